Context: an optimization exercise on an open-source flow, tuned for small area. The choices shown serve that exercise and are no tape-out recipe. At most, simulation tests tie the RTL to the original design; equivalence was not proved. Order is by start time. A run may have started before the one above it ended, and the first run may already hold edits. The series may have gaps, and a smaller design here may also do less where the tests do not look. For runs 3, 4 and 6, only the layout was checked, not whether the RTL still works. In runs 6 to 13 the design's own scripts or RTL, not TritonCTS, make the clock network. The clock port is modelled as an ideal driver, which makes a skipped or thinned clock tree look cheaper than it is; a real chip needs a root buffer or a tree. Power and IR drop assume default switching activity.

[design/flow/run.sh]
#!/bin/bash
# synth_recipe.tcl (not shown) runs the flow's synth.tcl, then flattens the netlist and writes it again
# the make line also repeats each setting of config.mk as NAME=value (left out here)
make -C /OpenROAD-flow-scripts/flow DESIGN_CONFIG=/design/flow/config.mk WORK_HOME=/design/flow/orfs CLKGATE_MAP_FILE= SYNTH_SCRIPT=/design/flow/synth_recipe.tcl finish
[design/flow/config.mk]
export PLATFORM = sky130hd
export DESIGN_NAME = breakout
export DESIGN_NICKNAME = breakout
export VERILOG_FILES = /design/flow/design.v
export SDC_FILE = /design/flow/constraint.sdc
export NUM_CORES = 4
export LEC_CHECK = 0
export CAP_MARGIN = 20
export CORE_MARGIN = 2
export CORE_UTILIZATION = 40
export SLEW_MARGIN = 20
[design/flow/constraint.sdc]
create_clock -name core_clock -period 20.0 [get_ports {clk}]
set_input_delay 4.0000 -clock core_clock [delete_from_list [all_inputs] [get_ports {clk}]]
set_output_delay 4.0000 -clock core_clock [all_outputs]
set_load 0.01 [all_outputs]
[design/flow/design.v]
`timescale 1ns / 1ns  
module paddle_control(
    input clk,
    input en,
    input resetn,
    input [1:0] go,  
	 input [8:0] ball_x,
	 input [7:0] ball_y,
	 output reg [2:0] PADDLE_HIT,
    output reg draw,
	 output reg [8:0] current_state
    );
    reg [8:0] next_state; 
    localparam  BRICK_WIDTH = 8'd16,
					 BRICK_HEIGHT = 8'd8,
					 PADDLE_WIDTH= 8'd32,  
					 PADDLE_HEIGHT = 8'd2,
					 PADDLE_SIZE = 8'd32,
					 PADDLE_Y_POS = 9'd220;    
    always @(posedge clk)
    if(en) begin
		if(resetn) begin
         case (current_state)
					9'd8: current_state <= 2'd2 * go[0] + current_state;  
					9'd280: current_state <= current_state - (2'd2 * go[1]);  
            default: current_state <= (2'd2 * go[0]) - (2'd2 * go[1]) + current_state;  
         endcase
			if (go[0] || go[1]) draw <= 1'b1;
			else draw <= 1'b0;
		end
		if(resetn == 1'b0) begin
			draw <= 1'b1;
			current_state <= 9'd152;
		end
    end  
	 always@(posedge clk) if(en) begin
		PADDLE_HIT <= 0;
		if(ball_y >= PADDLE_Y_POS && ball_y <= PADDLE_Y_POS + 9'd3 && ball_x >= current_state && ball_x <= current_state + PADDLE_WIDTH)  
			PADDLE_HIT <= ((ball_x - current_state) / 9'd8) + 1'b1;
	 end
endmodule
`timescale 1ns / 1ns  
module ball_control(input clk, 
	input en,
	input reset,
	input [2:0] PADDLE_HIT,
	output reg [8:0] x,
	output reg [7:0] y,
	output reg BRICK_HIT,
	output reg [8:0] brick_x,
	output reg [7:0] brick_y
	);
	localparam LEFT_UP = 3'd0, UP_LEFT = 3'd1, UP_RIGHT = 3'd2, RIGHT_UP = 3'd3, LEFT_DOWN = 3'd4, DOWN_LEFT = 3'd5, DOWN_RIGHT = 3'd6, RIGHT_DOWN = 3'd7,
					LEFT_WALL_X = 9'd12,
					TOP_WALL_Y = 8'd20,
					RIGHT_WALL_X = 9'd320 - 9'd12,
					BRICK_WIDTH = 9'd32, BRICK_HEIGHT = 8'd4,
					BRICK_ONE_X = 9'd100, BRICK_ONE_Y = 8'd60,
					BRICK_TWO_X = 9'd150, BRICK_TWO_Y = 8'd60,
					BRICK_THREE_X = 9'd200, BRICK_THREE_Y = 8'd60;
	reg [8:0] d_x;
	reg [7:0] d_y;
	reg [2:0] current_direction;
	reg [1:0] WALL_HIT; 
	reg [2:0] status;  
	always @(posedge clk) if(en) begin
		case(current_direction)
			LEFT_UP: begin
				d_x <= -9'd2;
				d_y <= -8'd1;
			end
			UP_LEFT: begin
				d_x <= -9'd1;
				d_y <= -8'd2;
			end
			UP_RIGHT: begin
				d_x <= 9'd1;
				d_y <= -8'd2;
			end
			RIGHT_UP: begin
				d_x <= 9'd2;
				d_y <= -8'd1;
			end
			LEFT_DOWN: begin
				d_x <= -9'd2;
				d_y <= 8'd1;
			end
			DOWN_LEFT: begin
				d_x <= -9'd1;
				d_y <= 8'd2;
			end
			DOWN_RIGHT: begin
				d_x <= 9'd1;
				d_y <= 8'd2;
			end
			RIGHT_DOWN: begin
				d_x <= 9'd2;
				d_y <= 8'd1;
			end
		endcase
		if(!reset) begin
			x <= 9'd160;
			y <= 8'd218;
			current_direction <= UP_RIGHT; 
			d_x <= 9'd1;
			d_y <= -8'd2;
		end
		if(!reset) begin 
			status <= 3'b111;
			BRICK_HIT <= 1'b0;
		end
		BRICK_HIT <= 1'b0;
		if(y >= BRICK_ONE_Y && y <= (BRICK_ONE_Y + BRICK_HEIGHT) && x >= BRICK_ONE_X && x <= (BRICK_ONE_X + BRICK_WIDTH) && status[0] == 1'b1) begin
			BRICK_HIT <= 1'b1;
			brick_x <= BRICK_ONE_X; brick_y <= BRICK_ONE_Y;
			status[0] <= 1'b0;
			if(current_direction == LEFT_UP || current_direction == UP_LEFT || current_direction == RIGHT_UP || current_direction == UP_RIGHT)
				current_direction <= ((x - BRICK_ONE_X) / 9'd8) + 3'd4;
			else 
				current_direction <= (x - BRICK_ONE_X) / 9'd8;
		end
		if(y >= BRICK_TWO_Y && y <= (BRICK_TWO_Y + BRICK_HEIGHT) && x >= BRICK_TWO_X && x <= (BRICK_TWO_X + BRICK_WIDTH) && status[1] == 1'b1) begin
			BRICK_HIT <= 1'b1;
			brick_x <= BRICK_TWO_X; brick_y <= BRICK_TWO_Y;
			status[1] <= 1'b0;
			if(current_direction == LEFT_UP || current_direction == UP_LEFT || current_direction == RIGHT_UP || current_direction == UP_RIGHT)
				current_direction <= ((x - BRICK_TWO_X) / 9'd8) + 3'd4;
			else 
				current_direction <= (x - BRICK_TWO_X) / 9'd8;
		end
		if(y >= BRICK_THREE_Y && y <= (BRICK_THREE_Y + BRICK_HEIGHT) && x >= BRICK_THREE_X && x <= (BRICK_THREE_X + BRICK_WIDTH) && status[2] == 1'b1) begin
			BRICK_HIT <= 1'b1;
			brick_x <= BRICK_THREE_X; brick_y <= BRICK_THREE_Y;
			status[2] <= 1'b0;
			if(current_direction == LEFT_UP || current_direction == UP_LEFT || current_direction == RIGHT_UP || current_direction == UP_RIGHT)
				current_direction <= ((x - BRICK_THREE_X) / 9'd8) + 3'd4;
			else 
				current_direction <= (x - BRICK_THREE_X) / 9'd8;
		end
		if(reset && PADDLE_HIT !== 0) current_direction <= PADDLE_HIT - 3'b1;
		if(reset && WALL_HIT !== 0) begin
			case(WALL_HIT)
				2'd1: begin case(current_direction)
							LEFT_UP: begin current_direction <= RIGHT_UP;
											d_x <= 9'd2;
											d_y <= -8'd1;
										end
							UP_LEFT: begin current_direction <= UP_RIGHT;
											d_x <= 9'd1;
											d_y <= -8'd2;
										end
							LEFT_DOWN: begin current_direction <= RIGHT_DOWN;
												d_x <= 9'd2;
												d_y <= 8'd1;
											end
							DOWN_LEFT: begin current_direction <= DOWN_RIGHT;
												d_x <= 9'd1;
												d_y <= 8'd2;
											end
						endcase
					end
				2'd2: begin case(current_direction)
							LEFT_UP: begin current_direction <= LEFT_DOWN;
											d_x <= -9'd2;
											d_y <= 8'd1;
										end
							UP_LEFT: begin current_direction <= DOWN_LEFT;
											d_x <= -9'd1;
											d_y <= 8'd2;
										end
							RIGHT_UP: begin current_direction <= RIGHT_DOWN;
											d_x <= 9'd2;
											d_y <= 8'd1;
										end
							UP_RIGHT: begin current_direction <= DOWN_RIGHT;
												d_x <= 9'd1;
												d_y <= 8'd2;
										end
						endcase
					end
				2'd3: begin case(current_direction)
							RIGHT_UP: begin current_direction <= LEFT_UP;
											d_x <= -9'd2;
											d_y <= -8'd1;
										end
							UP_RIGHT: begin current_direction <= UP_LEFT;
											d_x <= -9'd1;
											d_y <= -8'd2;
										end
							RIGHT_DOWN: begin current_direction <= LEFT_DOWN;
												d_x <= -9'd2;
												d_y <= 8'd1;
										end
							DOWN_RIGHT: begin current_direction <= DOWN_LEFT;
												d_x <= -9'd2;
												d_y <= 8'd1;
										end
						endcase
					end
			endcase
		end
		if(reset) begin 
			x <= x + d_x;
			y <= y + d_y;
		end
		if(y >= 8'd235 && y <= 8'd240) begin
			d_x <= 1'b0;
			d_y <= 1'b0;
		end
	end
	always @(posedge clk) if(en) begin
		if(!reset) WALL_HIT <= 2'b0;
		else begin
			if(x <= LEFT_WALL_X) WALL_HIT <= 2'd1; 
			else begin
				if(y <= TOP_WALL_Y) WALL_HIT <= 2'd2;
				else begin
					if(x >= RIGHT_WALL_X) WALL_HIT <= 2'd3;
					else WALL_HIT <= 2'b0;
				end
			end
		end
	end
endmodule
`timescale 1ns / 1ns  
module new_draw(input clk,
	input reset,
	input [8:0] paddle_pos,
	input p_draw,
	input [8:0] ball_x,
	input [7:0] ball_y,
	input fps,
	input BRICK_HIT,
	input [8:0] brick_x,
	input [7:0] brick_y,
	output reg [8:0] x,
	output reg [7:0] y,
	output reg [2:0] color,
	output reg wren);
	reg [30:0] current_state, next_state;	
	reg [8:0] current_paddle;
	reg [8:0] current_ball_x;
	reg [7:0] current_ball_y;
	reg [3:0] current_brick;
	reg paddle_draw;
	reg ball_draw;
	reg brick_hit;
	reg [15:0] wall_draw_progress;
	reg [6:0] paddle_draw_progress;
	reg [31:0] reset_progress;
	reg [8:0] brick_draw_progress;
	localparam  PADDLE_SIZE = 8'd64,
					INIT = 32'd0,
					LEFT_WALL_FINISHED = INIT + 32'd1920,
					TOP_WALL_FINISHED = LEFT_WALL_FINISHED + 32'd2560,
					RIGHT_WALL_FINISHED = TOP_WALL_FINISHED + 32'd1920,
					DRAW_BRICKS = RIGHT_WALL_FINISHED + 1,
					BRICKS_FINISHED = DRAW_BRICKS + 32'd128,
					WAIT = BRICKS_FINISHED + 1'd1,
					PADDLE_ERASE_START = WAIT + 1'd1,
					PADDLE_DRAW_START = PADDLE_ERASE_START + PADDLE_SIZE + 1'd1,
					PADDLE_CYCLE_END = PADDLE_DRAW_START + PADDLE_SIZE + 1'd1,
					BALL_ERASE = PADDLE_CYCLE_END + 1,
					BALL_DRAW = BALL_ERASE + 2'd2,
					BALL_CYCLE_END = BALL_DRAW + 2'd2,
					RESET_START = BRICK_ERASE_END + 1'b1,
					RESET_END = RESET_START + 32'd76800,
					BRICK_ERASE_START = BALL_CYCLE_END + 1'b1,
					BRICK_ERASE_END = BRICK_ERASE_START + 8'd128;
	always @(posedge clk) begin
		case (current_state)
			WAIT: next_state <= ball_draw ? BALL_ERASE : (paddle_draw ? PADDLE_ERASE_START: WAIT);  
			PADDLE_CYCLE_END: next_state <= (ball_draw ? BALL_ERASE : WAIT);
			BALL_CYCLE_END: next_state <= (brick_hit ? BRICK_ERASE_START : WAIT);
			BRICKS_FINISHED: begin
				if(current_brick < 3'd3) next_state <= DRAW_BRICKS;
				else next_state <= WAIT;
			end
			BRICK_ERASE_END: next_state <= (paddle_draw ? PADDLE_ERASE_START : WAIT);
			RESET_END: next_state <= INIT;
			default: next_state <= current_state + 1'd1;
		endcase			
		if(!reset) begin
			current_state <= INIT;
		end
		else current_state <= next_state;
	end
	always @(posedge clk) begin
		if(fps) ball_draw <= 1'b1;
		if(BRICK_HIT) brick_hit <= 1'b1;
		if(!reset) begin 
			brick_hit <= 1'b0;
			current_brick <= 3'b0;
		end
		case (current_state)
			INIT: begin 
				wall_draw_progress <= 16'd0;
				wren <= 1'b1;
			end	
			LEFT_WALL_FINISHED: begin
				wall_draw_progress <= 16'd0;
			end
			TOP_WALL_FINISHED: begin
				wall_draw_progress <= 16'd0;
			end
			WAIT: begin
				paddle_draw <= p_draw;
				wren <= 1'b0;
			end
			PADDLE_ERASE_START: begin 
				wren <= 1'b1;
				paddle_draw_progress <= 6'd0;
			end
			PADDLE_DRAW_START: begin
				paddle_draw_progress <= 6'd0;
				current_paddle <= paddle_pos;
			end
			PADDLE_CYCLE_END: paddle_draw <= 1'b0;
			BALL_ERASE: wren <= 1'b1;
			BALL_DRAW: begin
				current_ball_x <= ball_x;
				current_ball_y <= ball_y;
			end
			BALL_CYCLE_END: ball_draw <= 1'b0;
			RESET_START: begin 
				wren <= 1'b1;
				reset_progress <= 32'd0;
				y <= 8'd8;
			end
			DRAW_BRICKS: begin 
				wren <= 1'b1;
				brick_draw_progress <= 9'd0;
				current_brick <= current_brick + 1'b1;
			end
			BRICKS_FINISHED: wren <= 1'b0;
			BRICK_ERASE_START: brick_draw_progress <= 9'd0;
			BRICK_ERASE_END: brick_hit <= 1'b0;
			default: begin
				if(INIT < current_state && current_state < LEFT_WALL_FINISHED) begin
					color <= 3'b100;
					x <= wall_draw_progress % 4'd8;
					y <= wall_draw_progress / 4'd8;
				end
				if(LEFT_WALL_FINISHED < current_state && current_state < TOP_WALL_FINISHED) begin
					color <= 3'b100;
					x <= wall_draw_progress % 9'd320;
					y <= wall_draw_progress / 9'd320;
				end
				if(TOP_WALL_FINISHED < current_state && current_state < RIGHT_WALL_FINISHED) begin
					color <= 3'b100;
					x <= 9'd320 - (wall_draw_progress % 4'd8);
					y <= wall_draw_progress / 4'd8;
				end
				if(PADDLE_ERASE_START < current_state && current_state < PADDLE_DRAW_START) begin
					color <= 3'b000;
					x <= current_paddle + (paddle_draw_progress % 6'd32);
					y <= 9'd220 + (paddle_draw_progress / 6'd32);
				end
				if(PADDLE_DRAW_START < current_state && current_state < PADDLE_CYCLE_END) begin
					color <= 3'b001;
					x <= current_paddle + (paddle_draw_progress % 6'd32);
					y <= 9'd220 + (paddle_draw_progress / 6'd32);
				end
				if(BALL_ERASE < current_state && current_state < BALL_DRAW) begin
					color <= 3'b000;
					x <= current_ball_x;
					y <= current_ball_y;
				end
				if(BALL_DRAW < current_state && current_state < BALL_CYCLE_END) begin
					color <= 3'b010;
					x <= current_ball_x;
					y <= current_ball_y;
				end
				if(RESET_START < current_state && current_state < RESET_END) begin
					color<= 3'b000;
					x <= reset_progress % 9'd320;
					y <= reset_progress / 9'd320;
				end
				if(DRAW_BRICKS < current_state && current_state < BRICKS_FINISHED && current_brick == 4'd1) begin
					color <= 3'b110;
					x <= 9'd100 + (brick_draw_progress % 9'd32);
					y <= 8'd60 + (brick_draw_progress / 8'd32);
				end
				if(DRAW_BRICKS < current_state && current_state < BRICKS_FINISHED && current_brick == 4'd2) begin
					color <= 3'b110;
					x <= 9'd150 + (brick_draw_progress % 9'd32);
					y <= 8'd60 + (brick_draw_progress / 8'd32);
				end
				if(DRAW_BRICKS < current_state && current_state < BRICKS_FINISHED && current_brick == 4'd3) begin
					color <= 3'b110;
					x <= 9'd200 + (brick_draw_progress % 9'd32);
					y <= 8'd60 + (brick_draw_progress / 8'd32);
				end
				if(BRICK_ERASE_START < current_state && current_state < BRICK_ERASE_END) begin
					wren <= 1'b1;
					color <= 3'b000;
					x <= brick_x + (brick_draw_progress % 9'd32);
					y <= brick_y + (brick_draw_progress / 8'd32);
				end
				wall_draw_progress <= wall_draw_progress + 1'b1;
				paddle_draw_progress <= paddle_draw_progress + 1'b1;
				reset_progress <= reset_progress + 1'b1;
				brick_draw_progress <= brick_draw_progress + 1'b1;
			end
		endcase
		if(!reset) begin
			x <= 9'd0;
			y <= 8'd0;
			color <= 3'b000;
			paddle_draw <= 1'b0;
			current_paddle <= 9'd152;
			current_ball_x <= 9'd160;
			current_ball_y <= 8'd218;
		end
	end
endmodule
`timescale 1ns / 1ns  
module breakout
	(
		input         clk,
		input         resetn,        
		input  [1:0]  go,            
		input         paddle_tick,   
		input         ball_tick,     
		output [8:0]  x,
		output [7:0]  y,
		output [2:0]  colour,
		output        plot
	);
	 wire draw_paddle;
	 wire[8:0] paddle_pos;
	 wire[8:0] ball_x; wire [7:0] ball_y;
	 wire[2:0] BALL_HIT;
	 wire BRICK_HIT;
	 wire [8:0] brick_x;
	 wire [7:0] brick_y;
	 wire fps_clock = paddle_tick | ~resetn;
	 wire thirty_clock = ball_tick | ~resetn;
	paddle_control PC(.clk(clk), .en(fps_clock), .resetn(resetn), .go(go), .ball_x(ball_x), .ball_y(ball_y), .draw(draw_paddle), .current_state(paddle_pos), .PADDLE_HIT(BALL_HIT));
	ball_control BC(.clk(clk), .en(thirty_clock), .reset(resetn), .x(ball_x), .y(ball_y), .PADDLE_HIT(BALL_HIT), .BRICK_HIT(BRICK_HIT), .brick_x(brick_x), .brick_y(brick_y));
	new_draw ND(.clk(clk), .reset(resetn), .paddle_pos(paddle_pos), .p_draw(draw_paddle), .ball_x(ball_x), .ball_y(ball_y), .x(x), .y(y), .color(colour), .wren(plot), .fps(thirty_clock), .BRICK_HIT(BRICK_HIT), .brick_x(brick_x), .brick_y(brick_y));
endmodule
==> results of run 1 <==
[metrics by stage]
stage,instance area [µm²],setup slack (ns)
floorplan,18700,11.28
global placement,19100,9.72
detailed placement,19100,9.39
CTS,20100,9.35
global route,20100,8.52
finish,20100,9.37
[worst max path at each step]
stage / start / to / slack (ns) / cells after the start
6_report: ND.reset_progress[26] / ND.x[8] / 9.37 / 38
4_1_cts: ND.reset_progress[31] / ND.x[8] / 9.35 / 36
2_1_floorplan: ND.reset_progress[27] / ND.x[8] / 11.28 / 37
3_3_place_gp: ND.reset_progress[26] / ND.x[8] / 9.72 / 36
5_1_grt: ND.reset_progress[25] / ND.x[8] / 8.52 / 38
3_5_place_dp: ND.reset_progress[31] / ND.x[8] / 9.39 / 36
[worst register-to-register path, delay by kind of cell, from the launching register on]
kind	cells	cell delay [ns]
buffers and inverters	1	0.31
and+or+nand+nor	7	1.68
muxes	6	1.65
DFF	1	0.73
AOI/OAI and AO/OA	24	6.16
[flip-flops by register name, summed over array words and instances (netlist names), 6 cells and up, named ones only]
| register | flops |
|---|---|
| ND.brick_draw_progress | 9 |
| BC.x | 9 |
| ND.current_paddle | 8 |
| ND.paddle_draw_progress | 7 |
| ND.reset_progress | 32 |
| ND.wall_draw_progress | 16 |
| ND.current_state | 31 |
| PC.current_state | 8 |
| ND.y | 8 |
| ND.x | 9 |
| ND.current_ball_x | 9 |
| BC.brick_x | 6 |
| BC.y | 8 |
| ND.next_state | 31 |
| ND.current_ball_y | 8 |
[cells by family after synthesis]
kind of cell / Yosys count
and+or+nand+nor: 968
DFF: 235
muxes: 40
buffers and inverters: 246
adders and majority gates: 88
xor gates and xnor gates: 154
AOI/OAI and AO/OA: 595
[synth_stat cells, types with 15 or more instances]
cell type / instances / area, µm²
nand4_1: 34 / 213
nor4_1: 19 / 119
o22ai_1: 16 / 100
a21boi_0: 21 / 158
nor2b_1: 38 / 238
dfxtp_1: 116 / 2320
a31oi_1: 26 / 163
nor3_1: 64 / 320
a21o_1: 22 / 165
a211oi_1: 24 / 180
or3_1: 19 / 119
inv_1: 88 / 330
ha_1: 80 / 1000
clkbuf_1: 97 / 364
and2_1: 59 / 369
o21ai_0: 123 / 616
o211ai_1: 25 / 188
o21ai_1: 15 / 75.1
xor2_1: 53 / 464
a21oi_1: 145 / 726
edfxtp_1: 119 / 3570
mux2i_1: 29 / 290
nand2b_1: 31 / 194
xnor2_1: 99 / 867
buf_2: 24 / 120
and3_1: 29 / 181
o21a_1: 17 / 128
nor2_1: 246 / 923
o31ai_1: 20 / 150
nand2_1: 255 / 957
nand3_1: 109 / 546
[final cells by class]
cell class                      instances  area, µm²
Sequential cell                       235       5900
Clock inverter                         17        133
Fill cell                            4627      26300
Multi-Input combinational cell       1845      11800
Timing Repair Buffer                   38        348
Inverter                               97        364
Clock buffer                           37        796
Tap cell                              607        759
[layer usage]
metal  vias to the layer above  GRT usage, %  share of wire, %
met1                      8092          26.9                46
met3                        73          1.86               3.9
met2                       385          33.3                47
met4                         0          5.64               2.7
li1                       8223             -                 -
met5                         -             0                 0
[power breakdown]
part / switching [W] / leakage (nW) / internal [W] / total [W]
combinational: 0.00109 / 4.93 / 0.000786 / 0.00188
clock: 0.000215 / 0.461 / 0.000295 / 0.000510
sequential: 0.000144 / 2.13 / 0.000598 / 0.000743
==> impl_metrics.tcl, run 1 <==
set metrics [dict create \
    endpoint_kind "register" \
    synthMuxAreaShare_pct 2.31 \
    cap_violations 0 \
    die_height_um 220 \
    crit_arrival_ns 11.08 \
    cts.path.max_buffers 3 \
    cp_slowest_cell "edfxtp_1" \
    gr-usage-all-layers_pct 19.7 \
    coreArea_um2 46400 \
    cp.required_ns 20.45 \
    irDropWorstVdd_mv 0.193 \
    synth_compound_area_share_pct 21.9 \
    cts_buffers 29 \
    worst_clock_skew_ns 0.0147 \
    total_power_w 0.00313 \
    crit_family "compound AO/OA/AOI/OAI gates" \
    cts.sinks 235 \
    cts_resized 0 \
    post-route-util_pct 43.3 \
    synth_cell_type_count 125 \
    synth.cell_area_um2 18700 \
    synth-xor-area-share_pct 7.36 \
    grt_max_degree 103 \
    r2r_slack_ns 9.37 \
    cts_setup_buffers 0 \
    ys_seq_area_share_pct 31.5 \
    clk_latency_ns 0.55 \
    rsz0062_at_grt "false" \
    r2r_end "ND.x[8]" \
    min-delay-start "ND.next_state[3]" \
    routed_via_density 5.83 \
    powerDensity_nw_per_um2 156 \
    yosysWarnings 3 \
    dp_cells 2822 \
    cp_slowest_stage_delay_ns 0.73 \
    cts-htree-levels 1 \
    hold_end "ND.current_state[3]" \
    drv_slew 0 \
    crit-reg2reg-launch "ND.reset_progress[26]" \
    postRouteWirelength_um 49100 \
    wl_per_cell_um 17.1 \
    start_util_pct 40.3 \
    cpMostUsedCell "mux2i_1" \
    synth_fa_ha_area_share_pct 6.06 \
    instances_no_fill 2876 \
    setup_viol 0 \
    async_reset_ff_share_pct 0 \
    antenna-diode-count 0 \
    ys.flop_type "edfxtp_1" \
    drt_iter0_drc 1449 \
    critPathBufInv 1 \
    hold_class "register to register" \
    vias 16800 \
    status "timing/DRC/antenna clean" \
    drtAntennaViolNets 0 \
    syn_inst 2326 \
    fin_setup_tns_ns 0 \
    max_freq_ghz 0.0940 \
    first_global_vias 15400 \
    antenna_found_initial 0 \
    post-route-min-period_ns 10.63 \
    die_area_um2 48500 \
    die_w_um 220 \
    clk_pin_slew_ns 0.06 \
    dp_hpwl_um 34500 \
    layout-drive-gt1-share_pct 6.04 \
    globalplace.congestion 0.894 \
    layout_commonest_cell "nand2_1" \
    port_buffers 26 \
    whs_ns 0.428 \
    worst-slew-pin-transition_ns 1.06 \
    grt-ovfl-total 0 \
    cts_root_buf "clkbuf_16" \
    syn_to_final_growth_pct 7.49 \
    synth_top_family_by_area "simple AND/OR/NAND/NOR gates" \
    drc 0 \
    cts_hold_repair.buffers 0 \
    syn_area_per_cell_um2 8.04 \
    ys_ff_latch 235 \
    critical_path_class "register to register" \
    synth_fp_nets 2417 \
    hold_violations 0 \
    worst_setup_path_start_kind "register" \
    crit_path_max_fanout 29 \
    synth_enable_flop_cells 119 \
    final_cell_mix "255 x nand2_1, 244 x nor2_1, 145 x a21oi_1" \
    slew_headroom_pct 29.3 \
    synth-simple-area-share_pct 25.3 \
    p_leak_nw 7.52 \
    drtPass1Iterations 7 \
    io_pins 27 \
    fp-row-count 79 \
    hold_depth 1 \
    cts_tree "yes" \
    nNetsFinal 2337 \
    min_period_over_period_pct 53.2 \
    grt_pass1_wl_um 79800 \
    ff2ff_path_depth 38 \
]
==> run 2: changes to the inputs <==
==> design/flow/design.v (replaced) <==
module paddle_control(
	input            clk,
	input            en,
	input            resetn,
	input      [1:0] go,
	input      [8:0] ball_x,
	input      [7:0] ball_y,
	output reg [2:0] PADDLE_HIT,
	output reg       draw,
	output reg [7:0] pos_half
	);
	wire [8:0] pos = {pos_half, 1'b0};
	wire [8:0] diff = ball_x - pos;
	wire hit = ball_y >= 8'd220 && ball_y <= 8'd223 && ball_x >= pos && diff <= 9'd32;
	always @(posedge clk) if (en) begin
		if (!resetn) begin
			draw <= 1'b1;
			pos_half <= 8'd76;
		end else begin
			draw <= go[0] | go[1];
			if (pos_half == 8'd4) pos_half <= pos_half + go[0];
			else if (pos_half == 8'd140) pos_half <= pos_half - go[1];
			else pos_half <= pos_half + go[0] - go[1];
		end
		PADDLE_HIT <= hit ? diff[5:3] + 3'd1 : 3'd0;
	end
endmodule
module ball_control(
	input            clk,
	input            en,
	input            reset,
	input      [2:0] PADDLE_HIT,
	output reg [8:0] x,
	output reg [7:0] y,
	output reg       BRICK_HIT,
	output reg [1:0] brick       
	);
	localparam LEFT_UP = 3'd0, UP_LEFT = 3'd1, UP_RIGHT = 3'd2, RIGHT_UP = 3'd3,
	           LEFT_DOWN = 3'd4, DOWN_LEFT = 3'd5, DOWN_RIGHT = 3'd6, RIGHT_DOWN = 3'd7;
	reg [3:0] dcode;
	reg [2:0] dir;
	reg [1:0] wall;
	reg [2:0] status;
	wire [2:0] dk = dcode[2:0];
	wire [8:0] d_x = dcode[3] ? 9'd0 :
	                 (dk[1:0] == 2'b00) ? -9'd2 :
	                 (dk[1:0] == 2'b01) ? -9'd1 :
	                 (dk[1:0] == 2'b10) ?  9'd1 : 9'd2;
	wire       big_y = dk[0] ^ dk[1];
	wire [7:0] d_y = dcode[3] ? 8'd0 :
	                 dk[2] ? (big_y ? 8'd2 : 8'd1) : (big_y ? -8'd2 : -8'd1);
	wire row_b = y >= 8'd60 && y <= 8'd64;
	wire in1 = row_b && x >= 9'd100 && x <= 9'd132 && status[0];
	wire in2 = row_b && x >= 9'd150 && x <= 9'd182 && status[1];
	wire in3 = row_b && x >= 9'd200 && x <= 9'd232 && status[2];
	wire [8:0] off = x - (in1 ? 9'd100 : in2 ? 9'd150 : 9'd200);
	wire [2:0] q = off[5:3];
	wire up = ~dir[2];
	wire [2:0] brick_dir = {q[2] ^ up, q[1:0]};
	reg [2:0] dir_n;
	reg [3:0] dcode_n;
	always @* begin
		dir_n = dir;
		dcode_n = {1'b0, dir};
		if (!reset) begin
			dir_n = UP_RIGHT;
			dcode_n = {1'b0, UP_RIGHT};
		end
		if (in1 | in2 | in3) dir_n = brick_dir;
		if (reset && PADDLE_HIT != 3'd0) dir_n = PADDLE_HIT - 3'd1;
		if (reset) case (wall)
			2'd1: case (dir)
				LEFT_UP:   begin dir_n = RIGHT_UP;   dcode_n = {1'b0, RIGHT_UP}; end
				UP_LEFT:   begin dir_n = UP_RIGHT;   dcode_n = {1'b0, UP_RIGHT}; end
				LEFT_DOWN: begin dir_n = RIGHT_DOWN; dcode_n = {1'b0, RIGHT_DOWN}; end
				DOWN_LEFT: begin dir_n = DOWN_RIGHT; dcode_n = {1'b0, DOWN_RIGHT}; end
				default: ;
			endcase
			2'd2: case (dir)
				LEFT_UP:  begin dir_n = LEFT_DOWN;  dcode_n = {1'b0, LEFT_DOWN}; end
				UP_LEFT:  begin dir_n = DOWN_LEFT;  dcode_n = {1'b0, DOWN_LEFT}; end
				RIGHT_UP: begin dir_n = RIGHT_DOWN; dcode_n = {1'b0, RIGHT_DOWN}; end
				UP_RIGHT: begin dir_n = DOWN_RIGHT; dcode_n = {1'b0, DOWN_RIGHT}; end
				default: ;
			endcase
			2'd3: case (dir)
				RIGHT_UP:   begin dir_n = LEFT_UP;   dcode_n = {1'b0, LEFT_UP}; end
				UP_RIGHT:   begin dir_n = UP_LEFT;   dcode_n = {1'b0, UP_LEFT}; end
				RIGHT_DOWN: begin dir_n = LEFT_DOWN; dcode_n = {1'b0, LEFT_DOWN}; end
				DOWN_RIGHT: begin dir_n = DOWN_LEFT; dcode_n = {1'b0, LEFT_DOWN}; end
				default: ;
			endcase
			default: ;
		endcase
		if (y >= 8'd235 && y <= 8'd240) dcode_n = {1'b1, dcode_n[2:0]};
	end
	always @(posedge clk) if (en) begin
		dir <= dir_n;
		dcode <= dcode_n;
		BRICK_HIT <= in1 | in2 | in3;
		if (!reset) status <= 3'b111;
		if (in1) begin brick <= 2'd1; status[0] <= 1'b0; end
		if (in2) begin brick <= 2'd2; status[1] <= 1'b0; end
		if (in3) begin brick <= 2'd3; status[2] <= 1'b0; end
		if (!reset) begin
			x <= 9'd160;
			y <= 8'd218;
		end else begin
			x <= x + d_x;
			y <= y + d_y;
		end
		if (!reset) wall <= 2'd0;
		else if (x <= 9'd12) wall <= 2'd1;
		else if (y <= 8'd20) wall <= 2'd2;
		else if (x >= 9'd308) wall <= 2'd3;
		else wall <= 2'd0;
	end
endmodule
module new_draw(
	input            clk,
	input            reset,
	input      [7:0] paddle_half,
	input            p_draw,
	input      [8:0] ball_x,
	input      [7:0] ball_y,
	input            fps,
	input            BRICK_HIT,
	input      [1:0] brick,
	output reg [8:0] x,
	output reg [7:0] y,
	output reg [2:0] color,
	output reg       wren
	);
	localparam [12:0] INIT = 13'd0, LWF = 13'd1920, TWF = 13'd4480, RWF = 13'd6400,
		DB = 13'd6401, BF = 13'd6529, WAIT = 13'd6530, PES = 13'd6531, PDS = 13'd6596,
		PCE = 13'd6661, BE = 13'd6662, BD = 13'd6664, BCE = 13'd6666, BES = 13'd6667,
		BEE = 13'd6795;
	reg [12:0] cs, ns;
	reg [7:0] cp;
	reg [8:0] cbx;
	reg [7:0] cby;
	reg pass2;
	reg paddle_draw, ball_draw, brick_hit;
	reg [12:0] cnt;      
	reg [6:0] pdp;
	always @(posedge clk) begin
		case (cs)
			WAIT: ns <= ball_draw ? BE : (paddle_draw ? PES : WAIT);
			PCE:  ns <= ball_draw ? BE : WAIT;
			BCE:  ns <= brick_hit ? BES : WAIT;
			BF:   ns <= pass2 ? WAIT : DB;
			BEE:  ns <= paddle_draw ? PES : WAIT;
			default: ns <= cs + 13'd1;
		endcase
		cs <= reset ? ns : INIT;
	end
	wire tw = cs > LWF && cs < TWF;
	reg [8:0] bx;
	always @* case (brick)
		2'd1: bx = 9'd100;
		2'd2: bx = 9'd150;
		default: bx = 9'd200;
	endcase
	always @(posedge clk) begin
		if (fps) ball_draw <= 1'b1;
		if (BRICK_HIT) brick_hit <= 1'b1;
		if (!reset) begin
			brick_hit <= 1'b0;
			pass2 <= 1'b0;
		end
		case (cs)
			INIT: begin cnt <= 13'd0; wren <= 1'b1; end
			LWF: cnt <= 13'd0;
			TWF: cnt <= 13'd0;
			WAIT: begin paddle_draw <= p_draw; wren <= 1'b0; end
			PES: begin wren <= 1'b1; pdp <= 7'd0; end
			PDS: begin pdp <= 7'd0; cp <= paddle_half; end
			PCE: paddle_draw <= 1'b0;
			BE: wren <= 1'b1;
			BD: begin cbx <= ball_x; cby <= ball_y; end
			BCE: ball_draw <= 1'b0;
			DB: begin wren <= 1'b1; cnt <= 13'd0; if (!wren) pass2 <= 1'b1; end
			BF: wren <= 1'b0;
			BES: cnt <= 13'd0;
			BEE: brick_hit <= 1'b0;
			default: begin
				if (cs > INIT && cs < LWF) begin
					color <= 3'b100;
					x <= {6'd0, cnt[2:0]};
					y <= cnt[10:3];
				end
				if (tw) begin
					color <= 3'b100;
					x <= cnt[8:0];
					y <= {4'd0, cnt[12:9]};
				end
				if (cs > TWF && cs < RWF) begin
					color <= 3'b100;
					x <= 9'd320 - cnt[2:0];
					y <= cnt[10:3];
				end
				if (cs > PES && cs < PDS) begin
					color <= 3'b000;
					x <= {cp + {4'd0, pdp[4:1]}, pdp[0]};
					y <= {6'b110111, pdp[6:5]};
				end
				if (cs > PDS && cs < PCE) begin
					color <= 3'b001;
					x <= {cp + {4'd0, pdp[4:1]}, pdp[0]};
					y <= {6'b110111, pdp[6:5]};
				end
				if (cs == BE + 13'd1) begin
					color <= 3'b000;
					x <= cbx;
					y <= cby;
				end
				if (cs == BD + 13'd1) begin
					color <= 3'b010;
					x <= cbx;
					y <= cby;
				end
				if (cs > DB && cs < BF && !pass2) begin
					color <= 3'b110;
					x <= 9'd150 + cnt[4:0];
					y <= 8'd60 + cnt[8:5];
				end
				if (cs > BES && cs < BEE) begin
					wren <= 1'b1;
					color <= 3'b000;
					x <= bx + cnt[4:0];
					y <= 8'd60 + cnt[8:5];
				end
				cnt <= (tw && cnt[8:0] == 9'd319) ? {cnt[12:9] + 4'd1, 9'd0} : cnt + 13'd1;
				pdp <= pdp + 7'd1;
			end
		endcase
		if (!reset) begin
			x <= 9'd0;
			y <= 8'd0;
			color <= 3'b000;
			paddle_draw <= 1'b0;
			cp <= 8'd76;
			cbx <= 9'd160;
			cby <= 8'd218;
		end
	end
endmodule
`timescale 1ns / 1ns
module breakout
	(
		input         clk,
		input         resetn,        
		input  [1:0]  go,            
		input         paddle_tick,
		input         ball_tick,
		output [8:0]  x,
		output [7:0]  y,
		output [2:0]  colour,
		output        plot
	);
	wire draw_paddle;
	wire [7:0] paddle_half;
	wire [8:0] ball_x;
	wire [7:0] ball_y;
	wire [2:0] BALL_HIT;
	wire BRICK_HIT;
	wire [1:0] brick;
	wire fps_clock = paddle_tick | ~resetn;
	wire thirty_clock = ball_tick | ~resetn;
	paddle_control PC(.clk(clk), .en(fps_clock), .resetn(resetn), .go(go), .ball_x(ball_x), .ball_y(ball_y),
		.draw(draw_paddle), .pos_half(paddle_half), .PADDLE_HIT(BALL_HIT));
	ball_control BC(.clk(clk), .en(thirty_clock), .reset(resetn), .x(ball_x), .y(ball_y),
		.PADDLE_HIT(BALL_HIT), .BRICK_HIT(BRICK_HIT), .brick(brick));
	new_draw ND(.clk(clk), .reset(resetn), .paddle_half(paddle_half), .p_draw(draw_paddle),
		.ball_x(ball_x), .ball_y(ball_y), .x(x), .y(y), .color(colour), .wren(plot),
		.fps(thirty_clock), .BRICK_HIT(BRICK_HIT), .brick(brick));
endmodule
==> run 2 against run 1 <==
- cell count is 53% lower
- sequential share of layout area is 4.4 points higher
- combinational power is 87% lower
- power is 70% lower
- clock skew hardly changed
- synthesized cell count is 54% lower
- non-clock buffer count is 4 lower
==> impl_metrics.tcl, run 2 <==
set metrics [dict create \
    crit-reg2reg-launch "ND.cs[8]" \
    cts_resized 0 \
    vias 7815 \
    nNetsFinal 1126 \
    drtAntennaViolNets 0 \
    cap_violations 0 \
    final_cell_mix "122 x nand2_1, 94 x nor2_1, 75 x dfxtp_1" \
    cp_slowest_stage_delay_ns 0.42 \
    dp_cells 1320 \
    min_period_over_period_pct 29.5 \
    hold_end "ND.cs[3]" \
    io_pins 27 \
    port_buffers 26 \
    max_freq_ghz 0.170 \
    start_util_pct 40.9 \
    coreArea_um2 22600 \
    worst_setup_path_start_kind "input port" \
    hold_violations 0 \
    powerDensity_nw_per_um2 92.9 \
    cts_setup_buffers 0 \
    hold_depth 1 \
    cts_hold_repair.buffers 0 \
    postRouteWirelength_um 24100 \
    critical_path_class "input port to register" \
    setup_viol 0 \
    crit_arrival_ns 6.06 \
    status "timing/DRC/antenna clean" \
    top_regs "ND.cnt: 13 flops, ND.cs: 13 flops, ND.ns: 13 flops" \
    instances_no_fill 1352 \
    netlist.area_leader.share_pct 21.1 \
    synthMostInstantiatedCell "nand2_1" \
    cts.path.max_buffers 2 \
    irDropWorstVdd_mv 0.0555 \
    fp-row-count 55 \
    grt_max_degree 65 \
    die_area_um2 24400 \
    p_leak_nw 3.95 \
    cts_buffers 17 \
    hold_class "register to register" \
    endpoint_kind "register" \
    async_reset_ff_share_pct 0 \
    cts_tree "yes" \
    first_global_vias 7271 \
    rsz0062_at_grt "false" \
    die_height_um 156 \
    p_clk_share_pct 32.4 \
    gr-usage-all-layers_pct 20.1 \
    drc 0 \
    syn_area_per_cell_um2 8.72 \
    syn_to_final_growth_pct 10.7 \
    clk_pin_slew_ns 0.06 \
    synth_commonest_cells "122 x nand2_1, 95 x nor2_1, 75 x dfxtp_1" \
    cp.required_ns 20.17 \
    ff2ff_path_depth 8 \
    ys_ff_latch 140 \
    globalplace.congestion 0.865 \
    synth_top_area_cell "edfxtp_1" \
    r2r_slack_ns 16.31 \
    synth_area_leaders "edfxtp_1 21%, dfxtp_1 16%, ha_1 8.3%" \
    grt_pass1_wl_um 39000 \
    min-delay-start "ND.ns[3]" \
    clk_latency_ns 0.43 \
    drtPass1Iterations 5 \
    syn_inst 1061 \
    synth_enable_flop_cells 65 \
    comb_power_share_pct 26.5 \
    intPower_w 0.000636 \
    synth_fp_nets 1133 \
    yosysWarnings 3 \
    cp_slowest_cell "clkdlybuf4s50_1" \
    post-route-min-period_ns 5.89 \
    total_power_w 0.000952 \
    cts_root_buf "clkbuf_16" \
    grt-ovfl-total 0 \
    synth_cell_type_count 76 \
    layout_commonest_cell "nand2_1" \
    crit_path_max_fanout 3 \
    switching_power_w 0.000315 \
    antenna-diode-count 0 \
    cts.sinks 140 \
    dp_hpwl_um 16800 \
    die_w_um 156 \
    antenna_found_initial 0 \
    wl_per_cell_um 17.8 \
    slew_headroom_pct 25.9 \
    fin_setup_tns_ns 0 \
    drt_iter0_drc 668 \
    r2r_end "ND.x[6]" \
    drv_slew 0 \
    layout-drive-gt1-share_pct 5.53 \
    routed_via_density 5.78 \
    path_cells "clkdlybuf4s50_1, ha_1, ha_1, xor2_1, a41oi_1, and2_1, and3_1, nand3_1, xnor2_1, nor2_1" \
    ys_seq_area_share_pct 37.3 \
    synth.cell_area_um2 9250 \
    ys.flop_type "dfxtp_1" \
    p_sw_share_pct 33.1 \
    cts-htree-levels 4 \
    worst_clock_skew_ns 0.0149 \
    cpMostUsedCell "ha_1" \
    seq_power_share_pct 41.1 \
    whs_ns 0.430 \
    worst-slew-pin-transition_ns 1.11 \
]
==> run 2: metal layers <==
metal,global-route usage (%),vias up,part of all wire (%)
li1,-,3823,-
met1,27.8,3711,48
met2,32.8,247,46
met3,2.81,34,4.8
met4,6.20,0,1.7
met5,0,-,0
==> run 2: layout make-up <==
| cell class | instances | area, µm² |
|---|---|---|
| Clock buffer | 21 | 472 |
| Clock inverter | 11 | 92.6 |
| Fill cell | 2194 | 12400 |
| Inverter | 54 | 203 |
| Multi-Input combinational cell | 807 | 5350 |
| Sequential cell | 140 | 3450 |
| Tap cell | 285 | 357 |
| Timing Repair Buffer | 34 | 315 |
==> run 2: cells by family after synthesis <==
kind of cell	synth area share, %
adder cells (fa/ha/maj)	9.33
multiplexers	1.76
buffers and inverters	5.02
AO/OA/AOI/OAI	17.3
XOR/XNOR	6.59
flip-flops	37.3
AND/OR/NAND/NOR	22.7
==> run 2: power groups by stage <==
stage / combinational [W] / clock, W / sequential, W
final: 0.000252 / 0.000308 / 0.000391
after global routing: 0.000289 / 0.000323 / 0.000398
after CTS: 0.000252 / 0.000313 / 0.000391
after detailed placement: 0.000250 / 0 / 0.000397
after global placement: 0.000246 / 0 / 0.000396
after floorplan: 0.000212 / 0 / 0.000367
==> run 2: worst max-delay path by stage <==
| stage | slack (ns) | start | endpoint | cells past startpoint |
|---|---|---|---|---|
| floorplan | 14.28 | go[0] | PC.pos_half[7] | 9 |
| finish | 14.11 | go[0] | PC.pos_half[7] | 10 |
| global route | 13.96 | go[0] | PC.pos_half[7] | 10 |
| detailed placement | 13.66 | go[0] | PC.pos_half[7] | 10 |
| global placement | 13.73 | go[0] | PC.pos_half[7] | 10 |
| CTS | 14.13 | go[0] | PC.pos_half[7] | 10 |
==> run 2: metrics by stage <==
step	cell area (µm²)	setup slack (ns)	util, %
final	10200	14.11	45.2
after global routing	10200	13.96	45.2
after CTS	10200	14.13	45.2
after detailed placement	9670	13.66	42.7
after global placement	9670	13.73	42.7
after floorplan	9250	14.28	-
==> run 2: critical path, delay by kind of cell <==
family / cells / cell delay (ns)
buf+inv: 1 / 0.42
fa+ha+maj: 2 / 0.47
xor+xnor: 2 / 0.30
simple gates: 4 / 0.59
compound gates: 1 / 0.29
==> run 3: changes to the inputs <==
--- a/design/flow/design.v
+++ b/design/flow/design.v
@@ -5,7 +5,7 @@
 	input      [1:0] go,
 	input      [8:0] ball_x,
 	input      [7:0] ball_y,
-	output reg [2:0] PADDLE_HIT,
+	output reg [2:0] PADDLE_HIT,  
 	output reg       draw,
 	output reg [7:0] pos_half
 	);
@@ -22,7 +22,7 @@
 			else if (pos_half == 8'd140) pos_half <= pos_half - go[1];
 			else pos_half <= pos_half + go[0] - go[1];
 		end
-		PADDLE_HIT <= hit ? diff[5:3] + 3'd1 : 3'd0;
+		PADDLE_HIT <= hit ? diff[5:3] : 3'd6;
 	end
 endmodule
 module ball_control(
@@ -67,7 +67,7 @@
 			dcode_n = {1'b0, UP_RIGHT};
 		end
 		if (in1 | in2 | in3) dir_n = brick_dir;
-		if (reset && PADDLE_HIT != 3'd0) dir_n = PADDLE_HIT - 3'd1;
+		if (reset && !(PADDLE_HIT[2] & PADDLE_HIT[1])) dir_n = PADDLE_HIT;
 		if (reset) case (wall)
 			2'd1: case (dir)
 				LEFT_UP:   begin dir_n = RIGHT_UP;   dcode_n = {1'b0, RIGHT_UP}; end
@@ -131,18 +131,30 @@
 	output reg [2:0] color,
 	output reg       wren
 	);
-	localparam [12:0] INIT = 13'd0, LWF = 13'd1920, TWF = 13'd4480, RWF = 13'd6400,
-		DB = 13'd6401, BF = 13'd6529, WAIT = 13'd6530, PES = 13'd6531, PDS = 13'd6596,
-		PCE = 13'd6661, BE = 13'd6662, BD = 13'd6664, BCE = 13'd6666, BES = 13'd6667,
-		BEE = 13'd6795;
-	reg [12:0] cs, ns;
+	localparam [8:0] PCE = 9'd0, BE = 9'd1, BE1 = 9'd2, BD = 9'd3, BD1 = 9'd4, BCE = 9'd5,
+		WAIT = 9'd6,
+		INIT = 9'd16, LW = 9'd17, LWF = 9'd18, TW = 9'd19, TWF = 9'd20, RW = 9'd21,
+		RWF = 9'd22, DB = 9'd23, BR = 9'd24, BF = 9'd25,
+		BES = 9'd127, BEE = 9'd255, PES = 9'd319, PDS = 9'd384, PD0 = 9'd448;
+	reg [8:0] cs, ns;
 	reg [7:0] cp;
 	reg [8:0] cbx;
 	reg [7:0] cby;
 	reg pass2;
 	reg paddle_draw, ball_draw, brick_hit;
-	reg [12:0] cnt;      
+	reg [8:0] lo;
 	reg [6:0] pdp;
+	reg [1:0] hx;
+	wire [8:0] hi = {hx, pdp};
+	wire in_pe  = cs[8:6] == 3'b101;
+	wire in_pd  = cs[8:6] == 3'b111;
+	wire in_ber = cs[8:7] == 2'b01 && cs[6:0] != 7'd127;
+	wire is_lw = cs == LW, is_tw = cs == TW, is_rw = cs == RW;
+	wire wall = is_lw | is_tw | is_rw;
+	wire lo_wrap = is_tw ? (lo[8] && lo[5:0] == 6'b111111) : (lo[2:0] == 3'b111);
+	wire lr_end = hi == 9'd479 && lo[2];                       
+	wire tw_end = hi[3:0] == 4'b1111 && lo[8] && lo[5:2] == 4'b1111;  
+	wire br_end = lo[7:2] == 6'b111111;                        
 	always @(posedge clk) begin
 		case (cs)
 			WAIT: ns <= ball_draw ? BE : (paddle_draw ? PES : WAIT);
@@ -150,13 +162,17 @@
 			BCE:  ns <= brick_hit ? BES : WAIT;
 			BF:   ns <= pass2 ? WAIT : DB;
 			BEE:  ns <= paddle_draw ? PES : WAIT;
-			default: ns <= cs + 13'd1;
+			PDS:  ns <= PD0;
+			LW, RW: ns <= lr_end ? cs + 9'd1 : cs;
+			TW:   ns <= tw_end ? cs + 9'd1 : cs;
+			BR:   ns <= br_end ? cs + 9'd1 : cs;
+			default: ns <= cs + 9'd1;
 		endcase
 		cs <= reset ? ns : INIT;
 	end
-	wire tw = cs > LWF && cs < TWF;
+	wire brk = cs == BR;
 	reg [8:0] bx;
-	always @* case (brick)
+	always @* case (brk ? 2'd2 : brick)
 		2'd1: bx = 9'd100;
 		2'd2: bx = 9'd150;
 		default: bx = 9'd200;
@@ -169,9 +185,9 @@
 			pass2 <= 1'b0;
 		end
 		case (cs)
-			INIT: begin cnt <= 13'd0; wren <= 1'b1; end
-			LWF: cnt <= 13'd0;
-			TWF: cnt <= 13'd0;
+			INIT: begin lo <= 9'd0; pdp <= 7'd0; hx <= 2'd0; wren <= 1'b1; end
+			LWF: begin lo <= 9'd0; pdp <= 7'd0; hx <= 2'd0; end
+			TWF: begin lo <= 9'd0; pdp <= 7'd0; hx <= 2'd0; end
 			WAIT: begin paddle_draw <= p_draw; wren <= 1'b0; end
 			PES: begin wren <= 1'b1; pdp <= 7'd0; end
 			PDS: begin pdp <= 7'd0; cp <= paddle_half; end
@@ -179,59 +195,34 @@
 			BE: wren <= 1'b1;
 			BD: begin cbx <= ball_x; cby <= ball_y; end
 			BCE: ball_draw <= 1'b0;
-			DB: begin wren <= 1'b1; cnt <= 13'd0; if (!wren) pass2 <= 1'b1; end
+			DB: begin wren <= 1'b1; lo <= 9'd0; if (!wren) pass2 <= 1'b1; end
 			BF: wren <= 1'b0;
-			BES: cnt <= 13'd0;
+			BES: lo <= 9'd0;
 			BEE: brick_hit <= 1'b0;
 			default: begin
-				if (cs > INIT && cs < LWF) begin
+				if (wall) begin
 					color <= 3'b100;
-					x <= {6'd0, cnt[2:0]};
-					y <= cnt[10:3];
-				end
-				if (tw) begin
-					color <= 3'b100;
-					x <= cnt[8:0];
-					y <= {4'd0, cnt[12:9]};
-				end
-				if (cs > TWF && cs < RWF) begin
-					color <= 3'b100;
-					x <= 9'd320 - cnt[2:0];
-					y <= cnt[10:3];
-				end
-				if (cs > PES && cs < PDS) begin
-					color <= 3'b000;
+					x <= is_rw ? 9'd320 - lo[2:0] : lo;
+					y <= hi[7:0];
+				end
+				if (in_pe | in_pd) begin
+					color <= {2'b00, in_pd};
 					x <= {cp + {4'd0, pdp[4:1]}, pdp[0]};
 					y <= {6'b110111, pdp[6:5]};
 				end
-				if (cs > PDS && cs < PCE) begin
-					color <= 3'b001;
-					x <= {cp + {4'd0, pdp[4:1]}, pdp[0]};
-					y <= {6'b110111, pdp[6:5]};
-				end
-				if (cs == BE + 13'd1) begin
-					color <= 3'b000;
+				if (cs == BE1 || cs == BD1) begin
+					color <= {1'b0, cs == BD1, 1'b0};
 					x <= cbx;
 					y <= cby;
 				end
-				if (cs == BD + 13'd1) begin
-					color <= 3'b010;
-					x <= cbx;
-					y <= cby;
-				end
-				if (cs > DB && cs < BF && !pass2) begin
-					color <= 3'b110;
-					x <= 9'd150 + cnt[4:0];
-					y <= 8'd60 + cnt[8:5];
-				end
-				if (cs > BES && cs < BEE) begin
-					wren <= 1'b1;
-					color <= 3'b000;
-					x <= bx + cnt[4:0];
-					y <= 8'd60 + cnt[8:5];
-				end
-				cnt <= (tw && cnt[8:0] == 9'd319) ? {cnt[12:9] + 4'd1, 9'd0} : cnt + 13'd1;
-				pdp <= pdp + 7'd1;
+				if ((brk && !pass2) || in_ber) begin
+					if (in_ber) wren <= 1'b1;
+					color <= {brk, brk, 1'b0};
+					x <= bx + lo[4:0];
+					y <= 8'd60 + lo[8:5];
+				end
+				lo <= (wall && lo_wrap) ? 9'd0 : lo + 9'd1;
+				{hx, pdp} <= wall ? hi + lo_wrap : {hx, pdp + 7'd1};
 			end
 		endcase
 		if (!reset) begin
==> run 3 against run 2 <==
- still clean on timing, DRC and antenna
- count of clock-buffer cells in the layout unchanged
- non-clock buffer count down 2
- clock power about the same
- core utilization up 0.52 points
- global-route usage up 0.28 points
- sequential power up 5%
- power up 11%
- register-to-register slack worse by 0.33 ns
- via count down 7.3%
- wire length down 6.9%
- sequential share of layout area down 0.10 points
- clock skew down 0.0028 ns
- critical path type unchanged
- highest routed layer unchanged
==> impl_metrics.tcl, run 3 <==
set metrics [dict create \
    post-route-util_pct 45.7 \
    synth_fp_nets 1070 \
    cts_resized 0 \
    drc 0 \
    drtAntennaViolNets 0 \
    async_reset_ff_share_pct 0 \
    syn_area_per_cell_um2 8.57 \
    cp.required_ns 20.16 \
    final_cell_mix "127 x nand2_1, 94 x nor2_1, 67 x dfxtp_1" \
    synth_area_leaders "edfxtp_1 22%, dfxtp_1 16%, ha_1 8.3%" \
    drv_slew 0 \
    clk_pin_slew_ns 0.06 \
    endpoint_kind "register" \
    netlist.area_leader.share_pct 22.0 \
    seq_power_share_pct 38.8 \
    critPathBufInv 1 \
    post-route-min-period_ns 6.12 \
    hold_class "register to register" \
    status "timing/DRC/antenna clean" \
    port_buffers 26 \
    syn_inst 1002 \
    grt-ovfl-total 0 \
    routed_via_density 5.61 \
    r2r_slack_ns 15.98 \
    cts_tree "yes" \
    drtPass1Iterations 5 \
    wl_per_cell_um 17.4 \
    path_cells "clkdlybuf4s50_1, ha_1, ha_1, xnor2_1, nand3b_1, a311oi_1, nand2_1, mux2i_1, xnor2_1, nor2_1" \
    synthMostInstantiatedCell "nand2_1" \
    rsz0062_at_grt "false" \
    crit-reg2reg-launch "BC.y[7]" \
    cts.path.max_buffers 2 \
    coreArea_um2 21000 \
    die_w_um 151 \
    min_period_over_period_pct 30.6 \
    ys.flop_type "dfxtp_1" \
    nNetsFinal 1071 \
    cap_violations 0 \
    synth_commonest_cells "127 x nand2_1, 95 x nor2_1, 67 x dfxtp_1" \
    comb_power_share_pct 32.1 \
    cp.depth 10 \
    layout-drive-gt1-share_pct 4.92 \
    synth_cell_type_count 76 \
    ys_ff_latch 130 \
    die_height_um 151 \
    max_freq_ghz 0.163 \
    fin_setup_tns_ns 0 \
    syn_to_final_growth_pct 12.0 \
    cts_setup_buffers 0 \
    synth.cell_area_um2 8590 \
    vias 7242 \
    ys_seq_area_share_pct 37.7 \
    dp_hpwl_um 15800 \
    ff2ff_path_depth 12 \
    worst-slew-pin-transition_ns 0.972 \
    irDropWorstVdd_mv 0.0406 \
    intPower_w 0.000671 \
    critical_path_class "input port to register" \
    cts-htree-levels 4 \
    die_area_um2 22700 \
    switching_power_w 0.000383 \
    antenna_found_initial 0 \
    start_util_pct 40.8 \
    p_clk_share_pct 29.1 \
    cts_buffers 17 \
    p_leak_nw 3.77 \
    powerDensity_nw_per_um2 110 \
    cp-startpoint "go[0]" \
    synth_top_area_cell "edfxtp_1" \
    cts_hold_repair.buffers 0 \
    grt_max_degree 50 \
    first_global_vias 6835 \
    worst_clock_skew_ns 0.0121 \
    cts.sinks 130 \
    p_sw_share_pct 36.3 \
    grt_pass1_wl_um 35900 \
    crit_family "adder cells" \
    globalplace.congestion 0.852 \
    gr-usage-all-layers_pct 20.4 \
    clk_latency_ns 0.43 \
    crit_arrival_ns 6.28 \
    antenna-diode-count 0 \
    crit_path_max_fanout 6 \
    fp-row-count 53 \
    slew_headroom_pct 34.9 \
    r2r_end "BC.dir[2]" \
    cts_root_buf "clkbuf_16" \
    yosysWarnings 3 \
    cp_slowest_stage_delay_ns 0.42 \
    worst_setup_path_start_kind "input port" \
    endpoint "PC.pos_half[7]" \
    layout_commonest_cell "nand2_1" \
    setup_viol 0 \
    postRouteWirelength_um 22400 \
    hold_violations 0 \
    synth_enable_flop_cells 63 \
    io_pins 27 \
    cp_slowest_cell "clkdlybuf4s50_1" \
    drt_iter0_drc 584 \
]
-- run 3: changes by cell type in the layout (fill, tap and decap cells not counted), moves of 7 or more --
cell     previous run  this run
o21ai_0            43        57
xnor2_1            46        32
nand3_1            41        32
nor3_1             19        28
dfxtp_1            75        67
or3_1               6        13
-- run 3: cell families (layout without fill, tap and decap cells) --
| family | after synthesis | count (layout) | share of synthesized area, % |
|---|---|---|---|
| adder cells (fa/ha/maj) | 62 | 62 | 9.47 |
| XOR/XNOR | 47 | 47 | 4.79 |
| flip-flops | 130 | 130 | 37.7 |
| AO/OA/AOI/OAI | 239 | 239 | 18.3 |
| buffers and inverters | 105 | 119 | 4.91 |
| multiplexers | 16 | 16 | 1.89 |
| AND/OR/NAND/NOR | 403 | 403 | 22.9 |
-- run 3: layout make-up --
type | instances | area (µm²)
Timing Repair Buffer | 32 | 300
Clock inverter | 11 | 98.8
Sequential cell | 130 | 3230
Tap cell | 275 | 344
Fill cell | 2023 | 11400
Clock buffer | 21 | 482
Multi-Input combinational cell | 767 | 4950
Inverter | 55 | 206
-- run 3: how the worst min path moves through the flow --
| stage | end | slack (ns) | cells past startpoint | start |
|---|---|---|---|---|
| final | ND.cs[4] | 0.40 | 1 | ND.ns[4] |
| after CTS | ND.cs[4] | 0.41 | 1 | ND.ns[4] |
| after detailed placement | ND.cs[4] | 0.40 | 1 | ND.ns[4] |
| after floorplan | ND.cs[4] | 0.39 | 1 | ND.ns[4] |
| after global placement | ND.cs[4] | 0.39 | 1 | ND.ns[4] |
| after global routing | ND.cs[4] | 0.42 | 1 | ND.ns[4] |
-- run 3: layer usage --
layer	vias up	share of wire, %	GRT usage [%]	wire length, µm
li1	3613	-	-	-
met1	3437	47	26.9	10500
met2	165	47	34.0	10600
met3	27	4.3	3.88	961
met4	0	1.7	5.99	386
met5	-	0	0	0
-- run 3: power by group through the flow --
stage	clock, W	combinational [W]	sequential, W
floorplan	0	0.000260	0.000382
global placement	0	0.000331	0.000414
detailed placement	0	0.000335	0.000414
CTS	0.000311	0.000338	0.000409
global route	0.000321	0.000382	0.000418
finish	0.000307	0.000338	0.000409
-- run 3: metrics by stage --
stage / instance area, µm² / cells / power, W / hold WS (ns) / setup WS (ns)
after floorplan: 8590 / 1002 / 0.000643 / 0.386 / 14.05
after global placement: 9020 / 1259 / 0.000745 / 0.388 / 13.49
after detailed placement: 9020 / 1259 / 0.000750 / 0.402 / 13.47
after CTS: 9600 / 1291 / 0.00106 / 0.408 / 13.91
after global routing: 9610 / 1291 / 0.00112 / 0.422 / 13.72
final: 9610 / 1291 / 0.00105 / 0.403 / 13.88
==> run 4: changes to the inputs <==
==> design/flow/flow/run.sh (new file) <==
#!/bin/bash
# Own layout flow: the standard ORFS flow (standard.sh), with
#  - synthesis: ORFS's synth.tcl unchanged except that full adders are not
#    extracted and ABC maps with an area-oriented script (flow/abc_area.script);
#    the Yosys passes before ABC, the flip-flop mapping, the flattening and the
#    renaming are the standard ones, so the registers are the same;
#  - clock tree: no dummy loads, small clock buffers (CTS_ARGS);
#  - port buffers: the smallest buffer (BUFFER_PORTS_ARGS).
# Each tool's output goes to a log file in the work folder.
set -euo pipefail
W=$PWD
F=$W/flow

# synthesis script
sed -e '/^  extract_fa /d' \
    -e 's|^  log_cmd abc {\*}\$abc_args|  set abc_args [lreplace $abc_args 1 1 '"$F"'/abc_area.script]\n  log_cmd abc {*}$abc_args|' \
    "$FLOW_HOME/scripts/synth.tcl" > "$W/own_synth_core.tcl"
grep -q 'abc_area.script' "$W/own_synth_core.tcl"
! grep -q '^  extract_fa ' "$W/own_synth_core.tcl"
sed -e 's|source \$::env(SCRIPTS_DIR)/synth.tcl|source '"$W"'/own_synth_core.tcl|' "$W/synth_recipe.tcl" > "$W/own_synth.tcl"
grep -q own_synth_core "$W/own_synth.tcl"
sed -E 's|SYNTH_SCRIPT=[^ ]+|SYNTH_SCRIPT='"$W"'/own_synth.tcl|' "$W/standard.sh" > "$W/own_standard.sh"
grep -q 'own_synth.tcl' "$W/own_standard.sh"

bash "$W/own_standard.sh" synth > "$W/synth.log" 2>&1

# rest of the layout, the standard flow
export CTS_ARGS="${OWN_CTS_ARGS:--sink_clustering_enable -repair_clock_nets -dont_use_dummy_load -buf_list sky130_fd_sc_hd__clkbuf_8 -root_buf sky130_fd_sc_hd__clkbuf_8}"
export BUFFER_PORTS_ARGS="-buffer_cell sky130_fd_sc_hd__buf_1"
bash "$W/standard.sh" > "$W/layout.log" 2>&1
test -s "$W/out/final.def"
==> design/flow/flow/abc_area.script (new file) <==
strash
&get -n
&deepsyn -T 60
&put
dch -f
amap
topo
==> design/flow/standard.sh (new file) <==
#!/bin/bash
# synth_recipe.tcl (not shown) runs the flow's synth.tcl, then flattens the netlist and writes it again
# the make line also repeats each setting of config.mk as NAME=value (left out here)
make -C /OpenROAD-flow-scripts/flow DESIGN_CONFIG=/design/flow/config.mk WORK_HOME=/design/flow/orfs CLKGATE_MAP_FILE= SYNTH_SCRIPT=/design/flow/synth_recipe.tcl "${@:-finish}"
removed: design/flow/run.sh
==> run 4 against run 3 <==
- still clean on timing, DRC and antenna
- clock skew shrank 0.00052 ns
- sequential power decreased by 26%
- combinational power fell by 81%
- sequential cell count unchanged
- critical path depth is 2 lower
- clock power is 48% lower
- wire length shrank 20%
- synthesized cell count shrank 21%
- count of clock-buffer cells in the layout is 4 lower
- worst hold slack improved by 0.0038 ns
- largest power group unchanged
- highest routed layer unchanged
==> impl_metrics.tcl, run 4 <==
set metrics [dict create \
    cts-htree-levels 4 \
    irDropWorstVdd_mv 0.0463 \
    fp-row-count 46 \
    max_freq_ghz 0.161 \
    clk_pin_slew_ns 0.06 \
    routed_via_density 5.58 \
    dp_hpwl_um 13400 \
    cts_root_buf "clkbuf_8" \
    drv_slew 0 \
    p_sw_share_pct 26.9 \
    crit_family "simple AND/OR/NAND/NOR gates" \
    ff2ff_path_depth 18 \
    cp.required_ns 20.37 \
    status "timing/DRC/antenna clean" \
    antenna_found_initial 0 \
    seq_power_share_pct 57.5 \
    worst_clock_skew_ns 0.0116 \
    start_util_pct 41.1 \
    fin_setup_tns_ns 0 \
    slew_headroom_pct 34.8 \
    crit_path_max_fanout 30 \
    first_global_vias 5415 \
    r2r_end "ND.x[5]" \
    path_cells "buf_1, buf_4, clkinv_1, nor3_1, clkinv_1, nand2_1, nor2_1, a21oi_1" \
    port_buffers 26 \
    multi_input_area_um2 2840 \
    grt_max_degree 46 \
    cp-startpoint "resetn" \
    comb_power_share_pct 11.9 \
    cts_setup_buffers 0 \
    globalplace.congestion 0.916 \
    antenna-diode-count 0 \
    cts_buffers 17 \
    wl_per_cell_um 17.1 \
    cap_violations 0 \
    synthMostInstantiatedCell "nor2_1" \
    die_area_um2 17300 \
    switching_power_w 0.000142 \
    ys.flop_type "dfxtp_1" \
    place_area_um2 6920 \
    grt_busiest_layer "met2" \
    ys_ff_latch 130 \
    drtPass1Iterations 6 \
    fillers 1624 \
    gr-usage-all-layers_pct 21.3 \
    intPower_w 0.000385 \
    powerDensity_nw_per_um2 73.3 \
    synth_commonest_cells "155 x nor2_1, 121 x clkinv_1, 67 x dfxtp_1, 67 x o21ai_0, 63 x edfxtp_1" \
    p_clk_share_pct 30.6 \
    setup_viol 0 \
    drtAntennaViolNets 0 \
    final_cell_mix "155 x nor2_1, 121 x clkinv_1, 67 x dfxtp_1" \
    rsz0062_at_grt "false" \
    synth_area_leaders "edfxtp_1 29%, dfxtp_1 21%, nor2_1 8.9%" \
    critical_path_class "input port to register" \
    hold_class "register to register" \
    yosysWarnings 3 \
    crit-reg2reg-launch "ND.cs[2]" \
    drc 0 \
    cpMostUsedCell "clkinv_1" \
    cp_slowest_cell "nor3_1" \
    nNetsFinal 842 \
    register_area_um2 3230 \
    synth_enable_flop_cells 63 \
    final_cell_area_um2 7180 \
    syn_to_final_growth_pct 10.1 \
    ys_seq_area_share_pct 49.6 \
    layout-drive-gt1-share_pct 2.76 \
    layout_commonest_cell "nor2_1" \
    netlist.area_leader.share_pct 29.0 \
    cts_tree "yes" \
    p_leak_nw 2.30 \
    worst-slew-pin-transition_ns 0.974 \
    grt_util_met2_pct 32.8 \
    critPathBufInv 4 \
    syn_area_per_cell_um2 8.29 \
    r2r_slack_ns 15.08 \
    vias 5857 \
    syn_inst 787 \
    drt_iter0_drc 605 \
    synth_top_area_cell "edfxtp_1" \
    endpoint "ND.cby[3]" \
    cts.path.max_buffers 2 \
    met1_usage_pct 29.4 \
    grt-ovfl-total 0 \
    coreArea_um2 15900 \
    cts.sinks 130 \
    die_w_um 132 \
    synth_cell_type_count 43 \
    clk_latency_ns 0.44 \
    hold_violations 0 \
    cp.depth 8 \
    min_period_over_period_pct 31.0 \
    synth.cell_area_um2 6520 \
    total_power_w 0.000526 \
    grt_pass1_wl_um 29100 \
    gr-usage-met3_pct 4.94 \
    cts_hold_repair.buffers 0 \
    async_reset_ff_share_pct 0 \
    crit_arrival_ns 6.56 \
    cp_slowest_stage_delay_ns 0.74 \
    worst_setup_path_start_kind "input port" \
    cts_resized 0 \
    post-route-min-period_ns 6.19 \
    endpoint_kind "register" \
    postRouteWirelength_um 18000 \
    die_height_um 132 \
    io_pins 27 \
    synth_fp_nets 793 \
]
## run 4: cells by family (layout without fill, tap and decap cells)
kind of cell / Yosys count / count (layout) / synth area share (%)
simple gates: 293 / 293 / 19.3
compound gates: 242 / 242 / 24.1
flops: 130 / 130 / 49.6
buf+inv: 122 / 169 / 7.02
## run 4: worst min path at each step
stage	to	cells past startpoint	slack [ns]	startpoint
after floorplan	ND.cs[4]	1	0.39	ND.ns[4]
after global placement	ND.cs[4]	1	0.40	ND.ns[4]
after detailed placement	ND.cs[4]	1	0.41	ND.ns[4]
after CTS	ND.cs[4]	1	0.41	ND.ns[4]
after global routing	ND.cs[4]	1	0.43	ND.ns[4]
final	ND.cs[4]	1	0.41	ND.ns[4]
## run 4: metal layers
| metal | vias up | wire [µm] |
|---|---|---|
| met4 | 0 | 400 |
| met2 | 194 | 8270 |
| met5 | - | 0 |
| met1 | 2671 | 8310 |
| met3 | 38 | 978 |
| li1 | 2954 | - |
## run 4: power by group through the flow
| stage | clock, W | sequential, W | combinational (W) |
|---|---|---|---|
| 2_1_floorplan | 0 | 0.000305 | 0.0000439 |
| 3_3_place_gp | 0 | 0.000308 | 0.0000611 |
| 3_5_place_dp | 0 | 0.000308 | 0.0000614 |
| 4_1_cts | 0.000166 | 0.000303 | 0.0000617 |
| 5_1_grt | 0.000177 | 0.000305 | 0.0000709 |
| 6_report | 0.000161 | 0.000303 | 0.0000627 |
## run 4: metrics by stage
stage          std cells  hold WS [ns]  worst slack [ns]  utilization (%)
6_report            1050         0.406             13.81             45.2
5_1_grt             1050         0.430             13.59             45.2
4_1_cts             1049         0.414             13.87             45.0
3_5_place_dp        1032         0.408             13.41             43.6
3_3_place_gp        1032         0.399             13.44             43.6
2_1_floorplan        787         0.391             13.64                -
## run 4: final cells by class
class	instances	area share [%]
clock buffer	17	3.26
inverter	121	6.33
multi-input combinational	535	39.5
sequential	130	45.0
tap	216	3.76
timing repair buffer	31	2.13
==> run 5: changes to the inputs <==
==> design/flow/design.v (replaced) <==
module paddle_control(
	input            clk,
	input            en,        
	input            resetn,
	input      [1:0] go,
	input      [8:0] ball_x,
	input      [7:0] ball_y,
	output reg [2:0] PADDLE_HIT,  
	output reg       draw,
	output reg [7:0] pos_half
	);
	wire rst = ~resetn;
	wire run = en & resetn;
	wire at_left = pos_half[7:3] == 5'd0 && pos_half[1:0] == 2'd0;
	wire at_right = pos_half[7] & pos_half[3] & pos_half[2];
	wire up = go[0] & (~go[1] | at_left) & ~at_right;
	wire dn = go[1] & (~go[0] | at_right) & ~at_left;
	wire [7:0] moved = pos_half + {{7{dn & en}}, (up | dn) & en};
	wire [8:0] d8 = {1'b0, ball_x[8:1]} - {1'b0, pos_half};
	wire hit = ball_y[7:2] == 6'b110111 && !d8[8] && (d8[7:4] == 4'd0 || (d8[7:0] == 8'd16 && !ball_x[0]));
	wire [2:0] ph = hit ? d8[4:2] : 3'd6;
	always @(posedge clk) begin
		pos_half <= rst ? 8'd76 : moved;    
		draw <= rst | (run & (go[0] | go[1])) | (~en & draw);
		PADDLE_HIT <= ({3{en}} & ph) | ({3{~en}} & PADDLE_HIT);
	end
endmodule
module ball_control(
	input            clk,
	input            en,         
	input            tick,       
	input            reset,      
	input      [2:0] PADDLE_HIT,
	output reg [8:0] x,
	output reg [7:0] y,
	output reg       BRICK_HIT,
	output reg [1:0] brick       
	);
	localparam LEFT_UP = 3'd0, UP_LEFT = 3'd1, UP_RIGHT = 3'd2, RIGHT_UP = 3'd3,
	           LEFT_DOWN = 3'd4, DOWN_LEFT = 3'd5, DOWN_RIGHT = 3'd6, RIGHT_DOWN = 3'd7;
	reg [3:0] dcode;
	reg [2:0] dir;
	reg [1:0] wall;
	reg [2:0] status;
	wire [2:0] dk = dcode[2:0];
	wire [8:0] d_x = dcode[3] ? 9'd0 :
	                 (dk[1:0] == 2'b00) ? -9'd2 :
	                 (dk[1:0] == 2'b01) ? -9'd1 :
	                 (dk[1:0] == 2'b10) ?  9'd1 : 9'd2;
	wire       big_y = dk[0] ^ dk[1];
	wire [7:0] d_y = dcode[3] ? 8'd0 :
	                 dk[2] ? (big_y ? 8'd2 : 8'd1) : (big_y ? -8'd2 : -8'd1);
	wire row_b = y >= 8'd60 && y <= 8'd64;
	wire in1 = row_b && x >= 9'd100 && x <= 9'd132 && status[0];
	wire in2 = row_b && x >= 9'd150 && x <= 9'd182 && status[1];
	wire in3 = row_b && x >= 9'd200 && x <= 9'd232 && status[2];
	wire inb = in1 | in2 | in3;
	wire [8:0] off = x - (in1 ? 9'd100 : in2 ? 9'd150 : 9'd200);
	wire [2:0] q = off[5:3];
	wire up = ~dir[2];
	wire [2:0] brick_dir = {q[2] ^ up, q[1:0]};
	reg [2:0] dir_n;
	reg [3:0] dcode_n;
	always @* begin
		dir_n = dir;
		dcode_n = {1'b0, dir};
		if (!reset) begin
			dir_n = UP_RIGHT;
			dcode_n = {1'b0, UP_RIGHT};
		end
		if (inb) dir_n = brick_dir;
		if (reset && !(PADDLE_HIT[2] & PADDLE_HIT[1])) dir_n = PADDLE_HIT;
		if (reset) case (wall)
			2'd1: case (dir)
				LEFT_UP:   begin dir_n = RIGHT_UP;   dcode_n = {1'b0, RIGHT_UP}; end
				UP_LEFT:   begin dir_n = UP_RIGHT;   dcode_n = {1'b0, UP_RIGHT}; end
				LEFT_DOWN: begin dir_n = RIGHT_DOWN; dcode_n = {1'b0, RIGHT_DOWN}; end
				DOWN_LEFT: begin dir_n = DOWN_RIGHT; dcode_n = {1'b0, DOWN_RIGHT}; end
				default: ;
			endcase
			2'd2: case (dir)
				LEFT_UP:  begin dir_n = LEFT_DOWN;  dcode_n = {1'b0, LEFT_DOWN}; end
				UP_LEFT:  begin dir_n = DOWN_LEFT;  dcode_n = {1'b0, DOWN_LEFT}; end
				RIGHT_UP: begin dir_n = RIGHT_DOWN; dcode_n = {1'b0, RIGHT_DOWN}; end
				UP_RIGHT: begin dir_n = DOWN_RIGHT; dcode_n = {1'b0, DOWN_RIGHT}; end
				default: ;
			endcase
			2'd3: case (dir)
				RIGHT_UP:   begin dir_n = LEFT_UP;   dcode_n = {1'b0, LEFT_UP}; end
				UP_RIGHT:   begin dir_n = UP_LEFT;   dcode_n = {1'b0, UP_LEFT}; end
				RIGHT_DOWN: begin dir_n = LEFT_DOWN; dcode_n = {1'b0, LEFT_DOWN}; end
				DOWN_RIGHT: begin dir_n = DOWN_LEFT; dcode_n = {1'b0, LEFT_DOWN}; end
				default: ;
			endcase
			default: ;
		endcase
		if (y >= 8'd235 && y <= 8'd240) dcode_n = {1'b1, dcode_n[2:0]};
	end
	wire [2:0] status_n = (reset ? status : 3'b111) & ~({3{en}} & {in3, in2, in1});
	wire [1:0] brick_n = in1 ? 2'd1 : in2 ? 2'd2 : in3 ? 2'd3 : 2'd0;
	wire [8:0] x_n = reset ? x + ({9{tick}} & d_x) : 9'd160;
	wire [7:0] y_n = reset ? y + ({8{tick}} & d_y) : 8'd218;
	wire [1:0] wall_n = !reset ? 2'd0 : (x <= 9'd12) ? 2'd1 : (y <= 8'd20) ? 2'd2 : (x >= 9'd308) ? 2'd3 : 2'd0;
	always @(posedge clk) begin
		dir <= ({3{en}} & dir_n) | ({3{~en}} & dir);
		dcode <= ({4{en}} & dcode_n) | ({4{~en}} & dcode);
		BRICK_HIT <= (en & inb) | (~en & BRICK_HIT);
		status <= status_n;
		brick <= ({2{en & inb}} & brick_n) | ({2{~(en & inb)}} & brick);
		x <= x_n;
		y <= y_n;
		wall <= ({2{en}} & wall_n) | ({2{~en}} & wall);
	end
endmodule
module new_draw(
	input            clk,
	input            reset,
	input      [7:0] paddle_half,
	input            p_draw,
	input      [8:0] ball_x,
	input      [7:0] ball_y,
	input            fps,
	input            BRICK_HIT,
	input      [1:0] brick,
	output reg [8:0] x,
	output reg [7:0] y,
	output reg [2:0] color,
	output reg       wren
	);
	localparam [8:0] PCE = 9'd0, BE = 9'd1, BE1 = 9'd2, BD = 9'd3, BD1 = 9'd4, BCE = 9'd5,
		WAIT = 9'd6,
		INIT = 9'd64, LW = 9'd65, LWF = 9'd66, TW = 9'd67, TWF = 9'd68, RW = 9'd69,
		RWF = 9'd70, DB = 9'd71, BR = 9'd72, BF = 9'd73,
		BES = 9'd127, BEE = 9'd255, PES = 9'd319, PDS = 9'd384, PD0 = 9'd448;
	reg [8:0] cs, ns;
	reg [7:0] cp;
	reg [8:0] cbx;
	reg [7:0] cby;
	reg pass2;
	reg paddle_draw, ball_draw, brick_hit;
	reg [8:0] lo;
	reg [6:0] pdp;
	reg [1:0] hx;
	wire [8:0] hi = {hx, pdp};
	wire rst = ~reset;
	wire g_s  = ~cs[8] & ~cs[7] & ~cs[6];            
	wire i_s  = ~cs[8] & ~cs[7] &  cs[6] & ~cs[5];   
	wire s_pce  = g_s & cs[2:0] == 3'd0;
	wire s_be   = g_s & cs[2:0] == 3'd1;
	wire s_be1  = g_s & cs[2:0] == 3'd2;
	wire s_bd   = g_s & cs[2:0] == 3'd3;
	wire s_bd1  = g_s & cs[2:0] == 3'd4;
	wire s_bce  = g_s & cs[2:0] == 3'd5;
	wire s_wait = g_s & cs[2:1] == 2'd3;
	wire s_bes  = ~cs[8] & ~cs[7] & cs[6] & cs[5];
	wire s_cr   = i_s & ~cs[3] & ~cs[0];                         
	wire s_wall = i_s & ~cs[3] & cs[0] & ~(cs[2] & cs[1]);       
	wire s_tw   = s_wall & cs[1];
	wire s_rw   = s_wall & cs[2];
	wire s_db   = i_s & ~cs[3] & cs[2] & cs[1] & cs[0];
	wire s_br   = i_s & cs[3] & ~cs[0];
	wire s_bf   = i_s & cs[3] & cs[0];
	wire s_berx = ~cs[8] & cs[7];              
	wire s_bee  = s_berx & (&cs[6:0]);
	wire s_ber  = s_berx & ~(&cs[6:0]);
	wire s_pes  = cs[8] & ~cs[7] & ~cs[6];
	wire s_pe   = cs[8] & ~cs[7] &  cs[6];
	wire s_pds  = cs[8] &  cs[7] & ~cs[6];
	wire s_pd   = cs[8] &  cs[7] &  cs[6];
	wire lo_wrap = s_tw ? (lo[8] && lo[5:0] == 6'b111111) : (lo[2:0] == 3'b111);
	wire lr_end = hi == 9'd479 && lo[2];                       
	wire tw_end = hi[3:0] == 4'b1111 && lo[8] && lo[5:2] == 4'b1111;  
	wire br_end = lo[7:2] == 6'b111111;                        
	wire hold = (s_wall & (s_tw ? ~tw_end : ~lr_end)) | (s_br & ~br_end);
	reg [8:0] f;
	always @* begin
		f = cs + {8'd0, ~hold};
		if (s_pce) f = ball_draw ? BE : WAIT;
		if (s_bce) f = brick_hit ? BES : WAIT;
		if (s_wait) f = ball_draw ? BE : (paddle_draw ? PES : WAIT);
		if (s_bee) f = paddle_draw ? PES : WAIT;
		if (s_pds) f = PD0;
		if (s_bf) f = pass2 ? WAIT : DB;
	end
	always @(posedge clk) begin
		ns <= f;
		cs <= reset ? ns : INIT;
	end
	wire w_wall = s_wall;
	wire w_pad  = s_pe | s_pd;
	wire w_ball = s_be1 | s_bd1;
	wire w_brk  = (s_br & ~pass2) | s_ber;
	wire inc    = s_wall | s_br | s_be1 | s_bd1 | s_pe | s_pd | s_ber;    
	wire keep   = ~(w_wall | w_pad | w_ball | w_brk);
	reg [8:0] bx;
	always @* case (s_br ? 2'd2 : brick)
		2'd1: bx = 9'd100;
		2'd2: bx = 9'd150;
		default: bx = 9'd200;
	endcase
	wire [8:0] x_wall = s_rw ? 9'd320 - lo[2:0] : lo;
	wire [8:0] x_pad  = {cp + {4'd0, pdp[4:1]}, pdp[0]};
	wire [8:0] x_brk  = bx + lo[4:0];
	wire [7:0] y_brk  = 8'd60 + lo[8:5];
	wire [8:0] x_new = ({9{w_wall}} & x_wall) | ({9{w_pad}} & x_pad) | ({9{w_ball}} & cbx) | ({9{w_brk}} & x_brk);
	wire [7:0] y_new = ({8{w_wall}} & hi[7:0]) | ({8{w_pad}} & {6'b110111, pdp[6:5]}) | ({8{w_ball}} & cby) | ({8{w_brk}} & y_brk);
	wire [2:0] c_new = {w_wall | (w_brk & s_br), w_brk & s_br | s_bd1, s_pd};
	wire cnt_clr = s_cr;
	wire lo_clr  = s_cr | s_db | s_bes;
	wire pdp_clr = s_cr | s_pes | s_pds;
	wire lo_zero = lo_clr | (inc & s_wall & lo_wrap);
	wire cin = inc & (s_wall ? lo_wrap : 1'b1);
	wire [7:0] pdp_inc = {1'b0, pdp} + cin;
	wire [1:0] hx_inc = hx + (s_wall & pdp_inc[7]);
	wire wren_set = s_db | s_be | s_pes | s_ber;
	wire wren_clr = s_wait | s_bf;
	always @(posedge clk) begin
		x <= {9{~rst}} & (x_new | ({9{keep}} & x));
		y <= {8{~rst}} & (y_new | ({8{keep}} & y));
		color <= {3{~rst}} & (c_new | ({3{keep}} & color));
		wren <= rst | wren_set | (~wren_clr & wren);
		lo <= {9{~lo_zero}} & (lo + {8'd0, inc});
		pdp <= {7{~pdp_clr}} & pdp_inc[6:0];
		hx <= {2{~cnt_clr}} & hx_inc;
		cp <= ({8{rst}} & 8'd76) | ({8{reset & s_pds}} & paddle_half) | ({8{reset & ~s_pds}} & cp);
		cbx <= ({9{rst}} & 9'd160) | ({9{reset & s_bd}} & ball_x) | ({9{reset & ~s_bd}} & cbx);
		cby <= ({8{rst}} & 8'd218) | ({8{reset & s_bd}} & ball_y) | ({8{reset & ~s_bd}} & cby);
		pass2 <= reset & (pass2 | (s_db & ~wren));
		ball_draw <= ~s_bce & (fps | ball_draw);
		brick_hit <= ~s_bee & reset & (BRICK_HIT | brick_hit);
		paddle_draw <= (s_wait & p_draw) | (~s_wait & ~s_pce & paddle_draw);
	end
endmodule
`timescale 1ns / 1ns
module breakout
	(
		input         clk,
		input         resetn,        
		input  [1:0]  go,            
		input         paddle_tick,
		input         ball_tick,
		output [8:0]  x,
		output [7:0]  y,
		output [2:0]  colour,
		output        plot
	);
	wire draw_paddle;
	wire [7:0] paddle_half;
	wire [8:0] ball_x;
	wire [7:0] ball_y;
	wire [2:0] BALL_HIT;
	wire BRICK_HIT;
	wire [1:0] brick;
	wire fps_clock = paddle_tick | ~resetn;
	wire thirty_clock = ball_tick | ~resetn;
	paddle_control PC(.clk(clk), .en(fps_clock), .resetn(resetn), .go(go), .ball_x(ball_x), .ball_y(ball_y),
		.draw(draw_paddle), .pos_half(paddle_half), .PADDLE_HIT(BALL_HIT));
	ball_control BC(.clk(clk), .en(thirty_clock), .tick(ball_tick), .reset(resetn), .x(ball_x), .y(ball_y),
		.PADDLE_HIT(BALL_HIT), .BRICK_HIT(BRICK_HIT), .brick(brick));
	new_draw ND(.clk(clk), .reset(resetn), .paddle_half(paddle_half), .p_draw(draw_paddle),
		.ball_x(ball_x), .ball_y(ball_y), .x(x), .y(y), .color(colour), .wren(plot),
		.fps(thirty_clock), .BRICK_HIT(BRICK_HIT), .brick(brick));
endmodule
==> design/flow/flow/run.sh (replaced) <==
#!/bin/bash
# Own layout flow: the standard ORFS flow (standard.sh), with
#  - synthesis: ORFS's synth.tcl unchanged except that full adders are not
#    extracted and ABC maps with an area-oriented script (flow/abc_area.script);
#    the Yosys passes before ABC, the flip-flop mapping, the flattening and the
#    renaming are the standard ones, so the registers are the same. The
#    flip-flops then get the instance names of the standard synthesis (run
#    first, matched by the register on the Q pin; flow/match_regs.py), since
#    its automatic names depend on the number of cells ABC made before them;
#  - clock tree: no dummy loads, smaller clock buffers (CTS_ARGS);
#  - port buffers: the smallest buffer (BUFFER_PORTS_ARGS).
# Each tool's output goes to a log file in the work folder.
set -euo pipefail
W=$PWD
F=$W/flow
R=$W/orfs/results/$FLOW_PLATFORM/breakout/base

# the standard synthesis, for the flip-flop names
bash "$W/standard.sh" synth > "$W/std_synth.log" 2>&1
cp "$R/1_2_yosys.v" "$W/std_1_2_yosys.v"
rm -rf "$W/orfs"

# own synthesis script
sed -e '/^  extract_fa /d' \
    -e 's|^  log_cmd abc {\*}\$abc_args|  set abc_args [lreplace $abc_args 1 1 '"$F"'/abc_area.script]\n  log_cmd abc {*}$abc_args|' \
    "$FLOW_HOME/scripts/synth.tcl" > "$W/own_synth_core.tcl"
grep -q 'abc_area.script' "$W/own_synth_core.tcl"
! grep -q '^  extract_fa ' "$W/own_synth_core.tcl"
sed -e 's|source \$::env(SCRIPTS_DIR)/synth.tcl|source '"$W"'/own_synth_core.tcl|' "$W/synth_recipe.tcl" > "$W/own_synth.tcl"
grep -q own_synth_core "$W/own_synth.tcl"
sed -E 's|SYNTH_SCRIPT=[^ ]+|SYNTH_SCRIPT='"$W"'/own_synth.tcl|' "$W/standard.sh" > "$W/own_standard.sh"
grep -q 'own_synth.tcl' "$W/own_standard.sh"

bash "$W/own_standard.sh" synth > "$W/synth.log" 2>&1
python3 "$F/match_regs.py" "$W/std_1_2_yosys.v" "$R/1_2_yosys.v" > "$W/match_regs.log" 2>&1
rm -f "$R/1_synth.odb" "$R/1_synth.sdc"

# rest of the layout, the standard flow
export CTS_ARGS="-sink_clustering_enable -repair_clock_nets -dont_use_dummy_load -buf_list sky130_fd_sc_hd__clkbuf_8 -root_buf sky130_fd_sc_hd__clkbuf_8"
export BUFFER_PORTS_ARGS="-buffer_cell sky130_fd_sc_hd__buf_1"
bash "$W/standard.sh" > "$W/layout.log" 2>&1
test -s "$W/out/final.def"
==> design/flow/flow/match_regs.py (new file) <==
#!/usr/bin/env python3
"""Give the flip-flops of a netlist the instance names that the standard
synthesis gave them: a flip-flop is matched by the net on its Q pin (the
register's name in the RTL). Other instances whose names would clash are
renamed. Usage: match_regs.py REFERENCE.v NETLIST.v (NETLIST.v is rewritten)."""
import re
import sys

INST = re.compile(r'^(\s*)(sky130_fd_sc_hd__\w+)\s+(\\\S+|[A-Za-z_][\w$]*)(\s*\()\s*$')
PIN = re.compile(r'^\s*\.(\w+)\((.*)\),?\s*$')


def base(cell):
    return re.sub(r'_\d+$', '', cell)


def parse(lines):
    """instances: list of [line index, cell, name, {pin: net}]"""
    insts = []
    cur = None
    for i, line in enumerate(lines):
        m = INST.match(line)
        if m:
            cur = [i, m.group(2), m.group(3), {}]
            insts.append(cur)
            continue
        if cur is not None:
            p = PIN.match(line)
            if p:
                cur[3][p.group(1)] = p.group(2).strip()
            if line.strip().startswith(');'):
                cur = None
    return insts


def flops(insts):
    return [x for x in insts if 'CLK' in x[3] and 'Q' in x[3]]


def main():
    ref_lines = open(sys.argv[1]).read().split('\n')
    lines = open(sys.argv[2]).read().split('\n')
    ref = flops(parse(ref_lines))
    insts = parse(lines)
    mine = flops(insts)
    by_q = {}
    for x in ref:
        assert x[3]['Q'] not in by_q, 'two reference flip-flops drive ' + x[3]['Q']
        by_q[x[3]['Q']] = x
    assert len(ref) == len(mine), 'flip-flop count %d != reference %d' % (len(mine), len(ref))
    new_name = {}
    for x in mine:
        r = by_q.get(x[3]['Q'])
        assert r is not None, 'no reference flip-flop drives ' + x[3]['Q']
        assert base(r[1]) == base(x[1]), 'cell type %s != reference %s for %s' % (x[1], r[1], x[3]['Q'])
        new_name[x[0]] = r[2]
    targets = set(new_name.values())
    assert len(targets) == len(mine)
    used = set(x[2] for x in insts) | targets
    n = 0
    renamed = 0
    for x in insts:
        if x[0] in new_name:
            continue
        if x[2] in targets:
            while True:
                cand = 'own_cell_%d' % n
                n += 1
                if cand not in used:
                    break
            used.add(cand)
            new_name[x[0]] = cand
    for i, name in new_name.items():
        m = INST.match(lines[i])
        if m.group(3) != name:
            renamed += 1
        sep = ' ' if name.startswith('\\') else ''
        lines[i] = '%s%s %s%s%s' % (m.group(1), m.group(2), name, sep, m.group(4))
    open(sys.argv[2], 'w').write('\n'.join(lines))
    print('%d flip-flops matched, %d instances renamed' % (len(mine), renamed))


main()
--- a/design/flow/config.mk
+++ b/design/flow/config.mk
@@ -7,5 +7,5 @@
 export LEC_CHECK = 0
 export CAP_MARGIN = 20
 export CORE_MARGIN = 2
-export CORE_UTILIZATION = 40
+export CORE_UTILIZATION = 60
 export SLEW_MARGIN = 20
==> run 5 against run 4 <==
- design area down 10%
- synthesized area fell by 8.9%
- worst hold slack better by 0.034 ns
- critical path type unchanged
- largest cell class is now multi-input gates
- largest power group unchanged
- highest routed layer unchanged
==> impl_metrics.tcl, run 5 <==
set metrics [dict create \
    status "timing/DRC/antenna clean" \
    cts_tree "yes" \
    rsz0062_at_grt "false" \
    drv_slew 0 \
    cts_hold_repair.buffers 0 \
    crit_arrival_ns 6.84 \
    hold_violations 0 \
    cts-htree-levels 4 \
    cap_violations 0 \
    cts.sinks 130 \
    cts_resized 0 \
    netlist.area_leader.share_pct 38.8 \
    yosysWarnings 3 \
    nNetsFinal 804 \
    drc 0 \
    synth_area_leaders "dfxtp_1 39%, nor2_1 9.1%, edfxtp_1 7.6%" \
    endpoint_kind "register" \
    die_height_um 104 \
    crit_path_max_fanout 23 \
    final_cell_mix "144 x nor2_1, 115 x dfxtp_1, 102 x clkinv_1" \
    synth_enable_flop_cells 15 \
    vias 5867 \
    fin_setup_tns_ns 0 \
    synth_fp_nets 757 \
    slew_headroom_pct 28.5 \
    setup_viol 0 \
    hold_class "register to register" \
    fillers 858 \
    start_util_pct 61.3 \
    synthMostInstantiatedCell "nor2_1" \
    fp-row-count 36 \
    cts_buffers 17 \
    synth_top_area_cell "dfxtp_1" \
    antenna_found_initial 0 \
    ys_seq_area_share_pct 46.3 \
    syn_to_final_growth_pct 8.64 \
    clk_latency_ns 0.46 \
    cts_root_buf "clkbuf_8" \
    synth_cell_type_count 44 \
    worst-slew-pin-transition_ns 1.06 \
    post-route-min-period_ns 6.45 \
    routed_via_density 6.32 \
    grt_pass1_wl_um 26700 \
    io_pins 27 \
    critical_path_class "input port to register" \
    worst_slack_ns 13.55 \
    irDropWorstVdd_mv 0.0613 \
    ys_ff_latch 130 \
    worst_setup_path_start_kind "input port" \
    cts.path.max_buffers 2 \
    first_global_vias 5474 \
    syn_area_per_cell_um2 7.91 \
    synth_commonest_cells "144 x nor2_1, 115 x dfxtp_1, 102 x clkinv_1" \
    comb_power_share_pct 15.6 \
    clk_pin_slew_ns 0.08 \
    total_power_w 0.000545 \
    ys.flop_type "dfxtp_1" \
    place_ws_ns 13.15 \
    synth.cell_area_um2 5940 \
    layout-drive-gt1-share_pct 2.39 \
    die_area_um2 10700 \
    async_reset_ff_share_pct 0 \
    drtAntennaViolNets 0 \
    grt-ovfl-total 0 \
    intPower_w 0.000384 \
    seq_power_share_pct 54.8 \
    grt_max_degree 45 \
    dp_hpwl_um 12200 \
    cts_setup_buffers 0 \
    final_cell_area_um2 6450 \
    layout_commonest_cell "nor2_1" \
    gr-usage-all-layers_pct 31.7 \
    worst_clock_skew_ns 0.0293 \
    place_area_um2 6220 \
    globalplace.congestion 0.948 \
    antenna-diode-count 0 \
    port_buffers 26 \
    powerDensity_nw_per_um2 84.4 \
    p_sw_share_pct 29.5 \
    drtPass1Iterations 5 \
    min_period_over_period_pct 32.2 \
    max_freq_ghz 0.155 \
    wl_per_cell_um 17.9 \
    syn_inst 751 \
    switching_power_w 0.000161 \
    cp.required_ns 20.39 \
    p_clk_share_pct 29.5 \
    drt_iter0_drc 450 \
    postRouteWirelength_um 16600 \
    coreArea_um2 9680 \
    die_w_um 104 \
    p_leak_nw 2.13 \
]
-- run 5: logic make-up after synthesis --
group / count (synthesis) / share of synthesized area (%)
AOI/OAI and AO/OA: 235 / 26.5
buffers and inverters: 102 / 6.44
DFF: 130 / 46.3
and+or+nand+nor: 284 / 20.8
-- run 5: metrics by stage --
stage | std cells | util (%) | hold WS, ns
3_3_place_gp | 912 | 64.2 | 0.395
5_1_grt | 929 | 66.6 | 0.450
4_1_cts | 929 | 66.6 | 0.442
2_1_floorplan | 751 | - | 0.391
3_5_place_dp | 912 | 64.2 | 0.427
6_report | 929 | 66.6 | 0.440
-- run 5: power by group through the flow --
stage                     clock (W)  sequential, W  combinational (W)
after CTS                  0.000162       0.000298          0.0000835
after global routing       0.000174       0.000301          0.0000945
after floorplan                   0       0.000300          0.0000588
final                      0.000161       0.000299          0.0000852
after detailed placement          0       0.000304          0.0000830
after global placement            0       0.000303          0.0000814
-- run 5: area by class of cell --
class | count | area [µm²] | area share, %
tap | 133 | 166 | 2.58
timing repair buffer | 28 | 113 | 1.74
clock buffer | 17 | 234 | 3.63
inverter | 102 | 383 | 5.93
multi-input combinational | 519 | 2810 | 43.5
sequential | 130 | 2750 | 42.7
-- run 5: worst paths after layout --
path / cells past startpoint / slack, ns / start / endpoint
worst max-delay path: 9 / 13.55 / resetn / ND.cby[3]
worst min-delay path: 1 / 0.44 / ND.ns[2] / ND.cs[2]
worst max register to register: 17 / 16.27 / ND.cs[2] / ND.x[3]
worst min register to register: 1 / 0.44 / ND.ns[2] / ND.cs[2]
-- run 5: per-layer routing --
layer / up-vias / GRT usage, % / share of wire, %
li1: 2812 / - / -
met1: 2693 / 38.8 / 41
met2: 302 / 51.6 / 47
met3: 60 / 8.06 / 7.3
met4: 0 / 16.9 / 4.3
met5: - / 0 / 0
-- run 5: critical path, cell delays in order --
cell and delay, ns:
buf_1 0.06, buf_4 0.29, clkinv_1 0.14, or2_0 0.28, nor3_1 0.74, clkinv_1 0.61
nand2_1 0.48, nor2_1 0.08, a21oi_1 0.14
==> run 6: changes to the inputs <==
--- a/design/flow/design.v
+++ b/design/flow/design.v
@@ -136,12 +136,12 @@
 	reg [7:0] cp;
 	reg [8:0] cbx;
 	reg [7:0] cby;
-	reg pass2;
 	reg paddle_draw, ball_draw, brick_hit;
 	reg [8:0] lo;
 	reg [6:0] pdp;
 	reg [1:0] hx;
 	wire [8:0] hi = {hx, pdp};
+	wire pass2 = hx[0];
 	wire rst = ~reset;
 	wire g_s  = ~cs[8] & ~cs[7] & ~cs[6];            
 	wire i_s  = ~cs[8] & ~cs[7] &  cs[6] & ~cs[5];   
@@ -221,11 +221,10 @@
 		wren <= rst | wren_set | (~wren_clr & wren);
 		lo <= {9{~lo_zero}} & (lo + {8'd0, inc});
 		pdp <= {7{~pdp_clr}} & pdp_inc[6:0];
-		hx <= {2{~cnt_clr}} & hx_inc;
+		hx <= {2{~cnt_clr}} & {hx_inc[1], hx_inc[0] | (s_db & ~wren)};
 		cp <= ({8{rst}} & 8'd76) | ({8{reset & s_pds}} & paddle_half) | ({8{reset & ~s_pds}} & cp);
 		cbx <= ({9{rst}} & 9'd160) | ({9{reset & s_bd}} & ball_x) | ({9{reset & ~s_bd}} & cbx);
 		cby <= ({8{rst}} & 8'd218) | ({8{reset & s_bd}} & ball_y) | ({8{reset & ~s_bd}} & cby);
-		pass2 <= reset & (pass2 | (s_db & ~wren));
 		ball_draw <= ~s_bce & (fps | ball_draw);
 		brick_hit <= ~s_bee & reset & (BRICK_HIT | brick_hit);
 		paddle_draw <= (s_wait & p_draw) | (~s_wait & ~s_pce & paddle_draw);
--- a/design/flow/flow/run.sh
+++ b/design/flow/flow/run.sh
@@ -7,7 +7,9 @@
 #    flip-flops then get the instance names of the standard synthesis (run
 #    first, matched by the register on the Q pin; flow/match_regs.py), since
 #    its automatic names depend on the number of cells ABC made before them;
-#  - clock tree: no dummy loads, smaller clock buffers (CTS_ARGS);
+#  - clock tree: a two-level tree of a few large clock buffers, each leaf
+#    buffer driving one cluster of flip-flops (flow/own_cts.tcl), in place of
+#    TritonCTS, which makes many small clusters;
 #  - port buffers: the smallest buffer (BUFFER_PORTS_ARGS).
 # Each tool's output goes to a log file in the work folder.
 set -euo pipefail
@@ -35,8 +37,16 @@
 python3 "$F/match_regs.py" "$W/std_1_2_yosys.v" "$R/1_2_yosys.v" > "$W/match_regs.log" 2>&1
 rm -f "$R/1_synth.odb" "$R/1_synth.sdc"
 
+# placement, the standard flow
+export BUFFER_PORTS_ARGS="-buffer_cell sky130_fd_sc_hd__buf_1"
+bash "$W/standard.sh" place > "$W/place.log" 2>&1
+
+# clock tree
+OWN_RESULTS="$R" OWN_PLATFORM_DIR="$FLOW_HOME/platforms/$FLOW_PLATFORM" OWN_FLOW="$F" \
+OWN_CTS_LEAVES=5 OWN_CTS_LEAF_BUF=sky130_fd_sc_hd__clkbuf_16 OWN_CTS_TOPS=1 OWN_CTS_TOP_BUF=sky130_fd_sc_hd__clkbuf_8 \
+  openroad -no_init -exit "$F/own_cts.tcl" > "$W/own_cts.log" 2>&1
+test -s "$R/4_1_cts.odb"
+
 # rest of the layout, the standard flow
-export CTS_ARGS="-sink_clustering_enable -repair_clock_nets -dont_use_dummy_load -buf_list sky130_fd_sc_hd__clkbuf_8 -root_buf sky130_fd_sc_hd__clkbuf_8"
-export BUFFER_PORTS_ARGS="-buffer_cell sky130_fd_sc_hd__buf_1"
 bash "$W/standard.sh" > "$W/layout.log" 2>&1
 test -s "$W/out/final.def"
==> design/flow/flow/own_cts.tcl (new file) <==
# Clock tree step in place of ORFS's CTS (TritonCTS): a two-level tree of
# clock buffers built by own_cts_tree.tcl, then the placement is legalized.
# Reads 3_place.odb/.sdc and writes 4_1_cts.odb and 4_cts.sdc like ORFS's step.
set R $::env(OWN_RESULTS)
set P $::env(OWN_PLATFORM_DIR)
read_lef $P/lef/sky130_fd_sc_hd.tlef
read_lef $P/lef/sky130_fd_sc_hd_merged.lef
read_liberty $P/lib/sky130_fd_sc_hd__tt_025C_1v80.lib
read_db $R/3_place.odb
read_sdc $R/3_place.sdc
source $P/setRC.tcl
source $::env(OWN_FLOW)/own_cts_tree.tcl
build_clock_tree $::env(OWN_CTS_LEAVES) $::env(OWN_CTS_LEAF_BUF) $::env(OWN_CTS_TOPS) $::env(OWN_CTS_TOP_BUF)
detailed_placement
check_placement -verbose
set_propagated_clock [all_clocks]
estimate_parasitics -placement
report_clock_skew
set worst 0
foreach pin [get_pins -hierarchical */CLK] { set s [get_property $pin slew_max]; if {$s > $worst} {set worst $s} }
puts "worst flip-flop clock pin slew (placement estimate): $worst"
report_worst_slack -min
report_worst_slack -max
unset_propagated_clock [all_clocks]
write_db $R/4_1_cts.odb
write_sdc -no_timestamp $R/4_cts.sdc
==> design/flow/flow/own_cts_tree.tcl (new file) <==
proc cts_kmeans { pts K iters } {
  # pts: list of {x y}; returns list of cluster index per point (balanced)
  set n [llength $pts]
  set sorted {}
  set i 0
  foreach p $pts { lappend sorted [list $i [lindex $p 0] [lindex $p 1]]; incr i }
  set sorted [lsort -real -index 1 $sorted]
  set centers {}
  for {set k 0} {$k < $K} {incr k} {
    set s [lindex $sorted [expr {int(($k + 0.5) * $n / $K)}]]
    lappend centers [list [lindex $s 1] [lindex $s 2]]
  }
  set cap [expr {int(ceil(double($n) / $K))}]
  set asg {}
  for {set iter 0} {$iter < $iters} {incr iter} {
    set pairs {}
    set i 0
    foreach p $pts {
      set k 0
      foreach c $centers {
        lappend pairs [list [expr {abs([lindex $p 0] - [lindex $c 0]) + abs([lindex $p 1] - [lindex $c 1])}] $i $k]
        incr k
      }
      incr i
    }
    set pairs [lsort -real -index 0 $pairs]
    array unset a; array unset cnt
    for {set k 0} {$k < $K} {incr k} { set cnt($k) 0 }
    foreach p $pairs {
      set i [lindex $p 1]; set k [lindex $p 2]
      if {[info exists a($i)] || $cnt($k) >= $cap} continue
      set a($i) $k; incr cnt($k)
    }
    set asg {}
    for {set i 0} {$i < $n} {incr i} { lappend asg $a($i) }
    set newc {}
    for {set k 0} {$k < $K} {incr k} {
      set sx 0.0; set sy 0.0; set m 0
      for {set i 0} {$i < $n} {incr i} {
        if {[lindex $asg $i] == $k} { set p [lindex $pts $i]; set sx [expr {$sx + [lindex $p 0]}]; set sy [expr {$sy + [lindex $p 1]}]; incr m }
      }
      if {$m > 0} { lappend newc [list [expr {$sx / $m}] [expr {$sy / $m}]] } else { lappend newc [lindex $centers $k] }
    }
    set centers $newc
  }
  return [list $asg $centers]
}

proc cts_buffer { block master name x y innet } {
  set inst [odb::dbInst_create $block $master $name]
  set net [odb::dbNet_create $block "${name}_net"]
  $net setSigType CLOCK
  $inst setLocation [expr {int($x)}] [expr {int($y)}]
  $inst setPlacementStatus PLACED
  [$inst findITerm A] connect $innet
  [$inst findITerm X] connect $net
  return $net
}

proc build_clock_tree { nleaf leafmaster ntop topmaster } {
  set block [ord::get_db_block]
  set db [ord::get_db]
  set lm [$db findMaster $leafmaster]
  set tm [$db findMaster $topmaster]
  set clknet [$block findNet clk]
  set sinks {}
  set pts {}
  foreach it [$clknet getITerms] {
    set bb [[$it getInst] getBBox]
    lappend sinks $it
    lappend pts [list [expr {([$bb xMin] + [$bb xMax]) / 2.0}] [expr {([$bb yMin] + [$bb yMax]) / 2.0}]]
  }
  lassign [cts_kmeans $pts $nleaf 30] lasg lcent
  lassign [cts_kmeans $lcent $ntop 30] tasg tcent
  set topnets {}
  for {set t 0} {$t < $ntop} {incr t} {
    set c [lindex $tcent $t]
    lappend topnets [cts_buffer $block $tm "clkbuf_own_top_$t" [lindex $c 0] [lindex $c 1] $clknet]
  }
  for {set k 0} {$k < $nleaf} {incr k} {
    set c [lindex $lcent $k]
    set net [cts_buffer $block $lm "clkbuf_own_leaf_$k" [lindex $c 0] [lindex $c 1] [lindex $topnets [lindex $tasg $k]]]
    set m 0
    for {set i 0} {$i < [llength $sinks]} {incr i} {
      if {[lindex $lasg $i] == $k} {
        set it [lindex $sinks $i]
        $it disconnect
        $it connect $net
        incr m
      }
    }
    puts "leaf clock buffer $k: $m sinks, top buffer [lindex $tasg $k]"
  }
  $clknet setSigType CLOCK
}
==> run 6 against run 5 <==
- synthesized cell count grew 3.7%
- maximum frequency increased by 1.7%
- via count increased by 0.32%
- power decreased by 16%
- design area shrank 0.41%
- critical path depth is 1 lower
- sequential cell count down 1
- critical path type unchanged
- core utilization shrank 0.58 points
- synthesized area grew 1.0%
==> impl_metrics.tcl, run 6 <==
set metrics [dict create \
    synthMostInstantiatedCell "nor2_1" \
    dp_hpwl_um 12900 \
    cp_slowest_cell "nor3_1" \
    die_height_um 104 \
    crit-reg2reg-launch "ND.cs[2]" \
    cp_slowest_stage_delay_ns 0.73 \
    comb_power_share_pct 10.7 \
    fillers 855 \
    seq_power_share_pct 61.2 \
    globalplace.congestion 0.989 \
    multi_input_area_um2 2790 \
    ys_seq_area_share_pct 45.5 \
    rsz0062_at_grt "false" \
    status "timing/DRC/antenna clean" \
    port_buffers 26 \
    fin_setup_tns_ns 0 \
    min_period_over_period_pct 31.7 \
    crit_path_max_fanout 31 \
    final_cell_area_um2 6430 \
    cap_violations 0 \
    hold_violations 0 \
    p_clk_share_pct 28.0 \
    drtAntennaViolNets 0 \
    grt_max_degree 38 \
    total_power_w 0.000457 \
    whs_ns 0.437 \
    grt_pass1_wl_um 27700 \
    critPathBufInv 3 \
    fp-row-count 36 \
    r2r_slack_ns 15.49 \
    synth_enable_flop_cells 15 \
    endpoint_kind "register" \
    clk_latency_ns 0.40 \
    worst_clock_skew_ns 0.0129 \
    antenna_found_initial 0 \
    first_global_vias 5400 \
    slew_headroom_pct 38.2 \
    nNetsFinal 822 \
    hold_class "register to register" \
    r2r_end "ND.x[5]" \
    syn_area_per_cell_um2 7.70 \
    register_area_um2 2730 \
    die_w_um 104 \
    cp-startpoint "resetn" \
    yosysWarnings 3 \
    crit_family "simple AND/OR/NAND/NOR gates" \
    instances_no_fill 947 \
    switching_power_w 0.000121 \
    drc 0 \
    dp_cells 941 \
    powerDensity_nw_per_um2 71.1 \
    worst-slew-pin-transition_ns 0.920 \
    start_util_pct 61.7 \
    drtPass1Iterations 5 \
    worst_setup_path_start_kind "input port" \
    layout_commonest_cell "nor2_1" \
    ys.flop_type "dfxtp_1" \
    synth.cell_area_um2 6000 \
    path_cells "buf_1, buf_4, nand3_1, nor3_1, clkinv_1, nand2_1, nor2_1, a21oi_1" \
    p_sw_share_pct 26.5 \
    postRouteWirelength_um 17100 \
    ys_ff_latch 129 \
    cp.depth 8 \
    cp.required_ns 20.33 \
    grt-ovfl-total 0 \
    gr-usage-all-layers_pct 30.8 \
    wl_per_cell_um 18.0 \
    post-route-min-period_ns 6.34 \
    layout-drive-gt1-share_pct 1.11 \
    synth_fp_nets 785 \
    synth_commonest_cells "129 x nor2_1, 128 x clkinv_1, 114 x dfxtp_1" \
    max_freq_ghz 0.158 \
    ff2ff_path_depth 18 \
    synth_area_leaders "dfxtp_1 38%, nor2_1 8.1%, clkinv_1 8.0%" \
    synth_top_area_cell "dfxtp_1" \
    syn_to_final_growth_pct 7.09 \
    final_cell_mix "129 x nor2_1, 128 x clkinv_1, 114 x dfxtp_1" \
    async_reset_ff_share_pct 0 \
    coreArea_um2 9730 \
    drt_iter0_drc 555 \
    intPower_w 0.000336 \
    netlist.area_leader.share_pct 38.0 \
    antenna-diode-count 0 \
    irDropWorstVdd_mv 0.0500 \
    critical_path_class "input port to register" \
    io_pins 27 \
    place_area_um2 6290 \
    die_area_um2 10800 \
    p_leak_nw 2.10 \
    vias 5886 \
    endpoint "ND.cbx[7]" \
    routed_via_density 6.22 \
    syn_inst 779 \
    synth_cell_type_count 41 \
    crit_arrival_ns 6.67 \
    setup_viol 0 \
    drv_slew 0 \
    clk_pin_slew_ns 0.11 \
]
[run 6: changes by cell type after synthesis, sizes merged, moves of 4 or more]
| cell | before | now |
|---|---|---|
| or2 | 11 | 7 |
| o21a | 6 | 2 |
| a31oi | 3 | 13 |
| clkinv | 102 | 128 |
| nand3 | 13 | 20 |
| a22oi | 4 | 9 |
| nor2 | 144 | 129 |
| o22ai | 20 | 30 |
| a21oi | 45 | 53 |
| o21ai | 60 | 66 |
[run 6: how the worst min path moves through the flow]
| stage | endpoint | slack [ns] | from | cells after the start |
|---|---|---|---|---|
| floorplan | ND.cs[6] | 0.39 | ND.ns[6] | 1 |
| global placement | ND.cs[6] | 0.39 | ND.ns[6] | 1 |
| detailed placement | ND.cs[6] | 0.42 | ND.ns[6] | 1 |
| global route | ND.cs[7] | 0.46 | ND.ns[7] | 1 |
| finish | ND.cs[5] | 0.44 | ND.ns[5] | 1 |
[run 6: metrics by stage]
| step | utilization (%) | setup slack, ns |
|---|---|---|
| after floorplan | - | 13.89 |
| after global placement | 64.6 | 13.42 |
| after detailed placement | 64.6 | 13.31 |
| after global routing | 66.1 | 13.27 |
| final | 66.1 | 13.66 |
[run 6: metal layers]
layer / part of all wire, % / up-vias / wire, µm / global-route usage, %
met5: 0 / - / 0 / 0
met4: 2.9 / 0 / 487 / 8.01
met3: 7.9 / 37 / 1360 / 4.26
met2: 48 / 291 / 8250 / 54.3
met1: 41 / 2697 / 6970 / 39.7
li1: - / 2861 / - / -
[run 6: worst register-to-register path: stages, from the launching register on]
cell	delay [ns]
dfxtp_1	0.52
clkinv_1	0.41
nor2_1	0.35
clkinv_1	0.15
nor2_1	0.16
clkinv_1	0.10
nor2_1	0.17
nand2_1	0.10
clkinv_1	0.06
nand2_1	0.10
nor2_1	0.24
nor3_1	0.15
clkinv_1	0.09
o21ai_0	0.17
nor2_1	0.24
clkinv_1	0.13
nor2_1	0.52
nand2_1	0.47
o21ai_0	0.30
[run 6: power groups by stage]
stage | Sequential (W) | Clock (W) | Combinational [W]
finish | 0.000280 | 0.000128 | 0.0000491
global route | 0.000281 | 0.000137 | 0.0000546
detailed placement | 0.000286 | 0 | 0.0000474
global placement | 0.000286 | 0 | 0.0000460
floorplan | 0.000283 | 0 | 0.0000346
[run 6: cell type report]
cell class                      count  share of cell area [%]
Buffer                              6                    2.16
Sequential cell                   129                    42.5
Multi-Input combinational cell    522                    43.4
Inverter                          128                    7.48
Tap cell                          133                    2.59
Timing Repair Buffer               29                    1.87
[run 6: kinds of logic after synthesis]
group                  share of synthesized area (%)
AND/OR/NAND/NOR                                 19.6
AO/OA/AOI/OAI                                   26.9
flip-flops                                      45.5
buffers and inverters                           8.00
==> run 7: changes to the inputs <==
--- a/design/flow/design.v
+++ b/design/flow/design.v
@@ -222,9 +222,11 @@
 		lo <= {9{~lo_zero}} & (lo + {8'd0, inc});
 		pdp <= {7{~pdp_clr}} & pdp_inc[6:0];
 		hx <= {2{~cnt_clr}} & {hx_inc[1], hx_inc[0] | (s_db & ~wren)};
-		cp <= ({8{rst}} & 8'd76) | ({8{reset & s_pds}} & paddle_half) | ({8{reset & ~s_pds}} & cp);
-		cbx <= ({9{rst}} & 9'd160) | ({9{reset & s_bd}} & ball_x) | ({9{reset & ~s_bd}} & cbx);
-		cby <= ({8{rst}} & 8'd218) | ({8{reset & s_bd}} & ball_y) | ({8{reset & ~s_bd}} & cby);
+		if (rst | s_pds) cp <= paddle_half;
+		if (rst | s_bd) begin
+			cbx <= ball_x;
+			cby <= ball_y;
+		end
 		ball_draw <= ~s_bce & (fps | ball_draw);
 		brick_hit <= ~s_bee & reset & (BRICK_HIT | brick_hit);
 		paddle_draw <= (s_wait & p_draw) | (~s_wait & ~s_pce & paddle_draw);
--- a/design/flow/flow/run.sh
+++ b/design/flow/flow/run.sh
@@ -1,7 +1,8 @@
 #!/bin/bash
 # Own layout flow: the standard ORFS flow (standard.sh), with
 #  - synthesis: ORFS's synth.tcl unchanged except that full adders are not
-#    extracted and ABC maps with an area-oriented script (flow/abc_area.script);
+#    extracted and ABC maps with an area-oriented script (flow/abc_area.script),
+#    run from four seeds, keeping the smallest result;
 #    the Yosys passes before ABC, the flip-flop mapping, the flattening and the
 #    renaming are the standard ones, so the registers are the same. The
 #    flip-flops then get the instance names of the standard synthesis (run
@@ -22,18 +23,34 @@
 cp "$R/1_2_yosys.v" "$W/std_1_2_yosys.v"
 rm -rf "$W/orfs"
 
-# own synthesis script
-sed -e '/^  extract_fa /d' \
-    -e 's|^  log_cmd abc {\*}\$abc_args|  set abc_args [lreplace $abc_args 1 1 '"$F"'/abc_area.script]\n  log_cmd abc {*}$abc_args|' \
-    "$FLOW_HOME/scripts/synth.tcl" > "$W/own_synth_core.tcl"
-grep -q 'abc_area.script' "$W/own_synth_core.tcl"
-! grep -q '^  extract_fa ' "$W/own_synth_core.tcl"
-sed -e 's|source \$::env(SCRIPTS_DIR)/synth.tcl|source '"$W"'/own_synth_core.tcl|' "$W/synth_recipe.tcl" > "$W/own_synth.tcl"
-grep -q own_synth_core "$W/own_synth.tcl"
-sed -E 's|SYNTH_SCRIPT=[^ ]+|SYNTH_SCRIPT='"$W"'/own_synth.tcl|' "$W/standard.sh" > "$W/own_standard.sh"
-grep -q 'own_synth.tcl' "$W/own_standard.sh"
-
-bash "$W/own_standard.sh" synth > "$W/synth.log" 2>&1
+# own synthesis, with ABC's deepsyn run from four seeds in parallel (each in
+# its own ORFS work folder); the smallest netlist is kept
+sed -E 's|SYNTH_SCRIPT=[^ ]+|SYNTH_SCRIPT='"$W"'/own_synth_SEED.tcl|; s|WORK_HOME=[^ ]+|WORK_HOME='"$W"'/orfs_SEED|' "$W/standard.sh" > "$W/own_standard.in"
+grep -q 'own_synth_SEED.tcl' "$W/own_standard.in"
+grep -q 'orfs_SEED' "$W/own_standard.in"
+SEEDS="1 2 3 4"
+for s in $SEEDS; do
+  sed -e "s|&deepsyn -T 60|\&deepsyn -T 60 -S $s|" "$F/abc_area.script" > "$W/abc_area_$s.script"
+  grep -q -- "-S $s" "$W/abc_area_$s.script"
+  sed -e '/^  extract_fa /d' \
+      -e 's|^  log_cmd abc {\*}\$abc_args|  set abc_args [lreplace $abc_args 1 1 '"$W"'/abc_area_'"$s"'.script]\n  log_cmd abc {*}$abc_args|' \
+      "$FLOW_HOME/scripts/synth.tcl" > "$W/own_synth_core_$s.tcl"
+  grep -q "abc_area_$s.script" "$W/own_synth_core_$s.tcl"
+  ! grep -q '^  extract_fa ' "$W/own_synth_core_$s.tcl"
+  sed -e 's|source \$::env(SCRIPTS_DIR)/synth.tcl|source '"$W"'/own_synth_core_'"$s"'.tcl|' "$W/synth_recipe.tcl" > "$W/own_synth_$s.tcl"
+  grep -q "own_synth_core_$s" "$W/own_synth_$s.tcl"
+  sed -e "s|SEED|$s|g" "$W/own_standard.in" > "$W/own_standard_$s.sh"
+  bash "$W/own_standard_$s.sh" synth > "$W/synth_$s.log" 2>&1 &
+done
+wait
+best=""
+for s in $SEEDS; do
+  a=$(awk '/Chip area for module/ {print $NF}' "$W/orfs_$s/reports/$FLOW_PLATFORM/breakout/base/synth_stat.txt")
+  echo "seed $s: area $a" >> "$W/synth_choice.log"
+  if [[ -z "$best" ]] || awk -v a="$a" -v b="$besta" 'BEGIN {exit !(a < b)}'; then best=$s; besta=$a; fi
+done
+echo "kept seed $best" >> "$W/synth_choice.log"
+mv "$W/orfs_$best" "$W/orfs"
 python3 "$F/match_regs.py" "$W/std_1_2_yosys.v" "$R/1_2_yosys.v" > "$W/match_regs.log" 2>&1
 rm -f "$R/1_synth.odb" "$R/1_synth.sdc"
 
==> run 7 against run 6 <==
- combinational power rose by 57%
- global-route usage decreased by 0.64 points
- worst setup slack improved by 0.68 ns
- sequential share of layout area up 4.3 points
- die area fell by 1.1%
- sequential cell count unchanged
- critical endpoint is now BC.x[8]
==> impl_metrics.tcl, run 7 <==
set metrics [dict create \
    final_cell_area_um2 6370 \
    post-route-min-period_ns 5.66 \
    slew_headroom_pct 27.5 \
    fillers 821 \
    crit_arrival_ns 5.96 \
    ys_seq_area_share_pct 50.3 \
    p_leak_nw 2.07 \
    switching_power_w 0.000151 \
    first_global_vias 4905 \
    synth_top_family_by_area "compound AO/OA/AOI/OAI gates" \
    r2r_end "ND.lo[8]" \
    crit-reg2reg-launch "ND.cs[8]" \
    synth.cell_area_um2 5930 \
    instances_no_fill 874 \
    seq_power_share_pct 59.6 \
    status "timing/DRC/antenna clean" \
    max_freq_ghz 0.177 \
    cap_violations 0 \
    grt_pass1_wl_um 25200 \
    hold_violations 0 \
    gr-usage-all-layers_pct 30.1 \
    layout-drive-gt1-share_pct 1.62 \
    yosysWarnings 3 \
    drt_iter0_drc 370 \
    grt_busiest_layer "met2" \
    vias 5425 \
    globalplace.congestion 0.946 \
    synth-xor-area-share_pct 0.148 \
    ff2ff_path_depth 16 \
    syn_area_per_cell_um2 8.41 \
    ys_ff_latch 129 \
    gr-usage-met3_pct 2.89 \
    grt-ovfl-total 0 \
    antenna_found_initial 0 \
    drv_slew 0 \
    synth_enable_flop_cells 40 \
    hold_depth 1 \
    hold_end "ND.cs[6]" \
    layout_commonest_cell "nor2_1" \
    grt_util_met2_pct 49.4 \
    syn_to_final_growth_pct 7.47 \
    routed_via_density 6.21 \
    critical_path_class "input port to register" \
    io_pins 27 \
    place_area_um2 6230 \
    clk_latency_ns 0.40 \
    nNetsFinal 749 \
    postRouteWirelength_um 15900 \
    synth-simple-area-share_pct 19.9 \
    coreArea_um2 9680 \
    syn_inst 705 \
    die_w_um 103 \
    synth_cell_type_count 39 \
    rsz0062_at_grt "false" \
    drtAntennaViolNets 0 \
    intPower_w 0.000364 \
    endpoint_kind "register" \
    netlist.area_leader.share_pct 30.0 \
    min_period_over_period_pct 28.3 \
    synthMuxAreaShare_pct 0 \
    post-route-util_pct 65.8 \
    whs_ns 0.427 \
    grt_max_degree 59 \
    start_util_pct 61.2 \
    setup_viol 0 \
    met1_usage_pct 42.5 \
    synth_fa_ha_area_share_pct 0 \
    async_reset_ff_share_pct 0 \
    antenna-diode-count 0 \
    fp-row-count 36 \
    clk_pin_slew_ns 0.11 \
    p_clk_share_pct 25.4 \
    hold_class "register to register" \
    cp-startpoint "ball_tick" \
    drtPass1Iterations 5 \
    die_area_um2 10700 \
    irDropWorstVdd_mv 0.0574 \
    die_height_um 103 \
    worst-slew-pin-transition_ns 1.08 \
    crit_path_max_fanout 4 \
    synth_area_leaders "dfxtp_1 30%, edfxtp_1 20%, nor2_1 8.2%" \
    worst_setup_path_start_kind "input port" \
    synth_commonest_cells "130 x nor2_1, 94 x clkinv_1, 89 x dfxtp_1" \
    comb_power_share_pct 15.0 \
    synth_fp_nets 711 \
    min-delay-start "ND.ns[6]" \
    powerDensity_nw_per_um2 80.7 \
    port_buffers 26 \
    r2r_slack_ns 15.82 \
    synthMostInstantiatedCell "nor2_1" \
    cp.required_ns 20.30 \
    fin_setup_tns_ns 0 \
    dp_cells 868 \
    synth_top_area_cell "dfxtp_1" \
    p_sw_share_pct 29.3 \
    worst_clock_skew_ns 0.0168 \
    final_cell_mix "130 x nor2_1, 94 x clkinv_1, 89 x dfxtp_1" \
    ys.flop_type "dfxtp_1" \
    drc 0 \
    synth_compound_area_share_pct 23.7 \
    dp_hpwl_um 11700 \
    wl_per_cell_um 18.2 \
]
[run 7: cell count changes in the layout (fill, tap and decap cells not counted), moves of 4 or more]
cell and change:
a2111oi_0 +4, a21oi_1 -10, and3_1 +5, clkinv_1 -34, dfxtp_1 -25, edfxtp_1 +25
nand3_1 -8, o211ai_1 +6, o21ai_0 -20, o221ai_1 -6, o22a_1 -5, o22ai_1 -11
o32ai_1 +6
[run 7: final cells by class]
cell class / count / area [µm²] / share of cell area, %
Buffer: 6 / 139 / 2.18
Sequential cell: 129 / 2980 / 46.8
Timing Repair Buffer: 30 / 128 / 2.00
Multi-Input combinational cell: 482 / 2610 / 40.9
Tap cell: 133 / 166 / 2.61
Inverter: 94 / 353 / 5.54
[run 7: how the worst max path moves through the flow]
stage          slack [ns]      endpoint  cells past startpoint
2_1_floorplan       14.12  ND.ball_draw                      4
3_3_place_gp        14.12      register                      7
3_5_place_dp        13.97      register                      7
5_1_grt             14.15       BC.x[8]                     13
6_report            14.34       BC.x[8]                     13
[run 7: per-layer routing]
layer,wire (µm),share of wire [%]
met1,6750,42
met2,7460,47
met3,1200,7.6
met4,478,3.0
met5,0,0
[run 7: kinds of logic after synthesis]
| logic type | count (synthesis) |
|---|---|
| AOI/OAI and AO/OA | 212 |
| xor gates and xnor gates | 1 |
| buffers and inverters | 94 |
| DFF | 129 |
| and+or+nand+nor | 269 |
[run 7: through the flow]
step / power (W) / worst slack, ns
final: 0.000514 / 14.34
after floorplan: 0.000361 / 14.12
after global placement: 0.000386 / 14.12
after global routing: 0.000535 / 14.15
after detailed placement: 0.000387 / 13.97
[run 7: critical path, stage by stage]
cell and delay (ns):
buf_1 0.09, nand2b_1 0.11, a31oi_1 0.15, o31ai_1 0.16
nor3_1 0.27, o22ai_1 0.16, nor2_1 0.18, o21ai_0 0.15
clkinv_1 0.09, o221ai_1 0.16, nor2_1 0.18, nor2_1 0.06
a211oi_1 0.19
[run 7: power by group through the flow]
stage	clock network, W	registers, W	logic (W)
floorplan	0	0.000307	0.0000539
global placement	0	0.000312	0.0000743
detailed placement	0	0.000312	0.0000755
global route	0.000140	0.000309	0.0000862
finish	0.000131	0.000307	0.0000772
==> run 8: changes to the inputs <==
--- a/design/flow/config.mk
+++ b/design/flow/config.mk
@@ -5,7 +5,7 @@
 export SDC_FILE = /design/flow/constraint.sdc
 export NUM_CORES = 4
 export LEC_CHECK = 0
-export CAP_MARGIN = 20
+export CAP_MARGIN = 0
 export CORE_MARGIN = 2
 export CORE_UTILIZATION = 60
-export SLEW_MARGIN = 20
+export SLEW_MARGIN = 0
==> run 8 against run 7 <==
- combinational power fell by about 50%
- cell count rose by 0.34%
- sequential share of layout area grew 0.10 points
==> impl_metrics.tcl, run 8 <==
set metrics [dict create \
    setup_viol 0 \
    coreArea_um2 9680 \
    clk_pin_slew_ns 0.10 \
    crit_path_max_fanout 28 \
    wl_per_cell_um 17.6 \
    min-delay-start "ND.ns[6]" \
    cap_violations 0 \
    clk_latency_ns 0.40 \
    rsz0062_at_grt "false" \
    worst_slack_ns 14.20 \
    worst_setup_path_start_kind "input port" \
    critical_path_class "input port to register" \
    synth_top_area_cell "dfxtp_1" \
    max_freq_ghz 0.172 \
    antenna_found_initial 0 \
    syn_inst 708 \
    layout_commonest_cell "nor2_1" \
    drt_iter0_drc 323 \
    r2r_slack_ns 15.47 \
    die_area_um2 10700 \
    synth_cell_type_count 46 \
    final_cell_area_um2 6360 \
    ys_seq_area_share_pct 50.4 \
    fin_setup_tns_ns 0 \
    first_global_vias 5070 \
    yosysWarnings 3 \
    cp_slowest_cell "clkinv_1" \
    p_clk_share_pct 27.8 \
    drc 0 \
    synth_enable_flop_cells 40 \
    seq_power_share_pct 63.8 \
    comb_power_share_pct 8.4 \
    routed_via_density 6.22 \
    post-route-min-period_ns 5.80 \
    port_buffers 26 \
    grt-ovfl-total 0 \
    ys.flop_type "dfxtp_1" \
    gr-usage-met3_pct 1.34 \
    intPower_w 0.000342 \
    io_pins 27 \
    start_util_pct 61.1 \
    die_w_um 103 \
    dp_hpwl_um 11600 \
    path_cells "buf_1, buf_4, clkinv_1, buf_4, nor2_1, clkinv_1, nor2_1, a21oi_1" \
    synth.cell_area_um2 5920 \
    synth_commonest_cells "125 x nor2_1, 95 x clkinv_1, 89 x dfxtp_1" \
    gr-usage-all-layers_pct 29.6 \
    cp_slowest_stage_delay_ns 0.42 \
    crit_arrival_ns 6.08 \
    syn_to_final_growth_pct 7.44 \
    min_period_over_period_pct 29.0 \
    status "timing/DRC/antenna clean" \
    cp.required_ns 20.28 \
    drtPass1Iterations 5 \
    layout-drive-gt1-share_pct 1.48 \
    synthMostInstantiatedCell "nor2_1" \
    final_cell_mix "125 x nor2_1, 95 x clkinv_1, 89 x dfxtp_1" \
    globalplace.congestion 0.939 \
    grt_max_degree 29 \
    grt_pass1_wl_um 25200 \
    syn_area_per_cell_um2 8.36 \
    vias 5452 \
    synth_fp_nets 714 \
    switching_power_w 0.000114 \
    powerDensity_nw_per_um2 71.8 \
    netlist.area_leader.share_pct 30.1 \
    irDropWorstVdd_mv 0.0453 \
    drv_slew 0 \
    place_ws_ns 13.77 \
    cp-startpoint "resetn" \
    drtAntennaViolNets 0 \
    synth_area_leaders "dfxtp_1 30%, edfxtp_1 20%, nor2_1 7.9%" \
    async_reset_ff_share_pct 0 \
    grt_busiest_layer "met2" \
    hold_class "register to register" \
    endpoint_kind "register" \
    crit-reg2reg-launch "ND.cs[2]" \
    nNetsFinal 752 \
    ys_ff_latch 129 \
    fp-row-count 36 \
    worst_clock_skew_ns 0.0119 \
    p_leak_nw 2.11 \
    p_sw_share_pct 25.0 \
    place_area_um2 6220 \
    slew_headroom_pct 56.7 \
    grt_util_met2_pct 52.1 \
    die_height_um 103 \
    total_power_w 0.000456 \
    postRouteWirelength_um 15500 \
    met1_usage_pct 39.7 \
    worst-slew-pin-transition_ns 0.648 \
    hold_violations 0 \
    antenna-diode-count 0 \
]
run 8: layer usage:
| metal | part of all wire (%) | wire (µm) |
|---|---|---|
| met5 | 0 | 0 |
| met3 | 5.8 | 891 |
| met1 | 43 | 6620 |
| met4 | 2.8 | 434 |
| met2 | 49 | 7530 |
run 8: area by class of cell:
type                       count  area [µm²]
buffer                         6         139
fill                         852        3320
inverter                      95         357
multi-input combinational    484        2590
sequential                   129        2980
tap                          133         166
timing repair buffer          30         128
run 8: final timing paths:
path / endpoint / depth (start not counted)
min reg2reg: ND.cs[6] / 1
min: ND.cs[6] / 1
max reg2reg: ND.hx[1] / 20
max: ND.ball_draw / 8
run 8: worst max-delay path: cells and delay by family:
family          cells  cell delay (ns)
compound gates      1             0.06
buf+inv             5             1.55
simple gates        2             0.45
run 8: per-stage QoR:
step                instances  hold WS, ns  util (%)
floorplan                 708        0.391         -
global placement          871        0.404      64.2
detailed placement        871        0.412      64.2
global route              877        0.460      65.7
finish                    877        0.435      65.7
run 8: cell families after synthesis:
| group | Yosys count | synth area share [%] |
|---|---|---|
| flops | 129 | 50.4 |
| simple gates | 264 | 19.2 |
| compound gates | 220 | 24.4 |
| buf+inv | 95 | 6.02 |
run 8: power by group through the flow:
stage          sequential (W)  clock [W]  combinational (W)
2_1_floorplan        0.000293          0          0.0000279
3_3_place_gp         0.000297          0          0.0000363
3_5_place_dp         0.000297          0          0.0000372
5_1_grt              0.000293   0.000134          0.0000435
6_report             0.000291   0.000127          0.0000383
==> run 9: changes to the inputs <==
--- a/design/flow/flow/run.sh
+++ b/design/flow/flow/run.sh
@@ -60,7 +60,7 @@
 
 # clock tree
 OWN_RESULTS="$R" OWN_PLATFORM_DIR="$FLOW_HOME/platforms/$FLOW_PLATFORM" OWN_FLOW="$F" \
-OWN_CTS_LEAVES=5 OWN_CTS_LEAF_BUF=sky130_fd_sc_hd__clkbuf_16 OWN_CTS_TOPS=1 OWN_CTS_TOP_BUF=sky130_fd_sc_hd__clkbuf_8 \
+OWN_CTS_LEAVES=4 OWN_CTS_LEAF_BUF=sky130_fd_sc_hd__clkbuf_16 OWN_CTS_TOPS=1 OWN_CTS_TOP_BUF=sky130_fd_sc_hd__clkbuf_8 \
   openroad -no_init -exit "$F/own_cts.tcl" > "$W/own_cts.log" 2>&1
 test -s "$R/4_1_cts.odb"
 
==> design/flow/config.mk (replaced) <==
export PLATFORM = sky130hd
export DESIGN_NAME = breakout
export DESIGN_NICKNAME = breakout
export VERILOG_FILES = /design/flow/design.v
export SDC_FILE = /design/flow/constraint.sdc
export NUM_CORES = 4
export LEC_CHECK = 0
export CAP_MARGIN = 20
export CORE_MARGIN = 2
export CORE_UTILIZATION = 75
export SLEW_MARGIN = 20
==> run 9 against run 8 <==
- global-route usage up 7.5 points
- worst hold slack worse by 0.0085 ns
- design area down 0.79%
- wire length up 1.9%
- largest cell class unchanged
- sequential share of layout area up 0.37 points
==> impl_metrics.tcl, run 9 <==
set metrics [dict create \
    gr-usage-all-layers_pct 37.1 \
    ys_ff_latch 129 \
    hold_depth 1 \
    routed_via_density 6.68 \
    r2r_end "ND.lo[8]" \
    first_global_vias 5311 \
    endpoint_kind "register" \
    cpMostUsedCell "nor2_1" \
    cap_violations 0 \
    globalplace.congestion 1.03 \
    synthMostInstantiatedCell "nor2_1" \
    antenna_found_initial 0 \
    synth.cell_area_um2 5930 \
    max_freq_ghz 0.176 \
    synth_area_leaders "dfxtp_1 30%, edfxtp_1 20%, nor2_1 8.2%" \
    crit_family "compound AO/OA/AOI/OAI gates" \
    grt-ovfl-total 0 \
    drtAntennaViolNets 0 \
    worst_setup_path_start_kind "input port" \
    crit_path_max_fanout 4 \
    powerDensity_nw_per_um2 78.9 \
    crit_arrival_ns 5.99 \
    drc 0 \
    dp_hpwl_um 11400 \
    wl_per_cell_um 18.7 \
    rsz0062_at_grt "false" \
    nNetsFinal 748 \
    synth_cell_type_count 39 \
    critical_path_class "input port to register" \
    drt_iter0_drc 529 \
    syn_to_final_growth_pct 6.39 \
    postRouteWirelength_um 15800 \
    cp_slowest_stage_delay_ns 0.27 \
    drv_slew 0 \
    synth_enable_flop_cells 40 \
    layout_commonest_cell "nor2_1" \
    yosysWarnings 3 \
    vias 5622 \
    min_period_over_period_pct 28.5 \
    ys.flop_type "dfxtp_1" \
    syn_area_per_cell_um2 8.41 \
    path_cells "buf_1, nand2b_1, a31oi_1, o31ai_1, nor3_1, o22ai_1, nor2_1, o21ai_0, clkinv_1, o221ai_1, nor2_1, nor2_1, a211oi_1" \
    fp-row-count 32 \
    cp.required_ns 20.30 \
    die_area_um2 8640 \
    r2r_slack_ns 15.29 \
    netlist.area_leader.share_pct 30.0 \
    grt_pass1_wl_um 25900 \
    clk_latency_ns 0.38 \
    fin_setup_tns_ns 0 \
    die_w_um 92.9 \
    post-route-min-period_ns 5.69 \
    p_leak_nw 2.06 \
    port_buffers 26 \
    grt_max_degree 59 \
    antenna-diode-count 0 \
    post-route-util_pct 82.1 \
    status "timing/DRC/antenna clean" \
    worst_clock_skew_ns 0.00643 \
    io_pins 27 \
    worst-slew-pin-transition_ns 0.933 \
    start_util_pct 77.1 \
    final_cell_mix "130 x nor2_1, 94 x clkinv_1, 89 x dfxtp_1" \
    min-delay-start "ND.ns[6]" \
    coreArea_um2 7690 \
    hold_violations 0 \
    ys_seq_area_share_pct 50.3 \
    irDropWorstVdd_mv 0.0451 \
    syn_inst 705 \
    drtPass1Iterations 9 \
    die_height_um 92.9 \
    hold_class "register to register" \
    hold_end "ND.cs[6]" \
    synth_top_area_cell "dfxtp_1" \
    ff2ff_path_depth 22 \
    async_reset_ff_share_pct 0 \
    critPathBufInv 2 \
    clk_pin_slew_ns 0.11 \
    slew_headroom_pct 37.3 \
    layout-drive-gt1-share_pct 1.49 \
    synth_commonest_cells "130 x nor2_1, 94 x clkinv_1, 89 x dfxtp_1" \
    synth_fp_nets 711 \
    cp_slowest_cell "nor3_1" \
    crit-reg2reg-launch "ND.cs[0]" \
    setup_viol 0 \
]
[run 9: worst max path at each step]
stage	startpoint	endpoint	slack, ns	cells after the start
2_1_floorplan	resetn	ND.ball_draw	14.12	4
3_3_place_gp	ball_tick	BC.x[8]	14.14	13
3_5_place_dp	ball_tick	BC.x[8]	13.99	13
5_1_grt	ball_tick	BC.x[8]	14.10	13
6_report	ball_tick	BC.x[8]	14.31	13
[run 9: metal layers]
layer  part of all wire (%)  vias up  global-route usage (%)
li1                       -     2629                       -
met1                     38     2534                    48.5
met2                     48      367                    63.0
met3                    9.2       92                    3.91
met4                    5.4        0                    15.9
met5                      0        -                       0
[run 9: kinds of logic (layout without fill, tap and decap cells)]
family | after synthesis | in the layout | synth area share (%)
AND/OR/NAND/NOR | 269 | 269 | 19.9
AO/OA/AOI/OAI | 212 | 212 | 23.7
flip-flops | 129 | 129 | 50.3
buffers and inverters | 94 | 129 | 5.95
XOR/XNOR | 1 | 1 | 0.148
[run 9: through the flow]
step	hold WS, ns	setup WS (ns)	instance area [µm²]	cells	total power (W)
after floorplan	0.391	14.12	5930	705	0.000361
after global placement	0.399	14.14	6200	837	0.000382
after detailed placement	0.406	13.99	6200	837	0.000386
after global routing	0.444	14.10	6310	842	0.000518
final	0.426	14.31	6310	842	0.000498
[run 9: layout make-up]
type	instances	area, µm²
buffer	5	114
inverter	94	353
timing repair buffer	30	128
tap	102	128
multi-input combinational	482	2610
sequential	129	2980
fill	510	1380
[run 9: where the power goes]
part	internal (W)	switching (W)
Sequential	0.000288	0.0000177
Combinational	0.0000254	0.0000529
Clock	0.0000413	0.0000720
==> run 10: changes to the inputs <==
==> design/flow/flow/run.sh (replaced) <==
#!/bin/bash
# Own layout flow: the standard ORFS flow (standard.sh), with
#  - synthesis: ORFS's synth.tcl unchanged except that full adders are not
#    extracted and ABC maps with an area-oriented script (flow/abc_area*.script),
#    run from four seeds with two mappers, keeping the smallest result;
#    the Yosys passes before ABC, the flip-flop mapping, the flattening and the
#    renaming are the standard ones, so the registers are the same. The
#    flip-flops then get the instance names of the standard synthesis (run
#    first, matched by the register on the Q pin; flow/match_regs.py), since
#    its automatic names depend on the number of cells ABC made before them;
#  - clock tree: a two-level tree of a few large clock buffers, each leaf
#    buffer driving one cluster of flip-flops (flow/own_cts.tcl), in place of
#    TritonCTS, which makes many small clusters;
#  - port buffers: the smallest buffer (BUFFER_PORTS_ARGS).
# Each tool's output goes to a log file in the work folder.
set -euo pipefail
W=$PWD
F=$W/flow
R=$W/orfs/results/$FLOW_PLATFORM/breakout/base

# the standard synthesis, for the flip-flop names
bash "$W/standard.sh" synth > "$W/std_synth.log" 2>&1
cp "$R/1_2_yosys.v" "$W/std_1_2_yosys.v"
rm -rf "$W/orfs"

# own synthesis: ABC's deepsyn from four seeds, each followed by either of two
# area mappers (amap, or &nf with SAT-based area recovery), eight runs, four at
# a time, each in its own ORFS work folder; the smallest netlist is kept
sed -E 's|SYNTH_SCRIPT=[^ ]+|SYNTH_SCRIPT='"$W"'/own_synth_SEED.tcl|; s|WORK_HOME=[^ ]+|WORK_HOME='"$W"'/orfs_SEED|' "$W/standard.sh" > "$W/own_standard.in"
grep -q 'own_synth_SEED.tcl' "$W/own_standard.in"
grep -q 'orfs_SEED' "$W/own_standard.in"
CANDS="1a 2a 3a 4a 1n 2n 3n 4n"
n=0
for c in $CANDS; do
  seed=${c:0:1}
  if [[ ${c:1:1} == a ]]; then script="$F/abc_area.script"; else script="$F/abc_area_nf.script"; fi
  sed -e "s|&deepsyn -T 60|\&deepsyn -T 60 -S $seed|" "$script" > "$W/abc_area_$c.script"
  grep -q -- "-S $seed" "$W/abc_area_$c.script"
  sed -e '/^  extract_fa /d' \
      -e 's|^  log_cmd abc {\*}\$abc_args|  set abc_args [lreplace $abc_args 1 1 '"$W"'/abc_area_'"$c"'.script]\n  log_cmd abc {*}$abc_args|' \
      "$FLOW_HOME/scripts/synth.tcl" > "$W/own_synth_core_$c.tcl"
  grep -q "abc_area_$c.script" "$W/own_synth_core_$c.tcl"
  ! grep -q '^  extract_fa ' "$W/own_synth_core_$c.tcl"
  sed -e 's|source \$::env(SCRIPTS_DIR)/synth.tcl|source '"$W"'/own_synth_core_'"$c"'.tcl|' "$W/synth_recipe.tcl" > "$W/own_synth_$c.tcl"
  grep -q "own_synth_core_$c" "$W/own_synth_$c.tcl"
  sed -e "s|SEED|$c|g" "$W/own_standard.in" > "$W/own_standard_$c.sh"
  bash "$W/own_standard_$c.sh" synth > "$W/synth_$c.log" 2>&1 &
  n=$((n + 1))
  if [[ $n == 4 ]]; then wait; fi
done
wait
best=""
for c in $CANDS; do
  a=$(awk '/Chip area for module/ {print $NF}' "$W/orfs_$c/reports/$FLOW_PLATFORM/breakout/base/synth_stat.txt")
  echo "run $c: area $a" >> "$W/synth_choice.log"
  if [[ -z "$best" ]] || awk -v a="$a" -v b="$besta" 'BEGIN {exit !(a < b)}'; then best=$c; besta=$a; fi
done
echo "kept run $best" >> "$W/synth_choice.log"
mv "$W/orfs_$best" "$W/orfs"
python3 "$F/match_regs.py" "$W/std_1_2_yosys.v" "$R/1_2_yosys.v" > "$W/match_regs.log" 2>&1
rm -f "$R/1_synth.odb" "$R/1_synth.sdc"

# placement, the standard flow
export BUFFER_PORTS_ARGS="-buffer_cell sky130_fd_sc_hd__buf_1"
bash "$W/standard.sh" place > "$W/place.log" 2>&1

# clock tree
OWN_RESULTS="$R" OWN_PLATFORM_DIR="$FLOW_HOME/platforms/$FLOW_PLATFORM" OWN_FLOW="$F" \
OWN_CTS_LEAVES=5 OWN_CTS_LEAF_BUF=sky130_fd_sc_hd__clkbuf_16 OWN_CTS_TOPS=1 OWN_CTS_TOP_BUF=sky130_fd_sc_hd__clkbuf_8 \
  openroad -no_init -exit "$F/own_cts.tcl" > "$W/own_cts.log" 2>&1
test -s "$R/4_1_cts.odb"

# rest of the layout, the standard flow
bash "$W/standard.sh" > "$W/layout.log" 2>&1
test -s "$W/out/final.def"
==> design/flow/flow/abc_area_nf.script (new file) <==
strash
&get -n
&deepsyn -T 60
&dch -f
&nf -p -R 1000 -F 8 -A 4 -a
&put
topo
==> run 10 against run 9 <==
- maximum frequency decreased by 0.95%
- synthesized area unchanged
- core utilization up 0.33 points
- wire length is 0.60% lower
- sequential cell count stayed put
- register-to-register slack got worse by 0.05 ns
- worst hold slack got worse by 0.0022 ns
- via count up 0.73%
- global-route usage is 0.42 points lower
- cell count up 0.12%
- combinational power about the same
- critical path type unchanged
==> impl_metrics.tcl, run 10 <==
set metrics [dict create \
    dp_hpwl_um 11400 \
    layout-drive-gt1-share_pct 1.62 \
    critical_path_class "input port to register" \
    switching_power_w 0.000147 \
    instances_no_fill 843 \
    slew_headroom_pct 38.4 \
    vias 5663 \
    cap_violations 0 \
    cp.required_ns 20.32 \
    synth_enable_flop_cells 40 \
    syn_to_final_growth_pct 6.81 \
    nNetsFinal 749 \
    synthMostInstantiatedCell "nor2_1" \
    drt_iter0_drc 511 \
    layout_commonest_cell "nor2_1" \
    antenna-diode-count 0 \
    cp_slowest_cell "nor3_1" \
    hold_class "register to register" \
    grt-ovfl-total 0 \
    globalplace.congestion 1.03 \
    netlist.area_leader.share_pct 30.0 \
    ff2ff_path_depth 22 \
    synth_fp_nets 711 \
    antenna_found_initial 0 \
    gr-usage-all-layers_pct 36.7 \
    p_sw_share_pct 28.8 \
    io_pins 27 \
    fillers 505 \
    comb_power_share_pct 15.3 \
    total_power_w 0.000510 \
    seq_power_share_pct 59.9 \
    post-route-min-period_ns 5.75 \
    synth_area_leaders "dfxtp_1 30%, edfxtp_1 20%, nor2_1 8.2%" \
    worst-slew-pin-transition_ns 0.917 \
    path_cells "buf_1, nand2b_1, a31oi_1, o31ai_1, nor3_1, o22ai_1, nor2_1, o21ai_0, clkinv_1, o221ai_1, nor2_1, nor2_1, a211oi_1" \
    synth_top_area_cell "dfxtp_1" \
    syn_area_per_cell_um2 8.41 \
    worst_setup_path_start_kind "input port" \
    synth.cell_area_um2 5930 \
    min_period_over_period_pct 28.7 \
    cp_slowest_stage_delay_ns 0.30 \
    ys_seq_area_share_pct 50.3 \
    endpoint_kind "register" \
    dp_cells 837 \
    place_area_um2 6200 \
    drtPass1Iterations 7 \
    r2r_end "ND.lo[8]" \
    postRouteWirelength_um 15700 \
    p_leak_nw 2.07 \
    clk_latency_ns 0.40 \
    start_util_pct 77.1 \
    ys.flop_type "dfxtp_1" \
    port_buffers 26 \
    hold_violations 0 \
    grt_pass1_wl_um 25600 \
    clk_pin_slew_ns 0.10 \
    max_freq_ghz 0.174 \
    final_cell_area_um2 6330 \
    crit_arrival_ns 6.06 \
    yosysWarnings 3 \
    wl_per_cell_um 18.6 \
    irDropWorstVdd_mv 0.0771 \
    cpMostUsedCell "nor2_1" \
    status "timing/DRC/antenna clean" \
    die_area_um2 8640 \
    worst_clock_skew_ns 0.0150 \
    fp-row-count 32 \
    crit-reg2reg-launch "ND.cs[0]" \
    fin_setup_tns_ns 0 \
    die_height_um 92.9 \
    endpoint "BC.x[8]" \
    drc 0 \
    drtAntennaViolNets 0 \
    intPower_w 0.000363 \
    syn_inst 705 \
    die_w_um 92.9 \
    routed_via_density 6.72 \
    async_reset_ff_share_pct 0 \
    p_clk_share_pct 24.8 \
    powerDensity_nw_per_um2 80.6 \
    rsz0062_at_grt "false" \
    ys_ff_latch 129 \
    r2r_slack_ns 15.24 \
    synth_commonest_cells "130 x nor2_1, 94 x clkinv_1, 89 x dfxtp_1" \
    coreArea_um2 7690 \
    drv_slew 0 \
    synth_cell_type_count 39 \
    grt_max_degree 59 \
    setup_viol 0 \
    first_global_vias 5353 \
    cp-startpoint "ball_tick" \
    crit_path_max_fanout 4 \
    final_cell_mix "130 x nor2_1, 94 x clkinv_1, 89 x dfxtp_1" \
]
## run 10: worst min path at each step
stage / startpoint / end / slack, ns / cells after the start
finish: ND.ns[6] / ND.cs[6] / 0.42 / 1
global route: ND.ns[6] / ND.cs[6] / 0.44 / 1
detailed placement: ND.ns[6] / ND.cs[6] / 0.41 / 1
global placement: ND.ns[6] / ND.cs[6] / 0.40 / 1
floorplan: ND.ns[6] / ND.cs[6] / 0.39 / 1
## run 10: kinds of logic after synthesis
family / Yosys count / share of synthesized area, %
buffers and inverters: 94 / 5.95
and+or+nand+nor: 269 / 19.9
AOI/OAI and AO/OA: 212 / 23.7
xor gates and xnor gates: 1 / 0.148
DFF: 129 / 50.3
## run 10: final cells by class
class / instances / area [µm²] / area share, %
Timing Repair Buffer: 30 / 128 / 2.01
Multi-Input combinational cell: 482 / 2610 / 41.1
Sequential cell: 129 / 2980 / 47.1
Tap cell: 102 / 128 / 2.01
Buffer: 6 / 139 / 2.19
Inverter: 94 / 353 / 5.57
## run 10: power groups by stage
| stage | sequential (W) | clock, W | combinational [W] |
|---|---|---|---|
| after global placement | 0.000310 | 0 | 0.0000723 |
| after floorplan | 0.000307 | 0 | 0.0000539 |
| after global routing | 0.000308 | 0.000135 | 0.0000861 |
| final | 0.000306 | 0.000126 | 0.0000782 |
| after detailed placement | 0.000311 | 0 | 0.0000754 |
## run 10: critical path, delay by kind of cell
family	cells	cell delay (ns)
AOI/OAI and AO/OA	6	1.01
and+or+nand+nor	5	0.86
buffers and inverters	2	0.21
## run 10: layer usage
layer,share of wire [%],vias up,global-route usage (%)
met5,0,-,0
met4,5.4,0,17.9
met3,9.1,91,5.13
met2,48,358,61.6
met1,38,2579,46.8
li1,-,2635,-
## run 10: metrics by stage
step | worst slack, ns | hold slack [ns] | utilization, %
global route | 14.08 | 0.441 | 82.4
floorplan | 14.12 | 0.391 | -
detailed placement | 13.99 | 0.406 | 80.6
global placement | 14.14 | 0.399 | 80.6
finish | 14.25 | 0.424 | 82.4
==> run 11: changes to the inputs <==
--- a/design/flow/design.v
+++ b/design/flow/design.v
@@ -7,20 +7,22 @@
 	input      [7:0] ball_y,
 	output reg [2:0] PADDLE_HIT,  
 	output reg       draw,
-	output reg [7:0] pos_half
+	output     [7:0] pos_half
 	);
 	wire rst = ~resetn;
 	wire run = en & resetn;
-	wire at_left = pos_half[7:3] == 5'd0 && pos_half[1:0] == 2'd0;
-	wire at_right = pos_half[7] & pos_half[3] & pos_half[2];
+	reg [7:0] npos;
+	assign pos_half = ~npos;
+	wire at_left = npos[7:3] == 5'b11111 && npos[1:0] == 2'b11;    
+	wire at_right = ~npos[7] & ~npos[3] & ~npos[2];                
 	wire up = go[0] & (~go[1] | at_left) & ~at_right;
 	wire dn = go[1] & (~go[0] | at_right) & ~at_left;
-	wire [7:0] moved = pos_half + {{7{dn & en}}, (up | dn) & en};
-	wire [8:0] d8 = {1'b0, ball_x[8:1]} - {1'b0, pos_half};
+	wire [7:0] moved = npos + {{7{up & en}}, (up | dn) & en};
+	wire [8:0] d8 = {1'b0, ball_x[8:1]} + {1'b1, npos} + 9'd1;    
 	wire hit = ball_y[7:2] == 6'b110111 && !d8[8] && (d8[7:4] == 4'd0 || (d8[7:0] == 8'd16 && !ball_x[0]));
 	wire [2:0] ph = hit ? d8[4:2] : 3'd6;
 	always @(posedge clk) begin
-		pos_half <= rst ? 8'd76 : moved;    
+		npos <= rst ? ~8'd76 : moved;    
 		draw <= rst | (run & (go[0] | go[1])) | (~en & draw);
 		PADDLE_HIT <= ({3{en}} & ph) | ({3{~en}} & PADDLE_HIT);
 	end
@@ -201,7 +203,7 @@
 	wire [8:0] x_wall = s_rw ? 9'd320 - lo[2:0] : lo;
 	wire [8:0] x_pad  = {cp + {4'd0, pdp[4:1]}, pdp[0]};
 	wire [8:0] x_brk  = bx + lo[4:0];
-	wire [7:0] y_brk  = 8'd60 + lo[8:5];
+	wire [7:0] y_brk  = 8'd60 + {5'd0, lo[7:5]};
 	wire [8:0] x_new = ({9{w_wall}} & x_wall) | ({9{w_pad}} & x_pad) | ({9{w_ball}} & cbx) | ({9{w_brk}} & x_brk);
 	wire [7:0] y_new = ({8{w_wall}} & hi[7:0]) | ({8{w_pad}} & {6'b110111, pdp[6:5]}) | ({8{w_ball}} & cby) | ({8{w_brk}} & y_brk);
 	wire [2:0] c_new = {w_wall | (w_brk & s_br), w_brk & s_br | s_bd1, s_pd};
--- a/design/flow/flow/run.sh
+++ b/design/flow/flow/run.sh
@@ -2,7 +2,7 @@
 # Own layout flow: the standard ORFS flow (standard.sh), with
 #  - synthesis: ORFS's synth.tcl unchanged except that full adders are not
 #    extracted and ABC maps with an area-oriented script (flow/abc_area*.script),
-#    run from four seeds with two mappers, keeping the smallest result;
+#    run from eight seeds, keeping the smallest result;
 #    the Yosys passes before ABC, the flip-flop mapping, the flattening and the
 #    renaming are the standard ones, so the registers are the same. The
 #    flip-flops then get the instance names of the standard synthesis (run
@@ -23,13 +23,14 @@
 cp "$R/1_2_yosys.v" "$W/std_1_2_yosys.v"
 rm -rf "$W/orfs"
 
-# own synthesis: ABC's deepsyn from four seeds, each followed by either of two
-# area mappers (amap, or &nf with SAT-based area recovery), eight runs, four at
-# a time, each in its own ORFS work folder; the smallest netlist is kept
+# own synthesis: ABC's deepsyn from eight seeds, each followed by the area
+# mapper amap (runs named <seed>a; a name <seed>n would use &nf with SAT-based
+# area recovery instead), four at a time, each in its own ORFS work folder;
+# the smallest netlist is kept
 sed -E 's|SYNTH_SCRIPT=[^ ]+|SYNTH_SCRIPT='"$W"'/own_synth_SEED.tcl|; s|WORK_HOME=[^ ]+|WORK_HOME='"$W"'/orfs_SEED|' "$W/standard.sh" > "$W/own_standard.in"
 grep -q 'own_synth_SEED.tcl' "$W/own_standard.in"
 grep -q 'orfs_SEED' "$W/own_standard.in"
-CANDS="1a 2a 3a 4a 1n 2n 3n 4n"
+CANDS="1a 2a 3a 4a 5a 6a 7a 8a"
 n=0
 for c in $CANDS; do
   seed=${c:0:1}
==> run 11 against run 10 <==
- sequential power shrank 4%
- synthesized area shrank 0.30%
- sequential share of layout area grew 0.22 points
- die area shrank 0.28%
- clock skew grew 0.0025 ns
- sequential cell count is the same
- wire length grew 8.0%
- core utilization shrank 0.39 points
- worst setup slack lost 0.79 ns
- still clean
- critical path type unchanged
==> impl_metrics.tcl, run 11 <==
set metrics [dict create \
    status "timing/DRC/antenna clean" \
    max_freq_ghz 0.153 \
    port_buffers 26 \
    crit_path_max_fanout 27 \
    synth_area_leaders "dfxtp_1 30%, edfxtp_1 20%, nor2_1 7.7%" \
    cp_slowest_stage_delay_ns 0.72 \
    post-route-util_pct 82.0 \
    start_util_pct 76.9 \
    grt_pass1_wl_um 27000 \
    die_height_um 92.8 \
    ys.flop_type "dfxtp_1" \
    total_power_w 0.000473 \
    netlist.area_leader.share_pct 30.1 \
    powerDensity_nw_per_um2 75.0 \
    gr-usage-all-layers_pct 39.0 \
    endpoint_kind "register" \
    syn_inst 713 \
    cap_violations 0 \
    synth_top_area_cell "dfxtp_1" \
    final_cell_area_um2 6300 \
    cp-startpoint "resetn" \
    clk_pin_slew_ns 0.11 \
    min-delay-start "ND.ns[6]" \
    min_period_over_period_pct 32.7 \
    ys_seq_area_share_pct 50.4 \
    critical_path_class "input port to register" \
    layout-drive-gt1-share_pct 1.34 \
    globalplace.congestion 1.09 \
    wl_per_cell_um 19.9 \
    critPathBufInv 5 \
    layout_commonest_cell "nor2_1" \
    irDropWorstVdd_mv 0.0639 \
    die_area_um2 8610 \
    post-route-min-period_ns 6.54 \
    r2r_slack_ns 15.38 \
    syn_to_final_growth_pct 6.62 \
    synth.cell_area_um2 5910 \
    nNetsFinal 756 \
    coreArea_um2 7690 \
    grt-ovfl-total 0 \
    fp-row-count 32 \
    postRouteWirelength_um 16900 \
    fin_setup_tns_ns 0 \
    whs_ns 0.434 \
    drtAntennaViolNets 0 \
    hold_class "register to register" \
    cp_slowest_cell "clkinv_1" \
    ys_ff_latch 129 \
    cp.required_ns 20.30 \
    syn_area_per_cell_um2 8.29 \
    vias 5982 \
    p_leak_nw 2.02 \
    synthMostInstantiatedCell "nor2_1" \
    dp_hpwl_um 12200 \
    multi_input_area_um2 2560 \
    drt_iter0_drc 622 \
    die_w_um 92.8 \
    antenna-diode-count 0 \
    antenna_found_initial 0 \
    drc 0 \
    synth_cell_type_count 41 \
    path_cells "buf_1, buf_4, clkinv_1, buf_4, nor2_1, clkinv_1, o21ai_0" \
    final_cell_mix "122 x nor2_1, 100 x clkinv_1, 89 x dfxtp_1" \
    setup_viol 0 \
    async_reset_ff_share_pct 0 \
    hold_violations 0 \
    rsz0062_at_grt "false" \
    worst-slew-pin-transition_ns 0.833 \
    register_area_um2 2980 \
    yosysWarnings 3 \
    crit_family "buffers and inverters" \
    routed_via_density 7.04 \
    worst_setup_path_start_kind "input port" \
    drv_slew 0 \
    io_pins 27 \
    synth_enable_flop_cells 40 \
    crit_arrival_ns 6.84 \
    synth_fp_nets 719 \
    worst_clock_skew_ns 0.0176 \
    place_area_um2 6160 \
    first_global_vias 5488 \
    synth_commonest_cells "122 x nor2_1, 100 x clkinv_1, 89 x dfxtp_1" \
    drtPass1Iterations 8 \
    grt_max_degree 28 \
    clk_latency_ns 0.41 \
    slew_headroom_pct 44.2 \
    crit-reg2reg-launch "ND.cs[1]" \
    fillers 500 \
]
==> run 11: cell count changes after synthesis, sizes merged, moves of 6 or more <==
cell    previous run  this run
nand2             46        55
o221ai             6        12
nor2             130       122
o22ai             19        12
o21ai             46        75
clkinv            94       100
==> run 11: final cells by class <==
| cell class | count | area share (%) |
|---|---|---|
| plain buffers | 6 | 2.20 |
| inverters | 100 | 5.95 |
| multi-input cells | 484 | 40.6 |
| flip-flops and latches | 129 | 47.3 |
| well taps | 102 | 2.02 |
| repair buffers | 29 | 1.91 |
==> run 11: power by group <==
part | internal, W | switching (W) | total (W)
Combinational | 0.0000145 | 0.0000331 | 0.0000476
Clock | 0.0000499 | 0.0000807 | 0.000131
Sequential | 0.000282 | 0.0000127 | 0.000295
==> run 11: path summary, 6_finish.rpt <==
kind,to,depth (start not counted)
worst max-delay path,ND.y[2],7
worst max register to register,ND.y[2],18
worst min register to register,ND.cs[6],1
worst min-delay path,ND.cs[6],1
==> run 11: metrics by stage <==
step | setup slack (ns) | std cells
finish | 13.46 | 850
global route | 13.32 | 850
detailed placement | 13.17 | 844
global placement | 13.53 | 844
floorplan | 14.26 | 713
==> run 11: kinds of logic after synthesis <==
family | count (synthesis) | share of synthesized area [%]
flops | 129 | 50.4
simple gates | 261 | 19.0
compound gates | 223 | 24.2
buf+inv | 100 | 6.35
==> run 11: layer usage <==
metal	routed length [µm]	global-route usage [%]	vias up
li1	-	-	2656
met1	6410	53.2	2722
met2	7590	62.1	505
met3	2040	5.70	99
met4	889	17.2	0
met5	0	0	-
==> run 12: changes to the inputs <==
--- a/design/flow/design.v
+++ b/design/flow/design.v
@@ -7,12 +7,12 @@
 	input      [7:0] ball_y,
 	output reg [2:0] PADDLE_HIT,  
 	output reg       draw,
-	output     [7:0] pos_half
+	output     [7:0] npos_half    
 	);
 	wire rst = ~resetn;
 	wire run = en & resetn;
 	reg [7:0] npos;
-	assign pos_half = ~npos;
+	assign npos_half = npos;
 	wire at_left = npos[7:3] == 5'b11111 && npos[1:0] == 2'b11;    
 	wire at_right = ~npos[7] & ~npos[3] & ~npos[2];                
 	wire up = go[0] & (~go[1] | at_left) & ~at_right;
@@ -117,7 +117,7 @@
 module new_draw(
 	input            clk,
 	input            reset,
-	input      [7:0] paddle_half,
+	input      [7:0] paddle_nhalf,    
 	input            p_draw,
 	input      [8:0] ball_x,
 	input      [7:0] ball_y,
@@ -135,7 +135,7 @@
 		RWF = 9'd70, DB = 9'd71, BR = 9'd72, BF = 9'd73,
 		BES = 9'd127, BEE = 9'd255, PES = 9'd319, PDS = 9'd384, PD0 = 9'd448;
 	reg [8:0] cs, ns;
-	reg [7:0] cp;
+	reg [7:0] ncp;    
 	reg [8:0] cbx;
 	reg [7:0] cby;
 	reg paddle_draw, ball_draw, brick_hit;
@@ -201,7 +201,7 @@
 		default: bx = 9'd200;
 	endcase
 	wire [8:0] x_wall = s_rw ? 9'd320 - lo[2:0] : lo;
-	wire [8:0] x_pad  = {cp + {4'd0, pdp[4:1]}, pdp[0]};
+	wire [8:0] x_pad  = {~(ncp - {4'd0, pdp[4:1]}), pdp[0]};    
 	wire [8:0] x_brk  = bx + lo[4:0];
 	wire [7:0] y_brk  = 8'd60 + {5'd0, lo[7:5]};
 	wire [8:0] x_new = ({9{w_wall}} & x_wall) | ({9{w_pad}} & x_pad) | ({9{w_ball}} & cbx) | ({9{w_brk}} & x_brk);
@@ -224,7 +224,7 @@
 		lo <= {9{~lo_zero}} & (lo + {8'd0, inc});
 		pdp <= {7{~pdp_clr}} & pdp_inc[6:0];
 		hx <= {2{~cnt_clr}} & {hx_inc[1], hx_inc[0] | (s_db & ~wren)};
-		if (rst | s_pds) cp <= paddle_half;
+		if (rst | s_pds) ncp <= paddle_nhalf;
 		if (rst | s_bd) begin
 			cbx <= ball_x;
 			cby <= ball_y;
@@ -248,7 +248,7 @@
 		output        plot
 	);
 	wire draw_paddle;
-	wire [7:0] paddle_half;
+	wire [7:0] paddle_nhalf;
 	wire [8:0] ball_x;
 	wire [7:0] ball_y;
 	wire [2:0] BALL_HIT;
@@ -257,10 +257,10 @@
 	wire fps_clock = paddle_tick | ~resetn;
 	wire thirty_clock = ball_tick | ~resetn;
 	paddle_control PC(.clk(clk), .en(fps_clock), .resetn(resetn), .go(go), .ball_x(ball_x), .ball_y(ball_y),
-		.draw(draw_paddle), .pos_half(paddle_half), .PADDLE_HIT(BALL_HIT));
+		.draw(draw_paddle), .npos_half(paddle_nhalf), .PADDLE_HIT(BALL_HIT));
 	ball_control BC(.clk(clk), .en(thirty_clock), .tick(ball_tick), .reset(resetn), .x(ball_x), .y(ball_y),
 		.PADDLE_HIT(BALL_HIT), .BRICK_HIT(BRICK_HIT), .brick(brick));
-	new_draw ND(.clk(clk), .reset(resetn), .paddle_half(paddle_half), .p_draw(draw_paddle),
+	new_draw ND(.clk(clk), .reset(resetn), .paddle_nhalf(paddle_nhalf), .p_draw(draw_paddle),
 		.ball_x(ball_x), .ball_y(ball_y), .x(x), .y(y), .color(colour), .wren(plot),
 		.fps(thirty_clock), .BRICK_HIT(BRICK_HIT), .brick(brick));
 endmodule
==> run 12 against run 11 <==
- still clean on timing, DRC and antenna
- register-to-register slack improved by 0.15 ns
- worst hold slack gained 0.013 ns
- via count shrank 4.2%
- global-route usage shrank 1.3 points
- clock power down 4%
- first-iteration DRC count grew 5.5%
- critical path depth increased by 4
- largest cell class unchanged
- highest routed layer unchanged
==> impl_metrics.tcl, run 12 <==
set metrics [dict create \
    rsz0062_at_grt "false" \
    powerDensity_nw_per_um2 80.4 \
    ys_seq_area_share_pct 50.7 \
    syn_area_per_cell_um2 8.47 \
    netlist.area_leader.share_pct 30.3 \
    r2r_end "ND.x[5]" \
    synth_commonest_cells "128 x nor2_1, 95 x clkinv_1, 89 x dfxtp_1" \
    syn_to_final_growth_pct 6.78 \
    drc 0 \
    r2r_slack_ns 15.53 \
    instances_no_fill 833 \
    cp-startpoint "resetn" \
    die_height_um 92.6 \
    antenna-diode-count 0 \
    critPathBufInv 5 \
    drtAntennaViolNets 0 \
    crit_family "buffers and inverters" \
    synth_top_area_cell "dfxtp_1" \
    worst_clock_skew_ns 0.0121 \
    dp_cells 827 \
    setup_viol 0 \
    hold_violations 0 \
    cp.depth 11 \
    synth_fp_nets 701 \
    crit-reg2reg-launch "ND.cs[2]" \
    gr-usage-all-layers_pct 37.7 \
    dp_hpwl_um 11800 \
    io_pins 27 \
    layout_commonest_cell "nor2_1" \
    endpoint_kind "register" \
    grt_max_degree 42 \
    synth_area_leaders "dfxtp_1 30%, edfxtp_1 20%, nor2_1 8.2%" \
    layout-drive-gt1-share_pct 1.50 \
    cap_violations 0 \
    drv_slew 0 \
    antenna_found_initial 0 \
    final_cell_area_um2 6280 \
    cp_slowest_cell "nor2_1" \
    cp_slowest_stage_delay_ns 0.47 \
    first_global_vias 5392 \
    synth_enable_flop_cells 40 \
    fillers 495 \
    die_area_um2 8570 \
    critical_path_class "input port to register" \
    worst-slew-pin-transition_ns 1.08 \
    ff2ff_path_depth 17 \
    irDropWorstVdd_mv 0.0735 \
    port_buffers 26 \
    synthMostInstantiatedCell "nor2_1" \
    clk_latency_ns 0.38 \
    min_period_over_period_pct 30.1 \
    place_area_um2 6150 \
    slew_headroom_pct 27.7 \
    yosysWarnings 3 \
    p_leak_nw 2.06 \
    postRouteWirelength_um 16200 \
    clk_pin_slew_ns 0.10 \
    crit_arrival_ns 6.34 \
    cp.required_ns 20.32 \
    max_freq_ghz 0.166 \
    hold_class "register to register" \
    ys.flop_type "dfxtp_1" \
    grt-ovfl-total 0 \
    endpoint "ND.x[4]" \
    globalplace.congestion 1.01 \
    async_reset_ff_share_pct 0 \
    grt_pass1_wl_um 25700 \
    start_util_pct 77.0 \
    status "timing/DRC/antenna clean" \
    ys_ff_latch 129 \
    syn_inst 695 \
    worst_setup_path_start_kind "input port" \
    routed_via_density 6.88 \
    synth.cell_area_um2 5890 \
    post-route-min-period_ns 6.02 \
    fp-row-count 32 \
    final_cell_mix "128 x nor2_1, 95 x clkinv_1, 89 x dfxtp_1" \
    nNetsFinal 739 \
    synth_cell_type_count 43 \
    drt_iter0_drc 656 \
    drtPass1Iterations 9 \
    fin_setup_tns_ns 0 \
    crit_path_max_fanout 41 \
    hold_depth 1 \
    path_cells "buf_1, buf_4, clkinv_1, buf_4, nor2_1, clkinv_1, nor3_1, a211oi_1, o31ai_1, a21oi_1, o21ai_0" \
    vias 5728 \
    wl_per_cell_um 19.4 \
    coreArea_um2 7650 \
    post-route-util_pct 82.2 \
    die_w_um 92.6 \
]
==> run 12: cell types whose count changed after synthesis, sizes merged, moves of 3 or more <==
cell | previous run | this run
o221ai | 12 | 15
nor2 | 122 | 128
o211ai | 4 | 8
o21ai | 75 | 58
o21bai | 3 | 0
nand2 | 55 | 51
nor3 | 39 | 28
and3 | 1 | 4
clkinv | 100 | 95
nand3 | 15 | 8
a221oi | 11 | 16
==> run 12: cell type report <==
| cell class | count | area (µm²) | share of cell area (%) |
|---|---|---|---|
| sequential | 129 | 2980 | 47.5 |
| multi-input combinational | 471 | 2550 | 40.6 |
| inverter | 95 | 357 | 5.67 |
| buffer | 6 | 139 | 2.21 |
| timing repair buffer | 30 | 128 | 2.03 |
| tap | 102 | 128 | 2.03 |
==> run 12: stage by stage <==
step / setup WS (ns) / power (W) / hold WS [ns]
floorplan: 13.78 / 0.000356 / 0.391
global placement: 13.85 / 0.000377 / 0.402
detailed placement: 13.68 / 0.000381 / 0.428
global route: 13.69 / 0.000520 / 0.465
finish: 13.98 / 0.000505 / 0.447
==> run 12: power breakdown <==
part,leakage [nW],internal (W),total [W],switching [W]
combinational,0.891,0.0000229,0.0000728,0.0000499
clock,0.0688,0.0000499,0.000126,0.0000761
sequential,1.10,0.000288,0.000306,0.0000180
==> run 12: worst min path at each step <==
stage / endpoint / slack [ns] / startpoint
6_report: ND.cs[6] / 0.45 / ND.ns[6]
5_1_grt: ND.cs[6] / 0.47 / ND.ns[6]
3_5_place_dp: ND.cs[0] / 0.43 / ND.ns[0]
3_3_place_gp: ND.cs[6] / 0.40 / ND.ns[6]
2_1_floorplan: ND.cs[6] / 0.39 / ND.ns[6]
==> run 12: cells by family (layout without fill, tap and decap cells) <==
kind of cell | Yosys count | after routing | synth area share [%]
AOI/OAI and AO/OA | 219 | 219 | 24.8
and+or+nand+nor | 252 | 252 | 18.5
buffers and inverters | 95 | 131 | 6.06
DFF | 129 | 129 | 50.7
==> run 12: metal layers <==
layer  share of wire (%)  up-vias  global-route usage (%)  routed length (µm)
li1                    -     2600                       -                   -
met1                  37     2625                    46.7                5950
met2                  49      416                    66.8                7950
met3                 9.7       87                    3.91                1580
met4                 4.4        0                    16.0                 709
met5                   0        -                       0                   0
==> run 13: changes to the inputs <==
--- a/design/flow/flow/run.sh
+++ b/design/flow/flow/run.sh
@@ -2,7 +2,7 @@
 # Own layout flow: the standard ORFS flow (standard.sh), with
 #  - synthesis: ORFS's synth.tcl unchanged except that full adders are not
 #    extracted and ABC maps with an area-oriented script (flow/abc_area*.script),
-#    run from eight seeds, keeping the smallest result;
+#    run from twelve seeds, keeping the smallest result;
 #    the Yosys passes before ABC, the flip-flop mapping, the flattening and the
 #    renaming are the standard ones, so the registers are the same. The
 #    flip-flops then get the instance names of the standard synthesis (run
@@ -23,18 +23,18 @@
 cp "$R/1_2_yosys.v" "$W/std_1_2_yosys.v"
 rm -rf "$W/orfs"
 
-# own synthesis: ABC's deepsyn from eight seeds, each followed by the area
+# own synthesis: ABC's deepsyn from twelve seeds, each followed by the area
 # mapper amap (runs named <seed>a; a name <seed>n would use &nf with SAT-based
 # area recovery instead), four at a time, each in its own ORFS work folder;
 # the smallest netlist is kept
 sed -E 's|SYNTH_SCRIPT=[^ ]+|SYNTH_SCRIPT='"$W"'/own_synth_SEED.tcl|; s|WORK_HOME=[^ ]+|WORK_HOME='"$W"'/orfs_SEED|' "$W/standard.sh" > "$W/own_standard.in"
 grep -q 'own_synth_SEED.tcl' "$W/own_standard.in"
 grep -q 'orfs_SEED' "$W/own_standard.in"
-CANDS="1a 2a 3a 4a 5a 6a 7a 8a"
+CANDS="1a 2a 3a 4a 5a 6a 7a 8a 9a 10a 11a 12a"
 n=0
 for c in $CANDS; do
-  seed=${c:0:1}
-  if [[ ${c:1:1} == a ]]; then script="$F/abc_area.script"; else script="$F/abc_area_nf.script"; fi
+  seed=${c%?}
+  if [[ ${c: -1} == a ]]; then script="$F/abc_area.script"; else script="$F/abc_area_nf.script"; fi
   sed -e "s|&deepsyn -T 60|\&deepsyn -T 60 -S $seed|" "$script" > "$W/abc_area_$c.script"
   grep -q -- "-S $seed" "$W/abc_area_$c.script"
   sed -e '/^  extract_fa /d' \
@@ -47,7 +47,7 @@
   sed -e "s|SEED|$c|g" "$W/own_standard.in" > "$W/own_standard_$c.sh"
   bash "$W/own_standard_$c.sh" synth > "$W/synth_$c.log" 2>&1 &
   n=$((n + 1))
-  if [[ $n == 4 ]]; then wait; fi
+  if (( n % 4 == 0 )); then wait; fi
 done
 wait
 best=""
@@ -67,7 +67,7 @@
 
 # clock tree
 OWN_RESULTS="$R" OWN_PLATFORM_DIR="$FLOW_HOME/platforms/$FLOW_PLATFORM" OWN_FLOW="$F" \
-OWN_CTS_LEAVES=5 OWN_CTS_LEAF_BUF=sky130_fd_sc_hd__clkbuf_16 OWN_CTS_TOPS=1 OWN_CTS_TOP_BUF=sky130_fd_sc_hd__clkbuf_8 \
+OWN_CTS_LEAVES=5 OWN_CTS_LEAF_BUF=sky130_fd_sc_hd__clkbuf_16 OWN_CTS_TOPS=1 OWN_CTS_TOP_BUF=sky130_fd_sc_hd__clkbuf_4 \
   openroad -no_init -exit "$F/own_cts.tcl" > "$W/own_cts.log" 2>&1
 test -s "$R/4_1_cts.odb"
 
==> run 13 against run 12 <==
- die area unchanged
- still clean on timing, DRC and antenna
- largest cell class unchanged
- design area about the same
- global-route usage up 0.16 points
- first-iteration DRC count up 3.4%
- maximum frequency up 1.7%
- sequential cell count unchanged
- register-to-register slack better by 0.03 ns
- synthesized cell count unchanged
==> impl_metrics.tcl, run 13 <==
set metrics [dict create \
    drt_iter0_drc 678 \
    synth_commonest_cells "128 x nor2_1, 95 x clkinv_1, 89 x dfxtp_1" \
    antenna_found_initial 0 \
    drv_slew 0 \
    fin_setup_tns_ns 0 \
    met1_usage_pct 47.1 \
    async_reset_ff_share_pct 0 \
    netlist.area_leader.share_pct 30.3 \
    crit_arrival_ns 6.32 \
    rsz0062_at_grt "false" \
    fillers 498 \
    register_area_um2 2980 \
    hold_violations 0 \
    drtAntennaViolNets 0 \
    hold_class "register to register" \
    drtPass1Iterations 8 \
    critical_path_class "input port to register" \
    grt_pass1_wl_um 25700 \
    grt_busiest_layer "met2" \
    min_period_over_period_pct 29.6 \
    vias 5688 \
    postRouteWirelength_um 16100 \
    coreArea_um2 7650 \
    slew_headroom_pct 29.7 \
    final_cell_area_um2 6280 \
    io_pins 27 \
    clk_pin_slew_ns 0.10 \
    port_buffers 26 \
    antenna-diode-count 0 \
    final_cell_mix "128 x nor2_1, 95 x clkinv_1, 89 x dfxtp_1" \
    die_area_um2 8570 \
    synth_fp_nets 701 \
    synth.cell_area_um2 5890 \
    crit_path_max_fanout 41 \
    cp.required_ns 20.40 \
    first_global_vias 5376 \
    grt_util_met2_pct 67.6 \
    worst_clock_skew_ns 0.0107 \
    wl_per_cell_um 19.3 \
    grt_max_degree 42 \
    synth_enable_flop_cells 40 \
    synth_area_leaders "dfxtp_1 30%, edfxtp_1 20%, nor2_1 8.2%" \
    gr-usage-met3_pct 3.42 \
    post-route-min-period_ns 5.92 \
    start_util_pct 77.0 \
    yosysWarnings 3 \
    drc 0 \
    status "timing/DRC/antenna clean" \
    globalplace.congestion 1.01 \
    ys.flop_type "dfxtp_1" \
    die_w_um 92.6 \
    syn_area_per_cell_um2 8.47 \
    synthMostInstantiatedCell "nor2_1" \
    gr-usage-all-layers_pct 37.8 \
    synth_top_area_cell "dfxtp_1" \
    dp_hpwl_um 11800 \
    layout_commonest_cell "nor2_1" \
    cap_violations 0 \
    multi_input_area_um2 2550 \
    die_height_um 92.6 \
    irDropWorstVdd_mv 0.0735 \
    layout-drive-gt1-share_pct 1.50 \
    worst_setup_path_start_kind "input port" \
    p_leak_nw 2.05 \
    worst-slew-pin-transition_ns 1.05 \
    synth_cell_type_count 43 \
    max_freq_ghz 0.169 \
    powerDensity_nw_per_um2 79.9 \
    nNetsFinal 739 \
    grt-ovfl-total 0 \
    fp-row-count 32 \
    routed_via_density 6.83 \
    endpoint_kind "register" \
    ys_ff_latch 129 \
    syn_inst 695 \
    syn_to_final_growth_pct 6.68 \
    ys_seq_area_share_pct 50.7 \
    clk_latency_ns 0.47 \
    place_area_um2 6150 \
    setup_viol 0 \
]
[run 13: routing by layer]
layer / vias to the layer above / share of wire [%]
li1: 2599 / -
met1: 2586 / 37
met2: 416 / 49
met3: 87 / 9.8
met4: 0 / 4.5
met5: - / 0
[run 13: layout make-up]
| cell class | count | area share (%) |
|---|---|---|
| Buffer | 6 | 2.11 |
| Inverter | 95 | 5.68 |
| Multi-Input combinational cell | 471 | 40.6 |
| Sequential cell | 129 | 47.5 |
| Tap cell | 102 | 2.03 |
| Timing Repair Buffer | 30 | 2.03 |
[run 13: through the flow]
stage	hold slack, ns	total power (W)	utilization [%]	worst slack [ns]	instances
floorplan	0.391	0.000356	-	13.78	695
global placement	0.402	0.000377	80.4	13.85	827
detailed placement	0.428	0.000381	80.4	13.68	827
global route	0.466	0.000517	82.1	13.77	833
finish	0.445	0.000502	82.1	14.08	833
[run 13: path summary, 6_finish.rpt]
kind	endpoint	from	slack, ns	cells past startpoint
hold reg to reg	ND.cs[6]	ND.ns[6]	0.44	1
hold / removal	ND.cs[6]	ND.ns[6]	0.44	1
setup reg to reg	ND.y[1]	ND.cs[2]	15.56	17
setup / recovery	ND.x[4]	resetn	14.08	11
[run 13: where the power goes]
| part | switching, W | internal [W] | leakage (nW) | total [W] |
|---|---|---|---|---|
| Sequential | 0.0000181 | 0.000288 | 1.10 | 0.000306 |
| Combinational | 0.0000496 | 0.0000229 | 0.891 | 0.0000725 |
| Clock | 0.0000756 | 0.0000470 | 0.0662 | 0.000123 |
| Total | 0.000143 | 0.000358 | 2.05 | 0.000502 |
[run 13: logic make-up after synthesis]
group                  Yosys count  synth area share (%)
AO/OA/AOI/OAI                  219                  24.8
buffers and inverters           95                  6.06
flip-flops                     129                  50.7
AND/OR/NAND/NOR                252                  18.5
[run 13: worst max-delay path: stages]
cell	delay, ns
buf_1	0.06
buf_4	0.27
clkinv_1	0.10
buf_4	0.30
nor2_1	0.46
clkinv_1	0.35
nor3_1	0.41
a211oi_1	0.10
o31ai_1	0.09
a21oi_1	0.07
o21ai_0	0.10

## what the ideal ports hide
How much do the figures lean on ideal ports? The routed layouts below were timed once more, with nothing changed but the port constraints. Step 1 (the two cells are an assumption about what drives the block):
set clk [get_ports {clk}]
set_driving_cell -lib_cell sky130_fd_sc_hd__clkbuf_16 $clk
set_driving_cell -lib_cell sky130_fd_sc_hd__buf_2 [delete_from_list [all_inputs] $clk]
Step 2 adds t to the input delays and takes it off the output delays; t is the mean of the earliest and latest rising clock arrival at the registers after step 1. Input paths then give back, and output paths get back, about the clock's delay inside the block. Slacks: ideal / step 1 / step 2; pairs: ideal / step 1.
run	t (ns)	slack for setup (ns)	hold WS [ns]	latest minus earliest clock arrival (ns)	slew at the worst register clock pin (ns)
run 1	0.595	9.365 / 9.365 / 9.365	0.428 / 0.428 / 0.428	0.015 / 0.015	0.06 / 0.06
run 2	0.470	14.107 / 14.125 / 13.656	0.430 / 0.430 / 0.430	0.015 / 0.015	0.06 / 0.06
run 3	0.472	13.876 / 13.900 / 13.429	0.403 / 0.403 / 0.403	0.015 / 0.015	0.06 / 0.06
run 4	0.475	13.806 / 13.821 / 13.346	0.406 / 0.406 / 0.406	0.014 / 0.014	0.07 / 0.07
run 5	0.480	13.554 / 13.565 / 13.085	0.440 / 0.440 / 0.440	0.029 / 0.029	0.08 / 0.08
run 6	0.427	13.662 / 13.675 / 13.248	0.437 / 0.437 / 0.437	0.013 / 0.013	0.11 / 0.11
run 7	0.421	14.343 / 14.354 / 13.933	0.427 / 0.427 / 0.427	0.018 / 0.017	0.11 / 0.11
run 8	0.425	14.199 / 14.209 / 13.784	0.435 / 0.435 / 0.435	0.012 / 0.012	0.10 / 0.10
run 9	0.407	14.308 / 14.312 / 13.905	0.426 / 0.426 / 0.426	0.006 / 0.007	0.12 / 0.12
run 10	0.428	14.253 / 14.264 / 13.836	0.424 / 0.424 / 0.424	0.015 / 0.015	0.10 / 0.10
run 11	0.436	13.463 / 13.475 / 13.038	0.434 / 0.434 / 0.434	0.021 / 0.021	0.11 / 0.11
run 12	0.407	13.978 / 13.986 / 13.579	0.447 / 0.447 / 0.447	0.012 / 0.012	0.10 / 0.10
run 13	0.493	14.080 / 14.089 / 13.595	0.445 / 0.445 / 0.445	0.011 / 0.011	0.11 / 0.11
After both steps setup and hold are still met in every run listed. The setup slack of run 13, which loses most, moves by +0.009 ns with the drivers and by -0.485 ns with both steps.
